What follows belongs to an exercise in optimizing a design on an open flow for low power; a production flow would make more cautious choices. Where RTL was checked, it was by simulation tests only, not by an equivalence proof against the original. Order is by start time. A run may have started before the one above it ended, and the first run may already hold edits. Some runs may be left out. An edit can pass the tests and still lose a function that they never use. For runs 22 and 23, only the layout was checked, not whether the RTL still works. The clock cells of runs 13 to 17 and 19 to 29 come from the design's own scripts or RTL, not from TritonCTS. The clock input has no modelled driver; a real chip could not lean on it and would need a root buffer or a full tree.

--- flow/config.mk ---
export PLATFORM = sky130hd
export DESIGN_NAME = spi_ram_controller
export DESIGN_NICKNAME = spi_ram_controller
export VERILOG_FILES = /design/flow/design.v
export SDC_FILE = /design/flow/constraint.sdc
export NUM_CORES = 4
export LEC_CHECK = 0
export CAP_MARGIN = 20
export CORE_MARGIN = 2
export CORE_UTILIZATION = 40
export SLEW_MARGIN = 20
--- flow/constraint.sdc ---
create_clock -name core_clock -period 5.0 [get_ports {clk}]
set_input_delay 1.0000 -clock core_clock [delete_from_list [all_inputs] [get_ports {clk}]]
set_output_delay 1.0000 -clock core_clock [all_outputs]
set_load 0.01 [all_outputs]
--- flow/design.v ---
module spi_ram_controller #(parameter DATA_WIDTH_BYTES=4, parameter ADDR_BITS=16) (
    input clk,
    input rstn,
    input  spi_miso,
    output spi_select,
    output spi_mosi,
    input [ADDR_BITS-1:0]           addr_in,
    input [DATA_WIDTH_BYTES*8-1:0]  data_in,
    input                           start_read,
    input                           start_write,
    output [DATA_WIDTH_BYTES*8-1:0] data_out,
    output                          busy
);
    localparam DATA_WIDTH_BITS = DATA_WIDTH_BYTES * 8;
    localparam FSM_IDLE = 0;
    localparam FSM_CMD  = 1;
    localparam FSM_ADDR = 2;
    localparam FSM_DATA = 3;
    reg [1:0] fsm_state;
    reg writing;
    reg spi_miso_buf;
    reg [ADDR_BITS-1:0]       addr;
    reg [DATA_WIDTH_BITS-1:0] data;
    reg [$clog2((DATA_WIDTH_BITS > ADDR_BITS) ? DATA_WIDTH_BITS : ADDR_BITS)-1:0] bits_remaining;
    assign data_out = data;
    assign busy = fsm_state != FSM_IDLE;
    always @(posedge clk) begin
        if (!rstn) begin
            fsm_state <= FSM_IDLE;
            bits_remaining <= 0;
        end else begin
            if (fsm_state == FSM_IDLE) begin
                if (start_read || start_write) begin
                    fsm_state <= FSM_CMD;
                    bits_remaining <= 8-1;
                end
            end else begin
                if (bits_remaining == 0) begin
                    fsm_state <= fsm_state + 1;
                    if (fsm_state == FSM_CMD)       bits_remaining <= ADDR_BITS-1;
                    else if (fsm_state == FSM_ADDR) bits_remaining <= DATA_WIDTH_BITS-1;
                end else begin
                    bits_remaining <= bits_remaining - 1;
                end
            end
        end
    end
    always @(posedge clk) begin
        if (fsm_state == FSM_IDLE && (start_read || start_write)) begin
            addr <= addr_in;
            writing <= start_write;
        end else if (fsm_state == FSM_ADDR) begin
            addr <= {addr[ADDR_BITS-2:0], 1'b0};
        end
    end
    always @(negedge clk) begin
        spi_miso_buf <= spi_miso;
    end
    always @(posedge clk) begin
        if (fsm_state == FSM_IDLE && start_write) begin
            data <= data_in;
        end else if (fsm_state == FSM_DATA) begin
            data <= {data[DATA_WIDTH_BITS-2:0], spi_miso_buf};
        end
    end
    assign spi_select = fsm_state == FSM_IDLE;
    assign spi_mosi = fsm_state == FSM_IDLE ? 1'b0 :
                      fsm_state == FSM_CMD  ? (bits_remaining == 1 || (bits_remaining == 0 && !writing)) :
                      fsm_state == FSM_ADDR ? addr[ADDR_BITS-1] :
                                              data[DATA_WIDTH_BITS-1];
endmodule
--- flow/run.sh ---
#!/bin/bash
# synth_recipe.tcl (not shown) runs the flow's synth.tcl, then flattens the netlist and writes it again
# the make line also repeats each setting of config.mk as NAME=value (left out here)
make -C /OpenROAD-flow-scripts/flow DESIGN_CONFIG=/design/flow/config.mk WORK_HOME=/design/flow/orfs CLKGATE_MAP_FILE= SYNTH_SCRIPT=/design/flow/synth_recipe.tcl finish
==> impl_metrics.ini, run 1 <==
[synth]
yosysTopAreaCell = edfxtp_1
ys_seq_area_frac = 0.628
synthSimpleGateAreaFrac = 0.0539
syn_nets = 235
synth_cell_types = 28
synth-seq-cells = 57
synth_edf_count = 49
synth_mux_area_frac = 0.204
yosys_warnings = 1
synth_xor_area_frac = 0
synth_top_family_by_area = multiplexers
synth_area_um2 = 2600
synthFlopType = edfxtp_1
async_flop_share = 0
syn_inst = 175
synth_top_cells_by_area = edfxtp_1, mux2_2, dfxtp_1
synth_top_area_frac = 0.566
avgSynthCellArea_um2 = 14.8
synth_compound_area_frac = 0.0515
yosys.cell_count.top_type = edfxtp_1
yosys-top-cells-count = edfxtp_1, mux2_2, inv_1, dfxtp_1, nor2_1
synthAdderAreaFrac = 0.0337

[sta]
rsz0062_at_grt = no
max_slew.worst_pin.slew_ns = 0.792
final-hold-violation-count = 0
setup-violations-final = 0
fin_skew_ns = 0.0387
max-slew-margin-rel = 0.472
setup_tns_ns = 0
slew_violations = 0

[routing]
post-route-drc-count = 0
ant_nets = 0
viasPerCell = 4.91
drtIter0Drc = 63
wire_per_inst_um = 15.2
num_vias = 1725
wl_um = 5340
first_pass_iters = 4

[setup_path]
path_class = in -> reg
critPathTopFamily = buffers and inverters
path_buf_inv = 1
crit_path_max_fanout = 1
crit_chain = clkdlybuf4s50_1
start_kind = input pin
end_kind = register
arrival_ns = 1.39
required_ns = 2.75
slowest_stage = clkdlybuf4s50_1
slowest_delay_ns = 0.39

[grt]
antenna_found_initial = 0
grt_pass1_wl_um = 8790
grt_usage = 0.161
grt_pass1_vias = 1754
grt_max_degree = 34
overflow = 0

[clocking]
cts-root-buf = clkbuf_8
cts_setup_buffers = 0
cts_buffers = 9
tritoncts = done
clkSinkCount = 57
cts_hold_buf = 0
clk_path_buf_depth = 2
clk_pin_slew_ns = 0.06
clkLatencyLatePin_ns = 0.36
htree_levels = 3
cts-resized-gates = 0

[floorplanning]
die_w_um = 84.6
core_area_um2 = 6310
ios = 88
rows = 29
dieArea_um2 = 7150
die_h_um = 84.6
start_util = 0.411

[layout]
syn_to_final_growth_pct = 43.4
drive_gt1_frac = 0.237
antenna-diode-count = 0
final_nets = 329

[placement]
io_buffer_count = 87
dp_hpwl_um = 3810
place.gp.congestion = 0.814

[hold_path]
min_path_type = reg -> reg

[run]
maxCapViolCount = 0

[status]
outcome = finished clean
==> layout by cell type (no fill, tap or decap), types with 2 or more instances in the layout <==
| cell type | count |
|---|---|
| o21ai_0 | 4 |
| dfxtp_1 | 8 |
| nor3_1 | 2 |
| mux2_2 | 47 |
| ha_1 | 7 |
| clkbuf_1 | 2 |
| clkinv_1 | 3 |
| a211oi_1 | 3 |
| nand2_1 | 6 |
| buf_4 | 3 |
| edfxtp_1 | 49 |
| clkbuf_8 | 9 |
| clkdlybuf4s50_1 | 87 |
| nand3_1 | 5 |
| nor2_1 | 8 |
| o21ai_1 | 2 |
| a21oi_1 | 3 |
| inv_1 | 9 |
| nand2b_1 | 2 |
| o21ai_2 | 2 |
==> final cells by class <==
| cell class | instances | area (µm²) |
|---|---|---|
| fill | 526 | 2590 |
| sequential | 57 | 1630 |
| timing repair buffer | 90 | 893 |
| multi-input combinational | 102 | 891 |
| clock buffer | 11 | 131 |
| tap | 77 | 96.3 |
| clock inverter | 6 | 50.0 |
| inverter | 8 | 30.0 |
==> through the flow <==
| step | hold WS (ns) | instance area [µm²] | util | worst slack [ns] | cells |
|---|---|---|---|---|---|
| finish | 0.494 | 3720 | 0.590 | 1.36 | 351 |
| global route | 0.527 | 3720 | 0.590 | 1.36 | 351 |
| CTS | 0.497 | 3720 | 0.590 | 1.37 | 351 |
| detailed placement | 0.489 | 3550 | 0.562 | 0.991 | 335 |
| global placement | 0.490 | 3550 | 0.562 | 0.985 | 335 |
| floorplan | 0.461 | 2600 | - | 1.40 | 175 |
==> worst paths after layout <==
path / start / endpoint / slack, ns / depth (start not counted)
max: spi_miso / spi_miso_buf / 1.36 / 1
min: fsm_state[1] / fsm_state[1] / 0.49 / 2
max reg2reg: spi_miso_buf / data[0] / 1.68 / 1
min reg2reg: fsm_state[1] / fsm_state[1] / 0.49 / 2
==> kinds of logic after synthesis <==
logic type,Yosys count
compound gates,20
buf+inv,16
flops,57
simple gates,28
mux,47
fa+ha+maj,7
==> routing by layer <==
metal  wire length (µm)  track usage
met3                456       0.0826
met5                  0            0
met2               2390        0.222
met1               2440        0.220
met4                 58       0.0519
==> state kept, by name, summed over array words and instances (netlist names) <==
| register | count |
|---|---|
| addr | 16 |
| bits_remaining | 5 |
| data | 32 |
| fsm_state | 2 |
| spi_miso_buf | 1 |
| writing | 1 |
Power of run 1 is not shown: the default activity estimate is doubtful for this run.
==> run 2: changes to the inputs <==
==> flow/design.v (replaced) <==
module spi_ram_controller #(parameter DATA_WIDTH_BYTES=4, parameter ADDR_BITS=16) (
    input clk,
    input rstn,
    input  spi_miso,
    output spi_select,
    output spi_mosi,
    input [ADDR_BITS-1:0]           addr_in,
    input [DATA_WIDTH_BYTES*8-1:0]  data_in,
    input                           start_read,
    input                           start_write,
    output [DATA_WIDTH_BYTES*8-1:0] data_out,
    output                          busy
);
    reg [5:0] cnt;
    reg busy_r, addr_ph, data_ph;
    reg writing, miso_buf;
    reg [15:0] addr;
    reg [31:0] data;
    wire go = !busy_r & (start_read | start_write);
    always @(posedge clk)
        if (!rstn) begin cnt <= 0; busy_r <= 0; addr_ph <= 0; data_ph <= 0; end
        else begin
            if (go) begin cnt <= 0; busy_r <= 1; end
            else if (busy_r) begin
                cnt <= cnt + 1;
                if (cnt == 6'd55) busy_r <= 0;
            end
            if (busy_r && cnt == 6'd7) addr_ph <= 1;
            else if (cnt == 6'd23) addr_ph <= 0;
            if (busy_r && cnt == 6'd23) data_ph <= 1;
            else if (cnt == 6'd55) data_ph <= 0;
        end
    always @(posedge clk) begin
        if (!rstn) begin addr <= 0; writing <= 0; end
        else if (go) begin addr <= addr_in; writing <= start_write; end
        else if (addr_ph) addr <= {addr[14:0], 1'b0};
    end
    always @(negedge clk) miso_buf <= spi_miso;
    always @(posedge clk)
        if (!rstn) data <= 0; 
        else if (!busy_r & start_write) data <= data_in;
        else if (data_ph) data <= {data[30:0], miso_buf};
    assign busy = busy_r;
    assign spi_select = !busy_r;
    assign data_out = data;
    assign spi_mosi = (busy_r && (cnt == 6'd6 || (cnt == 6'd7 && !writing))) || (addr_ph & addr[15]) || (data_ph & data[31]);
endmodule
==> impl_metrics.ini, run 2 <==
[placement]
dp_hpwl_um = 3980
placed_area_um2 = 3460
place.gp.congestion = 0.775
place_worst_setup_slack_ns = 0.972
io_buffer_count = 87

[synth]
syn_inst = 267
synth_area_um2 = 2590
synth_cell_types = 29
yosys-top-cells-count = dfxtp_1, nor2_1, a211oi_1, mux2i_1, clkbuf_1
yosysTopAreaCell = dfxtp_1
synth_top_area_frac = 0.456
synth_top_cells_by_area = dfxtp_1, mux2i_1, a211oi_1
ys_seq_area_frac = 0.456
synthFlopType = dfxtp_1
syn_nets = 322
async_flop_share = 0
synth-seq-cells = 59
yosys.cell_count.top_type = dfxtp_1
yosys_warnings = 1
synth_edf_count = 0
avgSynthCellArea_um2 = 9.71

[setup_path]
slowest_delay_ns = 0.40
required_ns = 2.75
slowest_stage = clkdlybuf4s50_1
reg2reg_from = miso_buf
r2r_slack_ns = 1.75
r2r-end = data[0]
reg2reg_depth = 2
start_kind = input pin
arrival_ns = 1.40
critPathTopFamily = buffers and inverters
crit_path_max_fanout = 1
crit_chain = clkdlybuf4s50_1
path_class = in -> reg
path_buf_inv = 1
end_kind = register

[sta]
rsz0062_at_grt = no
setup_tns_ns = 0
final-hold-violation-count = 0
max-slew-margin-rel = 0.303
worst_slack_ns = 1.35
fin_skew_ns = 0.0381
max_slew.worst_pin.slew_ns = 1.05
slew_violations = 0
hold_ws_ns = 0.525
setup-violations-final = 0

[clocking]
clkLatencyLatePin_ns = 0.37
clk_path_buf_depth = 2
cts-root-buf = clkbuf_8
cts_hold_buf = 0
cts_setup_buffers = 0
clk_pin_slew_ns = 0.07
cts_buffers = 9
cts-resized-gates = 0
tritoncts = done
htree_levels = 3
clkSinkCount = 59

[routing]
route.met2.wl_um = 2490
ant_nets = 0
wl_um = 6080
drtIter0Drc = 108
num_vias = 2163
viasPerCell = 5.07
wl_met3_um = 334
post-route-drc-count = 0
top_layer = met4
first_pass_iters = 4
wl_met1_um = 3180
wire_per_inst_um = 14.2

[layout]
final_common_cell = clkdlybuf4s50_1
antenna-diode-count = 0
design_area_um2 = 3670
reg_top3 = data x32, addr x16, cnt x6
syn_to_final_growth_pct = 41.7
nFillCells = 597
multiInputGateArea_um2 = 1270
regArea_um2 = 1180
drive_gt1_frac = 0.0657
top_register = data
largest_reg_flops = 32
final_nets = 400
layout_common_cells = clkdlybuf4s50_1, dfxtp_1, nor2_1, a211oi_1, mux2i_1

[hold_path]
min-delay-start = cnt[1]
min_path_type = reg -> reg
min_to = cnt[1]
min_path_cells = 2

[floorplanning]
die_h_um = 84.5
core_area_um2 = 6310
dieArea_um2 = 7140
start_util = 0.411
die_w_um = 84.5
rows = 29
ios = 88

[grt]
antenna_found_initial = 0
grt_usage = 0.172
grt_pass1_wl_um = 9910
overflow = 0
grt_max_degree = 54
grt_pass1_vias = 2026

[run]
maxCapViolCount = 0

[status]
outcome = finished clean
==> run 2: cell families (layout without fill, tap and decap cells) <==
logic type | Yosys count | count (layout) | share of synthesized area
simple gates | 65 | 65 | 0.108
compound gates | 62 | 62 | 0.174
flops | 59 | 59 | 0.456
mux | 48 | 48 | 0.185
buf+inv | 27 | 110 | 0.0536
xor+xnor | 4 | 4 | 0.0135
fa+ha+maj | 2 | 2 | 0.00965
==> run 2: final cells by class <==
cell class,instances,share of cell area
clock inverter,7,0.0225
clock buffer,10,0.0375
sequential,59,0.322
tap,77,0.0262
multi-input combinational,181,0.347
timing repair buffer,89,0.241
inverter,4,0.00409
==> run 2: worst max path at each step <==
stage                to     start  slack (ns)  depth (start not counted)
2_1_floorplan  miso_buf  spi_miso        1.40                          0
3_3_place_gp   miso_buf  spi_miso        0.99                          1
3_5_place_dp   miso_buf  spi_miso        0.97                          1
4_1_cts        miso_buf  spi_miso        1.35                          1
5_1_grt        miso_buf  spi_miso        1.37                          1
6_report       miso_buf  spi_miso        1.35                          1
==> run 2: metrics by stage <==
stage / instances / utilization
3_5_place_dp: 411 / 0.548
2_1_floorplan: 267 / -
6_report: 427 / 0.582
4_1_cts: 427 / 0.582
5_1_grt: 427 / 0.582
3_3_place_gp: 411 / 0.548
==> run 2: per-layer routing <==
layer | vias to the layer above | GRT usage
met1 | 979 | 0.240
met4 | 0 | 0.0779
met5 | - | 0
met2 | 60 | 0.250
met3 | 7 | 0.0423
li1 | 1117 | -
Power of run 2 is not shown: the default activity estimate is doubtful for this run.
==> run 3: changes to the inputs <==
==> flow/flow/run.sh (new file) <==
#!/bin/bash
set -euo pipefail
export CTS_ARGS="-sink_clustering_enable -repair_clock_nets -dont_use_dummy_load"
bash standard.sh > standard.log 2>&1
==> flow/standard.sh (new file) <==
#!/bin/bash
# synth_recipe.tcl (not shown) runs the flow's synth.tcl, then flattens the netlist and writes it again
# the make line also repeats each setting of config.mk as NAME=value (left out here)
make -C /OpenROAD-flow-scripts/flow DESIGN_CONFIG=/design/flow/config.mk WORK_HOME=/design/flow/orfs CLKGATE_MAP_FILE= SYNTH_SCRIPT=/design/flow/synth_recipe.tcl "${@:-finish}"
removed: flow/run.sh
==> impl_metrics.ini, run 3 <==
[synth]
yosys-top-cells-count = dfxtp_1, nor2_1, a211oi_1, mux2i_1, clkbuf_1
yosys_warnings = 1
yosysTopAreaCell = dfxtp_1
synth_cell_types = 29
syn_inst = 267
avgSynthCellArea_um2 = 9.71
synthFlopType = dfxtp_1
async_flop_share = 0
syn_nets = 322
synth_top_area_frac = 0.456
synth_top_cells_by_area = dfxtp_1, mux2i_1, a211oi_1
synth_area_um2 = 2590
synth_edf_count = 0
ys_seq_area_frac = 0.456
synth-seq-cells = 59
yosys.cell_count.top_type = dfxtp_1

[setup_path]
crit_path_max_fanout = 1
path_class = in -> reg
crit_chain = clkdlybuf4s50_1
arrival_ns = 1.40
start_kind = input pin
end_kind = register
path_buf_inv = 1
required_ns = 2.74
slowest_stage = clkdlybuf4s50_1
slowest_delay_ns = 0.40
critPathTopFamily = buffers and inverters
r2r_slack_ns = 1.75

[layout]
post-route-util = 0.567
nFillCells = 599
regArea_um2 = 1180
drive_gt1_frac = 0.0496
top_register = data
syn_to_final_growth_pct = 38.2
stdcell_count = 420
antenna-diode-count = 0
multiInputGateArea_um2 = 1270
largest_reg_flops = 32
final_common_cell = clkdlybuf4s50_1
reg_top3 = data x32, addr x16, cnt x6
final_nets = 400
layout_common_cells = clkdlybuf4s50_1, dfxtp_1, nor2_1, a211oi_1, mux2i_1

[clocking]
cts_buffers = 9
htree_levels = 3
cts_hold_buf = 0
clkSinkCount = 59
clkLatencyLatePin_ns = 0.36
clk_pin_slew_ns = 0.07
cts-root-buf = clkbuf_8
tritoncts = done
clk_path_buf_depth = 2
cts_setup_buffers = 0
cts-resized-gates = 0

[routing]
wl_um = 6040
viasPerCell = 5.15
num_vias = 2165
first_pass_iters = 4
ant_nets = 0
wire_per_inst_um = 14.4
drtIter0Drc = 75
post-route-drc-count = 0

[sta]
rsz0062_at_grt = no
max-slew-margin-rel = 0.294
final-hold-violation-count = 0
slew_violations = 0
setup-violations-final = 0
setup_tns_ns = 0
fin_skew_ns = 0.0391
max_slew.worst_pin.slew_ns = 1.06

[grt]
gr-usage-met1 = 0.239
grt_usage = 0.171
grt_pass1_wl_um = 9840
overflow = 0
grt_max_degree = 54
met2_usage = 0.246
grt_busiest_layer = met2
antenna_found_initial = 0
grt_pass1_vias = 2007
use_met3 = 0.0452

[floorplanning]
die_w_um = 84.5
start_util = 0.411
dieArea_um2 = 7140
core_area_um2 = 6310
rows = 29
die_h_um = 84.5
ios = 88

[placement]
dp_hpwl_um = 3980
io_buffer_count = 87
place.gp.congestion = 0.775
placed_cells = 411

[status]
outcome = finished clean

[hold_path]
min_path_type = reg -> reg

[run]
maxCapViolCount = 0
-- run 3: logic make-up (layout without fill, tap and decap cells) --
family,after synthesis,in the layout,synth area share
and+or+nand+nor,65,65,0.108
AOI/OAI and AO/OA,62,62,0.174
DFF,59,59,0.456
muxes,48,48,0.185
buffers and inverters,27,103,0.0536
xor gates and xnor gates,4,4,0.0135
adders and majority gates,2,2,0.00965
-- run 3: final timing paths --
check | startpoint | end | depth (start not counted)
worst min register to register | cnt[1] | cnt[1] | 2
worst min-delay path | cnt[1] | cnt[1] | 2
worst max-delay path | spi_miso | miso_buf | 1
worst max register to register | miso_buf | data[0] | 2
-- run 3: cell type report --
class / count / area share
Clock buffer: 9 / 0.0346
Clock inverter: 1 / 0.00105
Inverter: 4 / 0.00419
Multi-Input combinational cell: 181 / 0.356
Sequential cell: 59 / 0.330
Tap cell: 77 / 0.0269
Timing Repair Buffer: 89 / 0.247
-- run 3: per-layer routing --
| metal | up-vias | wire length [µm] |
|---|---|---|
| li1 | 1116 | - |
| met1 | 972 | 3100 |
| met2 | 68 | 2490 |
| met3 | 9 | 363 |
| met4 | 0 | 86 |
| met5 | - | 0 |
-- run 3: per-stage QoR --
stage          hold WS (ns)  worst slack, ns  instance area, µm²
3_5_place_dp          0.516            0.972                3460
2_1_floorplan         0.485             1.40                2590
3_3_place_gp          0.514            0.986                3460
4_1_cts               0.527             1.35                3580
6_report              0.525             1.34                3580
5_1_grt               0.579             1.36                3580
Power of run 3 is not shown: the default activity estimate is doubtful for this run.
==> run 4: changes to the inputs <==
==> flow/flow/run.sh (replaced) <==
#!/bin/bash
set -euo pipefail
export CTS_ARGS="-sink_clustering_enable -repair_clock_nets -dont_use_dummy_load -sink_clustering_size 64 -sink_clustering_max_diameter 500"
bash standard.sh > standard.log 2>&1
==> impl_metrics.ini, run 4 <==
[status]
outcome = finished clean

[hold_path]
min_to = cnt[1]
min-delay-start = cnt[1]
min_path_type = reg -> reg
min_path_cells = 2

[setup_path]
path_buf_inv = 1
slowest_delay_ns = 0.40
end_kind = register
reg2reg_depth = 2
start_kind = input pin
critPathTopFamily = buffers and inverters
slowest_stage = clkdlybuf4s50_1
required_ns = 2.74
r2r_slack_ns = 1.75
reg2reg_from = miso_buf
r2r-end = data[0]
path_class = in -> reg
crit_chain = clkdlybuf4s50_1
arrival_ns = 1.40
crit_path_max_fanout = 1

[synth]
yosys-top-cells-count = dfxtp_1, nor2_1, a211oi_1, mux2i_1, clkbuf_1
syn_inst = 267
yosys.cell_count.top_type = dfxtp_1
synth_cell_types = 29
ys_seq_area_frac = 0.456
synth_area_um2 = 2590
synth_top_area_frac = 0.456
avgSynthCellArea_um2 = 9.71
syn_nets = 322
async_flop_share = 0
synth_edf_count = 0
synth-seq-cells = 59
yosysTopAreaCell = dfxtp_1
synth_top_cells_by_area = dfxtp_1, mux2i_1, a211oi_1
yosys_warnings = 1
synthFlopType = dfxtp_1

[routing]
ant_nets = 0
num_vias = 2165
drtIter0Drc = 75
first_pass_iters = 4
post-route-drc-count = 0
viasPerCell = 5.15
wire_per_inst_um = 14.4
wl_um = 6040

[sta]
max_slew.worst_pin.slew_ns = 1.06
setup_tns_ns = 0
final-hold-violation-count = 0
worst_slack_ns = 1.34
hold_ws_ns = 0.525
fin_skew_ns = 0.0391
setup-violations-final = 0
slew_violations = 0
max-slew-margin-rel = 0.294
rsz0062_at_grt = no

[run]
maxCapViolCount = 0

[grt]
overflow = 0
antenna_found_initial = 0
grt_usage = 0.171
grt_pass1_vias = 2007
grt_max_degree = 54
grt_pass1_wl_um = 9840

[layout]
post-route-util = 0.567
final_nets = 400
largest_reg_flops = 32
syn_to_final_growth_pct = 38.2
layout_common_cells = clkdlybuf4s50_1, dfxtp_1, nor2_1, a211oi_1, mux2i_1
drive_gt1_frac = 0.0496
nFillCells = 599
top_register = data
final_common_cell = clkdlybuf4s50_1
reg_top3 = data x32, addr x16, cnt x6
antenna-diode-count = 0

[floorplanning]
rows = 29
start_util = 0.411
core_area_um2 = 6310
die_h_um = 84.5
dieArea_um2 = 7140
ios = 88
die_w_um = 84.5

[clocking]
clkSinkCount = 59
cts_hold_buf = 0
cts_buffers = 9
cts_setup_buffers = 0
cts-resized-gates = 0
clkLatencyLatePin_ns = 0.36
tritoncts = done
htree_levels = 3
clk_path_buf_depth = 2
cts-root-buf = clkbuf_8
clk_pin_slew_ns = 0.07

[placement]
io_buffer_count = 87
dp_hpwl_um = 3980
place_worst_setup_slack_ns = 0.972
place.gp.congestion = 0.775
==> run 4: cell counts after synthesis <==
Identical to the previous run, type by type.
==> run 4: area by class of cell <==
class	count	area [µm²]	area share
Clock buffer	9	124	0.0346
Clock inverter	1	3.75	0.00105
Inverter	4	15.0	0.00419
Multi-Input combinational cell	181	1270	0.356
Sequential cell	59	1180	0.330
Tap cell	77	96.3	0.0269
Timing Repair Buffer	89	886	0.247
==> run 4: worst max-delay path by stage <==
| stage | startpoint | end | cells past startpoint |
|---|---|---|---|
| after CTS | spi_miso | miso_buf | 1 |
| after detailed placement | spi_miso | miso_buf | 1 |
| final | spi_miso | miso_buf | 1 |
| after floorplan | spi_miso | miso_buf | 0 |
| after global placement | spi_miso | miso_buf | 1 |
| after global routing | spi_miso | miso_buf | 1 |
==> run 4: through the flow <==
stage | cells | area [µm²]
final | 420 | 3580
after global routing | 420 | 3580
after CTS | 420 | 3580
after detailed placement | 411 | 3460
after global placement | 411 | 3460
after floorplan | 267 | 2590
==> run 4: per-layer routing <==
layer / GRT usage / up-vias / wire, µm
li1: - / 1116 / -
met5: 0 / - / 0
met2: 0.246 / 68 / 2490
met3: 0.0452 / 9 / 363
met4: 0.0779 / 0 / 86
met1: 0.239 / 972 / 3100
==> run 4: cells by family after synthesis <==
kind of cell             Yosys count  share of synthesized area
XOR/XNOR                           4                     0.0135
AND/OR/NAND/NOR                   65                      0.108
AO/OA/AOI/OAI                     62                      0.174
multiplexers                      48                      0.185
flip-flops                        59                      0.456
buffers and inverters             27                     0.0536
adder cells (fa/ha/maj)            2                    0.00965
==> run 4: worst reg2reg max path: stages (launching register included) <==
cell      delay [ns]
dfxtp_1         0.30
mux2i_1         0.07
a211oi_1        0.26
Power of run 4 is not shown: the default activity estimate is doubtful for this run.
==> run 5: changes to the inputs <==
--- a/flow/design.v
+++ b/flow/design.v
@@ -13,5 +13,5 @@
 );
     reg [5:0] cnt;
-    reg busy_r, addr_ph, data_ph;
+    reg busy_r;
     reg writing, miso_buf;
     reg [15:0] addr;
@@ -19,5 +19,5 @@
     wire go = !busy_r & (start_read | start_write);
     always @(posedge clk)
-        if (!rstn) begin cnt <= 0; busy_r <= 0; addr_ph <= 0; data_ph <= 0; end
+        if (!rstn) begin cnt <= 0; busy_r <= 0; end
         else begin
             if (go) begin cnt <= 0; busy_r <= 1; end
@@ -26,9 +26,7 @@
                 if (cnt == 6'd55) busy_r <= 0;
             end
-            if (busy_r && cnt == 6'd7) addr_ph <= 1;
-            else if (cnt == 6'd23) addr_ph <= 0;
-            if (busy_r && cnt == 6'd23) data_ph <= 1;
-            else if (cnt == 6'd55) data_ph <= 0;
         end
+    wire addr_ph = busy_r & (cnt[5:4] == 2'b01 || cnt[5:3] == 3'b001);
+    wire data_ph = busy_r & (cnt[5] | (cnt[4] & cnt[3]));
     always @(posedge clk) begin
         if (!rstn) begin addr <= 0; writing <= 0; end
==> flow/flow/run.sh (replaced) <==
#!/bin/bash
# Standard ORFS layout, but CTS without dummy loads and with small clock buffers.
set -euo pipefail
export CTS_ARGS="-sink_clustering_enable -repair_clock_nets -dont_use_dummy_load -buf_list sky130_fd_sc_hd__clkbuf_4"
bash standard.sh > standard.log 2>&1
==> impl_metrics.ini, run 5 <==
[floorplanning]
start_util = 0.416
ios = 88
dieArea_um2 = 7310
core_area_um2 = 6390
die_w_um = 85.5
die_h_um = 85.5
rows = 29

[synth]
synth_top_cells_by_area = dfxtp_1, mux2i_1, o211a_1
synth_area_um2 = 2660
synth_cell_types = 35
yosys-top-cells-count = dfxtp_1, nand2_1, mux2i_1, o211a_1, a22oi_1
synth_top_area_frac = 0.430
synth_edf_count = 0
avgSynthCellArea_um2 = 10.1
ys_seq_area_frac = 0.430
synthFlopType = dfxtp_1
yosys_warnings = 1
async_flop_share = 0
yosysTopAreaCell = dfxtp_1
syn_nets = 318
syn_inst = 263
yosys.cell_count.top_type = dfxtp_1
synth-seq-cells = 57

[setup_path]
crit_chain = clkdlybuf4s50_1
critPathTopFamily = buffers and inverters
slowest_delay_ns = 0.39
start_kind = input pin
end_kind = register
slowest_stage = clkdlybuf4s50_1
required_ns = 2.79
path_buf_inv = 1
arrival_ns = 1.39
path_class = in -> reg
crit_path_max_fanout = 1

[clocking]
cts_buffers = 9
cts_hold_buf = 0
cts_setup_buffers = 0
cts-root-buf = clkbuf_4
clk_pin_slew_ns = 0.07
clk_path_buf_depth = 2
tritoncts = done
htree_levels = 3
clkLatencyLatePin_ns = 0.40
cts-resized-gates = 0
clkSinkCount = 57

[grt]
grt_pass1_wl_um = 9770
antenna_found_initial = 0
grt_pass1_vias = 2033
overflow = 0
grt_max_degree = 65
grt_usage = 0.169

[layout]
final_common_cell = clkdlybuf4s50_1
largest_reg_flops = 32
layout_common_cells = clkdlybuf4s50_1, dfxtp_1, nand2_1, mux2i_1, o211a_1
drive_gt1_frac = 0.0560
top_register = data
post-route-util = 0.556
antenna-diode-count = 0
syn_to_final_growth_pct = 33.6
nFillCells = 630
reg_top3 = data x32, addr x16, cnt x6
final_nets = 396

[hold_path]
min_path_type = reg -> reg

[sta]
setup-violations-final = 0
fin_skew_ns = 0.0285
rsz0062_at_grt = no
max-slew-margin-rel = 0.394
setup_tns_ns = 0
final-hold-violation-count = 0
max_slew.worst_pin.slew_ns = 0.909
slew_violations = 0

[routing]
wire_per_inst_um = 14.4
viasPerCell = 5.20
first_pass_iters = 4
wl_um = 6010
post-route-drc-count = 0
num_vias = 2165
drtIter0Drc = 75
ant_nets = 0

[placement]
io_buffer_count = 87
place.gp.congestion = 0.705
dp_hpwl_um = 3940

[status]
outcome = finished clean

[run]
maxCapViolCount = 0
==> run 5: cell types whose count changed after synthesis, moves of 12 or more <==
cell and change:
mux2i_1 -13, a22oi_1 +12, o211a_1 +32, a211oi_1 -50
nand2_1 +44, nor2_1 -46
==> run 5: worst paths after layout <==
kind,endpoint,cells after the start,slack [ns],startpoint
setup / recovery,miso_buf,1,1.40,spi_miso
hold / removal,addr[13],2,0.45,addr[13]
hold reg to reg,addr[13],2,0.45,addr[13]
setup reg to reg,data[0],3,1.75,miso_buf
==> run 5: area by class of cell <==
cell class              count  area (µm²)  area share
multi-input cells         181        1360       0.382
flip-flops and latches     57        1140       0.322
repair buffers             88         873       0.246
well taps                  77        96.3      0.0272
clock buffers               9        67.6      0.0190
inverters                   3        11.3     0.00317
clock inverters             1        3.75     0.00106
==> run 5: cells by family after synthesis <==
family,count (synthesis),share of synthesized area
compound gates,76,0.244
mux,36,0.136
simple gates,62,0.100
xor+xnor,5,0.0165
flops,57,0.430
buf+inv,25,0.0641
fa+ha+maj,2,0.00942
==> run 5: layer usage <==
metal,up-vias,routed length (µm),track usage
li1,1093,-,-
met1,985,2770,0.215
met2,76,2630,0.253
met3,11,500,0.0827
met4,0,106,0.0534
met5,-,0,0
==> run 5: per-stage QoR <==
stage	instance area (µm²)	instances	setup slack [ns]	hold WS, ns
detailed placement	3480	407	0.990	0.442
global route	3550	416	1.44	0.494
global placement	3480	407	0.991	0.435
finish	3550	416	1.40	0.454
floorplan	2660	263	1.40	0.424
CTS	3540	416	1.43	0.456
==> run 5: worst min-delay path: stages (launching register included) <==
cell and delay, ns:
dfxtp_1 0.31, inv_1 0.05, a21oi_1 0.05
Power of run 5 is not shown: the default activity estimate is doubtful for this run.
==> run 6: changes to the inputs <==
--- a/flow/config.mk
+++ b/flow/config.mk
@@ -8,4 +8,4 @@
 export CAP_MARGIN = 20
 export CORE_MARGIN = 2
-export CORE_UTILIZATION = 40
+export CORE_UTILIZATION = 70
 export SLEW_MARGIN = 20
==> impl_metrics.ini, run 6 <==
[synth]
yosysTopAreaCell = dfxtp_1
yosys-top-cells-count = dfxtp_1, nand2_1, mux2i_1, o211a_1, a22oi_1
synth_edf_count = 0
yosys.cell_count.top_type = dfxtp_1
syn_inst = 263
synthFlopType = dfxtp_1
async_flop_share = 0
syn_nets = 318
avgSynthCellArea_um2 = 10.1
synth-seq-cells = 57
synth_cell_types = 35
ys_seq_area_frac = 0.430
synth_top_cells_by_area = dfxtp_1, mux2i_1, o211a_1
synth_area_um2 = 2660
synth_top_area_frac = 0.430
yosys_warnings = 1

[floorplanning]
start_util = 0.725
ios = 88
die_w_um = 65.6
rows = 22
die_h_um = 65.6

[status]
haltStage = global placement (3_3_place_gp)
outcome = aborted with a tool error
error = [ERROR GPL-0301] Utilization 103.753 % exceeds 100%.

[placement]
io_buffer_count = 87
run 6: cells by family after synthesis:
family / synth area share
simple gates: 0.100
compound gates: 0.244
buf+inv: 0.0641
fa+ha+maj: 0.00942
xor+xnor: 0.0165
flops: 0.430
mux: 0.136
==> run 7: changes to the inputs <==
--- a/flow/config.mk
+++ b/flow/config.mk
@@ -8,4 +8,4 @@
 export CAP_MARGIN = 20
 export CORE_MARGIN = 2
-export CORE_UTILIZATION = 70
+export CORE_UTILIZATION = 55
 export SLEW_MARGIN = 20
==> impl_metrics.ini, run 7 <==
[layout]
final_nets = 396
multiInputGateArea_um2 = 1360
syn_to_final_growth_pct = 33.3
reg_top3 = data x32, addr x16, cnt x6
nFillCells = 352
layout_common_cells = clkdlybuf4s50_1, dfxtp_1, nand2_1, mux2i_1, o211a_1
largest_reg_flops = 32
drive_gt1_frac = 0.0560
regArea_um2 = 1140
final_common_cell = clkdlybuf4s50_1
top_register = data
antenna-diode-count = 0

[grt]
grt_pass1_vias = 1985
grt_busiest_layer = met2
antenna_found_initial = 0
use_met3 = 0.0988
overflow = 0
gr-usage-met1 = 0.266
met2_usage = 0.357
grt_pass1_wl_um = 9130
grt_max_degree = 65
grt_usage = 0.222

[setup_path]
slowest_stage = clkdlybuf4s50_1
critPathTopFamily = buffers and inverters
crit_chain = clkdlybuf4s50_1
critPathLaunch = spi_miso
worst-path-stages = 1
crit_end = miso_buf
required_ns = 2.81
reg2reg_depth = 3
path_buf_inv = 1
r2r-end = data[0]
start_kind = input pin
end_kind = register
arrival_ns = 1.39
crit_path_max_fanout = 1
reg2reg_from = miso_buf
r2r_slack_ns = 1.75
path_class = in -> reg
slowest_delay_ns = 0.39

[routing]
drtIter0Drc = 91
viasPerCell = 5.56
post-route-drc-count = 0
wl_um = 5790
ant_nets = 0
first_pass_iters = 4
wire_per_inst_um = 14.7
num_vias = 2184

[placement]
dp_hpwl_um = 3890
io_buffer_count = 87
place.gp.congestion = 0.780

[clocking]
cts-root-buf = clkbuf_4
cts_hold_buf = 0
clkLatencyLatePin_ns = 0.42
cts_setup_buffers = 0
clk_path_buf_depth = 2
cts_buffers = 9
cts-resized-gates = 0
htree_levels = 3
clkSinkCount = 57
clk_pin_slew_ns = 0.08
tritoncts = done

[floorplanning]
rows = 25
dieArea_um2 = 5400
core_area_um2 = 4690
die_w_um = 73.5
die_h_um = 73.5
ios = 88
start_util = 0.566

[synth]
synth_area_um2 = 2660
synthFlopType = dfxtp_1
syn_nets = 318
synth_cell_types = 35
yosys_warnings = 1
yosysTopAreaCell = dfxtp_1
synth_top_area_frac = 0.430
yosys.cell_count.top_type = dfxtp_1
synth_top_cells_by_area = dfxtp_1, mux2i_1, o211a_1
synth_edf_count = 0
async_flop_share = 0
synth-seq-cells = 57
ys_seq_area_frac = 0.430
avgSynthCellArea_um2 = 10.1
yosys-top-cells-count = dfxtp_1, nand2_1, mux2i_1, o211a_1, a22oi_1
syn_inst = 263

[hold_path]
min_path_type = reg -> reg
min-delay-start = addr[12]
min_path_cells = 2

[sta]
slew_violations = 0
final-hold-violation-count = 0
rsz0062_at_grt = no
setup-violations-final = 0
setup_tns_ns = 0
max_slew.worst_pin.slew_ns = 0.855
fin_skew_ns = 0.0245
max-slew-margin-rel = 0.430

[status]
outcome = finished clean

[run]
maxCapViolCount = 0
## run 7: cell families after synthesis
kind of cell / after synthesis / synth area share
AOI/OAI and AO/OA: 76 / 0.244
xor gates and xnor gates: 5 / 0.0165
adders and majority gates: 2 / 0.00942
buffers and inverters: 25 / 0.0641
DFF: 57 / 0.430
muxes: 36 / 0.136
and+or+nand+nor: 62 / 0.100
## run 7: worst min-delay path by stage
stage	end	slack [ns]
6_report	addr[12]	0.46
5_1_grt	addr[12]	0.48
4_1_cts	addr[12]	0.46
3_5_place_dp	addr[12]	0.44
3_3_place_gp	addr[13]	0.44
2_1_floorplan	addr[13]	0.42
## run 7: layer usage
metal	routed length, µm	up-vias
met2	2880	57
met1	2450	1014
met4	76	0
met3	379	9
met5	0	-
li1	-	1104
## run 7: worst min-delay path, delay by kind of cell (launching register included)
| kind | cells | cell delay, ns |
|---|---|---|
| compound gates | 1 | 0.05 |
| simple gates | 1 | 0.05 |
| flops | 1 | 0.32 |
## run 7: final cells by class
type / count / share of cell area
clock buffer: 9 / 0.0191
clock inverter: 1 / 0.00106
inverter: 3 / 0.00318
multi-input combinational: 181 / 0.383
sequential: 57 / 0.322
tap: 54 / 0.0191
timing repair buffer: 88 / 0.252
## run 7: metrics by stage
stage           util  setup WS, ns  cells  hold slack, ns  cell area, µm²
2_1_floorplan      -          1.40    263           0.424            2660
3_3_place_gp   0.733         0.991    383           0.435            3440
3_5_place_dp   0.739         0.989    384           0.444            3470
4_1_cts        0.754          1.45    393           0.456            3540
5_1_grt        0.754          1.44    393           0.484            3540
6_report       0.754          1.42    393           0.456            3540
Power of run 7 is not shown: the default activity estimate is doubtful for this run.
==> run 8: changes to the inputs <==
==> flow/flow/run.sh (replaced) <==
#!/bin/bash
# Standard ORFS layout with power-oriented options:
#  - CTS without dummy loads, small clock buffers
#  - port buffers of the smallest buffer cell
#  - power recovery after global routing
set -euo pipefail
export CTS_ARGS="-sink_clustering_enable -repair_clock_nets -dont_use_dummy_load -buf_list sky130_fd_sc_hd__clkbuf_4"
export BUFFER_PORTS_ARGS="-buffer_cell sky130_fd_sc_hd__buf_1"
export RECOVER_POWER=100
bash standard.sh > standard.log 2>&1
--- a/flow/config.mk
+++ b/flow/config.mk
@@ -6,6 +6,7 @@
 export NUM_CORES = 4
 export LEC_CHECK = 0
+export ABC_AREA = 1
 export CAP_MARGIN = 20
 export CORE_MARGIN = 2
-export CORE_UTILIZATION = 55
+export CORE_UTILIZATION = 40
 export SLEW_MARGIN = 20
==> impl_metrics.ini, run 8 <==
[status]
outcome = failed layout checks
violations = capacitance limit, slew limit

[routing]
wl_met1_um = 3380
wire_per_inst_um = 11.6
wl_um = 6960
num_vias = 2890
wl_met3_um = 330
top_layer = met4
post-route-drc-count = 0
viasPerCell = 4.82
route.met2.wl_um = 3180
first_pass_iters = 4
ant_nets = 0
drtIter0Drc = 117

[setup_path]
arrival_ns = 2.43
required_ns = 4.00
path_buf_inv = 2
path_class = reg -> out
crit_path_max_fanout = 15
slowest_stage = dfxtp_1
end_kind = output pin
crit_chain = inv_1, nor2_1, nand3_1, o211ai_1, buf_1
slowest_delay_ns = 0.61
critPathTopFamily = simple AND/OR/NAND/NOR gates
start_kind = register

[layout]
final_nets = 561
drive_gt1_frac = 0.0397
largest_reg_flops = 32
regArea_um2 = 1140
top_register = data
final_common_cell = nand2_1
antenna-diode-count = 0
multiInputGateArea_um2 = 1420
nFillCells = 776
design_area_um2 = 3190
reg_top3 = data x32, addr x16, cnt x6
syn_to_final_growth_pct = 13.8
layout_common_cells = nand2_1, buf_1, nand3_1, dfxtp_1, a21oi_1

[sta]
fin_skew_ns = 0.0295
setup-violations-final = 0
max_freq_mhz = 292
slew_violations = 20
max-slew-margin-rel = -0.465
final-hold-violation-count = 0
fin_crit_sh = 0.686
period_needed_ns = 3.43
setup_tns_ns = 0
max_slew.worst_pin.slew_ns = 2.17
rsz0062_at_grt = no

[synth]
synth_top_area_frac = 0.407
synth_edf_count = 0
async_flop_share = 0
avgSynthCellArea_um2 = 6.51
synthFlopType = dfxtp_1
syn_nets = 485
yosysTopAreaCell = dfxtp_1
ys_seq_area_frac = 0.407
syn_inst = 430
synth_top_cells_by_area = dfxtp_1, nand2_1, nand3_1
yosys-top-cells-count = nand2_1, nand3_1, dfxtp_1, a21oi_1, inv_1
yosys_warnings = 1
synth-seq-cells = 57
yosys.cell_count.top_type = nand2_1
synth_area_um2 = 2800
synth_cell_types = 22

[grt]
grt_pass1_vias = 2547
antenna_found_initial = 0
grt_max_degree = 45
grt_usage = 0.192
overflow = 0
grt_pass1_wl_um = 11700

[floorplanning]
core_area_um2 = 6790
rows = 30
start_util = 0.412
dieArea_um2 = 7690
ios = 88
die_h_um = 87.7
die_w_um = 87.7

[placement]
place.gp.congestion = 0.846
io_buffer_count = 87
dp_hpwl_um = 4670
placed_area_um2 = 3140

[clocking]
cts-root-buf = clkbuf_4
htree_levels = 3
clk_pin_slew_ns = 0.07
cts-resized-gates = 0
clk_path_buf_depth = 2
cts_setup_buffers = 0
tritoncts = done
cts_buffers = 9
clkLatencyLatePin_ns = 0.40
clkSinkCount = 57
cts_hold_buf = 0

[hold_path]
min_path_type = reg -> reg

[run]
maxCapViolCount = 1
run 8: cell count changes in the layout (fill, tap and decap cells not counted), sizes merged, moves of 9 or more:
cell / delta
nand2: +130
a22oi: -13
clkdlybuf4s50: -86
a21oi: +40
inv: +20
buf: +88
nand3: +68
a21boi: -12
nor2: +9
mux2i: -35
o211a: -32
run 8: cells by family (layout without fill, tap and decap cells):
kind of cell               after synthesis  in the layout  share of synthesized area
buffers and inverters                   49            123                     0.0799
adders and majority gates                2              2                    0.00893
AOI/OAI and AO/OA                       51             51                     0.0947
and+or+nand+nor                        271            271                      0.409
DFF                                     57             57                      0.407
run 8: worst register-to-register path, cell delays in order, from the launching register on:
cell     delay (ns)
dfxtp_1        0.29
nand2_1        0.04
nand2_1        0.08
nand2_1        0.05
a21oi_1        0.15
run 8: path summary, 6_finish.rpt:
kind	from	to	slack, ns	depth (start not counted)
setup / recovery	busy_r	spi_mosi	1.57	5
setup reg to reg	miso_buf	data[0]	1.78	4
hold reg to reg	writing	writing	0.47	2
hold / removal	writing	writing	0.47	2
run 8: area by class of cell:
class / count / area share
flip-flops and latches: 57 / 0.358
clock inverters: 1 / 0.00118
well taps: 96 / 0.0377
repair buffers: 90 / 0.109
clock buffers: 9 / 0.0212
inverters: 23 / 0.0271
multi-input cells: 324 / 0.445
run 8: metrics by stage:
step / util / cells / setup slack, ns / hold WS [ns]
6_report: 0.469 / 600 / 1.57 / 0.471
3_3_place_gp: 0.462 / 591 / 1.32 / 0.453
3_5_place_dp: 0.462 / 591 / 1.32 / 0.461
2_1_floorplan: - / 430 / 1.40 / 0.441
5_1_grt: 0.469 / 600 / 1.37 / 0.509
4_1_cts: 0.472 / 600 / 1.76 / 0.474
run 8: metal layers:
metal,track usage,vias up
met3,0.0575,5
met5,0,-
met2,0.305,65
met1,0.254,1286
met4,0.0531,0
li1,-,1534
Power of run 8 is not shown: the default activity estimate is doubtful for this run.
==> run 9: changes to the inputs <==
==> flow/flow/run.sh (replaced) <==
#!/bin/bash
# Standard ORFS layout with power-oriented options:
#  - CTS without dummy loads, small clock buffers
#  - port buffers of the smallest buffer cell
set -euo pipefail
export CTS_ARGS="-sink_clustering_enable -repair_clock_nets -dont_use_dummy_load -buf_list sky130_fd_sc_hd__clkbuf_4"
export BUFFER_PORTS_ARGS="-buffer_cell sky130_fd_sc_hd__buf_1"
bash standard.sh > standard.log 2>&1
--- a/flow/config.mk
+++ b/flow/config.mk
@@ -6,5 +6,4 @@
 export NUM_CORES = 4
 export LEC_CHECK = 0
-export ABC_AREA = 1
 export CAP_MARGIN = 20
 export CORE_MARGIN = 2
==> impl_metrics.ini, run 9 <==
[clocking]
tritoncts = done
clk_path_buf_depth = 2
cts_hold_buf = 0
clk_pin_slew_ns = 0.10
cts-root-buf = clkbuf_4
cts-resized-gates = 0
cts_setup_buffers = 0
clkLatencyLatePin_ns = 0.39
cts_buffers = 9
clkSinkCount = 57
htree_levels = 3

[sta]
setup-violations-final = 0
final-hold-violation-count = 0
setup_tns_ns = 0
max_slew.worst_pin.slew_ns = 1.01
rsz0062_at_grt = no
hold_ws_ns = 0.454
max-slew-margin-rel = 0.326
slew_violations = 0
fin_skew_ns = 0.0309

[routing]
wire_per_inst_um = 13.8
num_vias = 2161
drtIter0Drc = 49
wl_um = 5740
post-route-drc-count = 0
viasPerCell = 5.19
first_pass_iters = 4
ant_nets = 0

[run]
maxCapViolCount = 0

[synth]
synth_cell_types = 35
synth-seq-cells = 57
async_flop_share = 0
yosysTopAreaCell = dfxtp_1
synth_edf_count = 0
yosys_warnings = 1
yosys.cell_count.top_type = dfxtp_1
syn_inst = 263
synth_area_um2 = 2660
syn_nets = 318
avgSynthCellArea_um2 = 10.1
synthFlopType = dfxtp_1
ys_seq_area_frac = 0.430
synth_top_area_frac = 0.430
synth_top_cells_by_area = dfxtp_1, mux2i_1, o211a_1
yosys-top-cells-count = dfxtp_1, nand2_1, mux2i_1, o211a_1, a22oi_1

[hold_path]
min_to = addr[13]
min_path_type = reg -> reg
min_path_cells = 2
min-delay-start = addr[13]

[layout]
antenna-diode-count = 0
final_common_cell = buf_1
layout_common_cells = buf_1, dfxtp_1, nand2_1, mux2i_1, o211a_1
largest_reg_flops = 32
syn_to_final_growth_pct = 13.4
final_nets = 396
drive_gt1_frac = 0.0560
nFillCells = 656
reg_top3 = data x32, addr x16, cnt x6
top_register = data

[placement]
io_buffer_count = 87
dp_hpwl_um = 3790
place.gp.congestion = 0.767

[floorplanning]
dieArea_um2 = 7310
start_util = 0.416
die_h_um = 85.5
core_area_um2 = 6390
die_w_um = 85.5
rows = 29
ios = 88

[setup_path]
critPathTopFamily = buffers and inverters
slowest_stage = buf_1
path_class = in -> reg
start_kind = input pin
crit_chain = buf_1
slowest_delay_ns = 0.07
arrival_ns = 1.07
reg2reg_depth = 3
path_buf_inv = 1
r2r-end = data[0]
r2r_slack_ns = 1.76
end_kind = register
required_ns = 2.80
reg2reg_from = miso_buf
crit_path_max_fanout = 1

[grt]
grt_pass1_vias = 1992
overflow = 0
antenna_found_initial = 0
grt_max_degree = 65
grt_usage = 0.159
grt_pass1_wl_um = 9100

[status]
outcome = finished clean
run 9: cell type report:
cell class,count,area [µm²],area share
clock buffers,9,67.6,0.0224
repair buffers,88,335,0.111
clock inverters,1,3.75,0.00125
well taps,77,96.3,0.0320
flip-flops and latches,57,1140,0.379
inverters,3,11.3,0.00374
multi-input cells,181,1360,0.450
run 9: kinds of logic after synthesis:
group	share of synthesized area
AND/OR/NAND/NOR	0.100
XOR/XNOR	0.0165
adder cells (fa/ha/maj)	0.00942
AO/OA/AOI/OAI	0.244
flip-flops	0.430
multiplexers	0.136
buffers and inverters	0.0641
run 9: how the worst max path moves through the flow:
stage | start | to | slack, ns | depth (start not counted)
finish | spi_miso | miso_buf | 1.74 | 1
global route | miso_buf | data[0] | 1.75 | 3
CTS | miso_buf | data[0] | 1.74 | 3
detailed placement | spi_miso | miso_buf | 1.32 | 1
global placement | spi_miso | miso_buf | 1.32 | 1
floorplan | spi_miso | miso_buf | 1.40 | 0
run 9: routing by layer:
layer,wire length (µm),global-route usage,vias to the layer above
li1,-,-,1100
met1,2720,0.201,995
met2,2550,0.237,59
met3,391,0.0661,7
met4,85,0.0736,0
met5,0,0,-
run 9: through the flow:
step | setup WS, ns | utilization | instance area [µm²] | instances
after detailed placement | 1.32 | 0.460 | 2940 | 407
after global placement | 1.32 | 0.460 | 2940 | 407
final | 1.74 | 0.471 | 3010 | 416
after global routing | 1.75 | 0.471 | 3010 | 416
after floorplan | 1.40 | - | 2660 | 263
after CTS | 1.74 | 0.471 | 3010 | 416
Power of run 9 is not shown: the default activity estimate is doubtful for this run.
==> run 10: changes to the inputs <==
--- a/flow/config.mk
+++ b/flow/config.mk
@@ -6,4 +6,5 @@
 export NUM_CORES = 4
 export LEC_CHECK = 0
+export ABC_AREA = 1
 export CAP_MARGIN = 20
 export CORE_MARGIN = 2
==> impl_metrics.ini, run 10 <==
[setup_path]
path_buf_inv = 1
crit_chain = buf_1
arrival_ns = 1.07
critPathLaunch = spi_miso
critPathTopFamily = buffers and inverters
end_kind = register
reg2reg_depth = 4
r2r_slack_ns = 1.80
crit_path_max_fanout = 1
slowest_delay_ns = 0.07
path_class = in -> reg
reg2reg_from = miso_buf
required_ns = 2.80
start_kind = input pin
r2r-end = data[0]
slowest_stage = buf_1

[floorplanning]
rows = 30
die_h_um = 87.7
die_w_um = 87.7
dieArea_um2 = 7690
ios = 88
start_util = 0.412
core_area_um2 = 6790

[layout]
final_nets = 561
layout_common_cells = nand2_1, buf_1, nand3_1, dfxtp_1, a21oi_1
reg_top3 = data x32, addr x16, cnt x6
drive_gt1_frac = 0.0496
final_common_cell = nand2_1
largest_reg_flops = 32
nFillCells = 771
top_register = data
syn_to_final_growth_pct = 14.4
antenna-diode-count = 0

[placement]
dp_hpwl_um = 4670
io_buffer_count = 87
place.gp.congestion = 0.846

[routing]
viasPerCell = 4.84
wl_um = 7000
drtIter0Drc = 132
wire_per_inst_um = 11.7
ant_nets = 0
num_vias = 2905
post-route-drc-count = 0
first_pass_iters = 4

[clocking]
tritoncts = done
clkSinkCount = 57
clk_path_buf_depth = 2
cts_buffers = 9
cts_hold_buf = 0
htree_levels = 3
cts_setup_buffers = 0
cts-root-buf = clkbuf_4
clk_pin_slew_ns = 0.07
cts-resized-gates = 0
clkLatencyLatePin_ns = 0.40

[sta]
slew_violations = 0
setup_tns_ns = 0
setup-violations-final = 0
max-slew-margin-rel = 0.431
final-hold-violation-count = 0
fin_skew_ns = 0.0296
max_slew.worst_pin.slew_ns = 0.853
rsz0062_at_grt = no

[synth]
synth_cell_types = 22
synth-seq-cells = 57
synthFlopType = dfxtp_1
yosys-top-cells-count = nand2_1, nand3_1, dfxtp_1, a21oi_1, inv_1
synth_area_um2 = 2800
ys_seq_area_frac = 0.407
synth_top_area_frac = 0.407
synth_edf_count = 0
yosys_warnings = 1
syn_inst = 430
syn_nets = 485
async_flop_share = 0
synth_top_cells_by_area = dfxtp_1, nand2_1, nand3_1
avgSynthCellArea_um2 = 6.51
yosysTopAreaCell = dfxtp_1
yosys.cell_count.top_type = nand2_1

[hold_path]
min_path_cells = 2
min_to = writing
min_path_type = reg -> reg
min-delay-start = writing

[run]
maxCapViolCount = 0

[grt]
grt_max_degree = 45
overflow = 0
grt_pass1_wl_um = 11700
antenna_found_initial = 0
grt_usage = 0.192
grt_pass1_vias = 2547

[status]
outcome = finished clean
[run 10: cell count changes in the layout (fill, tap and decap cells not counted), sizes merged, moves of 20 or more]
cell   change
a21oi     +40
inv       +20
mux2i     -35
nand2    +130
nand3     +68
o211a     -32
[run 10: cells by family after synthesis]
kind of cell | count (synthesis) | synth area share
buf+inv | 49 | 0.0799
flops | 57 | 0.407
compound gates | 51 | 0.0947
simple gates | 271 | 0.409
fa+ha+maj | 2 | 0.00893
[run 10: final cells by class]
class	count	area, µm²	area share
sequential	57	1140	0.356
tap	96	120	0.0375
timing repair buffer	90	349	0.109
clock buffer	9	67.6	0.0211
multi-input combinational	324	1440	0.448
clock inverter	1	3.75	0.00117
inverter	23	86.3	0.0269
[run 10: how the worst max path moves through the flow]
stage / slack [ns] / depth (start not counted) / end
floorplan: 1.40 / 0 / miso_buf
global placement: 1.32 / 1 / miso_buf
detailed placement: 1.32 / 1 / miso_buf
CTS: 1.76 / 1 / miso_buf
global route: 1.73 / 4 / data[0]
finish: 1.73 / 1 / miso_buf
[run 10: routing by layer]
layer  track usage  wire length (µm)  vias up
met2         0.305              3180       68
met4        0.0531                72        0
met5             0                 0        -
met1         0.254              3420     1293
met3        0.0575               325        5
li1              -                 -     1539
[run 10: tightest hold or removal path, stage by stage, from the launching register on]
cell and delay, ns:
dfxtp_1 0.32, nand2_1 0.06, a21oi_1 0.05
[run 10: through the flow]
stage / hold slack [ns] / setup WS [ns] / area, µm² / cells / util
CTS: 0.474 / 1.76 / 3200 / 600 / 0.472
floorplan: 0.441 / 1.40 / 2800 / 430 / -
global route: 0.509 / 1.73 / 3200 / 600 / 0.472
finish: 0.473 / 1.73 / 3200 / 600 / 0.472
detailed placement: 0.461 / 1.32 / 3140 / 591 / 0.462
global placement: 0.453 / 1.32 / 3140 / 591 / 0.462
Power of run 10 is not shown: the default activity estimate is doubtful for this run.
==> run 11: changes to the inputs <==
--- a/flow/config.mk
+++ b/flow/config.mk
@@ -10,3 +10,4 @@
 export CORE_MARGIN = 2
 export CORE_UTILIZATION = 40
+export PLACE_DENSITY = 0.9
 export SLEW_MARGIN = 20
==> impl_metrics.ini, run 11 <==
[synth]
synth_xor_area_frac = 0
synth_top_area_frac = 0.407
yosysTopAreaCell = dfxtp_1
synth_top_cells_by_area = dfxtp_1, nand2_1, nand3_1
synth_compound_area_frac = 0.0947
yosys.cell_count.top_type = nand2_1
synth_top_family_by_area = simple AND/OR/NAND/NOR gates
synth_area_um2 = 2800
syn_nets = 485
synth_edf_count = 0
async_flop_share = 0
yosys-top-cells-count = nand2_1, nand3_1, dfxtp_1, a21oi_1, inv_1
synthFlopType = dfxtp_1
synth_cell_types = 22
synthSimpleGateAreaFrac = 0.409
synth-seq-cells = 57
avgSynthCellArea_um2 = 6.51
synthAdderAreaFrac = 0.00893
syn_inst = 430
synth_mux_area_frac = 0
ys_seq_area_frac = 0.407
yosys_warnings = 1

[sta]
fin_skew_ns = 0.0267
setup-violations-final = 0
setup_tns_ns = 0
slew_violations = 0
rsz0062_at_grt = no
final-hold-violation-count = 0
max-slew-margin-rel = 0.490
hold_ws_ns = 0.470
max_slew.worst_pin.slew_ns = 0.764

[hold_path]
min_path_type = reg -> reg

[setup_path]
critPathTopFamily = buffers and inverters
crit_chain = buf_1
path_class = in -> reg
arrival_ns = 1.07
path_buf_inv = 1
start_kind = input pin
crit_path_max_fanout = 1
slowest_delay_ns = 0.07
required_ns = 2.79
end_kind = register
slowest_stage = buf_1

[floorplanning]
die_w_um = 87.7
start_util = 0.412
dieArea_um2 = 7690
die_h_um = 87.7
rows = 30
core_area_um2 = 6790
ios = 88

[routing]
top_layer = met4
first_pass_iters = 4
drtIter0Drc = 141
num_vias = 3013
ant_nets = 0
post-route-drc-count = 0
wl_met3_um = 341
wl_um = 7040
wl_met1_um = 3250
wire_per_inst_um = 11.7
viasPerCell = 5.02
route.met2.wl_um = 3330

[clocking]
cts_hold_buf = 0
clkSinkCount = 57
cts_setup_buffers = 0
clk_path_buf_depth = 2
clkLatencyLatePin_ns = 0.40
cts_buffers = 9
clk_pin_slew_ns = 0.09
cts-resized-gates = 0
htree_levels = 3
tritoncts = done
cts-root-buf = clkbuf_4

[layout]
drive_gt1_frac = 0.0496
syn_to_final_growth_pct = 14.4
antenna-diode-count = 0
layout_common_cells = nand2_1, buf_1, nand3_1, dfxtp_1, a21oi_1
top_register = data
nFillCells = 686
largest_reg_flops = 32
multiInputGateArea_um2 = 1440
design_area_um2 = 3200
reg_top3 = data x32, addr x16, cnt x6
final_common_cell = nand2_1
final_nets = 561
regArea_um2 = 1140

[grt]
grt_usage = 0.192
grt_max_degree = 68
grt_pass1_wl_um = 11800
grt_pass1_vias = 2733
overflow = 0
antenna_found_initial = 0

[run]
maxCapViolCount = 0

[status]
outcome = finished clean

[placement]
place.gp.congestion = 0.857
dp_hpwl_um = 4600
io_buffer_count = 87
placed_area_um2 = 3140
==> run 11: cell counts after synthesis <==
No cell type changed its count.
==> run 11: layer usage <==
| metal | vias to the layer above | track usage |
|---|---|---|
| met5 | - | 0 |
| met4 | 0 | 0.0783 |
| met3 | 13 | 0.0386 |
| met2 | 104 | 0.341 |
| met1 | 1364 | 0.226 |
| li1 | 1532 | - |
==> run 11: worst paths after layout <==
check | from | to | slack, ns | depth (start not counted)
hold reg to reg | writing | writing | 0.47 | 2
setup reg to reg | miso_buf | data[0] | 1.77 | 4
hold / removal | writing | writing | 0.47 | 2
setup / recovery | spi_miso | miso_buf | 1.73 | 1
==> run 11: cell type report <==
| type | count | share of cell area |
|---|---|---|
| flip-flops and latches | 57 | 0.356 |
| clock inverters | 1 | 0.00117 |
| clock buffers | 9 | 0.0211 |
| inverters | 23 | 0.0269 |
| well taps | 96 | 0.0375 |
| repair buffers | 90 | 0.109 |
| multi-input cells | 324 | 0.448 |
==> run 11: cells by family (layout without fill, tap and decap cells) <==
family / Yosys count / in the layout
buffers and inverters: 49 / 123
AND/OR/NAND/NOR: 271 / 271
adder cells (fa/ha/maj): 2 / 2
AO/OA/AOI/OAI: 51 / 51
flip-flops: 57 / 57
==> run 11: per-stage QoR <==
stage / cells / util / worst slack (ns)
2_1_floorplan: 430 / - / 1.40
6_report: 600 / 0.472 / 1.73
4_1_cts: 600 / 0.472 / 1.74
3_3_place_gp: 591 / 0.462 / 1.32
3_5_place_dp: 591 / 0.462 / 1.32
5_1_grt: 600 / 0.472 / 1.66
Power of run 11 is not shown: the default activity estimate is doubtful for this run.
==> run 12: changes to the inputs <==
==> flow/flow/run.sh (replaced) <==
#!/bin/bash
# Standard ORFS layout with power-oriented options:
#  - own clock tree: the clock port drives a few buffers, one per cluster of clock sinks
#  - port buffers of the smallest buffer cell
set -euo pipefail
HERE=$(cd "$(dirname "$0")" && pwd)
export PRE_CTS_TCL=$HERE/pre_cts.tcl
export MY_CLK_CLUSTERS=4
export MY_CLK_SLEW_NS=0.10
export BUFFER_PORTS_ARGS="-buffer_cell sky130_fd_sc_hd__buf_1"
bash standard.sh > standard.log 2>&1
==> flow/flow/clock_tree.tcl (new file) <==
# Clock tree for a small design: the clock port drives up to K buffers directly, each buffer
# drives one cluster of clock sinks (k-means on sink positions). Each buffer gets the smallest
# size whose sinks' clock slew stays under a target.
proc my_clock_tree {K target_ns} {
  set block [ord::get_db_block]
  set db [ord::get_db]
  set net [$block findNet clk]
  set its {}
  set pts {}
  foreach it [$net getITerms] {
    set b [[$it getInst] getBBox]
    lappend its $it
    lappend pts [list [expr {([$b xMin] + [$b xMax]) / 2.0}] [expr {([$b yMin] + [$b yMax]) / 2.0}]]
  }
  set n [llength $pts]
  set order [lsort -real -indices [lmap p $pts {expr {[lindex $p 0] + [lindex $p 1]}}]]
  set cs {}
  for {set k 0} {$k < $K} {incr k} {
    lappend cs [lindex $pts [lindex $order [expr {int(($k + 0.5) * $n / $K)}]]]
  }
  for {set iter 0} {$iter < 100} {incr iter} {
    set asg {}
    foreach p $pts {
      set best 0; set bd 1e18
      for {set k 0} {$k < $K} {incr k} {
        set c [lindex $cs $k]
        set d [expr {abs([lindex $p 0] - [lindex $c 0]) + abs([lindex $p 1] - [lindex $c 1])}]
        if {$d < $bd} { set bd $d; set best $k }
      }
      lappend asg $best
    }
    set ncs {}
    for {set k 0} {$k < $K} {incr k} {
      set xs {}; set ys {}
      foreach p $pts a $asg { if {$a == $k} { lappend xs [lindex $p 0]; lappend ys [lindex $p 1] } }
      if {[llength $xs] == 0} { lappend ncs [lindex $cs $k]; continue }
      set xs [lsort -real $xs]; set ys [lsort -real $ys]
      set m [expr {[llength $xs] / 2}]
      lappend ncs [list [lindex $xs $m] [lindex $ys $m]]
    }
    if {$ncs eq $cs} break
    set cs $ncs
  }
  set sizes {sky130_fd_sc_hd__clkbuf_2 sky130_fd_sc_hd__clkbuf_4 sky130_fd_sc_hd__clkbuf_8 sky130_fd_sc_hd__clkbuf_16}
  set bufs {}
  for {set k 0} {$k < $K} {incr k} {
    set inst [odb::dbInst_create $block [$db findMaster [lindex $sizes 0]] clkbuf_my_$k]
    set newnet [odb::dbNet_create $block clknet_my_$k]
    $newnet setSigType CLOCK
    foreach it $its a $asg { if {$a == $k} { $it disconnect; $it connect $newnet } }
    [$inst findITerm A] connect $net
    [$inst findITerm X] connect $newnet
    set c [lindex $cs $k]
    $inst setLocation [expr {int([lindex $c 0])}] [expr {int([lindex $c 1])}]
    $inst setPlacementStatus PLACED
    lappend bufs $inst
  }
  set_propagated_clock [all_clocks]
  for {set round 0} {$round < 4} {incr round} {
    estimate_parasitics -placement
    set changed 0
    foreach inst $bufs {
      set worst 0
      foreach it [[[$inst findITerm X] getNet] getITerms] {
        if {[$it isOutputSignal]} continue
        set pin [get_pins [[$it getInst] getName]/[[$it getMTerm] getName]]
        foreach e {rise fall} { foreach a {min max} {
          set s [get_property $pin slew_${a}_$e]
          if {$s > $worst} { set worst $s }
        } }
      }
      set cur [[$inst getMaster] getName]
      set i [lsearch $sizes $cur]
      if {$worst > $target_ns && $i < [llength $sizes] - 1} {
        $inst swapMaster [$db findMaster [lindex $sizes [expr {$i + 1}]]]
        set changed 1
      }
      puts "my_clock_tree: round $round [$inst getName] $cur worst slew $worst"
    }
    if {!$changed} break
  }
}
==> flow/flow/pre_cts.tcl (new file) <==
# Runs inside ORFS's cts.tcl before clock_tree_synthesis: builds the clock tree here, then
# points clock_tree_synthesis at a net with a single sink, so it adds nothing.
source [file join [file dirname [info script]] clock_tree.tcl]
my_clock_tree $::env(MY_CLK_CLUSTERS) $::env(MY_CLK_SLEW_NS)
set one ""
foreach pin [all_registers -clock_pins -edge_triggered] {
  set n [get_nets -of $pin]
  if {[llength [get_pins -of $n -filter "direction==input"]] == 1} { set one [get_full_name $n]; break }
}
if {$one eq ""} { error "pre_cts: no single-sink clock net" }
puts "pre_cts: clock_tree_synthesis limited to $one"
set ::env(CTS_ARGS) "-clk_nets $one -dont_use_dummy_load"
--- a/flow/config.mk
+++ b/flow/config.mk
@@ -10,4 +10,3 @@
 export CORE_MARGIN = 2
 export CORE_UTILIZATION = 40
-export PLACE_DENSITY = 0.9
 export SLEW_MARGIN = 20
==> impl_metrics.ini, run 12 <==
[status]
outcome = aborted with a tool error
haltStage = clock tree synthesis (4_1_cts)
error = [ERROR CTS-0056] Error when finding -clk_nets in DB.

[placement]
dp_hpwl_um = 4670
io_buffer_count = 87
place.gp.congestion = 0.846

[synth]
yosysTopAreaCell = dfxtp_1
yosys_warnings = 1
synth_edf_count = 0
syn_inst = 430
async_flop_share = 0
synth_cell_types = 22
synth_top_area_frac = 0.407
synth_area_um2 = 2800
avgSynthCellArea_um2 = 6.51
synth_top_cells_by_area = dfxtp_1, nand2_1, nand3_1
synthFlopType = dfxtp_1
yosys.cell_count.top_type = nand2_1
yosys-top-cells-count = nand2_1, nand3_1, dfxtp_1, a21oi_1, inv_1
syn_nets = 485
synth-seq-cells = 57
ys_seq_area_frac = 0.407

[floorplanning]
ios = 88
start_util = 0.412
die_h_um = 87.7
rows = 30
die_w_um = 87.7
[run 12: how the worst max path moves through the flow]
stage / end / startpoint
floorplan: miso_buf / spi_miso
global placement: miso_buf / spi_miso
detailed placement: miso_buf / spi_miso
[run 12: kinds of logic after synthesis]
| logic type | count (synthesis) | synth area share |
|---|---|---|
| adder cells (fa/ha/maj) | 2 | 0.00893 |
| buffers and inverters | 49 | 0.0799 |
| AO/OA/AOI/OAI | 51 | 0.0947 |
| AND/OR/NAND/NOR | 271 | 0.409 |
| flip-flops | 57 | 0.407 |
[run 12: stage by stage]
stage	instances	hold slack, ns	util	setup WS [ns]	area [µm²]
3_3_place_gp	591	0.453	0.462	1.32	3140
2_1_floorplan	430	0.441	-	1.40	2800
3_5_place_dp	591	0.461	0.462	1.32	3140
==> run 13: changes to the inputs <==
==> flow/flow/pre_cts.tcl (replaced) <==
# Runs inside ORFS's cts.tcl before clock_tree_synthesis: builds the clock tree here and
# turns the clock_tree_synthesis call that follows into a no-op.
source [file join [file dirname [info script]] clock_tree.tcl]
my_clock_tree $::env(MY_CLK_CLUSTERS) $::env(MY_CLK_SLEW_NS)
rename clock_tree_synthesis orfs_clock_tree_synthesis
proc clock_tree_synthesis {args} {
  puts "clock_tree_synthesis skipped: the clock tree was built by pre_cts.tcl"
  set_propagated_clock [all_clocks]
}
==> impl_metrics.ini, run 13 <==
[layout]
reg_top3 = data x32, addr x16, cnt x6
antenna-diode-count = 0
syn_to_final_growth_pct = 14.3
largest_reg_flops = 32
layout_common_cells = nand2_1, buf_1, nand3_1, dfxtp_1, a21oi_1
drive_gt1_frac = 0.0401
final_common_cell = nand2_1
final_nets = 556
nFillCells = 772
top_register = data

[placement]
place.gp.congestion = 0.846
io_buffer_count = 87
dp_hpwl_um = 4670

[routing]
wire_per_inst_um = 11.7
wl_um = 6970
ant_nets = 0
num_vias = 2878
post-route-drc-count = 0
first_pass_iters = 5
viasPerCell = 4.84
drtIter0Drc = 117

[hold_path]
min_path_cells = 2
min_path_type = reg -> reg
min-delay-start = writing
min_to = writing

[grt]
use_met3 = 0.0160
grt_usage = 0.180
grt_pass1_wl_um = 11600
grt_pass1_vias = 2512
grt_max_degree = 45
met2_usage = 0.307
gr-usage-met1 = 0.257
antenna_found_initial = 0
overflow = 0
grt_busiest_layer = met2

[floorplanning]
dieArea_um2 = 7690
ios = 88
rows = 30
die_w_um = 87.7
start_util = 0.412
die_h_um = 87.7
core_area_um2 = 6790

[setup_path]
critPathTopFamily = buffers and inverters
end_kind = register
required_ns = 2.59
path_class = in -> reg
crit_chain = buf_1
slowest_stage = buf_1
reg2reg_depth = 4
r2r_slack_ns = 1.76
crit_path_max_fanout = 1
path_buf_inv = 1
slowest_delay_ns = 0.07
arrival_ns = 1.07
start_kind = input pin
r2r-end = data[0]
reg2reg_from = miso_buf

[sta]
setup-violations-final = 0
max-slew-margin-rel = 0.441
fin_skew_ns = 0.0517
setup_tns_ns = 0
slew_violations = 0
final-hold-violation-count = 0
rsz0062_at_grt = no
max_slew.worst_pin.slew_ns = 0.838

[clocking]
cts_setup_buffers = 0
clk_pin_slew_ns = 0.07
cts_hold_buf = 0
cts-resized-gates = 0
clkLatencyLatePin_ns = 0.19

[synth]
synth_edf_count = 0
synth_top_cells_by_area = dfxtp_1, nand2_1, nand3_1
syn_nets = 485
yosys-top-cells-count = nand2_1, nand3_1, dfxtp_1, a21oi_1, inv_1
synth_top_area_frac = 0.407
async_flop_share = 0
ys_seq_area_frac = 0.407
yosys_warnings = 1
synth-seq-cells = 57
synth_cell_types = 22
synthFlopType = dfxtp_1
avgSynthCellArea_um2 = 6.51
yosys.cell_count.top_type = nand2_1
yosysTopAreaCell = dfxtp_1
syn_inst = 430
synth_area_um2 = 2800

[run]
maxCapViolCount = 0

[status]
outcome = finished clean
## run 13: cell type report
class	instances	area [µm²]	share of cell area
plain buffers	4	66.3	0.0207
multi-input cells	324	1440	0.448
clock inverters	1	3.75	0.00117
inverters	23	86.3	0.0270
repair buffers	90	349	0.109
flip-flops and latches	57	1140	0.356
well taps	96	120	0.0375
## run 13: layer usage
metal / vias to the layer above / share of wire
met3: 5 / 0.054
met2: 72 / 0.46
met5: - / 0
met4: 0 / 0.0076
li1: 1523 / -
met1: 1278 / 0.47
## run 13: cells by family after synthesis
group	Yosys count	synth area share
AO/OA/AOI/OAI	51	0.0947
adder cells (fa/ha/maj)	2	0.00893
buffers and inverters	49	0.0799
flip-flops	57	0.407
AND/OR/NAND/NOR	271	0.409
## run 13: worst max-delay path by stage
stage	end	from	cells after the start	slack (ns)
6_report	miso_buf	spi_miso	1	1.52
5_1_grt	miso_buf	spi_miso	1	1.53
4_1_cts	miso_buf	spi_miso	1	1.53
3_5_place_dp	miso_buf	spi_miso	1	1.32
3_3_place_gp	miso_buf	spi_miso	1	1.32
2_1_floorplan	miso_buf	spi_miso	0	1.40
## run 13: through the flow
step	worst slack, ns	util	std cells	hold slack (ns)	cell area (µm²)
final	1.52	0.471	595	0.471	3200
after global routing	1.53	0.471	595	0.510	3200
after CTS	1.53	0.471	595	0.474	3200
after detailed placement	1.32	0.462	591	0.461	3140
after global placement	1.32	0.462	591	0.453	3140
after floorplan	1.40	-	430	0.441	2800
Power of run 13 is not shown: the default activity estimate is doubtful for this run.
==> run 14: changes to the inputs <==
--- a/flow/flow/run.sh
+++ b/flow/flow/run.sh
@@ -7,5 +7,5 @@
 export PRE_CTS_TCL=$HERE/pre_cts.tcl
 export MY_CLK_CLUSTERS=4
-export MY_CLK_SLEW_NS=0.10
+export MY_CLK_SLEW_NS=0.115
 export BUFFER_PORTS_ARGS="-buffer_cell sky130_fd_sc_hd__buf_1"
 bash standard.sh > standard.log 2>&1
--- a/flow/flow/clock_tree.tcl
+++ b/flow/flow/clock_tree.tcl
@@ -14,4 +14,5 @@
   }
   set n [llength $pts]
+  set cap [expr {($n + $K - 1) / $K + 1}]
   set order [lsort -real -indices [lmap p $pts {expr {[lindex $p 0] + [lindex $p 1]}}]]
   set cs {}
@@ -19,14 +20,22 @@
     lappend cs [lindex $pts [lindex $order [expr {int(($k + 0.5) * $n / $K)}]]]
   }
-  for {set iter 0} {$iter < 100} {incr iter} {
-    set asg {}
+  for {set iter 0} {$iter < 30} {incr iter} {
+    # balanced assignment: nearest free cluster first, at most cap sinks per cluster
+    set trip {}
+    set i 0
     foreach p $pts {
-      set best 0; set bd 1e18
       for {set k 0} {$k < $K} {incr k} {
         set c [lindex $cs $k]
-        set d [expr {abs([lindex $p 0] - [lindex $c 0]) + abs([lindex $p 1] - [lindex $c 1])}]
-        if {$d < $bd} { set bd $d; set best $k }
+        lappend trip [list [expr {abs([lindex $p 0] - [lindex $c 0]) + abs([lindex $p 1] - [lindex $c 1])}] $i $k]
       }
-      lappend asg $best
+      incr i
+    }
+    set asg [lrepeat $n -1]
+    set fill [lrepeat $K 0]
+    foreach t [lsort -real -index 0 $trip] {
+      lassign $t d i k
+      if {[lindex $asg $i] >= 0 || [lindex $fill $k] >= $cap} continue
+      lset asg $i $k
+      lset fill $k [expr {[lindex $fill $k] + 1}]
     }
     set ncs {}
==> impl_metrics.ini, run 14 <==
[layout]
nFillCells = 775
drive_gt1_frac = 0.0401
largest_reg_flops = 32
final_common_cell = nand2_1
reg_top3 = data x32, addr x16, cnt x6
syn_to_final_growth_pct = 13.9
layout_common_cells = nand2_1, buf_1, nand3_1, dfxtp_1, a21oi_1
final_nets = 556
top_register = data
antenna-diode-count = 0

[floorplanning]
ios = 88
dieArea_um2 = 7690
start_util = 0.412
rows = 30
die_w_um = 87.7
core_area_um2 = 6790
die_h_um = 87.7

[grt]
grt_pass1_vias = 2520
grt_max_degree = 45
grt_pass1_wl_um = 11700
overflow = 0
antenna_found_initial = 0
grt_usage = 0.180

[routing]
wire_per_inst_um = 11.8
post-route-drc-count = 0
num_vias = 2899
wl_um = 7040
drtIter0Drc = 130
viasPerCell = 4.87
first_pass_iters = 4
ant_nets = 0

[status]
outcome = finished clean

[placement]
io_buffer_count = 87
place.gp.congestion = 0.846
dp_hpwl_um = 4670

[synth]
async_flop_share = 0
synth_area_um2 = 2800
synthFlopType = dfxtp_1
synth_cell_types = 22
ys_seq_area_frac = 0.407
syn_nets = 485
yosys.cell_count.top_type = nand2_1
synth_top_area_frac = 0.407
synth-seq-cells = 57
synth_top_cells_by_area = dfxtp_1, nand2_1, nand3_1
yosys-top-cells-count = nand2_1, nand3_1, dfxtp_1, a21oi_1, inv_1
yosys_warnings = 1
avgSynthCellArea_um2 = 6.51
synth_edf_count = 0
syn_inst = 430
yosysTopAreaCell = dfxtp_1

[setup_path]
arrival_ns = 1.07
required_ns = 2.60
crit_chain = buf_1
slowest_delay_ns = 0.07
critPathTopFamily = buffers and inverters
path_class = in -> reg
end_kind = register
start_kind = input pin
slowest_stage = buf_1
path_buf_inv = 1
crit_path_max_fanout = 1

[sta]
max-slew-margin-rel = 0.434
slew_violations = 0
max_slew.worst_pin.slew_ns = 0.848
setup_tns_ns = 0
fin_skew_ns = 0.0509
setup-violations-final = 0
rsz0062_at_grt = no
final-hold-violation-count = 0

[clocking]
cts-resized-gates = 0
cts_setup_buffers = 0
clkLatencyLatePin_ns = 0.20
cts_hold_buf = 0
clk_pin_slew_ns = 0.08

[hold_path]
min_path_type = reg -> reg

[run]
maxCapViolCount = 0
## run 14: cell counts after synthesis
No cell type changed its count.
## run 14: final timing paths
check	start	end	slack, ns	depth (start not counted)
min reg2reg	writing	writing	0.47	2
min	writing	writing	0.47	2
max	spi_miso	miso_buf	1.53	1
max reg2reg	miso_buf	data[0]	1.77	4
## run 14: metal layers
metal | global-route usage | wire (µm) | share of wire | vias up
met3 | 0.0113 | 347 | 0.049 | 6
met1 | 0.261 | 3410 | 0.48 | 1296
met2 | 0.306 | 3190 | 0.45 | 78
li1 | - | - | - | 1519
met5 | 0 | 0 | 0 | -
met4 | 0.0224 | 92 | 0.013 | 0
## run 14: cells by family (layout without fill, tap and decap cells)
group           after synthesis  in the layout  share of synthesized area
simple gates                271            271                      0.409
flops                        57             57                      0.407
compound gates               51             51                     0.0947
buf+inv                      49            118                     0.0799
fa+ha+maj                     2              2                    0.00893
## run 14: stage by stage
stage	hold WS [ns]	worst slack [ns]	cells	util	area (µm²)
finish	0.472	1.53	595	0.470	3190
global route	0.512	1.54	595	0.470	3190
CTS	0.476	1.54	595	0.470	3190
detailed placement	0.461	1.32	591	0.462	3140
global placement	0.453	1.32	591	0.462	3140
floorplan	0.441	1.40	430	-	2800
## run 14: final cells by class
class / count / area (µm²) / area share
multi-input cells: 324 / 1440 / 0.450
plain buffers: 4 / 55.1 / 0.0172
flip-flops and latches: 57 / 1140 / 0.358
inverters: 23 / 86.3 / 0.0270
repair buffers: 90 / 349 / 0.109
clock inverters: 1 / 3.75 / 0.00118
well taps: 96 / 120 / 0.0376
Power of run 14 is not shown: the default activity estimate is doubtful for this run.
==> run 15: changes to the inputs <==
--- a/flow/config.mk
+++ b/flow/config.mk
@@ -9,4 +9,6 @@
 export CAP_MARGIN = 20
 export CORE_MARGIN = 2
-export CORE_UTILIZATION = 40
+export CORE_UTILIZATION = 50
+export GPL_ROUTABILITY_DRIVEN = 0
+export GPL_TIMING_DRIVEN = 0
 export SLEW_MARGIN = 20
==> impl_metrics.ini, run 15 <==
[layout]
final_common_cell = nand2_1
multiInputGateArea_um2 = 1440
final_nets = 578
nFillCells = 571
drive_gt1_frac = 0.0710
post-route-util = 0.598
reg_top3 = data x32, addr x16, cnt x6
stdcell_count = 593
regArea_um2 = 1140
antenna-diode-count = 0
top_register = data
largest_reg_flops = 32
layout_common_cells = nand2_1, buf_1, nand3_1, dfxtp_1, a21oi_1
syn_to_final_growth_pct = 16.8

[setup_path]
path_class = in -> reg
worst-path-stages = 1
start_kind = input pin
slowest_delay_ns = 0.07
crit_chain = buf_1
slowest_stage = buf_1
arrival_ns = 1.07
path_buf_inv = 1
reg2reg_depth = 4
end_kind = register
critPathTopFamily = buffers and inverters
crit_path_max_fanout = 1
required_ns = 2.58

[synth]
synth_top_cells_by_area = dfxtp_1, nand2_1, nand3_1
synth_cell_types = 22
synth-seq-cells = 57
yosys-top-cells-count = nand2_1, nand3_1, dfxtp_1, a21oi_1, inv_1
yosys.cell_count.top_type = nand2_1
ys_seq_area_frac = 0.407
synth_area_um2 = 2800
syn_inst = 430
synth_top_area_frac = 0.407
syn_nets = 485
avgSynthCellArea_um2 = 6.51
yosys_warnings = 1
yosysTopAreaCell = dfxtp_1
async_flop_share = 0
synth_edf_count = 0
synthFlopType = dfxtp_1

[clocking]
clkLatencyLatePin_ns = 0.19
cts-resized-gates = 0
clk_pin_slew_ns = 0.09
cts_setup_buffers = 0
cts_hold_buf = 0

[placement]
io_buffer_count = 87
placed_cells = 589
dp_hpwl_um = 5240
place_worst_setup_slack_ns = 1.32

[floorplanning]
core_area_um2 = 5470
die_h_um = 78.9
dieArea_um2 = 6220
ios = 88
start_util = 0.512
die_w_um = 78.9
rows = 27

[routing]
post-route-drc-count = 0
num_vias = 3010
wl_um = 7250
viasPerCell = 5.08
ant_nets = 0
drtIter0Drc = 119
first_pass_iters = 4
wire_per_inst_um = 12.2

[grt]
grt_max_degree = 17
overflow = 0
grt_pass1_wl_um = 12200
antenna_found_initial = 0
gr-usage-met1 = 0.323
grt_pass1_vias = 2670
use_met3 = 0.0136
grt_busiest_layer = met2
met2_usage = 0.409
grt_usage = 0.233

[sta]
worst_slack_ns = 1.52
slew_violations = 0
max-slew-margin-rel = 0.604
setup-violations-final = 0
final-hold-violation-count = 0
fin_skew_ns = 0.0527
max_slew.worst_pin.slew_ns = 0.593
rsz0062_at_grt = no
setup_tns_ns = 0

[status]
outcome = finished clean

[hold_path]
min_path_type = reg -> reg
min_path_cells = 2

[run]
maxCapViolCount = 0
-- run 15: worst paths after layout --
| check | to | start | slack (ns) |
|---|---|---|---|
| worst max-delay path | miso_buf | spi_miso | 1.52 |
| worst min-delay path | addr[0] | addr[0] | 0.49 |
| worst max register to register | data[0] | miso_buf | 1.81 |
| worst min register to register | addr[0] | addr[0] | 0.49 |
-- run 15: layout make-up --
type / instances / area share
inverter: 23 / 0.0264
tap: 72 / 0.0275
timing repair buffer: 87 / 0.0998
sequential: 57 / 0.349
multi-input combinational: 324 / 0.439
buffer: 29 / 0.0577
clock inverter: 1 / 0.00115
-- run 15: stage by stage --
step	hold slack [ns]	instance area [µm²]
floorplan	0.441	2800
global placement	0.468	3220
detailed placement	0.478	3220
CTS	0.491	3270
global route	0.514	3270
finish	0.493	3270
-- run 15: layer usage --
layer | part of all wire | wire, µm
met1 | 0.48 | 3510
met3 | 0.048 | 347
met2 | 0.45 | 3250
met4 | 0.019 | 139
met5 | 0 | 0
-- run 15: logic make-up after synthesis --
logic type	after synthesis	synth area share
AOI/OAI and AO/OA	51	0.0947
adders and majority gates	2	0.00893
buffers and inverters	49	0.0799
DFF	57	0.407
and+or+nand+nor	271	0.409
Power of run 15 is not shown: the default activity estimate is doubtful for this run.
==> run 16: changes to the inputs <==
--- a/flow/config.mk
+++ b/flow/config.mk
@@ -7,8 +7,7 @@
 export LEC_CHECK = 0
 export ABC_AREA = 1
+export ABC_CLOCK_PERIOD_IN_PS = 20000
 export CAP_MARGIN = 20
 export CORE_MARGIN = 2
-export CORE_UTILIZATION = 50
-export GPL_ROUTABILITY_DRIVEN = 0
-export GPL_TIMING_DRIVEN = 0
+export CORE_UTILIZATION = 40
 export SLEW_MARGIN = 20
==> impl_metrics.ini, run 16 <==
[status]
outcome = finished clean

[setup_path]
required_ns = 2.60
crit_chain = buf_1
crit_path_max_fanout = 1
start_kind = input pin
slowest_stage = buf_1
slowest_delay_ns = 0.07
end_kind = register
arrival_ns = 1.07
path_class = in -> reg
critPathTopFamily = buffers and inverters
path_buf_inv = 1

[synth]
synthFlopType = dfxtp_1
syn_nets = 485
synth_edf_count = 0
synth-seq-cells = 57
synth_top_area_frac = 0.407
avgSynthCellArea_um2 = 6.51
yosysTopAreaCell = dfxtp_1
ys_seq_area_frac = 0.407
synth_cell_types = 22
syn_inst = 430
synth_area_um2 = 2800
yosys_warnings = 1
async_flop_share = 0
yosys-top-cells-count = nand2_1, nand3_1, dfxtp_1, a21oi_1, inv_1
yosys.cell_count.top_type = nand2_1
synth_top_cells_by_area = dfxtp_1, nand2_1, nand3_1

[layout]
top_register = data
largest_reg_flops = 32
final_common_cell = nand2_1
reg_top3 = data x32, addr x16, cnt x6
drive_gt1_frac = 0.0401
layout_common_cells = nand2_1, buf_1, nand3_1, dfxtp_1, a21oi_1
syn_to_final_growth_pct = 13.9
final_nets = 556
antenna-diode-count = 0
design_area_um2 = 3190

[hold_path]
min_path_type = reg -> reg

[placement]
dp_hpwl_um = 4670
io_buffer_count = 87
placed_area_um2 = 3140
place.gp.congestion = 0.846

[routing]
first_pass_iters = 4
wl_um = 7040
drtIter0Drc = 130
viasPerCell = 4.87
ant_nets = 0
num_vias = 2899
post-route-drc-count = 0
wire_per_inst_um = 11.8

[floorplanning]
dieArea_um2 = 7690
rows = 30
core_area_um2 = 6790
die_w_um = 87.7
ios = 88
die_h_um = 87.7
start_util = 0.412

[grt]
grt_max_degree = 45
grt_pass1_vias = 2520
grt_usage = 0.180
antenna_found_initial = 0
overflow = 0
grt_pass1_wl_um = 11700

[clocking]
cts_hold_buf = 0
cts_setup_buffers = 0
clk_pin_slew_ns = 0.08
clkLatencyLatePin_ns = 0.20
cts-resized-gates = 0

[sta]
max-slew-margin-rel = 0.434
setup-violations-final = 0
final-hold-violation-count = 0
setup_tns_ns = 0
rsz0062_at_grt = no
max_slew.worst_pin.slew_ns = 0.848
slew_violations = 0
hold_ws_ns = 0.472
fin_skew_ns = 0.0509

[run]
maxCapViolCount = 0
==> run 16: final timing paths <==
check / to / from / slack, ns / cells after the start
setup / recovery: miso_buf / spi_miso / 1.53 / 1
hold / removal: writing / writing / 0.47 / 2
setup reg to reg: data[0] / miso_buf / 1.77 / 4
hold reg to reg: writing / writing / 0.47 / 2
==> run 16: layout make-up <==
cell class              count  area (µm²)
flip-flops and latches     57        1140
repair buffers             90         349
clock inverters             1        3.75
well taps                  96         120
plain buffers               4        55.1
fillers                   775        3600
multi-input cells         324        1440
inverters                  23        86.3
==> run 16: cell families after synthesis <==
family,Yosys count,synth area share
DFF,57,0.407
buffers and inverters,49,0.0799
adders and majority gates,2,0.00893
and+or+nand+nor,271,0.409
AOI/OAI and AO/OA,51,0.0947
==> run 16: per-stage QoR <==
| step | cells | utilization | worst slack, ns |
|---|---|---|---|
| 6_report | 595 | 0.470 | 1.53 |
| 5_1_grt | 595 | 0.470 | 1.54 |
| 4_1_cts | 595 | 0.470 | 1.54 |
| 3_5_place_dp | 591 | 0.462 | 1.32 |
| 3_3_place_gp | 591 | 0.462 | 1.32 |
| 2_1_floorplan | 430 | - | 1.40 |
==> run 16: layer usage <==
| metal | vias to the layer above | track usage | share of wire |
|---|---|---|---|
| met3 | 6 | 0.0113 | 0.049 |
| li1 | 1519 | - | - |
| met5 | - | 0 | 0 |
| met4 | 0 | 0.0224 | 0.013 |
| met2 | 78 | 0.306 | 0.45 |
| met1 | 1296 | 0.261 | 0.48 |
==> run 16: tightest hold or removal path: stages, from the launching register on <==
cell and delay [ns]:
dfxtp_1 0.32, nand2_1 0.06, a21oi_1 0.05
Power of run 16 is not shown: the default activity estimate is doubtful for this run.
==> run 17: changes to the inputs <==
--- a/flow/design.v
+++ b/flow/design.v
@@ -29,14 +29,14 @@
     wire addr_ph = busy_r & (cnt[5:4] == 2'b01 || cnt[5:3] == 3'b001);
     wire data_ph = busy_r & (cnt[5] | (cnt[4] & cnt[3]));
+    wire d_ld = rstn & !busy_r & start_write;
+    wire d_sh = rstn & data_ph;
+    wire d_hd = rstn & !(!busy_r & start_write) & !data_ph;
     always @(posedge clk) begin
         if (!rstn) begin addr <= 0; writing <= 0; end
         else if (go) begin addr <= addr_in; writing <= start_write; end
         else if (addr_ph) addr <= {addr[14:0], 1'b0};
+        data <= ({32{d_ld}} & data_in) | ({32{d_sh}} & {data[30:0], miso_buf}) | ({32{d_hd}} & data);
     end
     always @(negedge clk) miso_buf <= spi_miso;
-    always @(posedge clk)
-        if (!rstn) data <= 0; 
-        else if (!busy_r & start_write) data <= data_in;
-        else if (data_ph) data <= {data[30:0], miso_buf};
     assign busy = busy_r;
     assign spi_select = !busy_r;
--- a/flow/config.mk
+++ b/flow/config.mk
@@ -7,5 +7,4 @@
 export LEC_CHECK = 0
 export ABC_AREA = 1
-export ABC_CLOCK_PERIOD_IN_PS = 20000
 export CAP_MARGIN = 20
 export CORE_MARGIN = 2
==> impl_metrics.ini, run 17 <==
[setup_path]
required_ns = 2.60
crit_path_max_fanout = 1
path_class = in -> reg
arrival_ns = 1.07
slowest_stage = buf_1
end_kind = register
path_buf_inv = 1
reg2reg_from = miso_buf
crit_chain = buf_1
critPathLaunch = spi_miso
critPathTopFamily = buffers and inverters
slowest_delay_ns = 0.07
r2r_slack_ns = 1.93
start_kind = input pin

[synth]
synthSimpleGateAreaFrac = 0.426
synth-seq-cells = 57
synth_top_cells_by_area = dfxtp_1, nand2_1, nand3_2
synth_area_um2 = 2770
synth_xor_area_frac = 0.00632
synth_cell_types = 27
synth_top_area_frac = 0.412
yosys_warnings = 1
avgSynthCellArea_um2 = 7.77
synthAdderAreaFrac = 0.00903
async_flop_share = 0
yosys.cell_count.top_type = nand2_1
synthFlopType = dfxtp_1
synth_edf_count = 0
ys_seq_area_frac = 0.412
synth_top_family_by_area = simple AND/OR/NAND/NOR gates
syn_nets = 412
yosysTopAreaCell = dfxtp_1
synth_compound_area_frac = 0.0523
yosys-top-cells-count = nand2_1, dfxtp_1, nand3_1, nand3_2
synth_mux_area_frac = 0
syn_inst = 357

[layout]
antenna-diode-count = 0
reg_top3 = data x32, addr x16, cnt x6
nFillCells = 749
drive_gt1_frac = 0.128
final_common_cell = nand2_1
multiInputGateArea_um2 = 1370
top_register = data
layout_common_cells = nand2_1, buf_1, dfxtp_1, nand3_1, nand3_2
final_nets = 487
largest_reg_flops = 32
syn_to_final_growth_pct = 12.0
regArea_um2 = 1140

[status]
outcome = finished clean

[clocking]
cts_hold_buf = 0
cts_setup_buffers = 0
clk_pin_slew_ns = 0.09
clkLatencyLatePin_ns = 0.20
cts-resized-gates = 0

[floorplanning]
die_h_um = 87.3
die_w_um = 87.3
ios = 88
dieArea_um2 = 7610
rows = 30
start_util = 0.410
core_area_um2 = 6760

[placement]
io_buffer_count = 87
place.gp.congestion = 0.744
dp_hpwl_um = 4080

[hold_path]
min-delay-start = writing
min_path_type = reg -> reg

[routing]
post-route-drc-count = 0
num_vias = 2493
wl_um = 6050
first_pass_iters = 4
ant_nets = 0
wire_per_inst_um = 11.9
viasPerCell = 4.89
drtIter0Drc = 101

[grt]
grt_pass1_wl_um = 9940
grt_usage = 0.153
antenna_found_initial = 0
overflow = 0
grt_pass1_vias = 2247
grt_max_degree = 33

[sta]
setup-violations-final = 0
fin_skew_ns = 0.0480
rsz0062_at_grt = no
max_slew.worst_pin.slew_ns = 0.831
max-slew-margin-rel = 0.445
setup_tns_ns = 0
slew_violations = 0
final-hold-violation-count = 0

[run]
maxCapViolCount = 0
-- run 17: changes by cell type after synthesis, moves of 5 or more --
cell	previous run	this run
a21oi_1	46	21
buf_2	14	9
buf_6	0	5
nand2_1	173	120
nand3_1	68	52
nand3_2	0	30
nor2_1	13	6
nor3_1	5	0
-- run 17: final timing paths --
path | depth (start not counted) | to
max | 1 | miso_buf
min | 2 | writing
max reg2reg | 2 | data[0]
min reg2reg | 2 | writing
-- run 17: stage by stage --
| step | area, µm² | cells | utilization | hold WS, ns | setup WS (ns) |
|---|---|---|---|---|---|
| final | 3100 | 510 | 0.459 | 0.482 | 1.53 |
| after global routing | 3100 | 510 | 0.459 | 0.507 | 1.53 |
| after CTS | 3100 | 510 | 0.459 | 0.487 | 1.54 |
| after detailed placement | 3050 | 506 | 0.451 | 0.469 | 1.32 |
| after global placement | 3050 | 506 | 0.451 | 0.469 | 1.32 |
| after floorplan | 2770 | 357 | - | 0.447 | 1.40 |
-- run 17: cell families (layout without fill, tap and decap cells) --
kind of cell             count (synthesis)  count (layout)
flip-flops                              57              57
adder cells (fa/ha/maj)                  2               2
buffers and inverters                   45             118
XOR/XNOR                                 2               2
AO/OA/AOI/OAI                           26              26
AND/OR/NAND/NOR                        225             225
-- run 17: layer usage --
| layer | vias to the layer above | wire, µm | track usage |
|---|---|---|---|
| li1 | 1295 | - | - |
| met1 | 1137 | 2920 | 0.211 |
| met2 | 49 | 2720 | 0.258 |
| met3 | 12 | 254 | 0.0171 |
| met4 | 0 | 150 | 0.0364 |
| met5 | - | 0 | 0 |
-- run 17: layout make-up --
class | count | share of cell area
plain buffers | 4 | 0.0177
clock inverters | 1 | 0.00121
inverters | 24 | 0.0298
multi-input cells | 255 | 0.441
flip-flops and latches | 57 | 0.368
well taps | 80 | 0.0322
repair buffers | 89 | 0.110
-- run 17: worst reg2reg max path, cell delays in order, from the launching register on --
cell     delay [ns]
dfxtp_1        0.29
nand2_1        0.06
nand3_1        0.07
Power of run 17 is not shown: the default activity estimate is doubtful for this run.
==> run 18: changes to the inputs <==
--- a/flow/flow/run.sh
+++ b/flow/flow/run.sh
@@ -5,4 +5,5 @@
 set -euo pipefail
 HERE=$(cd "$(dirname "$0")" && pwd)
+export PRE_GLOBAL_PLACE_TCL=$HERE/pre_gpl.tcl
 export PRE_CTS_TCL=$HERE/pre_cts.tcl
 export MY_CLK_CLUSTERS=4
--- a/flow/flow/clock_tree.tcl
+++ b/flow/flow/clock_tree.tcl
@@ -2,5 +2,5 @@
 # drives one cluster of clock sinks (k-means on sink positions). Each buffer gets the smallest
 # size whose sinks' clock slew stays under a target.
-proc my_clock_tree {K target_ns} {
+proc my_clock_tree {K} {
   set block [ord::get_db_block]
   set db [ord::get_db]
@@ -54,5 +54,5 @@
   set bufs {}
   for {set k 0} {$k < $K} {incr k} {
-    set inst [odb::dbInst_create $block [$db findMaster [lindex $sizes 0]] clkbuf_my_$k]
+    set inst [odb::dbInst_create $block [$db findMaster [lindex $sizes 2]] clkbuf_my_$k]
     set newnet [odb::dbNet_create $block clknet_my_$k]
     $newnet setSigType CLOCK
@@ -65,4 +65,12 @@
     lappend bufs $inst
   }
+  return $bufs
+}
+
+# Give each clock buffer the smallest size whose sinks' clock slew stays under target_ns.
+proc my_clock_tree_size {bufs target_ns} {
+  set db [ord::get_db]
+  set sizes {sky130_fd_sc_hd__clkbuf_2 sky130_fd_sc_hd__clkbuf_4 sky130_fd_sc_hd__clkbuf_8 sky130_fd_sc_hd__clkbuf_16}
+  foreach inst $bufs { $inst swapMaster [$db findMaster [lindex $sizes 0]] }
   set_propagated_clock [all_clocks]
   for {set round 0} {$round < 4} {incr round} {
==> flow/flow/pre_cts.tcl (replaced) <==
# Runs inside ORFS's cts.tcl before clock_tree_synthesis: sizes the clock buffers that
# pre_gpl.tcl made and turns the clock_tree_synthesis call that follows into a no-op.
source [file join [file dirname [info script]] clock_tree.tcl]
set block [ord::get_db_block]
set bufs {}
for {set k 0} {$k < $::env(MY_CLK_CLUSTERS)} {incr k} { lappend bufs [$block findInst clkbuf_my_$k] }
my_clock_tree_size $bufs $::env(MY_CLK_SLEW_NS)
rename clock_tree_synthesis orfs_clock_tree_synthesis
proc clock_tree_synthesis {args} {
  puts "clock_tree_synthesis skipped: the clock tree was built by pre_gpl.tcl and pre_cts.tcl"
  set_propagated_clock [all_clocks]
}
==> flow/flow/pre_gpl.tcl (new file) <==
# Runs inside ORFS's global_place.tcl before global placement: splits the clock into
# clusters, each behind one buffer, using the positions of the placement without I/Os, so
# that global placement then keeps each cluster's registers close to its buffer.
source [file join [file dirname [info script]] clock_tree.tcl]
my_clock_tree $::env(MY_CLK_CLUSTERS)
==> impl_metrics.ini, run 18 <==
[status]
outcome = aborted with a tool error
haltStage = clock tree synthesis (4_1_cts)
error = Error: cts.tcl, 6 invalid command name "NULL"

[synth]
synthSimpleGateAreaFrac = 0.426
synth_xor_area_frac = 0.00632
synthAdderAreaFrac = 0.00903
yosys-top-cells-count = nand2_1, dfxtp_1, nand3_1, nand3_2
syn_inst = 357
synth_top_area_frac = 0.412
synth_cell_types = 27
yosysTopAreaCell = dfxtp_1
synth_top_family_by_area = simple AND/OR/NAND/NOR gates
avgSynthCellArea_um2 = 7.77
yosys.cell_count.top_type = nand2_1
synth_mux_area_frac = 0
synth_compound_area_frac = 0.0523
synth_edf_count = 0
syn_nets = 412
ys_seq_area_frac = 0.412
synth_area_um2 = 2770
synthFlopType = dfxtp_1
synth_top_cells_by_area = dfxtp_1, nand2_1, nand3_2
synth-seq-cells = 57
yosys_warnings = 1
async_flop_share = 0

[floorplanning]
die_w_um = 87.3
start_util = 0.410
rows = 30
ios = 88
die_h_um = 87.3

[placement]
dp_hpwl_um = 4090
place.gp.congestion = 0.743
io_buffer_count = 87
placed_area_um2 = 3050
run 18: cell counts after synthesis:
No cell type changed its count.
run 18: kinds of logic after synthesis:
family | Yosys count
and+or+nand+nor | 225
DFF | 57
buffers and inverters | 45
AOI/OAI and AO/OA | 26
xor gates and xnor gates | 2
adders and majority gates | 2
run 18: worst min-delay path by stage:
stage                  from      end  slack, ns  depth (start not counted)
floorplan           writing  writing       0.45                          2
global placement    writing  writing       0.47                          2
detailed placement  writing  writing       0.46                          2
run 18: through the flow:
| stage | instances | hold WS, ns | setup slack (ns) | utilization |
|---|---|---|---|---|
| global placement | 506 | 0.468 | 1.32 | 0.451 |
| floorplan | 357 | 0.447 | 1.40 | - |
| detailed placement | 506 | 0.464 | 1.32 | 0.451 |
==> run 19: changes to the inputs <==
--- a/flow/flow/pre_cts.tcl
+++ b/flow/flow/pre_cts.tcl
@@ -5,4 +5,5 @@
 set bufs {}
 for {set k 0} {$k < $::env(MY_CLK_CLUSTERS)} {incr k} { lappend bufs [$block findInst clkbuf_my_$k] }
+unset_dont_touch [get_cells clkbuf_my_*]
 my_clock_tree_size $bufs $::env(MY_CLK_SLEW_NS)
 rename clock_tree_synthesis orfs_clock_tree_synthesis
--- a/flow/flow/pre_gpl.tcl
+++ b/flow/flow/pre_gpl.tcl
@@ -4,2 +4,4 @@
 source [file join [file dirname [info script]] clock_tree.tcl]
 my_clock_tree $::env(MY_CLK_CLUSTERS)
+# keep global_place.tcl's remove_buffers and the repairs before CTS off these buffers
+set_dont_touch [get_cells clkbuf_my_*]
==> impl_metrics.ini, run 19 <==
[layout]
antenna-diode-count = 0
largest_reg_flops = 32
regArea_um2 = 1140
syn_to_final_growth_pct = 12.0
final_nets = 487
drive_gt1_frac = 0.128
nFillCells = 704
stdcell_count = 510
reg_top3 = data x32, addr x16, cnt x6
design_area_um2 = 3100
layout_common_cells = nand2_1, buf_1, dfxtp_1, nand3_1, nand3_2
multiInputGateArea_um2 = 1370
final_common_cell = nand2_1
top_register = data

[routing]
num_vias = 2454
drtIter0Drc = 118
post-route-drc-count = 0
wl_um = 5910
ant_nets = 0
wire_per_inst_um = 11.6
viasPerCell = 4.81
first_pass_iters = 4

[setup_path]
start_kind = input pin
r2r_slack_ns = 1.92
reg2reg_from = miso_buf
slowest_stage = buf_1
end_kind = register
required_ns = 2.60
crit_chain = buf_1
path_buf_inv = 1
slowest_delay_ns = 0.07
crit_path_max_fanout = 1
critPathTopFamily = buffers and inverters
arrival_ns = 1.07
reg2reg_depth = 2
path_class = in -> reg
r2r-end = data[0]

[synth]
synth_top_cells_by_area = dfxtp_1, nand2_1, nand3_2
avgSynthCellArea_um2 = 7.77
async_flop_share = 0
yosys_warnings = 1
synth_top_area_frac = 0.412
synth_area_um2 = 2770
synth_cell_types = 27
synthFlopType = dfxtp_1
synth_edf_count = 0
syn_nets = 412
synth-seq-cells = 57
yosys.cell_count.top_type = nand2_1
yosysTopAreaCell = dfxtp_1
yosys-top-cells-count = nand2_1, dfxtp_1, nand3_1, nand3_2
syn_inst = 357
ys_seq_area_frac = 0.412

[grt]
grt_max_degree = 33
grt_pass1_wl_um = 10000
grt_pass1_vias = 2211
overflow = 0
antenna_found_initial = 0
grt_usage = 0.152

[clocking]
clkLatencyLatePin_ns = 0.20
cts-resized-gates = 0
cts_hold_buf = 0
clk_pin_slew_ns = 0.10
cts_setup_buffers = 0

[hold_path]
min_path_type = reg -> reg
min_to = writing
min-delay-start = writing
min_path_cells = 2

[floorplanning]
ios = 88
rows = 30
die_w_um = 87.3
dieArea_um2 = 7610
die_h_um = 87.3
core_area_um2 = 6760
start_util = 0.410

[placement]
io_buffer_count = 87
placed_cells = 510
dp_hpwl_um = 4250
placed_area_um2 = 3100
place.gp.congestion = 0.780

[sta]
final-hold-violation-count = 0
hold_ws_ns = 0.486
rsz0062_at_grt = no
slew_violations = 0
setup-violations-final = 0
max-slew-margin-rel = 0.425
setup_tns_ns = 0
fin_skew_ns = 0.0570
max_slew.worst_pin.slew_ns = 0.860

[run]
maxCapViolCount = 0

[status]
outcome = finished clean
run 19: cell counts after synthesis:
Identical to the previous run, type by type.
run 19: worst min-delay path, cell delays in order, from the launching register on:
cell	delay (ns)
dfxtp_1	0.31
inv_1	0.06
o22ai_1	0.07
run 19: worst max path at each step:
stage | slack [ns] | endpoint | startpoint | cells after the start
2_1_floorplan | 1.40 | miso_buf | spi_miso | 0
3_3_place_gp | 1.32 | miso_buf | spi_miso | 1
3_5_place_dp | 1.32 | miso_buf | spi_miso | 1
4_1_cts | 1.53 | miso_buf | spi_miso | 1
5_1_grt | 1.54 | miso_buf | spi_miso | 1
6_report | 1.53 | miso_buf | spi_miso | 1
run 19: cell families after synthesis:
logic type | Yosys count | synth area share
XOR/XNOR | 2 | 0.00632
AND/OR/NAND/NOR | 225 | 0.426
adder cells (fa/ha/maj) | 2 | 0.00902
AO/OA/AOI/OAI | 26 | 0.0523
flip-flops | 57 | 0.412
buffers and inverters | 45 | 0.0943
run 19: metrics by stage:
step / util / setup WS [ns]
after floorplan: - / 1.40
after global placement: 0.459 / 1.32
after detailed placement: 0.459 / 1.32
after CTS: 0.459 / 1.53
after global routing: 0.459 / 1.54
final: 0.459 / 1.53
run 19: cell type report:
cell class	instances	share of cell area
inverter	24	0.0298
tap	80	0.0322
buffer	4	0.0177
timing repair buffer	89	0.110
clock inverter	1	0.00121
sequential	57	0.368
multi-input combinational	255	0.441
run 19: routing by layer:
| layer | share of wire | up-vias | track usage |
|---|---|---|---|
| li1 | - | 1298 | - |
| met1 | 0.49 | 1104 | 0.216 |
| met2 | 0.47 | 48 | 0.262 |
| met3 | 0.038 | 4 | 0.0123 |
| met4 | 0.0081 | 0 | 0.0126 |
| met5 | 0 | - | 0 |
Power of run 19 is not shown: the default activity estimate is doubtful for this run.
==> run 20: changes to the inputs <==
--- a/flow/flow/pre_cts.tcl
+++ b/flow/flow/pre_cts.tcl
@@ -6,4 +6,5 @@
 for {set k 0} {$k < $::env(MY_CLK_CLUSTERS)} {incr k} { lappend bufs [$block findInst clkbuf_my_$k] }
 unset_dont_touch [get_cells clkbuf_my_*]
+for {set k 0} {$k < $::env(MY_CLK_CLUSTERS)} {incr k} { [$block findNet clknet_my_$k] setSigType CLOCK }
 my_clock_tree_size $bufs $::env(MY_CLK_SLEW_NS)
 rename clock_tree_synthesis orfs_clock_tree_synthesis
--- a/flow/flow/pre_gpl.tcl
+++ b/flow/flow/pre_gpl.tcl
@@ -6,2 +6,4 @@
 # keep global_place.tcl's remove_buffers and the repairs before CTS off these buffers
 set_dont_touch [get_cells clkbuf_my_*]
+# let global placement weigh the cluster nets like any other net
+for {set k 0} {$k < $::env(MY_CLK_CLUSTERS)} {incr k} { [[ord::get_db_block] findNet clknet_my_$k] setSigType SIGNAL }
==> impl_metrics.ini, run 20 <==
[sta]
max_slew.worst_pin.slew_ns = 0.860
rsz0062_at_grt = no
max-slew-margin-rel = 0.425
setup-violations-final = 0
setup_tns_ns = 0
final-hold-violation-count = 0
fin_skew_ns = 0.0570
slew_violations = 0
worst_slack_ns = 1.53

[placement]
place.gp.congestion = 0.780
dp_hpwl_um = 4250
placed_cells = 510
place_worst_setup_slack_ns = 1.32
io_buffer_count = 87

[setup_path]
path_buf_inv = 1
reg2reg_from = miso_buf
slowest_delay_ns = 0.07
end_kind = register
required_ns = 2.60
slowest_stage = buf_1
r2r_slack_ns = 1.92
arrival_ns = 1.07
crit_path_max_fanout = 1
critPathTopFamily = buffers and inverters
worst-path-stages = 1
crit_chain = buf_1
reg2reg_depth = 2
path_class = in -> reg
start_kind = input pin
r2r-end = data[0]

[synth]
synth_top_cells_by_area = dfxtp_1, nand2_1, nand3_2
yosys_warnings = 1
synth_area_um2 = 2770
async_flop_share = 0
yosys-top-cells-count = nand2_1, dfxtp_1, nand3_1, nand3_2
yosys.cell_count.top_type = nand2_1
avgSynthCellArea_um2 = 7.77
synth_cell_types = 27
yosysTopAreaCell = dfxtp_1
synth-seq-cells = 57
ys_seq_area_frac = 0.412
syn_inst = 357
synth_top_area_frac = 0.412
synth_edf_count = 0
syn_nets = 412
synthFlopType = dfxtp_1

[layout]
syn_to_final_growth_pct = 12.0
layout_common_cells = nand2_1, buf_1, dfxtp_1, nand3_1, nand3_2
reg_top3 = data x32, addr x16, cnt x6
final_common_cell = nand2_1
antenna-diode-count = 0
final_nets = 487
nFillCells = 704
drive_gt1_frac = 0.128
stdcell_count = 510
top_register = data
largest_reg_flops = 32

[clocking]
clkLatencyLatePin_ns = 0.20
cts_setup_buffers = 0
cts-resized-gates = 0
cts_hold_buf = 0
clk_pin_slew_ns = 0.10

[routing]
wire_per_inst_um = 11.6
ant_nets = 0
drtIter0Drc = 118
post-route-drc-count = 0
viasPerCell = 4.81
first_pass_iters = 4
wl_um = 5910
num_vias = 2454

[run]
maxCapViolCount = 0

[hold_path]
min-delay-start = writing
min_path_cells = 2
min_path_type = reg -> reg
min_to = writing

[floorplanning]
die_w_um = 87.3
die_h_um = 87.3
start_util = 0.410
dieArea_um2 = 7610
rows = 30
ios = 88
core_area_um2 = 6760

[status]
outcome = finished clean

[grt]
grt_max_degree = 33
grt_usage = 0.152
antenna_found_initial = 0
grt_pass1_wl_um = 10000
grt_pass1_vias = 2211
overflow = 0
[run 20: cell counts after synthesis]
Identical to the previous run, type by type.
[run 20: cells by family (layout without fill, tap and decap cells)]
logic type,after synthesis,after routing,share of synthesized area
AOI/OAI and AO/OA,26,26,0.0523
xor gates and xnor gates,2,2,0.00632
adders and majority gates,2,2,0.00902
buffers and inverters,45,118,0.0943
DFF,57,57,0.412
and+or+nand+nor,225,225,0.426
[run 20: area by class of cell]
type                    count  area, µm²  share of cell area
inverters                  24       92.6              0.0298
repair buffers             89        342               0.110
flip-flops and latches     57       1140               0.368
well taps                  80        100              0.0322
plain buffers               4       55.1              0.0177
multi-input cells         255       1370               0.441
clock inverters             1       3.75             0.00121
[run 20: how the worst max path moves through the flow]
stage	from	to	slack, ns
floorplan	spi_miso	miso_buf	1.40
global placement	spi_miso	miso_buf	1.32
detailed placement	spi_miso	miso_buf	1.32
CTS	spi_miso	miso_buf	1.53
global route	spi_miso	miso_buf	1.54
finish	spi_miso	miso_buf	1.53
[run 20: routing by layer]
metal / part of all wire / track usage / vias to the layer above
li1: - / - / 1298
met1: 0.49 / 0.216 / 1104
met4: 0.0081 / 0.0126 / 0
met2: 0.47 / 0.262 / 48
met3: 0.038 / 0.0123 / 4
met5: 0 / 0 / -
[run 20: metrics by stage]
| stage | cell area (µm²) | hold WS [ns] | util |
|---|---|---|---|
| after detailed placement | 3100 | 0.473 | 0.459 |
| after global routing | 3100 | 0.511 | 0.459 |
| after CTS | 3100 | 0.490 | 0.459 |
| final | 3100 | 0.486 | 0.459 |
| after floorplan | 2770 | 0.447 | - |
| after global placement | 3100 | 0.469 | 0.459 |
[run 20: worst register-to-register path, delay by kind of cell (launching register included)]
kind / cells / cell delay [ns]
AND/OR/NAND/NOR: 2 / 0.13
flip-flops: 1 / 0.29
Power of run 20 is not shown: the default activity estimate is doubtful for this run.
==> run 21: changes to the inputs <==
==> flow/design.v (replaced) <==
module spi_ram_controller #(parameter DATA_WIDTH_BYTES=4, parameter ADDR_BITS=16) (
    input clk,
    input rstn,
    input  spi_miso,
    output spi_select,
    output spi_mosi,
    input [ADDR_BITS-1:0]           addr_in,
    input [DATA_WIDTH_BYTES*8-1:0]  data_in,
    input                           start_read,
    input                           start_write,
    output [DATA_WIDTH_BYTES*8-1:0] data_out,
    output                          busy
);
    reg [5:0] cnt;
    reg writing, miso_buf;
    reg [15:0] addr;
    reg [31:0] data;
    wire busy_w = |cnt[5:3];
    wire go = !busy_w & (start_read | start_write);
    wire addr_ph = cnt[5:4] == 2'b01;
    wire data_ph = cnt[5];
    always @(posedge clk)
        if (!rstn) cnt <= 6'd0;
        else if (go) cnt <= 6'd8;
        else if (busy_w) cnt <= cnt + 6'd1;
    always @(posedge clk) begin
        if (!rstn) begin addr <= 0; writing <= 0; end
        else if (go) begin addr <= addr_in; writing <= start_write; end
        else if (addr_ph) addr <= {addr[14:0], 1'b0};
    end
    always @(negedge clk) miso_buf <= spi_miso;
    wire d_ld = rstn & !busy_w & start_write;
    wire d_sh = rstn & data_ph;
    wire d_hd = rstn & !(!busy_w & start_write) & !data_ph;
    always @(posedge clk)
        data <= ({32{d_ld}} & data_in) | ({32{d_sh}} & {data[30:0], miso_buf}) | ({32{d_hd}} & data);
    assign busy = busy_w;
    assign spi_select = !busy_w;
    assign data_out = data;
    assign spi_mosi = cnt == 6'd14 || (cnt == 6'd15 && !writing) || (addr_ph & addr[15]) || (data_ph & data[31]);
endmodule
--- a/flow/flow/run.sh
+++ b/flow/flow/run.sh
@@ -5,5 +5,4 @@
 set -euo pipefail
 HERE=$(cd "$(dirname "$0")" && pwd)
-export PRE_GLOBAL_PLACE_TCL=$HERE/pre_gpl.tcl
 export PRE_CTS_TCL=$HERE/pre_cts.tcl
 export MY_CLK_CLUSTERS=4
--- a/flow/flow/clock_tree.tcl
+++ b/flow/flow/clock_tree.tcl
@@ -2,5 +2,5 @@
 # drives one cluster of clock sinks (k-means on sink positions). Each buffer gets the smallest
 # size whose sinks' clock slew stays under a target.
-proc my_clock_tree {K} {
+proc my_clock_tree {K target_ns} {
   set block [ord::get_db_block]
   set db [ord::get_db]
@@ -54,5 +54,5 @@
   set bufs {}
   for {set k 0} {$k < $K} {incr k} {
-    set inst [odb::dbInst_create $block [$db findMaster [lindex $sizes 2]] clkbuf_my_$k]
+    set inst [odb::dbInst_create $block [$db findMaster [lindex $sizes 0]] clkbuf_my_$k]
     set newnet [odb::dbNet_create $block clknet_my_$k]
     $newnet setSigType CLOCK
@@ -65,12 +65,4 @@
     lappend bufs $inst
   }
-  return $bufs
-}
-
-# Give each clock buffer the smallest size whose sinks' clock slew stays under target_ns.
-proc my_clock_tree_size {bufs target_ns} {
-  set db [ord::get_db]
-  set sizes {sky130_fd_sc_hd__clkbuf_2 sky130_fd_sc_hd__clkbuf_4 sky130_fd_sc_hd__clkbuf_8 sky130_fd_sc_hd__clkbuf_16}
-  foreach inst $bufs { $inst swapMaster [$db findMaster [lindex $sizes 0]] }
   set_propagated_clock [all_clocks]
   for {set round 0} {$round < 4} {incr round} {
==> flow/flow/pre_cts.tcl (replaced) <==
# Runs inside ORFS's cts.tcl before clock_tree_synthesis: builds the clock tree here and
# turns the clock_tree_synthesis call that follows into a no-op.
source [file join [file dirname [info script]] clock_tree.tcl]
my_clock_tree $::env(MY_CLK_CLUSTERS) $::env(MY_CLK_SLEW_NS)
rename clock_tree_synthesis orfs_clock_tree_synthesis
proc clock_tree_synthesis {args} {
  puts "clock_tree_synthesis skipped: the clock tree was built by pre_cts.tcl"
  set_propagated_clock [all_clocks]
}
removed: flow/flow/pre_gpl.tcl
==> impl_metrics.ini, run 21 <==
[setup_path]
start_kind = input pin
slowest_stage = buf_1
required_ns = 2.60
path_buf_inv = 1
path_class = in -> reg
crit_chain = buf_1
slowest_delay_ns = 0.07
critPathTopFamily = buffers and inverters
reg2reg_depth = 2
arrival_ns = 1.07
crit_path_max_fanout = 1
worst-path-stages = 1
end_kind = register

[sta]
rsz0062_at_grt = no
final-hold-violation-count = 0
max_slew.worst_pin.slew_ns = 0.963
max-slew-margin-rel = 0.357
setup_tns_ns = 0
slew_violations = 0
setup-violations-final = 0
fin_skew_ns = 0.0507

[status]
outcome = finished clean

[grt]
antenna_found_initial = 0
grt_pass1_wl_um = 10200
grt_usage = 0.166
overflow = 0
grt_pass1_vias = 2249
grt_max_degree = 34

[clocking]
cts-resized-gates = 0
cts_setup_buffers = 0
cts_hold_buf = 0
clk_pin_slew_ns = 0.08
clkLatencyLatePin_ns = 0.20

[synth]
yosys-top-cells-count = nand2_1, dfxtp_1, nand3_1, inv_1, a21oi_1
syn_inst = 366
synth_edf_count = 0
synth_top_area_frac = 0.441
synth_area_um2 = 2540
synth-seq-cells = 56
synth_top_cells_by_area = dfxtp_1, nand2_1, nand3_1
async_flop_share = 0
syn_nets = 421
synth_cell_types = 23
yosys.cell_count.top_type = nand2_1
synthFlopType = dfxtp_1
yosysTopAreaCell = dfxtp_1
avgSynthCellArea_um2 = 6.95
ys_seq_area_frac = 0.441
yosys_warnings = 1

[layout]
drive_gt1_frac = 0.0433
final_nets = 496
reg_top3 = data x32, addr x16, cnt x6
layout_common_cells = nand2_1, buf_1, dfxtp_1, nand3_1, inv_1
largest_reg_flops = 32
final_common_cell = nand2_1
antenna-diode-count = 0
top_register = data
syn_to_final_growth_pct = 14.5

[run]
maxCapViolCount = 0

[routing]
wl_um = 5880
first_pass_iters = 4
drtIter0Drc = 105
viasPerCell = 4.81
wire_per_inst_um = 11.4
post-route-drc-count = 0
ant_nets = 0
num_vias = 2483

[floorplanning]
core_area_um2 = 6240
dieArea_um2 = 7010
rows = 29
start_util = 0.407
die_h_um = 83.7
ios = 88
die_w_um = 83.7

[hold_path]
min_path_cells = 2
min_path_type = reg -> reg

[placement]
dp_hpwl_um = 3970
io_buffer_count = 87
place.gp.congestion = 0.762
## run 21: cell types whose count changed in the layout (fill, tap and decap cells not counted), moves of 2 or more
cell / change
nand2_1: +34
nand3_2: -29
nand4_1: +13
nand2_2: -6
a21oi_1: -4
a21oi_2: +3
inv_1: +3
nand2_4: -3
nor2_8: -2
nor3_1: +2
## run 21: final timing paths
check                           slack (ns)        to     start
worst min register to register        0.49   writing   writing
worst min-delay path                  0.49   writing   writing
worst max register to register        1.93   data[0]  miso_buf
worst max-delay path                  1.53  miso_buf  spi_miso
## run 21: cell type report
type,count,area [µm²]
repair buffers,89,342
multi-input cells,262,1190
well taps,77,96.3
clock inverters,1,3.75
flip-flops and latches,56,1120
plain buffers,4,55.1
fillers,710,3330
inverters,27,101
## run 21: kinds of logic after synthesis
logic type | Yosys count | share of synthesized area
AND/OR/NAND/NOR | 236 | 0.403
flip-flops | 56 | 0.441
buffers and inverters | 48 | 0.0906
AO/OA/AOI/OAI | 22 | 0.0492
XOR/XNOR | 2 | 0.00689
adder cells (fa/ha/maj) | 2 | 0.00984
## run 21: through the flow
step | area, µm² | cells | hold slack [ns] | setup WS, ns | util
floorplan | 2540 | 366 | 0.446 | 1.40 | -
global placement | 2860 | 512 | 0.465 | 1.32 | 0.457
detailed placement | 2860 | 512 | 0.472 | 1.32 | 0.457
CTS | 2910 | 516 | 0.487 | 1.54 | 0.466
global route | 2910 | 516 | 0.505 | 1.53 | 0.466
finish | 2910 | 516 | 0.485 | 1.53 | 0.466
## run 21: routing by layer
metal / vias up / global-route usage / part of all wire
li1: 1314 / - / -
met1: 1094 / 0.229 / 0.48
met2: 70 / 0.284 / 0.45
met3: 5 / 0.0277 / 0.064
met4: 0 / 0.0161 / 0.010
met5: - / 0 / 0
Power of run 21 is not shown: the default activity estimate is doubtful for this run.
==> run 22: changes to the inputs <==
--- a/flow/design.v
+++ b/flow/design.v
@@ -24,8 +24,11 @@
         else if (go) cnt <= 6'd8;
         else if (busy_w) cnt <= cnt + 6'd1;
+    wire a_ld = rstn & go;
+    wire a_sh = rstn & addr_ph;
+    wire a_hd = rstn & !go & !addr_ph;
     always @(posedge clk) begin
-        if (!rstn) begin addr <= 0; writing <= 0; end
-        else if (go) begin addr <= addr_in; writing <= start_write; end
-        else if (addr_ph) addr <= {addr[14:0], 1'b0};
+        if (!rstn) writing <= 0;
+        else if (go) writing <= start_write;
+        addr <= ({16{a_ld}} & addr_in) | ({16{a_sh}} & {addr[14:0], 1'b0}) | ({16{a_hd}} & addr);
     end
     always @(negedge clk) miso_buf <= spi_miso;
==> impl_metrics.ini, run 22 <==
[layout]
final_nets = 455
antenna-diode-count = 0
top_register = data
syn_to_final_growth_pct = 14.9
layout_common_cells = nand3_1, nand2_1, buf_1, dfxtp_1, nand4_1
largest_reg_flops = 32
final_common_cell = nand3_1
drive_gt1_frac = 0.0402
reg_top3 = data x32, addr x16, cnt x6

[synth]
synth_cell_types = 23
yosys_warnings = 1
syn_inst = 325
synthFlopType = dfxtp_1
yosys-top-cells-count = nand3_1, nand2_1, dfxtp_1, nand4_1, inv_1
syn_nets = 380
ys_seq_area_frac = 0.459
synth_top_cells_by_area = dfxtp_1, nand3_1, nand2_1
async_flop_share = 0
synth_edf_count = 0
avgSynthCellArea_um2 = 7.52
synth-seq-cells = 56
synth_top_area_frac = 0.459
synth_area_um2 = 2440
yosys.cell_count.top_type = nand3_1
yosysTopAreaCell = dfxtp_1

[sta]
setup_tns_ns = 0
slew_violations = 0
rsz0062_at_grt = no
setup-violations-final = 0
final-hold-violation-count = 0
max-slew-margin-rel = 0.351
hold_ws_ns = 0.464
fin_skew_ns = 0.0484
max_slew.worst_pin.slew_ns = 0.973

[setup_path]
crit_chain = buf_1
slowest_stage = buf_1
path_class = in -> reg
required_ns = 2.59
slowest_delay_ns = 0.07
end_kind = register
start_kind = input pin
arrival_ns = 1.07
critPathTopFamily = buffers and inverters
path_buf_inv = 1
crit_path_max_fanout = 1

[clocking]
cts_setup_buffers = 0
clkLatencyLatePin_ns = 0.19
clk_pin_slew_ns = 0.10
cts-resized-gates = 0
cts_hold_buf = 0

[grt]
antenna_found_initial = 0
grt_usage = 0.159
grt_max_degree = 38
grt_pass1_wl_um = 9000
grt_pass1_vias = 2036
overflow = 0

[placement]
place.gp.congestion = 0.733
dp_hpwl_um = 3850
io_buffer_count = 87

[routing]
wire_per_inst_um = 12.0
first_pass_iters = 4
wl_um = 5690
post-route-drc-count = 0
num_vias = 2371
viasPerCell = 5.01
drtIter0Drc = 149
ant_nets = 0

[floorplanning]
ios = 88
die_h_um = 82.2
die_w_um = 82.2
start_util = 0.413
rows = 28
dieArea_um2 = 6750
core_area_um2 = 5920

[status]
outcome = finished clean

[run]
maxCapViolCount = 0

[hold_path]
min_path_type = reg -> reg
run 22: worst paths after layout:
path	startpoint	end	slack (ns)	cells after the start
max	spi_miso	miso_buf	1.52	1
min	addr[14]	addr[15]	0.46	2
max reg2reg	miso_buf	data[0]	1.91	2
min reg2reg	addr[14]	addr[15]	0.46	2
run 22: cell type report:
| cell class | count | area, µm² |
|---|---|---|
| inverter | 12 | 45.0 |
| sequential | 56 | 1120 |
| multi-input combinational | 236 | 1150 |
| tap | 75 | 93.8 |
| fill | 648 | 3110 |
| clock inverter | 1 | 3.75 |
| timing repair buffer | 89 | 342 |
| buffer | 4 | 55.1 |
run 22: kinds of logic (layout without fill, tap and decap cells):
kind of cell | after synthesis | count (layout) | share of synthesized area
compound gates | 10 | 10 | 0.0220
simple gates | 224 | 224 | 0.437
fa+ha+maj | 2 | 2 | 0.0102
buf+inv | 33 | 106 | 0.0717
flops | 56 | 56 | 0.459
run 22: through the flow:
| step | cell area [µm²] | setup slack, ns | instances | util |
|---|---|---|---|---|
| final | 2810 | 1.52 | 473 | 0.474 |
| after detailed placement | 2750 | 1.32 | 469 | 0.465 |
| after global placement | 2750 | 1.32 | 469 | 0.465 |
| after floorplan | 2440 | 1.40 | 325 | - |
| after global routing | 2810 | 1.54 | 473 | 0.474 |
| after CTS | 2810 | 1.53 | 473 | 0.474 |
run 22: routing by layer:
| metal | track usage | vias to the layer above | routed length, µm |
|---|---|---|---|
| met5 | 0 | - | 0 |
| met4 | 0.0150 | 0 | 55 |
| met3 | 0.0152 | 5 | 356 |
| met2 | 0.293 | 67 | 2580 |
| met1 | 0.210 | 1050 | 2700 |
| li1 | - | 1249 | - |
Power of run 22 is not shown: the default activity estimate is doubtful for this run.
==> run 23: changes to the inputs <==
--- a/flow/design.v
+++ b/flow/design.v
@@ -24,4 +24,5 @@
         else if (go) cnt <= 6'd8;
         else if (busy_w) cnt <= cnt + 6'd1;
+        else cnt <= 6'd0;
     wire a_ld = rstn & go;
     wire a_sh = rstn & addr_ph;
@@ -29,5 +30,5 @@
     always @(posedge clk) begin
         if (!rstn) writing <= 0;
-        else if (go) writing <= start_write;
+        else if (!busy_w) writing <= start_write;
         addr <= ({16{a_ld}} & addr_in) | ({16{a_sh}} & {addr[14:0], 1'b0}) | ({16{a_hd}} & addr);
     end
==> impl_metrics.ini, run 23 <==
[setup_path]
slowest_stage = buf_1
path_buf_inv = 1
slowest_delay_ns = 0.07
required_ns = 2.60
start_kind = input pin
critPathTopFamily = buffers and inverters
end_kind = register
crit_path_max_fanout = 1
reg2reg_from = miso_buf
arrival_ns = 1.07
critPathLaunch = spi_miso
path_class = in -> reg
crit_chain = buf_1

[clocking]
cts_hold_buf = 0
clk_pin_slew_ns = 0.10
clkLatencyLatePin_ns = 0.20
cts_setup_buffers = 0
cts-resized-gates = 0

[synth]
synth_area_um2 = 2390
synth-seq-cells = 56
syn_nets = 374
yosys.cell_count.top_type = nand3_1
yosys-top-cells-count = nand3_1, nand2_1, dfxtp_1, inv_1, buf_2
avgSynthCellArea_um2 = 7.48
synth_top_cells_by_area = dfxtp_1, nand3_1, nand2_1
synthFlopType = dfxtp_1
synth_top_area_frac = 0.470
synth_edf_count = 0
yosysTopAreaCell = dfxtp_1
ys_seq_area_frac = 0.470
async_flop_share = 0
synth_cell_types = 22
yosys_warnings = 1
syn_inst = 319

[floorplanning]
core_area_um2 = 5850
start_util = 0.408
dieArea_um2 = 6600
die_h_um = 81.2
die_w_um = 81.2
rows = 28
ios = 88

[sta]
slew_violations = 0
max-slew-margin-rel = 0.352
fin_skew_ns = 0.0641
setup-violations-final = 0
setup_tns_ns = 0
hold_ws_ns = 0.482
worst_slack_ns = 1.53
rsz0062_at_grt = no
max_slew.worst_pin.slew_ns = 0.971
final-hold-violation-count = 0

[placement]
place_worst_setup_slack_ns = 1.32
dp_hpwl_um = 3850
io_buffer_count = 87
place.gp.congestion = 0.754

[layout]
layout_common_cells = nand3_1, nand2_1, buf_1, dfxtp_1, inv_1
final_common_cell = nand3_1
final_nets = 451
drive_gt1_frac = 0.0381
reg_top3 = data x32, addr x16, cnt x6
syn_to_final_growth_pct = 16.2
largest_reg_flops = 32
antenna-diode-count = 0
top_register = data

[routing]
wl_um = 5600
drtIter0Drc = 111
ant_nets = 0
viasPerCell = 5.00
post-route-drc-count = 0
wire_per_inst_um = 11.9
first_pass_iters = 5
num_vias = 2344

[grt]
grt_usage = 0.160
grt_max_degree = 35
grt_pass1_vias = 2005
antenna_found_initial = 0
grt_pass1_wl_um = 8850
overflow = 0

[status]
outcome = finished clean

[hold_path]
min-delay-start = addr[10]
min_path_type = reg -> reg

[run]
maxCapViolCount = 0
[run 23: logic make-up after synthesis]
group,synth area share
AND/OR/NAND/NOR,0.426
flip-flops,0.470
XOR/XNOR,0.00367
AO/OA/AOI/OAI,0.0231
buffers and inverters,0.0671
adder cells (fa/ha/maj),0.0105
[run 23: cell type report]
| type | instances | area [µm²] |
|---|---|---|
| Inverter | 13 | 48.8 |
| Tap cell | 75 | 93.8 |
| Sequential cell | 56 | 1120 |
| Clock inverter | 1 | 3.75 |
| Multi-Input combinational cell | 231 | 1110 |
| Timing Repair Buffer | 89 | 342 |
| Fill cell | 629 | 3080 |
| Buffer | 4 | 55.1 |
[run 23: routing by layer]
layer / vias up / global-route usage / share of wire
met5: - / 0 / 0
met1: 1053 / 0.199 / 0.45
met3: 6 / 0.0244 / 0.074
met4: 0 / 0.0186 / 0.0098
met2: 72 / 0.298 / 0.47
li1: 1213 / - / -
[run 23: through the flow]
stage | instances | cell area [µm²] | utilization
detailed placement | 465 | 2720 | 0.464
finish | 469 | 2770 | 0.474
global route | 469 | 2770 | 0.474
global placement | 465 | 2720 | 0.464
floorplan | 319 | 2390 | -
CTS | 469 | 2770 | 0.474
[run 23: path summary, 6_finish.rpt]
| path | endpoint | slack, ns | depth (start not counted) |
|---|---|---|---|
| max | miso_buf | 1.53 | 1 |
| min | addr[11] | 0.48 | 2 |
| max reg2reg | data[0] | 1.91 | 2 |
| min reg2reg | addr[11] | 0.48 | 2 |
Power of run 23 is not shown: the default activity estimate is doubtful for this run.
==> run 24: changes to the inputs <==
--- a/flow/design.v
+++ b/flow/design.v
@@ -27,5 +27,5 @@
     wire a_ld = rstn & go;
     wire a_sh = rstn & addr_ph;
-    wire a_hd = rstn & !go & !addr_ph;
+    wire a_hd = rstn & (cnt[5:3] == 3'b001);
     always @(posedge clk) begin
         if (!rstn) writing <= 0;
--- a/flow/config.mk
+++ b/flow/config.mk
@@ -7,6 +7,6 @@
 export LEC_CHECK = 0
 export ABC_AREA = 1
-export CAP_MARGIN = 20
+export CAP_MARGIN = 0
 export CORE_MARGIN = 2
 export CORE_UTILIZATION = 40
-export SLEW_MARGIN = 20
+export SLEW_MARGIN = 0
==> impl_metrics.ini, run 24 <==
[synth]
synth_compound_area_frac = 0.0140
async_flop_share = 0
synthAdderAreaFrac = 0.0104
synth_edf_count = 0
synth_top_cells_by_area = dfxtp_1, nand2_1, nand3_1
synth_mux_area_frac = 0
synthFlopType = dfxtp_1
synth_xor_area_frac = 0
synth_area_um2 = 2410
synth_top_family_by_area = simple AND/OR/NAND/NOR gates
yosys-top-cells-count = nand2_1, nand3_1, dfxtp_1, inv_1, buf_2
syn_inst = 346
synth_top_area_frac = 0.464
yosys.cell_count.top_type = nand2_1
syn_nets = 401
yosys_warnings = 1
synth-seq-cells = 56
yosysTopAreaCell = dfxtp_1
avgSynthCellArea_um2 = 6.98
ys_seq_area_frac = 0.464
synthSimpleGateAreaFrac = 0.434
synth_cell_types = 22

[grt]
use_met3 = 0.0330
overflow = 0
grt_pass1_wl_um = 8750
grt_pass1_vias = 2030
gr-usage-met1 = 0.197
grt_usage = 0.158
met2_usage = 0.289
grt_busiest_layer = met2
antenna_found_initial = 1
grt_max_degree = 35

[setup_path]
path_buf_inv = 1
required_ns = 2.61
crit_chain = buf_1
path_class = in -> reg
critPathTopFamily = buffers and inverters
start_kind = input pin
worst-path-stages = 1
reg2reg_from = miso_buf
end_kind = register
slowest_stage = buf_1
critPathLaunch = spi_miso
slowest_delay_ns = 0.07
crit_end = miso_buf
r2r-end = data[0]
arrival_ns = 1.07
crit_path_max_fanout = 1
reg2reg_depth = 2
r2r_slack_ns = 1.90

[run]
maxCapViolCount = 0

[routing]
wl_um = 5420
first_pass_iters = 4
post-route-drc-count = 0
wire_per_inst_um = 10.9
ant_nets = 0
num_vias = 2312
viasPerCell = 4.65
drtIter0Drc = 124

[layout]
final_nets = 479
drive_gt1_frac = 0.0379
reg_top3 = data x32, addr x16, cnt x6
syn_to_final_growth_pct = 16.5
layout_common_cells = nand2_1, buf_1, nand3_1, dfxtp_1, inv_1
antenna-diode-count = 0
largest_reg_flops = 32
top_register = data
nFillCells = 660
post-route-util = 0.478
final_common_cell = nand2_1

[hold_path]
min_path_type = reg -> reg

[floorplanning]
ios = 88
dieArea_um2 = 6670
die_w_um = 81.7
start_util = 0.410
die_h_um = 81.7
rows = 28
core_area_um2 = 5890

[placement]
place.gp.congestion = 0.751
dp_hpwl_um = 3670
io_buffer_count = 87

[clocking]
clkLatencyLatePin_ns = 0.21
cts_setup_buffers = 0
cts-resized-gates = 0
clk_pin_slew_ns = 0.09
cts_hold_buf = 0

[sta]
final-hold-violation-count = 0
rsz0062_at_grt = no
fin_skew_ns = 0.0581
setup_tns_ns = 0
max-slew-margin-rel = 0.311
max_slew.worst_pin.slew_ns = 1.03
setup-violations-final = 0
slew_violations = 0

[status]
outcome = finished clean
run 24: cell types whose count changed after synthesis, moves of 2 or more:
cell	change
buf_4	-5
clkbuf_1	+2
inv_1	+14
nand2_1	+60
nand2_2	+2
nand3_1	-48
run 24: metrics by stage:
stage	hold slack, ns	instances	setup WS, ns	instance area, µm²
5_1_grt	0.489	497	1.55	2810
3_5_place_dp	0.440	493	1.32	2760
3_3_place_gp	0.439	493	1.32	2760
2_1_floorplan	0.426	346	1.40	2410
4_1_cts	0.459	497	1.54	2810
6_report	0.462	497	1.54	2810
run 24: layer usage:
| metal | vias to the layer above | share of wire |
|---|---|---|
| met1 | 1009 | 0.45 |
| met3 | 7 | 0.082 |
| li1 | 1230 | - |
| met5 | - | 0.0013 |
| met2 | 64 | 0.46 |
| met4 | 2 | 0.0074 |
run 24: logic make-up (layout without fill, tap and decap cells):
kind of cell             Yosys count  count (layout)
AND/OR/NAND/NOR                  238             238
flip-flops                        56              56
AO/OA/AOI/OAI                      6               6
adder cells (fa/ha/maj)            2               2
buffers and inverters             44             120
run 24: worst reg2reg max path: cells and delay by family (launching register included):
family,cells,cell delay (ns)
flip-flops,1,0.29
AND/OR/NAND/NOR,2,0.14
run 24: final cells by class:
cell class,count,area (µm²),share of cell area
Sequential cell,56,1120,0.399
Tap cell,75,93.8,0.0334
Buffer,4,55.1,0.0196
Inverter,28,105,0.0374
Clock inverter,1,3.75,0.00134
Timing Repair Buffer,87,327,0.116
Multi-Input combinational cell,246,1110,0.393
run 24: worst min path at each step:
stage / from / endpoint / slack [ns] / cells after the start
after floorplan: addr[0] / addr[0] / 0.43 / 2
after global placement: addr[0] / addr[0] / 0.44 / 2
after detailed placement: addr[0] / addr[0] / 0.44 / 2
after CTS: addr[0] / addr[0] / 0.46 / 2
after global routing: addr[0] / addr[0] / 0.49 / 2
final: addr[0] / addr[0] / 0.46 / 2
Power of run 24 is not shown: the default activity estimate is doubtful for this run.
==> run 25: changes to the inputs <==
--- a/flow/config.mk
+++ b/flow/config.mk
@@ -7,6 +7,6 @@
 export LEC_CHECK = 0
 export ABC_AREA = 1
-export CAP_MARGIN = 0
+export CAP_MARGIN = 20
 export CORE_MARGIN = 2
 export CORE_UTILIZATION = 40
-export SLEW_MARGIN = 0
+export SLEW_MARGIN = 20
==> impl_metrics.ini, run 25 <==
[layout]
reg_top3 = data x32, addr x16, cnt x6
final_nets = 479
layout_common_cells = nand2_1, buf_1, nand3_1, dfxtp_1, inv_1
final_common_cell = nand2_1
syn_to_final_growth_pct = 16.5
antenna-diode-count = 0
largest_reg_flops = 32
top_register = data
drive_gt1_frac = 0.0379
design_area_um2 = 2810

[grt]
grt_pass1_wl_um = 8750
antenna_found_initial = 1
grt_max_degree = 35
grt_pass1_vias = 2030
grt_usage = 0.158
overflow = 0

[routing]
wire_per_inst_um = 10.9
ant_nets = 0
num_vias = 2312
drtIter0Drc = 124
viasPerCell = 4.65
first_pass_iters = 4
post-route-drc-count = 0
wl_um = 5420

[sta]
rsz0062_at_grt = no
fin_skew_ns = 0.0581
max-slew-margin-rel = 0.311
setup_tns_ns = 0
final-hold-violation-count = 0
slew_violations = 0
setup-violations-final = 0
max_slew.worst_pin.slew_ns = 1.03

[setup_path]
slowest_delay_ns = 0.07
path_class = in -> reg
critPathTopFamily = buffers and inverters
required_ns = 2.61
crit_chain = buf_1
crit_path_max_fanout = 1
end_kind = register
arrival_ns = 1.07
slowest_stage = buf_1
path_buf_inv = 1
start_kind = input pin

[placement]
dp_hpwl_um = 3670
io_buffer_count = 87
place.gp.congestion = 0.751
placed_area_um2 = 2760

[synth]
syn_nets = 401
yosys.cell_count.top_type = nand2_1
ys_seq_area_frac = 0.464
synth-seq-cells = 56
synth_top_family_by_area = simple AND/OR/NAND/NOR gates
yosys-top-cells-count = nand2_1, nand3_1, dfxtp_1, inv_1, buf_2
synth_top_cells_by_area = dfxtp_1, nand2_1, nand3_1
synth_xor_area_frac = 0
async_flop_share = 0
synth_mux_area_frac = 0
synthAdderAreaFrac = 0.0104
synth_area_um2 = 2410
synth_cell_types = 22
avgSynthCellArea_um2 = 6.98
synth_compound_area_frac = 0.0140
syn_inst = 346
yosys_warnings = 1
yosysTopAreaCell = dfxtp_1
synthSimpleGateAreaFrac = 0.434
synthFlopType = dfxtp_1
synth_edf_count = 0
synth_top_area_frac = 0.464

[hold_path]
min_path_type = reg -> reg

[floorplanning]
die_w_um = 81.7
ios = 88
die_h_um = 81.7
dieArea_um2 = 6670
start_util = 0.410
core_area_um2 = 5890
rows = 28

[clocking]
clkLatencyLatePin_ns = 0.21
cts_setup_buffers = 0
cts_hold_buf = 0
clk_pin_slew_ns = 0.09
cts-resized-gates = 0

[run]
maxCapViolCount = 0

[status]
outcome = finished clean
-- run 25: cells by family (layout without fill, tap and decap cells) --
group                    Yosys count  count (layout)
adder cells (fa/ha/maj)            2               2
AND/OR/NAND/NOR                  238             238
buffers and inverters             44             120
flip-flops                        56              56
AO/OA/AOI/OAI                      6               6
-- run 25: routing by layer --
metal  part of all wire  vias up  global-route usage  wire length [µm]
met5             0.0013        -                   0                 7
met4             0.0074        2              0.0133                40
met3              0.082        7              0.0330               444
met2               0.46       64               0.289              2480
met1               0.45     1009               0.197              2450
li1                   -     1230                   -                 -
-- run 25: final timing paths --
check / startpoint / slack (ns) / depth (start not counted) / end
max: spi_miso / 1.54 / 1 / miso_buf
min: addr[0] / 0.46 / 2 / addr[0]
max reg2reg: miso_buf / 1.90 / 2 / data[0]
min reg2reg: addr[0] / 0.46 / 2 / addr[0]
-- run 25: final cells by class --
type / count / area, µm²
clock inverters: 1 / 3.75
inverters: 28 / 105
well taps: 75 / 93.8
plain buffers: 4 / 55.1
multi-input cells: 246 / 1110
repair buffers: 87 / 327
fillers: 660 / 3070
flip-flops and latches: 56 / 1120
-- run 25: per-stage QoR --
step	hold WS (ns)	utilization	cells	worst slack, ns
2_1_floorplan	0.426	-	346	1.40
3_3_place_gp	0.439	0.468	493	1.32
3_5_place_dp	0.440	0.468	493	1.32
6_report	0.462	0.478	497	1.54
4_1_cts	0.459	0.478	497	1.54
5_1_grt	0.489	0.478	497	1.55
Power of run 25 is not shown: the default activity estimate is doubtful for this run.
==> run 26: changes to the inputs <==
--- a/flow/flow/run.sh
+++ b/flow/flow/run.sh
@@ -7,5 +7,6 @@
 export PRE_CTS_TCL=$HERE/pre_cts.tcl
 export MY_CLK_CLUSTERS=4
-export MY_CLK_SLEW_NS=0.115
+export MY_CLK_SLEW_NS=0.11
+export MY_CLK_SHRINK=0.7
 export BUFFER_PORTS_ARGS="-buffer_cell sky130_fd_sc_hd__buf_1"
 bash standard.sh > standard.log 2>&1
--- a/flow/flow/clock_tree.tcl
+++ b/flow/flow/clock_tree.tcl
@@ -2,5 +2,5 @@
 # drives one cluster of clock sinks (k-means on sink positions). Each buffer gets the smallest
 # size whose sinks' clock slew stays under a target.
-proc my_clock_tree {K target_ns} {
+proc my_clock_tree {K target_ns {shrink 0}} {
   set block [ord::get_db_block]
   set db [ord::get_db]
@@ -62,7 +62,20 @@
     set c [lindex $cs $k]
     $inst setLocation [expr {int([lindex $c 0])}] [expr {int([lindex $c 1])}]
+    # pull the cluster's cells towards its buffer (shrink 0 leaves them where they are);
+    # the detailed placement that follows in cts.tcl makes the placement legal again
+    if {$shrink > 0} {
+      foreach it $its a $asg p $pts {
+        if {$a != $k} continue
+        set i [$it getInst]
+        lassign [$i getLocation] x y
+        set nx [expr {int($x - $shrink * ([lindex $p 0] - [lindex $c 0]))}]
+        set ny [expr {int($y - $shrink * ([lindex $p 1] - [lindex $c 1]))}]
+        $i setLocation $nx $ny
+      }
+    }
     $inst setPlacementStatus PLACED
     lappend bufs $inst
   }
+  if {$shrink > 0} { detailed_placement }
   set_propagated_clock [all_clocks]
   for {set round 0} {$round < 4} {incr round} {
--- a/flow/flow/pre_cts.tcl
+++ b/flow/flow/pre_cts.tcl
@@ -2,5 +2,5 @@
 # turns the clock_tree_synthesis call that follows into a no-op.
 source [file join [file dirname [info script]] clock_tree.tcl]
-my_clock_tree $::env(MY_CLK_CLUSTERS) $::env(MY_CLK_SLEW_NS)
+my_clock_tree $::env(MY_CLK_CLUSTERS) $::env(MY_CLK_SLEW_NS) $::env(MY_CLK_SHRINK)
 rename clock_tree_synthesis orfs_clock_tree_synthesis
 proc clock_tree_synthesis {args} {
==> impl_metrics.ini, run 26 <==
[clocking]
cts_setup_buffers = 0
clk_pin_slew_ns = 0.09
clkLatencyLatePin_ns = 0.20
cts_hold_buf = 0
cts-resized-gates = 0

[routing]
ant_nets = 0
post-route-drc-count = 0
drtIter0Drc = 121
wl_um = 6390
wire_per_inst_um = 12.9
viasPerCell = 4.80
num_vias = 2385
first_pass_iters = 4

[layout]
antenna-diode-count = 0
final_common_cell = nand2_1
syn_to_final_growth_pct = 16.2
nFillCells = 645
post-route-util = 0.477
reg_top3 = data x32, addr x16, cnt x6
final_nets = 479
layout_common_cells = nand2_1, buf_1, nand3_1, dfxtp_1, inv_1
stdcell_count = 497
largest_reg_flops = 32
top_register = data
drive_gt1_frac = 0.0379

[sta]
slew_violations = 0
rsz0062_at_grt = no
setup-violations-final = 0
setup_tns_ns = 0
fin_skew_ns = 0.0598
final-hold-violation-count = 0
worst_slack_ns = 1.53
max-slew-margin-rel = 0.319
max_slew.worst_pin.slew_ns = 1.02

[synth]
synth_cell_types = 22
syn_nets = 401
yosys-top-cells-count = nand2_1, nand3_1, dfxtp_1, inv_1, buf_2
syn_inst = 346
synth_area_um2 = 2410
synth_top_area_frac = 0.464
yosysTopAreaCell = dfxtp_1
synth_edf_count = 0
yosys_warnings = 1
async_flop_share = 0
synth-seq-cells = 56
synth_top_cells_by_area = dfxtp_1, nand2_1, nand3_1
avgSynthCellArea_um2 = 6.98
yosys.cell_count.top_type = nand2_1
synthFlopType = dfxtp_1
ys_seq_area_frac = 0.464

[placement]
io_buffer_count = 87
place_worst_setup_slack_ns = 1.32
placed_cells = 493
dp_hpwl_um = 3670
place.gp.congestion = 0.751

[setup_path]
start_kind = input pin
arrival_ns = 1.07
slowest_delay_ns = 0.07
end_kind = register
critPathTopFamily = buffers and inverters
crit_path_max_fanout = 1
path_class = in -> reg
slowest_stage = buf_1
crit_chain = buf_1
required_ns = 2.60
path_buf_inv = 1

[floorplanning]
rows = 28
die_h_um = 81.7
dieArea_um2 = 6670
start_util = 0.410
die_w_um = 81.7
core_area_um2 = 5890
ios = 88

[hold_path]
min_path_type = reg -> reg

[grt]
grt_pass1_wl_um = 10100
grt_pass1_vias = 2157
grt_max_degree = 35
grt_usage = 0.185
overflow = 0
antenna_found_initial = 1

[status]
outcome = finished clean

[run]
maxCapViolCount = 0
## run 26: cell counts after synthesis
No cell type changed its count.
## run 26: per-stage QoR
| stage | cell area [µm²] | hold WS [ns] |
|---|---|---|
| 3_3_place_gp | 2760 | 0.439 |
| 6_report | 2810 | 0.472 |
| 2_1_floorplan | 2410 | 0.426 |
| 4_1_cts | 2810 | 0.475 |
| 5_1_grt | 2810 | 0.498 |
| 3_5_place_dp | 2760 | 0.440 |
## run 26: worst paths after layout
path | start | end | slack [ns] | depth (start not counted)
worst min register to register | addr[0] | addr[0] | 0.47 | 2
worst max-delay path | spi_miso | miso_buf | 1.53 | 1
worst min-delay path | addr[0] | addr[0] | 0.47 | 2
worst max register to register | miso_buf | data[0] | 1.90 | 2
## run 26: area by class of cell
type | count | area (µm²) | area share
flip-flops and latches | 56 | 1120 | 0.400
multi-input cells | 246 | 1110 | 0.394
repair buffers | 87 | 327 | 0.116
inverters | 28 | 105 | 0.0375
well taps | 75 | 93.8 | 0.0335
plain buffers | 4 | 48.8 | 0.0174
clock inverters | 1 | 3.75 | 0.00134
## run 26: routing by layer
metal	up-vias	wire (µm)	track usage
met5	-	16	0
met4	2	42	0.0100
met3	6	411	0.0242
met2	70	3100	0.331
met1	1079	2830	0.251
li1	1228	-	-
## run 26: cell families (layout without fill, tap and decap cells)
kind of cell / Yosys count / in the layout / synth area share
flip-flops: 56 / 56 / 0.464
buffers and inverters: 44 / 120 / 0.0772
AND/OR/NAND/NOR: 238 / 238 / 0.434
AO/OA/AOI/OAI: 6 / 6 / 0.0140
adder cells (fa/ha/maj): 2 / 2 / 0.0104
Power of run 26 is not shown: the default activity estimate is doubtful for this run.
==> run 27: changes to the inputs <==
--- a/flow/flow/run.sh
+++ b/flow/flow/run.sh
@@ -8,5 +8,5 @@
 export MY_CLK_CLUSTERS=4
 export MY_CLK_SLEW_NS=0.11
-export MY_CLK_SHRINK=0.7
+export MY_CLK_SHRINK=1.0
 export BUFFER_PORTS_ARGS="-buffer_cell sky130_fd_sc_hd__buf_1"
 bash standard.sh > standard.log 2>&1
==> impl_metrics.ini, run 27 <==
[setup_path]
r2r-end = data[0]
slowest_delay_ns = 0.07
end_kind = register
path_class = in -> reg
arrival_ns = 1.07
path_buf_inv = 1
r2r_slack_ns = 1.90
start_kind = input pin
crit_path_max_fanout = 1
slowest_stage = buf_1
critPathTopFamily = buffers and inverters
reg2reg_from = miso_buf
required_ns = 2.60
worst-path-stages = 1
crit_chain = buf_1
reg2reg_depth = 2

[sta]
max_slew.worst_pin.slew_ns = 1.03
setup-violations-final = 0
rsz0062_at_grt = no
hold_ws_ns = 0.500
slew_violations = 0
final-hold-violation-count = 0
max-slew-margin-rel = 0.310
setup_tns_ns = 0
worst_slack_ns = 1.54
fin_skew_ns = 0.0597

[synth]
syn_nets = 401
synth_top_area_frac = 0.464
ys_seq_area_frac = 0.464
async_flop_share = 0
yosysTopAreaCell = dfxtp_1
synth_area_um2 = 2410
synthFlopType = dfxtp_1
synth_cell_types = 22
synth_top_cells_by_area = dfxtp_1, nand2_1, nand3_1
yosys-top-cells-count = nand2_1, nand3_1, dfxtp_1, inv_1, buf_2
avgSynthCellArea_um2 = 6.98
synth_edf_count = 0
yosys.cell_count.top_type = nand2_1
yosys_warnings = 1
synth-seq-cells = 56
syn_inst = 346

[layout]
layout_common_cells = nand2_1, buf_1, nand3_1, dfxtp_1, inv_1
nFillCells = 630
antenna-diode-count = 0
final_common_cell = nand2_1
top_register = data
drive_gt1_frac = 0.0379
largest_reg_flops = 32
syn_to_final_growth_pct = 16.2
final_nets = 479
post-route-util = 0.477
reg_top3 = data x32, addr x16, cnt x6

[floorplanning]
ios = 88
dieArea_um2 = 6670
rows = 28
die_h_um = 81.7
core_area_um2 = 5890
die_w_um = 81.7
start_util = 0.410

[routing]
ant_nets = 0
first_pass_iters = 4
num_vias = 2454
drtIter0Drc = 128
viasPerCell = 4.94
wl_um = 7130
wire_per_inst_um = 14.4
post-route-drc-count = 0

[grt]
grt_usage = 0.208
grt_max_degree = 35
overflow = 0
grt_pass1_wl_um = 11000
antenna_found_initial = 0
grt_pass1_vias = 2259

[placement]
place_worst_setup_slack_ns = 1.32
place.gp.congestion = 0.751
io_buffer_count = 87
dp_hpwl_um = 3670

[run]
maxCapViolCount = 0

[clocking]
clk_pin_slew_ns = 0.09
cts-resized-gates = 0
cts_setup_buffers = 0
cts_hold_buf = 0
clkLatencyLatePin_ns = 0.21

[hold_path]
min-delay-start = addr[0]
min_to = addr[0]
min_path_type = reg -> reg
min_path_cells = 2

[status]
outcome = finished clean
run 27: cell counts in the layout (fill, tap and decap cells not counted):
Identical to the previous run, type by type.
run 27: cell type report:
cell class	count	area [µm²]	area share
clock inverters	1	3.75	0.00134
inverters	28	105	0.0375
flip-flops and latches	56	1120	0.400
plain buffers	4	48.8	0.0174
repair buffers	87	327	0.116
well taps	75	93.8	0.0335
multi-input cells	246	1110	0.394
run 27: through the flow:
| step | cell area [µm²] | std cells |
|---|---|---|
| floorplan | 2410 | 346 |
| global placement | 2760 | 493 |
| detailed placement | 2760 | 493 |
| CTS | 2810 | 497 |
| global route | 2810 | 497 |
| finish | 2810 | 497 |
run 27: worst max path at each step:
stage	startpoint	to	slack (ns)
2_1_floorplan	spi_miso	miso_buf	1.40
3_3_place_gp	spi_miso	miso_buf	1.32
3_5_place_dp	spi_miso	miso_buf	1.32
4_1_cts	spi_miso	miso_buf	1.53
5_1_grt	spi_miso	miso_buf	1.54
6_report	spi_miso	miso_buf	1.54
run 27: layer usage:
metal | routed length [µm] | global-route usage | part of all wire
met5 | 0 | 0 | 0
met4 | 142 | 0.0417 | 0.020
met3 | 539 | 0.0385 | 0.076
met2 | 3330 | 0.356 | 0.47
met1 | 3120 | 0.276 | 0.44
run 27: kinds of logic (layout without fill, tap and decap cells):
kind of cell	Yosys count	after routing	share of synthesized area
and+or+nand+nor	238	238	0.434
DFF	56	56	0.464
buffers and inverters	44	120	0.0772
AOI/OAI and AO/OA	6	6	0.0140
adders and majority gates	2	2	0.0104
Power of run 27 is not shown: the default activity estimate is doubtful for this run.
==> run 28: changes to the inputs <==
--- a/flow/flow/run.sh
+++ b/flow/flow/run.sh
@@ -6,7 +6,7 @@
 HERE=$(cd "$(dirname "$0")" && pwd)
 export PRE_CTS_TCL=$HERE/pre_cts.tcl
-export MY_CLK_CLUSTERS=4
+export MY_CLK_CLUSTERS=3
 export MY_CLK_SLEW_NS=0.11
-export MY_CLK_SHRINK=1.0
+export MY_CLK_SHRINK=0.7
 export BUFFER_PORTS_ARGS="-buffer_cell sky130_fd_sc_hd__buf_1"
 bash standard.sh > standard.log 2>&1
==> impl_metrics.ini, run 28 <==
[hold_path]
min_path_type = reg -> reg
min_path_cells = 2
min_to = addr[0]
min-delay-start = addr[0]

[synth]
synth_area_um2 = 2410
synth-seq-cells = 56
yosysTopAreaCell = dfxtp_1
synth_top_cells_by_area = dfxtp_1, nand2_1, nand3_1
async_flop_share = 0
ys_seq_area_frac = 0.464
yosys_warnings = 1
synth_cell_types = 22
syn_inst = 346
avgSynthCellArea_um2 = 6.98
syn_nets = 401
synth_top_area_frac = 0.464
yosys.cell_count.top_type = nand2_1
yosys-top-cells-count = nand2_1, nand3_1, dfxtp_1, inv_1, buf_2
synthFlopType = dfxtp_1
synth_edf_count = 0

[sta]
final-hold-violation-count = 0
slew_violations = 0
rsz0062_at_grt = no
max-slew-margin-rel = 0.308
setup-violations-final = 0
setup_tns_ns = 0
fin_skew_ns = 0.0558
max_slew.worst_pin.slew_ns = 1.04

[routing]
wl_um = 6770
ant_nets = 0
num_vias = 2395
drtIter0Drc = 170
post-route-drc-count = 0
wire_per_inst_um = 13.6
viasPerCell = 4.83
first_pass_iters = 4

[layout]
layout_common_cells = nand2_1, buf_1, nand3_1, dfxtp_1, inv_1
final_common_cell = nand2_1
nFillCells = 637
final_nets = 478
drive_gt1_frac = 0.0356
multiInputGateArea_um2 = 1110
reg_top3 = data x32, addr x16, cnt x6
antenna-diode-count = 0
top_register = data
stdcell_count = 496
regArea_um2 = 1120
syn_to_final_growth_pct = 15.9
largest_reg_flops = 32

[run]
maxCapViolCount = 0

[status]
outcome = finished clean

[setup_path]
arrival_ns = 1.07
critPathTopFamily = buffers and inverters
reg2reg_depth = 2
path_buf_inv = 1
crit_path_max_fanout = 1
crit_chain = buf_1
path_class = in -> reg
slowest_delay_ns = 0.07
end_kind = register
r2r_slack_ns = 1.89
required_ns = 2.62
reg2reg_from = miso_buf
start_kind = input pin
r2r-end = data[0]
slowest_stage = buf_1

[floorplanning]
rows = 28
core_area_um2 = 5890
die_h_um = 81.7
die_w_um = 81.7
start_util = 0.410
dieArea_um2 = 6670
ios = 88

[clocking]
cts-resized-gates = 0
clkLatencyLatePin_ns = 0.22
clk_pin_slew_ns = 0.11
cts_hold_buf = 0
cts_setup_buffers = 0

[placement]
placed_cells = 493
io_buffer_count = 87
dp_hpwl_um = 3670
place.gp.congestion = 0.751

[grt]
grt_pass1_vias = 2119
grt_max_degree = 35
grt_usage = 0.196
grt_pass1_wl_um = 10500
overflow = 0
antenna_found_initial = 1
## run 28: worst max path at each step
stage | from | cells past startpoint | slack [ns] | end
4_1_cts | spi_miso | 1 | 1.54 | miso_buf
2_1_floorplan | spi_miso | 0 | 1.40 | miso_buf
5_1_grt | spi_miso | 1 | 1.55 | miso_buf
6_report | spi_miso | 1 | 1.55 | miso_buf
3_5_place_dp | spi_miso | 1 | 1.32 | miso_buf
3_3_place_gp | spi_miso | 1 | 1.32 | miso_buf
## run 28: per-layer routing
| layer | routed length [µm] | track usage | vias up |
|---|---|---|---|
| li1 | - | - | 1229 |
| met1 | 3140 | 0.286 | 1084 |
| met2 | 3120 | 0.318 | 73 |
| met3 | 440 | 0.0297 | 7 |
| met4 | 63 | 0.0167 | 2 |
| met5 | 7 | 0 | - |
## run 28: cell type report
| class | count | area share |
|---|---|---|
| flip-flops and latches | 56 | 0.401 |
| multi-input cells | 246 | 0.395 |
| repair buffers | 87 | 0.117 |
| inverters | 28 | 0.0376 |
| well taps | 75 | 0.0335 |
| plain buffers | 3 | 0.0148 |
| clock inverters | 1 | 0.00134 |
## run 28: cell families after synthesis
group	after synthesis	synth area share
simple gates	238	0.434
fa+ha+maj	2	0.0104
compound gates	6	0.0140
buf+inv	44	0.0772
flops	56	0.464
## run 28: worst reg2reg max path, cell delays in order, from the launching register on
cell	delay [ns]
dfxtp_1	0.30
nand2_1	0.07
nand3_1	0.09
## run 28: stage by stage
stage | cell area, µm² | setup slack (ns) | util | hold WS [ns]
floorplan | 2410 | 1.40 | - | 0.426
global placement | 2760 | 1.32 | 0.468 | 0.439
finish | 2800 | 1.55 | 0.475 | 0.481
CTS | 2800 | 1.54 | 0.475 | 0.475
detailed placement | 2760 | 1.32 | 0.468 | 0.440
global route | 2800 | 1.55 | 0.475 | 0.511
Power of run 28 is not shown: the default activity estimate is doubtful for this run.
==> run 29: changes to the inputs <==
--- a/flow/flow/run.sh
+++ b/flow/flow/run.sh
@@ -8,5 +8,5 @@
 export MY_CLK_CLUSTERS=3
 export MY_CLK_SLEW_NS=0.11
-export MY_CLK_SHRINK=0.7
+export MY_CLK_SHRINK=0.5
 export BUFFER_PORTS_ARGS="-buffer_cell sky130_fd_sc_hd__buf_1"
 bash standard.sh > standard.log 2>&1
==> impl_metrics.ini, run 29 <==
[synth]
synth_top_area_frac = 0.464
synth_edf_count = 0
synth-seq-cells = 56
syn_inst = 346
yosys-top-cells-count = nand2_1, nand3_1, dfxtp_1, inv_1, buf_2
async_flop_share = 0
yosys.cell_count.top_type = nand2_1
synthFlopType = dfxtp_1
synth_top_cells_by_area = dfxtp_1, nand2_1, nand3_1
synth_area_um2 = 2410
syn_nets = 401
yosysTopAreaCell = dfxtp_1
synth_cell_types = 22
ys_seq_area_frac = 0.464
avgSynthCellArea_um2 = 6.98
yosys_warnings = 1

[setup_path]
critPathTopFamily = buffers and inverters
path_buf_inv = 1
crit_path_max_fanout = 1
required_ns = 2.60
path_class = in -> reg
end_kind = register
start_kind = input pin
arrival_ns = 1.07
slowest_stage = buf_1
slowest_delay_ns = 0.07
crit_chain = buf_1

[run]
maxCapViolCount = 0

[sta]
max_slew.worst_pin.slew_ns = 1.02
hold_ws_ns = 0.475
setup-violations-final = 0
rsz0062_at_grt = no
slew_violations = 0
max-slew-margin-rel = 0.317
final-hold-violation-count = 0
worst_slack_ns = 1.53
fin_skew_ns = 0.0587
setup_tns_ns = 0

[grt]
use_met3 = 0.0242
overflow = 0
gr-usage-met1 = 0.255
antenna_found_initial = 1
grt_pass1_wl_um = 9940
met2_usage = 0.311
grt_busiest_layer = met2
grt_max_degree = 35
grt_usage = 0.182
grt_pass1_vias = 2103

[layout]
nFillCells = 636
final_common_cell = nand2_1
syn_to_final_growth_pct = 16.4
antenna-diode-count = 0
drive_gt1_frac = 0.0356
reg_top3 = data x32, addr x16, cnt x6
top_register = data
layout_common_cells = nand2_1, buf_1, nand3_1, dfxtp_1, inv_1
regArea_um2 = 1120
largest_reg_flops = 32
multiInputGateArea_um2 = 1110
final_nets = 478

[placement]
place.gp.congestion = 0.751
io_buffer_count = 87
dp_hpwl_um = 3670
place_worst_setup_slack_ns = 1.32

[clocking]
cts_setup_buffers = 0
clkLatencyLatePin_ns = 0.20
cts-resized-gates = 0
clk_pin_slew_ns = 0.08
cts_hold_buf = 0

[routing]
viasPerCell = 4.74
wire_per_inst_um = 12.6
post-route-drc-count = 0
first_pass_iters = 4
num_vias = 2353
wl_um = 6250
ant_nets = 0
drtIter0Drc = 166

[status]
outcome = finished clean

[floorplanning]
dieArea_um2 = 6670
die_h_um = 81.7
die_w_um = 81.7
start_util = 0.410
core_area_um2 = 5890
rows = 28
ios = 88

[hold_path]
min_path_type = reg -> reg
==> run 29: worst paths after layout <==
check / startpoint / to / slack [ns] / cells past startpoint
min reg2reg: addr[0] / addr[0] / 0.48 / 2
min: addr[0] / addr[0] / 0.48 / 2
max: spi_miso / miso_buf / 1.53 / 1
max reg2reg: miso_buf / data[0] / 1.88 / 2
==> run 29: tightest hold or removal path, stage by stage (launching register included) <==
cell and delay (ns):
dfxtp_1 0.32, nand2_1 0.06, nand2_1 0.05
==> run 29: logic make-up after synthesis <==
logic type / synth area share
adders and majority gates: 0.0104
AOI/OAI and AO/OA: 0.0140
DFF: 0.464
and+or+nand+nor: 0.434
buffers and inverters: 0.0772
==> run 29: metrics by stage <==
step	cells	utilization	cell area (µm²)
2_1_floorplan	346	-	2410
3_3_place_gp	493	0.468	2760
3_5_place_dp	493	0.468	2760
4_1_cts	496	0.477	2810
5_1_grt	496	0.477	2810
6_report	496	0.477	2810
==> run 29: final cells by class <==
class	instances	share of cell area
inverters	28	0.0374
flip-flops and latches	56	0.399
multi-input cells	246	0.394
repair buffers	87	0.116
clock inverters	1	0.00134
plain buffers	3	0.0187
well taps	75	0.0334
==> run 29: metal layers <==
| layer | part of all wire | up-vias | wire length, µm |
|---|---|---|---|
| met5 | 0.0011 | - | 7 |
| met4 | 0.0088 | 2 | 55 |
| li1 | - | 1228 | - |
| met2 | 0.46 | 58 | 2870 |
| met3 | 0.060 | 8 | 378 |
| met1 | 0.47 | 1057 | 2940 |
Power of run 29 is not shown: the default activity estimate is doubtful for this run.
